Source: an optimization exercise on an open RTL-to-GDS flow (aim: small area). Production flows keep margins and buffers that such runs may drop.
At most, simulation tests tie the RTL to the original design; equivalence was not proved.
Order is by start time. A run may have started before the one above it ended, and the first run may already hold edits.
Not every run is shown, and edits may drop behaviour that the tests do not exercise.
For runs 1, 5 and 6, only the layout was checked, not whether the RTL still works.
Power is estimated from default activity; no workload was simulated.

<file path="flow/design.v">
`timescale 1ns/1ns
module ALU (
    input  logic clk,
    input  logic rst_n,
    input  logic [5:0] alu_op,
    input  logic word,
    input  logic [15:0] a,
    input  logic [15:0] b,
    input  logic cf_in,
    input  logic [4:0] shift_cnt,
    output logic [15:0] result
);
    logic [15:0] a_in, b_in;
    parameter ADD = 6'b000000;
    parameter SUB = 6'b000001;
    parameter CMP = 6'b000010;
    parameter INC = 6'b000011;
    parameter DEC = 6'b000100;
    parameter NEG = 6'b000101;
    parameter AND = 6'b000110;
    parameter OR = 6'b000111;
    parameter XOR = 6'b001000;
    parameter NOT = 6'b001001;
    parameter TEST = 6'b001010;
    parameter SHL = 6'b001011;
    parameter SHR = 6'b001100;
    parameter SAR = 6'b001101;
    parameter ROL = 6'b001110;
    parameter ROR = 6'b001111;
    parameter RCL = 6'b010000;
    parameter RCR = 6'b010001;
    parameter MUL = 6'b010010;
    parameter IMUL = 6'b010011;
    parameter DIV = 6'b010100;
    parameter IDIV = 6'b010101;
    always @(posedge clk or negedge rst_n) begin
        if (!rst_n) begin
            a_in <= 0;
            b_in <= 0;
        end else begin
            case(alu_op)
                ADD: begin
                    result <= a + b;
                end
                SUB: begin
                    result <= a - b;
                end
                CMP: begin
                    result <= a - b;
                end
                INC: begin
                    result <= a + 1;
                end
                DEC: begin
                    result <= a - 1;
                end
                NEG: begin
                    result <= 0 - a;
                end
                AND: begin
                    result <= a & b;
                end
                OR: begin
                    result <= a | b;
                end
                XOR: begin
                    result <= a ^ b;
                end
                NOT: begin
                    result <= ~a;
                end
                TEST: begin
                    result <= a & b;
                end
                SHL: begin
                    result <= a << shift_cnt;
                end
                SHR: begin
                    result <= a >> shift_cnt;
                end
                SAR: begin
                    result <= a >>> shift_cnt;
                end
                ROL: begin
                    result <= {a[15:0], a[15:0]};
                end
                ROR: begin
                    result <= {a[0], a[15:1]};
                end
                RCL: begin
                    result <= {a[15:0], cf_in};
                end
                RCR: begin
                    result <= {cf_in, a[15:0]};
                end
                MUL: begin
                    result <= a * b;    
                end
                IMUL: begin
                    result <= a * b;    
                end
                DIV: begin
                    result <= (b == 16'd0) ? 16'hFFFF : a / b;
                end
                IDIV: begin
                    result <= (b == 16'd0) ? 16'hFFFF : a / b;
                end
            endcase
        end
    end
endmodule
</file>
<file path="flow/run.sh">
#!/bin/bash
# synth_recipe.tcl (not shown) runs the flow's synth.tcl, then flattens the netlist and writes it again
# the make line also repeats each setting of config.mk as NAME=value (left out here)
make -C /OpenROAD-flow-scripts/flow DESIGN_CONFIG=/design/flow/config.mk WORK_HOME=/design/flow/orfs CLKGATE_MAP_FILE= SYNTH_SCRIPT=/design/flow/synth_recipe.tcl finish
</file>
<file path="flow/config.mk">
export PLATFORM = sky130hd
export DESIGN_NAME = ALU
export DESIGN_NICKNAME = ALU
export VERILOG_FILES = /design/flow/design.v
export SDC_FILE = /design/flow/constraint.sdc
export NUM_CORES = 4
export LEC_CHECK = 0
export CAP_MARGIN = 20
export CORE_MARGIN = 2
export CORE_UTILIZATION = 40
export SLEW_MARGIN = 20
</file>
<file path="flow/constraint.sdc">
create_clock -name core_clock -period 100.0 [get_ports {clk}]
set_input_delay 20.0000 -clock core_clock [delete_from_list [all_inputs] [get_ports {clk}]]
set_output_delay 20.0000 -clock core_clock [all_outputs]
set_load 0.01 [all_outputs]
</file>
==> impl_metrics.json, run 1 <==
{
  "status": "finished clean",
  "drt_first_pass_iters": 6,
  "root_buffer": "clkbuf_16",
  "synthAdderAreaFrac_pct": 29.0,
  "critical_path_arrival_ns": 51.82,
  "vias": 16800,
  "synth_area_um2": 15800,
  "syn_inst": 2158,
  "cts_resized": 0,
  "synth_top_family_by_area": "adder cells",
  "grt_pass1_vias": 16200,
  "drc": 0,
  "hold_viol": 0,
  "htreeDepth": 1,
  "cp-end-kind": "register",
  "grt_max_degree": 43,
  "fmax_ghz": 0.0193,
  "cp_common_cell": "ha_1",
  "antenna_found_initial": 2,
  "utilization_pct": 44.0,
  "tightest_slew_ns": 1.00,
  "avgViaCountPerCell": 6.28,
  "slew_viol_final": 0,
  "wl_per_cell_um": 22.4,
  "cts.sinks": 16,
  "ys_ff_latch": 16,
  "setup_tns_ns": 0,
  "leakage_nw": 7.50,
  "worstPathRequired_ns": 99.95,
  "largestRegisters": "result x16",
  "start_util_pct": 40.7,
  "io_buffers": 61,
  "rsz0062_at_grt": "false",
  "post-dp-hpwl_um": 45500,
  "clk_path_buf_depth": 2,
  "ir_drop_v": 0.0000202,
  "synth-xor-area-share_pct": 6.74,
  "cp-start-kind": "input pin",
  "rows": 72,
  "area_growth_pct": 8.11,
  "power.total_uw": 208,
  "core-area_um2": 38900,
  "synth_compound_area_share_pct": 27.1,
  "fin_crit_sh_pct": 51.9,
  "drt_wl_total_um": 60100,
  "critical_path_class": "in -> reg",
  "crit_fanout": 21,
  "syn_avg_cell_area_um2": 7.34,
  "cts_setup_buffers": 0,
  "gr-total-overflow": 0,
  "fp.dieH_um": 203,
  "synth_edf_count": 16,
  "synth.distinct_cells": 95,
  "synth.yosys.warnings": 1,
  "period_needed_ns": 51.87,
  "hold_ws_ns": 20.76,
  "die_w_um": 203,
  "grt_pass1_wl_um": 92200,
  "ys_seq_area_share_pct": 3.03,
  "layout_common_cells": "ha_1, nand2_1, nor2_1",
  "cp_slowest_cell": "clkdlybuf4s50_1",
  "grt_use_total_pct": 28.4,
  "synth-main-ff-cell": "edfxtp_1",
  "numCtsBuffers": 3,
  "cts_tree": "done",
  "dieArea_um2": 41200,
  "async_reset_ff_share_pct": 0,
  "nets": 2527,
  "pin_count": 63,
  "synth_mux_area_share_pct": 4.97,
  "largest_reg_flops": 16,
  "drtIter0Drc": 1868,
  "ant_nets": 0,
  "regMostFlops": "result",
  "hold_class": "in -> reg",
  "cts_hold_repair.buffers": 0,
  "diodes": 0,
  "finalSetupViolCount": 0,
  "gp_congestion": 0.993,
  "max-slew-margin-rel_pct": 32.9,
  "power_density_nw_per_um2": 12.1,
  "yosys.area_share.simple_pct": 21.6,
  "drive_gt1_share_pct": 7.36,
  "drv_cap": 0,
  "final_common_cell": "ha_1",
  "path_clk_slew_ns": 0.05,
  "max_stage_delay_ns": 0.80
}
==> final timing paths <==
path | depth (start not counted) | startpoint | slack, ns | endpoint
max | 113 | b[15] | 48.13 | result[0]
min | 2 | rst_n | 20.76 | result[9]
==> metrics by stage <==
step	instances	instance area [um^2]	setup slack [ns]
6_report	2678	17100	48.13
4_1_cts	2677	17100	48.36
3_5_place_dp	2673	17000	48.23
2_1_floorplan	2158	15800	53.80
5_1_grt	2678	17100	45.91
3_3_place_gp	2673	17000	48.72
==> cell type report <==
cell class | count | area (um^2)
fillers | 4046 | 21800
inverters | 181 | 679
repair buffers | 114 | 1010
flip-flops and latches | 16 | 480
multi-input cells | 1845 | 14200
well taps | 518 | 648
clock buffers | 3 | 75.1
clock inverters | 1 | 3.75
==> synthesized netlist by cell type (all sizes together) (7+ instances only) <==
library cell / instances / area share [%]
a211o: 7 / 0.39
nand3: 56 / 1.8
nor4b: 7 / 0.43
nor2b: 13 / 0.51
clkbuf: 89 / 2.1
a21oi: 131 / 4.1
nor3: 58 / 1.9
mux4: 7 / 0.99
and3: 18 / 0.71
a311oi: 15 / 0.83
a211oi: 21 / 1.0
mux2: 29 / 2.1
or3: 40 / 1.6
xnor2: 76 / 4.2
nor2: 208 / 5.0
inv: 175 / 4.1
a2111oi: 10 / 0.55
buf: 26 / 1.1
a21boi: 13 / 0.62
a21o: 40 / 1.9
a221o: 12 / 0.77
fa: 81 / 10
o31a: 7 / 0.39
o31ai: 16 / 0.79
a31oi: 26 / 1.1
o21a: 39 / 1.9
a22oi: 20 / 0.95
ha: 238 / 19
o211ai: 45 / 2.2
o21ai: 107 / 3.4
and2: 15 / 0.59
mux2i: 30 / 1.9
nand4: 16 / 0.63
nor4: 16 / 0.81
nand2: 222 / 5.3
a31o: 8 / 0.44
edfxtp: 16 / 3.0
a221oi: 23 / 1.3
nand2b: 16 / 0.63
or2: 20 / 0.79
xor2: 46 / 2.5
==> routing by layer <==
layer / track usage [%] / vias to the layer above / wire [um]
li1: - / 7872 / -
met4: 9.62 / 2 / 2380
met1: 38.0 / 8035 / 25600
met3: 2.33 / 146 / 4590
met2: 48.1 / 755 / 27500
met5: 0 / - / 10
==> where the power goes <==
part           total (mW)  switching [mW]  leakage, nW  internal (mW)
Clock             0.00751         0.00223       0.0385        0.00528
Combinational       0.191           0.109         7.31         0.0820
Sequential        0.00869        0.000145        0.149        0.00854
Total               0.208           0.112         7.50         0.0958
==> critical path, delay by kind of cell <==
family	cells	cell delay, ns
AND/OR/NAND/NOR	30	7.51
adder cells (fa/ha/maj)	15	4.87
AO/OA/AOI/OAI	58	16.47
multiplexers	2	0.81
buffers and inverters	8	2.11
==> logic make-up after synthesis <==
group,count (synthesis)
adders and majority gates,319
buffers and inverters,297
muxes,66
and+or+nand+nor,723
xor gates and xnor gates,122
AOI/OAI and AO/OA,615
DFF,16
==> run 2, diff against run 1 <==
==> flow/design.v (replaced) <==
`timescale 1ns/1ns
module ALU (
    input  logic clk,
    input  logic rst_n,
    input  logic [5:0] alu_op,
    input  logic word,
    input  logic [15:0] a,
    input  logic [15:0] b,
    input  logic cf_in,
    input  logic [4:0] shift_cnt,
    output logic [15:0] result
);
    logic       valid;
    logic       x0a, use_b, oh_en, force1, inv, divm, mulm, arith0, cin0;
    logic       selx, selq, rcl, ror;
    logic [3:0] lut;     
    always_comb begin
        valid = 1'b1;
        x0a = 1'b0; use_b = 1'b0; oh_en = 1'b0; force1 = 1'b0; inv = 1'b0;
        divm = 1'b0; mulm = 1'b0; arith0 = 1'b0; cin0 = 1'b0;
        selx = 1'b0; selq = 1'b0; rcl = 1'b0; ror = 1'b0; lut = 4'b0000;
        case (alu_op)
            6'd0:        begin x0a = 1'b1; use_b = 1'b1; arith0 = 1'b1; selx = 1'b1; end
            6'd1, 6'd2:  begin x0a = 1'b1; use_b = 1'b1; inv = 1'b1; arith0 = 1'b1; cin0 = 1'b1; selx = 1'b1; end
            6'd3:        begin x0a = 1'b1; arith0 = 1'b1; cin0 = 1'b1; selx = 1'b1; end
            6'd4:        begin x0a = 1'b1; inv = 1'b1; arith0 = 1'b1; selx = 1'b1; end
            6'd5:        begin inv = 1'b1; mulm = 1'b1; selx = 1'b1; end
            6'd6, 6'd10: lut = 4'b1000;
            6'd7:        lut = 4'b1110;
            6'd8:        lut = 4'b0110;
            6'd9:        lut = 4'b0011;
            6'd11:       begin oh_en = 1'b1; mulm = 1'b1; selx = 1'b1; end
            6'd12, 6'd13: begin x0a = 1'b1; oh_en = 1'b1; inv = 1'b1; divm = 1'b1; selq = ~shift_cnt[4]; end
            6'd14, 6'd17: lut = 4'b1100;
            6'd15:       begin x0a = 1'b1; oh_en = 1'b1; force1 = 1'b1; inv = 1'b1; divm = 1'b1; selq = 1'b1; ror = 1'b1; end
            6'd16:       begin oh_en = 1'b1; force1 = 1'b1; mulm = 1'b1; selx = 1'b1; rcl = 1'b1; end
            6'd18, 6'd19: begin use_b = 1'b1; mulm = 1'b1; selx = 1'b1; end
            6'd20, 6'd21: begin x0a = 1'b1; use_b = 1'b1; inv = 1'b1; divm = 1'b1; selq = 1'b1; end
            default:     valid = 1'b0;
        endcase
    end
    logic [15:0] oh, yb, y;
    genvar k;
    generate
        for (k = 0; k < 16; k++) begin : g_oh
            assign oh[k] = oh_en & (force1 ? (k == 1) : (!shift_cnt[4] && shift_cnt[3:0] == k));
        end
    endgenerate
    assign yb = use_b ? b : oh;
    assign y  = yb ^ {16{inv}};
    logic [15:0] hz;
    assign hz[0] = 1'b1;
    generate
        for (k = 1; k < 16; k++) begin : g_hz
            assign hz[k] = hz[k-1] & ~yb[16-k];
        end
    endgenerate
    logic [15:0] x [0:16];
    logic [15:0] q;
    assign x[16] = a & {16{x0a}};
    generate
        for (k = 15; k >= 0; k--) begin : g_row
            localparam int W = 16 - k;
            logic [W-1:0] s, xi;
            logic [W:0]   c;
            logic         sel;
            assign xi = x[k+1][15:k];
            assign c[0] = (k == 0) ? (divm | cin0) : divm;
            assign s = xi ^ y[W-1:0] ^ c[W-1:0];
            assign c[W:1] = (xi & y[W-1:0]) | (c[W-1:0] & (xi ^ y[W-1:0]));
            assign q[k] = c[W] & hz[k];
            assign sel = mulm ? a[k] : divm ? q[k] : ((k == 0) & arith0);
            if (k > 0) begin : g_lo
                assign x[k][k-1:0] = x[k+1][k-1:0];
            end
            assign x[k][15:k] = sel ? s[W-1:0] : x[k+1][15:k];
        end
    endgenerate
    logic [15:0] nxt, ext;
    assign ext = {ror & a[0], 14'd0, rcl & cf_in};
    generate
        for (k = 0; k < 16; k++) begin : g_out
            assign nxt[k] = (selx & x[0][k]) | (selq & q[k]) | lut[{a[k], b[k]}] | ext[k];
        end
    endgenerate
    always_ff @(posedge clk) begin
        if (rst_n && valid)
            result <= nxt;
    end
endmodule
--- a/flow/config.mk
+++ b/flow/config.mk
@@ -6,4 +6,5 @@
 export NUM_CORES = 4
 export LEC_CHECK = 0
+export ABC_AREA = 1
 export CAP_MARGIN = 20
 export CORE_MARGIN = 2
==> impl_metrics.json, run 2 <==
{
  "status": "finished clean",
  "cts_hold_repair.buffers": 0,
  "synth.distinct_cells": 54,
  "synth_area_leaders": "fa_1, nand2_1, inv_1, edfxtp_1, nand3_1",
  "power.total_uw": 64.2,
  "max_stage_delay_ns": 0.65,
  "cts_setup_buffers": 0,
  "cp-end-kind": "register",
  "critical_path_arrival_ns": 87.98,
  "crit_end": "result[0]",
  "drive_gt1_share_pct": 14.2,
  "place_area_um2": 8380,
  "yosys.area_share.simple_pct": 32.9,
  "grt_pass1_vias": 6737,
  "tightest_slew_ns": 1.02,
  "crit_fanout": 25,
  "rows": 50,
  "die_w_um": 141,
  "synth-main-ff-cell": "edfxtp_1",
  "clk_path_buf_depth": 2,
  "min_from": "cf_in",
  "htreeDepth": 1,
  "slew_viol_final": 0,
  "synthMostInstantiatedCell": "nand2_1",
  "cts.sinks": 16,
  "dpl.cell_count": 1249,
  "finalNonFillerCells": 1253,
  "regMostFlops": "result",
  "fin_crit_sh_pct": 88.0,
  "path_clk_slew_ns": 0.05,
  "fp.dieH_um": 141,
  "ant_nets": 0,
  "critical_path_class": "in -> reg",
  "rsz0062_at_grt": "false",
  "core-area_um2": 18600,
  "synthTopCellsByCount": "nand2_1, fa_1, inv_1",
  "ir_drop_v": 0.00000581,
  "io_buffers": 61,
  "gp_congestion": 0.984,
  "synth_edf_count": 16,
  "regArea_um2": 480,
  "hold_viol": 0,
  "synth_top_family_by_area": "adder cells",
  "grt_max_degree": 26,
  "cts_tree": "done",
  "synthAdderAreaFrac_pct": 36.1,
  "drt_wl_total_um": 21900,
  "multi_input_area_um2": 6390,
  "worstPathRequired_ns": 99.95,
  "final_area_um2": 8460,
  "synth.yosys.warnings": 2,
  "final_common_cell": "nand2_1",
  "gr-total-overflow": 0,
  "utilization_pct": 45.5,
  "drtIter0Drc": 399,
  "area_growth_pct": 12.3,
  "antenna_found_initial": 0,
  "diodes": 0,
  "max-slew-margin-rel_pct": 32.0,
  "syn_avg_cell_area_um2": 7.77,
  "synth_mux_area_share_pct": 0,
  "drt_first_pass_iters": 6,
  "critPathLaunch": "alu_op[1]",
  "drc": 0,
  "dieArea_um2": 19900,
  "synth_area_um2": 7530,
  "setup_tns_ns": 0,
  "numCtsBuffers": 3,
  "cp_slowest_cell": "clkinv_1",
  "syn_inst": 970,
  "start_util_pct": 40.5,
  "power_density_nw_per_um2": 7.59,
  "leakage_nw": 3.39,
  "root_buffer": "clkbuf_16",
  "fill_cells": 1905,
  "nets": 1203,
  "vias": 6635,
  "synth_compound_area_share_pct": 13.5,
  "synth.largest_area_cell": "fa_1",
  "cp_common_cell": "fa_1",
  "post-dp-hpwl_um": 17900,
  "period_needed_ns": 88.03,
  "grt_pass1_wl_um": 36000,
  "async_reset_ff_share_pct": 0,
  "setup_slack_ns": 11.97,
  "avgViaCountPerCell": 5.30,
  "cp-start-kind": "input pin",
  "largest_reg_flops": 16,
  "finalSetupViolCount": 0,
  "largestRegisters": "result x16",
  "fmax_ghz": 0.0114,
  "ys_ff_latch": 16,
  "yosysTopAreaCellShare_pct": 36.1,
  "cts_resized": 0,
  "layout_common_cells": "nand2_1, fa_1, inv_1",
  "wl_per_cell_um": 17.5,
  "place_ws_ns": 11.46,
  "ys_seq_area_share_pct": 6.38,
  "pin_count": 63,
  "hold_class": "in -> reg",
  "hold_ws_ns": 20.50,
  "grt_use_total_pct": 23.0,
  "drv_cap": 0,
  "synth-xor-area-share_pct": 1.86
}
run 2: changes by cell type in the layout (fill, tap and decap cells not counted), sizes merged, moves of 40 or more:
cell | previous run | this run
buf | 53 | 8
fa | 81 | 136
nor3 | 58 | 4
xnor2 | 76 | 4
o21ai | 107 | 31
a21oi | 131 | 24
ha | 238 | 0
a21o | 40 | 0
nand2 | 222 | 267
or3 | 40 | 0
nor2 | 208 | 83
run 2: critical path: cells and delay by family:
kind	cells	cell delay (ns)
buffers and inverters	39	7.70
XOR/XNOR	1	0.20
AO/OA/AOI/OAI	26	4.80
AND/OR/NAND/NOR	50	6.27
adder cells (fa/ha/maj)	121	49.04
run 2: area by class of cell:
cell class	instances	share of cell area, %
clock buffers	3	0.887
clock inverters	1	0.0444
inverters	145	6.48
multi-input cells	785	75.5
flip-flops and latches	16	5.68
well taps	234	3.46
repair buffers	69	7.93
run 2: worst min-delay path by stage:
stage | end | slack (ns) | cells past startpoint
floorplan | result[12] | 20.21 | 2
global placement | result[0] | 20.76 | 3
detailed placement | result[0] | 20.75 | 3
CTS | result[0] | 20.50 | 3
global route | result[0] | 20.51 | 3
finish | result[0] | 20.50 | 3
run 2: report_power, final:
group / switching [mW] / total (mW) / internal (mW)
logic: 0.0296 / 0.0470 / 0.0174
registers: 0.000263 / 0.00855 / 0.00829
clock network: 0.00329 / 0.00863 / 0.00534
total: 0.0332 / 0.0642 / 0.0310
run 2: cell families after synthesis:
group                      Yosys count
DFF                                 16
adders and majority gates          136
AOI/OAI and AO/OA                  128
buffers and inverters              169
xor gates and xnor gates            16
and+or+nand+nor                    505
run 2: layer usage:
| metal | track usage (%) | up-vias | part of all wire, % |
|---|---|---|---|
| met5 | 0 | - | 0 |
| met1 | 32.1 | 3194 | 46 |
| li1 | - | 3224 | - |
| met4 | 10.4 | 0 | 5.0 |
| met2 | 36.7 | 173 | 45 |
| met3 | 1.87 | 44 | 4.1 |
==> run 3, diff against run 2 <==
==> flow/design.v (replaced) <==
`timescale 1ns/1ns
module ALU_fa (
    input  logic x,
    input  logic y,
    input  logic ci,
    output logic s,
    output logic co
);
    assign s  = x ^ y ^ ci;
    assign co = (x & y) | (ci & (x ^ y));
endmodule
module ALU_mx (
    input  logic s,
    input  logic x,
    input  logic sel,
    input  logic nsel,
    output logic xo_n
);
    assign xo_n = ~((s | nsel) & (x | sel));
endmodule
module ALU_yb (
    input  logic       a,
    input  logic       b,
    input  logic [3:0] lut,
    input  logic       oh,
    output logic       y,
    output logic       yn
);
    assign y  = lut[{a, b}] ^ oh;
    assign yn = ~y;
endmodule
module ALU_ctl #(
    parameter logic P = 1'b0,
    parameter logic LAST = 1'b0
) (
    input  logic co,       
    input  logic hz_in,    
    input  logic ytop,     
    input  logic ak,
    input  logic mulm,
    input  logic divm,
    input  logic arith0,
    output logic hz,
    output logic q,
    output logic sel,
    output logic nsel
);
    assign hz   = hz_in & ytop;
    assign q    = (co ^ P) & hz;
    assign sel  = (mulm & ak) | (divm & q) | (LAST & arith0);
    assign nsel = ~sel;
endmodule
module ALU_ob (
    input  logic x,
    input  logic selx,
    input  logic q,
    input  logic selq,
    output logic o
);
    assign o = (selx & x) | (selq & q);
endmodule
module ALU (
    input  logic clk,
    input  logic rst_n,
    input  logic [5:0] alu_op,
    input  logic word,
    input  logic [15:0] a,
    input  logic [15:0] b,
    input  logic cf_in,
    input  logic [4:0] shift_cnt,
    output logic [15:0] result
);
    logic       valid;
    logic       x0a, oh_en, force1, divm, mulm, arith0, cin0;
    logic       selx, selq, rcl, ror;
    logic [3:0] lut;     
    always_comb begin
        valid = 1'b1;
        x0a = 1'b0; oh_en = 1'b0; force1 = 1'b0;
        divm = 1'b0; mulm = 1'b0; arith0 = 1'b0; cin0 = 1'b0;
        selx = 1'b0; selq = 1'b0; rcl = 1'b0; ror = 1'b0; lut = 4'b0000;
        case (alu_op)
            6'd0:         begin x0a = 1'b1; lut = 4'b1010; arith0 = 1'b1; selx = 1'b1; end               
            6'd1, 6'd2:   begin x0a = 1'b1; lut = 4'b0101; arith0 = 1'b1; cin0 = 1'b1; selx = 1'b1; end  
            6'd3:         begin x0a = 1'b1; lut = 4'b0000; arith0 = 1'b1; cin0 = 1'b1; selx = 1'b1; end  
            6'd4:         begin x0a = 1'b1; lut = 4'b1111; arith0 = 1'b1; selx = 1'b1; end               
            6'd5:         begin lut = 4'b1111; mulm = 1'b1; selx = 1'b1; end                             
            6'd6, 6'd10:  begin lut = 4'b1000; arith0 = 1'b1; selx = 1'b1; end                           
            6'd7:         begin lut = 4'b1110; arith0 = 1'b1; selx = 1'b1; end                           
            6'd8:         begin lut = 4'b0110; arith0 = 1'b1; selx = 1'b1; end                           
            6'd9:         begin lut = 4'b0011; arith0 = 1'b1; selx = 1'b1; end                           
            6'd11:        begin oh_en = 1'b1; mulm = 1'b1; selx = 1'b1; end                              
            6'd12, 6'd13: begin x0a = 1'b1; oh_en = 1'b1; lut = 4'b1111; divm = 1'b1; selq = ~shift_cnt[4]; end  
            6'd14, 6'd17: begin lut = 4'b1100; arith0 = 1'b1; selx = 1'b1; end                           
            6'd15:        begin x0a = 1'b1; oh_en = 1'b1; force1 = 1'b1; lut = 4'b1111; divm = 1'b1; selq = 1'b1; ror = 1'b1; end  
            6'd16:        begin oh_en = 1'b1; force1 = 1'b1; mulm = 1'b1; selx = 1'b1; rcl = 1'b1; end   
            6'd18, 6'd19: begin lut = 4'b1010; mulm = 1'b1; selx = 1'b1; end                             
            6'd20, 6'd21: begin x0a = 1'b1; lut = 4'b0101; divm = 1'b1; selq = 1'b1; end                 
            default:      valid = 1'b0;
        endcase
    end
    genvar k;
    logic [15:0] oh, y, yn;
    generate
        for (k = 0; k < 16; k++) begin : g_y
            assign oh[k] = oh_en & (force1 ? (k == 1) : (!shift_cnt[4] && shift_cnt[3:0] == k));
            ALU_yb u_yb (.a(a[k]), .b(b[k]), .lut(lut), .oh(oh[k]), .y(y[k]), .yn(yn[k]));
        end
    endgenerate
    logic [16:0] hz, ypad;
    assign hz[0] = 1'b1;
    assign ypad  = {1'b1, y};
    logic [15:0] x0;
    logic [15:0] xo [0:15];    
    logic [15:0] q;
    assign x0 = a & {16{x0a}};
    generate
        for (k = 15; k >= 0; k--) begin : g_row
            localparam int W = 16 - k;
            localparam logic P = 1'((15 - k) & 1);
            logic [W-1:0] xi, yi;
            logic [W:0]   c;
            logic         sel, nsel;
            if (k == 15) begin : g_first
                assign xi = x0[15] ^ P;
            end else begin : g_next
                assign xi = {xo[k+1][15:k+1], x0[k] ^ P};
            end
            assign yi   = P ? yn[W-1:0] : y[W-1:0];
            assign c[0] = ((k == 0) ? (divm | cin0) : divm) ^ P;
            ALU_ctl #(.P(P), .LAST(k == 0)) u_ctl (
                .co(c[W]), .hz_in(hz[k]), .ytop(ypad[16-k]),
                .ak(a[k]), .mulm(mulm), .divm(divm), .arith0(arith0),
                .hz(hz[k+1]), .q(q[k]), .sel(sel), .nsel(nsel)
            );
            for (genvar j = 0; j < W; j++) begin : g_bit
                logic s;
                ALU_fa u_fa (.x(xi[j]), .y(yi[j]), .ci(c[j]), .s(s), .co(c[j+1]));
                ALU_mx u_mx (.s(s), .x(xi[j]), .sel(sel), .nsel(nsel), .xo_n(xo[k][k+j]));
            end
            if (k > 0) begin : g_lo
                assign xo[k][k-1:0] = '0;
            end
        end
    endgenerate
    logic [15:0] nxt, ext;
    assign ext = {ror & a[0], 14'd0, rcl & cf_in};
    logic [15:0] ob;
    generate
        for (k = 0; k < 16; k++) begin : g_ob
            ALU_ob u_ob (.x(xo[0][k]), .selx(selx), .q(q[k]), .selq(selq), .o(ob[k]));
        end
    endgenerate
    assign nxt = ob | ext;
    always_ff @(posedge clk) begin
        if (rst_n && valid)
            result <= nxt;
    end
endmodule
--- a/flow/config.mk
+++ b/flow/config.mk
@@ -6,7 +6,8 @@
 export NUM_CORES = 4
 export LEC_CHECK = 0
-export ABC_AREA = 1
 export CAP_MARGIN = 20
 export CORE_MARGIN = 2
 export CORE_UTILIZATION = 40
 export SLEW_MARGIN = 20
+export SYNTH_HIERARCHICAL = 1
+export SYNTH_MINIMUM_KEEP_SIZE = 0
==> impl_metrics.json, run 3 <==
{
  "busiest_layer": "met2",
  "path_clk_slew_ns": 0.05,
  "grt_pass1_wl_um": 31600,
  "layout_common_cells": "o22ai_1, fa_1, clkdlybuf4s50_1",
  "cts_setup_buffers": 0,
  "synth_area_um2": 6150,
  "clk_path_buf_depth": 2,
  "worstHoldEndpoint": "result[0]",
  "die_w_um": 128,
  "status": "finished clean",
  "critical_path_class": "in -> reg",
  "max-slew-margin-rel_pct": 41.1,
  "max_stage_delay_ns": 0.79,
  "grtUsageMet3_pct": 3.76,
  "tightest_slew_ns": 0.877,
  "crit_fanout": 21,
  "grt_use_total_pct": 25.2,
  "syn_avg_cell_area_um2": 11.2,
  "critPathLaunch": "alu_op[2]",
  "hold_viol": 0,
  "post-dp-hpwl_um": 15800,
  "syn_inst": 549,
  "utilization_pct": 47.9,
  "cp_slowest_cell": "clkdlybuf4s50_1",
  "antenna_found_initial": 0,
  "use_met1_pct": 34.7,
  "hold_class": "in -> reg",
  "fp.dieH_um": 128,
  "min_path_cells": 2,
  "setup_tns_ns": 0,
  "cts_hold_repair.buffers": 0,
  "root_buffer": "clkbuf_16",
  "power.total_uw": 54.1,
  "cp_common_cell": "fa_1",
  "regArea_um2": 480,
  "dieArea_um2": 16400,
  "nets": 815,
  "period_needed_ns": 87.14,
  "grt_pass1_vias": 5603,
  "largestRegisters": "result x16",
  "min_from": "cf_in",
  "synth.yosys.warnings": 9,
  "ir_drop_v": 0.00000491,
  "critical_path_arrival_ns": 87.13,
  "worstPathRequired_ns": 100.00,
  "grt_max_degree": 41,
  "gr-total-overflow": 0,
  "cts_tree": "done",
  "drive_gt1_share_pct": 12.4,
  "wl_per_cell_um": 24.4,
  "drv_cap": 0,
  "gp_congestion": 0.896,
  "rows": 45,
  "drt_first_pass_iters": 5,
  "avgViaCountPerCell": 6.63,
  "io_buffers": 61,
  "drt_wl_total_um": 20000,
  "diodes": 0,
  "cp-end-kind": "register",
  "cts.sinks": 16,
  "fmax_ghz": 0.0115,
  "grt_use_met2_pct": 41.2,
  "htreeDepth": 1,
  "start_util_pct": 40.8,
  "final_common_cell": "o22ai_1",
  "multi_input_area_um2": 5600,
  "regMostFlops": "result",
  "slew_viol_final": 0,
  "area_growth_pct": 17.5,
  "pin_count": 63,
  "drtIter0Drc": 377,
  "drc": 0,
  "core-area_um2": 15100,
  "fill_cells": 1390,
  "numCtsBuffers": 3,
  "cp-start-kind": "input pin",
  "rsz0062_at_grt": "false",
  "largest_reg_flops": 16,
  "power_density_nw_per_um2": 7.48,
  "fin_crit_sh_pct": 87.1,
  "vias": 5427,
  "cts_resized": 0,
  "leakage_nw": 2.43,
  "ant_nets": 0,
  "finalSetupViolCount": 0
}
run 3: cell type report:
| cell class | count | share of cell area [%] |
|---|---|---|
| sequential | 16 | 6.65 |
| timing repair buffer | 89 | 11.3 |
| clock buffer | 3 | 1.04 |
| multi-input combinational | 517 | 77.4 |
| inverter | 5 | 0.260 |
| tap | 188 | 3.25 |
| clock inverter | 1 | 0.0519 |
run 3: power breakdown:
group / total [mW] / leakage [nW] / internal (mW) / switching [mW]
sequential: 0.00802 / 0.126 / 0.00792 / 0.0000986
combinational: 0.0381 / 2.27 / 0.0150 / 0.0232
clock: 0.00792 / 0.0385 / 0.00531 / 0.00261
total: 0.0541 / 2.43 / 0.0282 / 0.0259
run 3: metrics by stage:
| stage | hold WS, ns | setup WS (ns) | cells | area, um^2 |
|---|---|---|---|---|
| 6_report | 20.50 | 12.86 | 819 | 7230 |
| 5_1_grt | 20.50 | 10.38 | 819 | 7230 |
| 4_1_cts | 20.49 | 13.10 | 818 | 7220 |
| 3_5_place_dp | 20.74 | 12.88 | 814 | 7140 |
| 3_3_place_gp | 20.74 | 13.94 | 814 | 7140 |
| 2_1_floorplan | 20.24 | 17.56 | 552 | 6160 |
run 3: worst max-delay path: cells and delay by family:
family	cells	cell delay [ns]
AO/OA/AOI/OAI	36	10.10
adder cells (fa/ha/maj)	120	47.82
buffers and inverters	3	1.28
XOR/XNOR	1	0.08
multiplexers	1	0.42
AND/OR/NAND/NOR	32	7.37
run 3: metal layers:
metal | vias up | part of all wire [%]
li1 | 2358 | -
met1 | 2814 | 43
met2 | 217 | 48
met3 | 38 | 6.3
met4 | 0 | 3.2
met5 | - | 0
run 3: how the worst max path moves through the flow:
stage	endpoint	slack, ns	depth (start not counted)
finish	result[15]	12.86	193
global placement	result[15]	13.94	193
CTS	result[0]	13.10	193
detailed placement	result[15]	12.88	193
floorplan	result[0]	17.56	192
global route	result[15]	10.38	193
==> run 4, diff against run 3 <==
==> flow/design.v (replaced) <==
`timescale 1ns/1ns
module ALU_fa (
    input  logic x,
    input  logic y,
    input  logic ci,
    output logic s,
    output logic co
);
    assign s  = x ^ y ^ ci;
    assign co = (x & y) | (ci & (x ^ y));
endmodule
module ALU_mx (
    input  logic s,
    input  logic x,
    input  logic sel,
    input  logic nsel,
    output logic xo_n
);
    assign xo_n = ~((s | nsel) & (x | sel));
endmodule
module ALU_inv (
    input  logic a,
    output logic y
);
    assign y = ~a;
endmodule
module ALU_bs (
    input  logic b,
    input  logic nsh,
    input  logic pa,
    input  logic pb,
    output logic bs
);
    assign bs = (b & nsh) | (pa & pb);
endmodule
module ALU_yb (
    input  logic       a,
    input  logic       bs,
    input  logic [3:0] lut,
    output logic       y
);
    assign y = lut[{a, bs}];
endmodule
module ALU_ctl #(
    parameter logic P = 1'b0
) (
    input  logic co,       
    input  logic hz_in,    
    input  logic ytop,     
    input  logic mulm,
    input  logic ak,
    output logic hz,
    output logic q,
    output logic nsel
);
    assign hz   = hz_in & ytop;
    assign q    = (co ^ P) & hz;
    assign nsel = ~((mulm & ak) | q);
endmodule
module ALU_ob (
    input  logic x,
    input  logic selx,
    input  logic q,
    input  logic selq,
    input  logic r,
    input  logic hold,
    output logic d
);
    assign d = (selx & x) | (selq & q) | (hold & r);
endmodule
module ALU (
    input  logic clk,
    input  logic rst_n,
    input  logic [5:0] alu_op,
    input  logic word,
    input  logic [15:0] a,
    input  logic [15:0] b,
    input  logic cf_in,
    input  logic [4:0] shift_cnt,
    output logic [15:0] result
);
    logic       valid;
    logic       x0a, sh, force1, divm, mulm, arith0, cin0;
    logic       selx, selq, rcl, ror;
    logic [3:0] lut;     
    always_comb begin
        valid = 1'b1;
        x0a = 1'b0; sh = 1'b0; force1 = 1'b0;
        divm = 1'b0; mulm = 1'b0; arith0 = 1'b0; cin0 = 1'b0;
        selx = 1'b0; selq = 1'b0; rcl = 1'b0; ror = 1'b0; lut = 4'b0000;
        case (alu_op)
            6'd0:         begin x0a = 1'b1; lut = 4'b1010; arith0 = 1'b1; selx = 1'b1; end               
            6'd1, 6'd2:   begin x0a = 1'b1; lut = 4'b0101; arith0 = 1'b1; cin0 = 1'b1; selx = 1'b1; end  
            6'd3:         begin x0a = 1'b1; lut = 4'b0000; arith0 = 1'b1; cin0 = 1'b1; selx = 1'b1; end  
            6'd4:         begin x0a = 1'b1; lut = 4'b1111; arith0 = 1'b1; selx = 1'b1; end               
            6'd5:         begin lut = 4'b1111; mulm = 1'b1; selx = 1'b1; end                             
            6'd6, 6'd10:  begin lut = 4'b1000; arith0 = 1'b1; selx = 1'b1; end                           
            6'd7:         begin lut = 4'b1110; arith0 = 1'b1; selx = 1'b1; end                           
            6'd8:         begin lut = 4'b0110; arith0 = 1'b1; selx = 1'b1; end                           
            6'd9:         begin lut = 4'b0011; arith0 = 1'b1; selx = 1'b1; end                           
            6'd11:        begin sh = 1'b1; lut = 4'b1010; mulm = 1'b1; selx = 1'b1; end                  
            6'd12, 6'd13: begin x0a = 1'b1; sh = 1'b1; lut = 4'b0101; divm = 1'b1; selq = ~shift_cnt[4]; end  
            6'd14, 6'd17: begin lut = 4'b1100; arith0 = 1'b1; selx = 1'b1; end                           
            6'd15:        begin x0a = 1'b1; sh = 1'b1; force1 = 1'b1; lut = 4'b0101; divm = 1'b1; selq = 1'b1; ror = 1'b1; end  
            6'd16:        begin sh = 1'b1; force1 = 1'b1; lut = 4'b1010; mulm = 1'b1; selx = 1'b1; rcl = 1'b1; end  
            6'd18, 6'd19: begin lut = 4'b1010; mulm = 1'b1; selx = 1'b1; end                             
            6'd20, 6'd21: begin x0a = 1'b1; lut = 4'b0101; divm = 1'b1; selq = 1'b1; end                 
            default:      valid = 1'b0;
        endcase
    end
    genvar k;
    logic [3:0] pa, pb;
    always_comb begin
        for (int i = 0; i < 4; i++) begin
            pa[i] = sh & (force1 ? (i == 1) : (shift_cnt[1:0] == i));
            pb[i] = force1 ? (i == 0) : (!shift_cnt[4] && shift_cnt[3:2] == i);
        end
    end
    logic [15:0] bs, y, yn;
    generate
        for (k = 0; k < 16; k++) begin : g_y
            ALU_bs  u_bs (.b(b[k]), .nsh(~sh), .pa(pa[k % 4]), .pb(pb[k / 4]), .bs(bs[k]));
            ALU_yb  u_yb (.a(a[k]), .bs(bs[k]), .lut(lut), .y(y[k]));
            ALU_inv u_yn (.a(y[k]), .y(yn[k]));
        end
    endgenerate
    logic [16:0] hz, ypad;
    assign hz[0] = divm;
    assign ypad  = {1'b1, y};
    logic [15:0] x0;
    logic [15:0] xo [0:15];    
    logic [15:0] q;
    assign x0 = a & {16{x0a}};
    generate
        for (k = 15; k >= 0; k--) begin : g_row
            localparam int W = 16 - k;
            localparam logic P = 1'((15 - k) & 1);
            logic [W-1:0] xi, yi;
            logic [W:0]   c;
            logic         sel, nsel, nsel0;
            if (k == 15) begin : g_first
                assign xi = x0[15] ^ P;
            end else begin : g_next
                assign xi = {xo[k+1][15:k+1], x0[k] ^ P};
            end
            assign yi   = P ? yn[W-1:0] : y[W-1:0];
            assign c[0] = ((k == 0) ? (divm | cin0) : divm) ^ P;
            ALU_ctl #(.P(P)) u_ctl (
                .co(c[W]), .hz_in(hz[k]), .ytop(ypad[16-k]), .mulm(mulm), .ak(a[k]),
                .hz(hz[k+1]), .q(q[k]), .nsel(nsel0)
            );
            if (k == 0) begin : g_last
                assign nsel = nsel0 & ~arith0;
            end else begin : g_mid
                assign nsel = nsel0;
            end
            ALU_inv u_sel (.a(nsel), .y(sel));
            for (genvar j = 0; j < W; j++) begin : g_bit
                logic s;
                ALU_fa u_fa (.x(xi[j]), .y(yi[j]), .ci(c[j]), .s(s), .co(c[j+1]));
                ALU_mx u_mx (.s(s), .x(xi[j]), .sel(sel), .nsel(nsel), .xo_n(xo[k][k+j]));
            end
            if (k > 0) begin : g_lo
                assign xo[k][k-1:0] = '0;
            end
        end
    endgenerate
    logic        en;
    logic [15:0] d;
    assign en = rst_n & valid;
    generate
        for (k = 0; k < 16; k++) begin : g_ob
            logic dk;
            ALU_ob u_ob (
                .x(xo[0][k]), .selx(selx & en), .q(q[k]), .selq(selq & en),
                .r(result[k]), .hold(~en), .d(dk)
            );
            if (k == 0) begin : g_rcl
                assign d[k] = dk | (rcl & en & cf_in);
            end else if (k == 15) begin : g_ror
                assign d[k] = dk | (ror & en & a[0]);
            end else begin : g_plain
                assign d[k] = dk;
            end
        end
    endgenerate
    always_ff @(posedge clk)
        result <= d;
endmodule
==> impl_metrics.json, run 4 <==
{
  "start_util_pct": 40.8,
  "sw_frac_of_total_pct": 47.8,
  "slew_viol_final": 0,
  "path_clk_slew_ns": 0.05,
  "gp_congestion": 0.938,
  "finalSetupViolCount": 0,
  "rsz0062_at_grt": "false",
  "cp_common_cell": "fa_1",
  "layout_common_cells": "fa_1, o22ai_1, clkdlybuf4s50_1",
  "synth.yosys.warnings": 9,
  "numCtsBuffers": 3,
  "area_growth_pct": 15.8,
  "worstPathRequired_ns": 100.13,
  "cp-end-kind": "register",
  "ant_nets": 0,
  "hold_ws_ns": 0.478,
  "clock_power_share_pct": 13.7,
  "max-slew-margin-rel_pct": 38.7,
  "regMostFlops": "result",
  "hold_class": "reg -> reg",
  "nets": 797,
  "drc": 0,
  "cp-start-kind": "input pin",
  "fp.dieH_um": 126,
  "leakage_nw": 2.60,
  "dieArea_um2": 15800,
  "grt_pass1_wl_um": 30400,
  "gr-total-overflow": 0,
  "wl_per_cell_um": 23.4,
  "root_buffer": "clkbuf_16",
  "fill_cells": 1387,
  "largestRegisters": "result x16",
  "avgViaCountPerCell": 6.58,
  "crit_fanout": 20,
  "drv_cap": 0,
  "fmax_ghz": 0.0116,
  "largest_reg_flops": 16,
  "pin_count": 63,
  "max_stage_delay_ns": 0.77,
  "ir_drop_v": 0.00000746,
  "power.total_uw": 54.6,
  "drive_gt1_share_pct": 11.6,
  "synth_area_um2": 5910,
  "status": "finished clean",
  "period_needed_ns": 86.49,
  "antenna_found_initial": 0,
  "power_density_nw_per_um2": 7.97,
  "place_ws_ns": 13.32,
  "cts_setup_buffers": 0,
  "pwr-share-comb_pct": 71.6,
  "cts_tree": "done",
  "io_buffers": 61,
  "drt_first_pass_iters": 5,
  "rows": 44,
  "setup_slack_ns": 13.51,
  "internal-power_uw": 28.5,
  "grt_use_total_pct": 24.3,
  "pwr-share-seq_pct": 14.7,
  "critical_path_class": "in -> reg",
  "syn_inst": 549,
  "drtIter0Drc": 367,
  "cts_hold_repair.buffers": 0,
  "clk_path_buf_depth": 2,
  "die_w_um": 126,
  "cts.sinks": 16,
  "clkLatencyLatePin_ns": 0.24,
  "utilization_pct": 47.3,
  "path_buf_inv": 13,
  "cts_resized": 0,
  "drt_wl_total_um": 18600,
  "diodes": 0,
  "critical_path_arrival_ns": 86.62,
  "skew_ns": 0,
  "htreeDepth": 1,
  "hold_viol": 0,
  "p_sw_uw": 26.1,
  "vias": 5234,
  "grt_pass1_vias": 5438,
  "fin_crit_sh_pct": 86.5,
  "crit_family": "adder cells",
  "core-area_um2": 14500,
  "grt_max_degree": 26,
  "setup_tns_ns": 0,
  "tightest_slew_ns": 0.917,
  "post-dp-hpwl_um": 15400,
  "syn_avg_cell_area_um2": 10.8,
  "cp_slowest_cell": "clkdlybuf4s50_1"
}
[run 4: worst paths after layout]
check | from | to | cells past startpoint | slack (ns)
setup reg to reg | result[15] | result[15] | 3 | 98.99
setup / recovery | alu_op[2] | result[15] | 194 | 13.51
hold reg to reg | result[13] | result[13] | 2 | 0.48
hold / removal | result[13] | result[13] | 2 | 0.48
[run 4: metrics by stage]
step,area [um^2],cells
after floorplan,5920,550
after global placement,6760,792
after detailed placement,6760,792
after CTS,6840,795
after global routing,6850,796
final,6850,796
[run 4: metal layers]
layer,up-vias,track usage [%],part of all wire (%)
met3,28,1.93,4.0
met1,2737,32.7,41
met2,170,42.5,52
li1,2299,-,-
met4,0,6.34,3.0
met5,-,0,0
[run 4: worst register-to-register path, delay by kind of cell (launching register included)]
family                 cells  cell delay, ns
AO/OA/AOI/OAI              2            0.50
flip-flops                 1            0.31
buffers and inverters      1            0.09
[run 4: cell type report]
class	count	area, um^2	area share [%]
Timing Repair Buffer	73	701	10.2
Clock buffer	3	75.1	1.10
Inverter	55	206	3.02
Sequential cell	16	320	4.68
Multi-Input combinational cell	465	5310	77.6
Tap cell	184	230	3.36
[run 4: power by group through the flow]
stage | clock, mW | sequential (mW) | combinational, mW
2_1_floorplan | 0 | 0.00856 | 0.0261
3_3_place_gp | 0 | 0.00809 | 0.0378
3_5_place_dp | 0 | 0.00812 | 0.0392
4_1_cts | 0.00769 | 0.00802 | 0.0392
5_1_grt | 0.00800 | 0.00813 | 0.0445
6_report | 0.00749 | 0.00801 | 0.0391
==> run 5, diff against run 4 <==
==> flow/design.v (replaced) <==
`timescale 1ns/1ns
module ALU_fa (
    input  logic x,
    input  logic y,
    input  logic ci,
    output logic s,
    output logic co
);
    assign s  = x ^ y ^ ci;
    assign co = (x & y) | (ci & (x ^ y));
endmodule
module ALU_mx (
    input  logic s,
    input  logic x,
    input  logic sel,
    input  logic nsel,
    output logic xo_n
);
    assign xo_n = ~((s | nsel) & (x | sel));
endmodule
module ALU_inv (
    input  logic a,
    output logic y
);
    assign y = ~a;
endmodule
module ALU_bs (
    input  logic b,
    input  logic nsh,
    input  logic pa,
    input  logic pb,
    output logic bs
);
    assign bs = (b & nsh) | (pa & pb);
endmodule
module ALU_yb (
    input  logic       a,
    input  logic       bs,
    input  logic [3:0] lut,
    output logic       y
);
    assign y = lut[{a, bs}];
endmodule
module ALU_ctl #(
    parameter logic P = 1'b0
) (
    input  logic co,       
    input  logic hz_in,    
    input  logic ytop,     
    input  logic mulm,
    input  logic ak,
    output logic hz,
    output logic q,
    output logic nsel
);
    assign hz   = hz_in & ytop;
    assign q    = (co ^ P) & hz;
    assign nsel = ~((mulm & ak) | q);
endmodule
module ALU_ob (
    input  logic x,
    input  logic selx,
    input  logic q,
    input  logic selq,
    input  logic r,
    input  logic hold,
    output logic d
);
    assign d = (selx & x) | (selq & q) | (hold & r);
endmodule
module ALU_and2 (
    input  logic a,
    input  logic b,
    output logic y
);
    assign y = a & b;
endmodule
module ALU_nand2 (
    input  logic a,
    input  logic b,
    output logic y
);
    assign y = ~(a & b);
endmodule
module ALU_a21o (
    input  logic a1,
    input  logic a2,
    input  logic b1,
    output logic x
);
    assign x = (a1 & a2) | b1;
endmodule
module ALU_dec (
    input  logic [5:0] alu_op,
    input  logic [4:0] shift_cnt,
    input  logic       rst_n,
    output logic       x0a,      
    output logic       nsh,      
    output logic [3:0] pa,       
    output logic [3:0] pb,
    output logic       divm,     
    output logic       mulm,     
    output logic       narith0,  
    output logic       cin0,     
    output logic [3:0] lut,      
    output logic       selx,     
    output logic       selq,     
    output logic       hold,     
    output logic       rcl,      
    output logic       ror       
);
    logic valid, sh, force1, arith0, cin, sx, sq, rc, rr;
    always_comb begin
        valid = 1'b1;
        x0a = 1'b0; sh = 1'b0; force1 = 1'b0;
        divm = 1'b0; mulm = 1'b0; arith0 = 1'b0; cin = 1'b0;
        sx = 1'b0; sq = 1'b0; rc = 1'b0; rr = 1'b0; lut = 4'b0000;
        case (alu_op)
            6'd0:         begin x0a = 1'b1; lut = 4'b1010; arith0 = 1'b1; sx = 1'b1; end               
            6'd1, 6'd2:   begin x0a = 1'b1; lut = 4'b0101; arith0 = 1'b1; cin = 1'b1; sx = 1'b1; end   
            6'd3:         begin x0a = 1'b1; lut = 4'b0000; arith0 = 1'b1; cin = 1'b1; sx = 1'b1; end   
            6'd4:         begin x0a = 1'b1; lut = 4'b1111; arith0 = 1'b1; sx = 1'b1; end               
            6'd5:         begin lut = 4'b1111; mulm = 1'b1; sx = 1'b1; end                             
            6'd6, 6'd10:  begin lut = 4'b1000; arith0 = 1'b1; sx = 1'b1; end                           
            6'd7:         begin lut = 4'b1110; arith0 = 1'b1; sx = 1'b1; end                           
            6'd8:         begin lut = 4'b0110; arith0 = 1'b1; sx = 1'b1; end                           
            6'd9:         begin lut = 4'b0011; arith0 = 1'b1; sx = 1'b1; end                           
            6'd11:        begin sh = 1'b1; lut = 4'b1010; mulm = 1'b1; sx = 1'b1; end                  
            6'd12, 6'd13: begin x0a = 1'b1; sh = 1'b1; lut = 4'b0101; divm = 1'b1; sq = ~shift_cnt[4]; end  
            6'd14, 6'd17: begin lut = 4'b1100; arith0 = 1'b1; sx = 1'b1; end                           
            6'd15:        begin x0a = 1'b1; sh = 1'b1; force1 = 1'b1; lut = 4'b0101; divm = 1'b1; sq = 1'b1; rr = 1'b1; end  
            6'd16:        begin sh = 1'b1; force1 = 1'b1; lut = 4'b1010; mulm = 1'b1; sx = 1'b1; rc = 1'b1; end  
            6'd18, 6'd19: begin lut = 4'b1010; mulm = 1'b1; sx = 1'b1; end                             
            6'd20, 6'd21: begin x0a = 1'b1; lut = 4'b0101; divm = 1'b1; sq = 1'b1; end                 
            default:      valid = 1'b0;
        endcase
        for (int i = 0; i < 4; i++) begin
            pa[i] = sh & (force1 ? (i == 1) : (shift_cnt[1:0] == i));
            pb[i] = force1 ? (i == 0) : (!shift_cnt[4] && shift_cnt[3:2] == i);
        end
    end
    logic en;
    assign en      = rst_n & valid;
    assign nsh     = ~sh;
    assign narith0 = ~arith0;
    assign cin0    = divm | cin;
    assign selx    = sx & en;
    assign selq    = sq & en;
    assign hold    = ~en;
    assign rcl     = rc & en;
    assign ror     = rr & en;
endmodule
module ALU (
    input  logic clk,
    input  logic rst_n,
    input  logic [5:0] alu_op,
    input  logic word,
    input  logic [15:0] a,
    input  logic [15:0] b,
    input  logic cf_in,
    input  logic [4:0] shift_cnt,
    output logic [15:0] result
);
    genvar k;
    logic       x0a, nsh, divm, mulm, narith0, cin0, selx, selq, hold, rcl, ror;
    logic [3:0] pa, pb, lut;
    ALU_dec u_dec (
        .alu_op(alu_op), .shift_cnt(shift_cnt), .rst_n(rst_n),
        .x0a(x0a), .nsh(nsh), .pa(pa), .pb(pb), .divm(divm), .mulm(mulm),
        .narith0(narith0), .cin0(cin0), .lut(lut), .selx(selx), .selq(selq),
        .hold(hold), .rcl(rcl), .ror(ror)
    );
    logic [15:0] bs, y, yn;
    generate
        for (k = 0; k < 16; k++) begin : g_y
            ALU_bs  u_bs (.b(b[k]), .nsh(nsh), .pa(pa[k % 4]), .pb(pb[k / 4]), .bs(bs[k]));
            ALU_yb  u_yb (.a(a[k]), .bs(bs[k]), .lut(lut), .y(y[k]));
            ALU_inv u_yn (.a(y[k]), .y(yn[k]));
        end
    endgenerate
    logic [16:0] hz, ypad;
    assign hz[0] = divm;
    assign ypad  = {1'b1, y};
    logic [15:0] x0;
    generate
        for (k = 0; k < 16; k++) begin : g_x0
            if (((15 - k) & 1) == 1) begin : g_n
                ALU_nand2 u_x0 (.a(a[k]), .b(x0a), .y(x0[k]));
            end else begin : g_p
                ALU_and2 u_x0 (.a(a[k]), .b(x0a), .y(x0[k]));
            end
        end
    endgenerate
    logic [15:0] xo [0:15];    
    logic [15:0] q;
    generate
        for (k = 15; k >= 0; k--) begin : g_row
            localparam int W = 16 - k;
            localparam logic P = 1'((15 - k) & 1);
            logic [W-1:0] xi, yi;
            logic [W:0]   c;
            logic         sel, nsel, nsel0;
            if (k == 15) begin : g_first
                assign xi = x0[15];
            end else begin : g_next
                assign xi = {xo[k+1][15:k+1], x0[k]};
            end
            assign yi   = P ? yn[W-1:0] : y[W-1:0];
            assign c[0] = ((k == 0) ? cin0 : divm) ^ P;
            ALU_ctl #(.P(P)) u_ctl (
                .co(c[W]), .hz_in(hz[k]), .ytop(ypad[16-k]), .mulm(mulm), .ak(a[k]),
                .hz(hz[k+1]), .q(q[k]), .nsel(nsel0)
            );
            if (k == 0) begin : g_last
                ALU_and2 u_n0 (.a(nsel0), .b(narith0), .y(nsel));
            end else begin : g_mid
                assign nsel = nsel0;
            end
            ALU_inv u_sel (.a(nsel), .y(sel));
            for (genvar j = 0; j < W; j++) begin : g_bit
                logic s;
                ALU_fa u_fa (.x(xi[j]), .y(yi[j]), .ci(c[j]), .s(s), .co(c[j+1]));
                ALU_mx u_mx (.s(s), .x(xi[j]), .sel(sel), .nsel(nsel), .xo_n(xo[k][k+j]));
            end
            if (k > 0) begin : g_lo
                assign xo[k][k-1:0] = '0;
            end
        end
    endgenerate
    logic [15:0] d;
    generate
        for (k = 0; k < 16; k++) begin : g_ob
            logic dk;
            ALU_ob u_ob (
                .x(xo[0][k]), .selx(selx), .q(q[k]), .selq(selq),
                .r(result[k]), .hold(hold), .d(dk)
            );
            if (k == 0) begin : g_rcl
                ALU_a21o u_e (.a1(rcl), .a2(cf_in), .b1(dk), .x(d[k]));
            end else if (k == 15) begin : g_ror
                ALU_a21o u_e (.a1(ror), .a2(a[0]), .b1(dk), .x(d[k]));
            end else begin : g_plain
                assign d[k] = dk;
            end
        end
    endgenerate
    always_ff @(posedge clk)
        result <= d;
endmodule
==> impl_metrics.json, run 5 <==
{
  "synth.yosys.warnings": 10,
  "grtUsageMet3_pct": 2.36,
  "leakage_nw": 2.49,
  "dpl.cell_count": 796,
  "gp_congestion": 0.913,
  "drc": 0,
  "pin_count": 63,
  "drtIter0Drc": 403,
  "wl_per_cell_um": 23.0,
  "cts_hold_repair.buffers": 0,
  "busiest_layer": "met2",
  "drv_cap": 0,
  "io_buffers": 61,
  "avgViaCountPerCell": 6.47,
  "hold_ws_ns": 0.474,
  "gr-total-overflow": 0,
  "cts.sinks": 16,
  "regMostFlops": "result",
  "rows": 44,
  "grt_pass1_vias": 5457,
  "drt_first_pass_iters": 5,
  "start_util_pct": 40.4,
  "crit_fanout": 22,
  "dieArea_um2": 15500,
  "largest_reg_flops": 16,
  "cts_resized": 0,
  "worstPathRequired_ns": 100.14,
  "crit_end": "result[15]",
  "use_met1_pct": 32.1,
  "utilization_pct": 47.2,
  "max_stage_delay_ns": 0.82,
  "critical_path_class": "in -> reg",
  "finalSetupViolCount": 0,
  "fmax_ghz": 0.0115,
  "cp_common_cell": "fa_1",
  "power.total_uw": 53.9,
  "clkLatencyLatePin_ns": 0.25,
  "r2r-start": "result[15]",
  "cp-start-kind": "input pin",
  "skew_ns": 0,
  "slew_viol_final": 0,
  "fin_crit_sh_pct": 86.6,
  "post-dp-hpwl_um": 15100,
  "final_common_cell": "o22ai_1",
  "r2r_cells": 3,
  "cp_slowest_cell": "clkdlybuf4s50_1",
  "max-slew-margin-rel_pct": 33.1,
  "hold_viol": 0,
  "htreeDepth": 1,
  "drt_wl_total_um": 18400,
  "cts_tree": "done",
  "drive_gt1_share_pct": 10.7,
  "rsz0062_at_grt": "false",
  "place_area_um2": 6690,
  "finalNonFillerCells": 799,
  "fill_cells": 1377,
  "tightest_slew_ns": 0.989,
  "numCtsBuffers": 3,
  "min_path_cells": 2,
  "core-area_um2": 14400,
  "period_needed_ns": 86.65,
  "grt_max_degree": 23,
  "synth_area_um2": 5800,
  "syn_inst": 550,
  "diodes": 0,
  "antenna_found_initial": 0,
  "root_buffer": "clkbuf_16",
  "critical_path_arrival_ns": 86.79,
  "die_w_um": 124,
  "hold_class": "reg -> reg",
  "vias": 5166,
  "grt_use_met2_pct": 42.3,
  "area_growth_pct": 16.8,
  "clk_path_buf_depth": 2,
  "setup_slack_ns": 13.35,
  "fp.dieH_um": 124,
  "final_area_um2": 6780,
  "nets": 800,
  "ant_nets": 0,
  "largestRegisters": "result x16",
  "regToRegSetupSlack_ns": 99.09,
  "cp-end-kind": "register",
  "status": "finished clean",
  "layout_common_cells": "o22ai_1, fa_1, clkdlybuf4s50_1",
  "path_clk_slew_ns": 0.05,
  "critPathLaunch": "alu_op[2]",
  "place_ws_ns": 13.51,
  "grt_pass1_wl_um": 30100,
  "cts_setup_buffers": 0,
  "power_density_nw_per_um2": 7.96,
  "syn_avg_cell_area_um2": 10.5,
  "ir_drop_v": 0.00000676,
  "reg2reg_to": "result[15]",
  "grt_use_total_pct": 24.4,
  "setup_tns_ns": 0
}
-- run 5: cell count changes in the layout (fill, tap and decap cells not counted), moves of 3 or more --
cell / delta
o21ai_0: -5
o211ai_1: -8
and2_1: +9
inv_1: -4
o211a_1: -8
a21o_1: +5
nand2b_1: +3
nand2_1: +13
nor2b_1: -3
o22ai_1: +4
-- run 5: power breakdown --
group	total, mW	switching (mW)	internal (mW)
registers	0.00788	0.000480	0.00739
logic	0.0385	0.0230	0.0156
clock network	0.00752	0.00229	0.00523
total	0.0539	0.0257	0.0282
-- run 5: how the worst min path moves through the flow --
stage / startpoint / to / slack, ns
after floorplan: result[3] / result[3] / 0.52
after global placement: result[12] / result[12] / 0.47
after detailed placement: result[7] / result[7] / 0.47
after CTS: result[7] / result[7] / 0.48
after global routing: result[8] / result[8] / 0.51
final: result[7] / result[7] / 0.47
-- run 5: final cells by class --
| cell class | instances | area [um^2] | share of cell area, % |
|---|---|---|---|
| clock buffer | 3 | 75.1 | 1.11 |
| inverter | 51 | 191 | 2.83 |
| multi-input combinational | 474 | 5270 | 77.8 |
| sequential | 16 | 320 | 4.73 |
| tap | 184 | 230 | 3.40 |
| timing repair buffer | 71 | 686 | 10.1 |
-- run 5: layer usage --
metal | up-vias | part of all wire [%] | wire (um)
li1 | 2277 | - | -
met5 | - | 0 | 0
met4 | 0 | 4.0 | 743
met1 | 2667 | 40 | 7350
met2 | 193 | 51 | 9410
met3 | 29 | 4.8 | 891
-- run 5: critical path, delay by kind of cell --
family          cells  cell delay [ns]
fa+ha+maj         120            47.91
compound gates     37             8.24
simple gates       23             6.23
buf+inv            13             3.77
mux                 1             0.60
==> run 6, diff against run 5 <==
--- a/flow/config.mk
+++ b/flow/config.mk
@@ -6,8 +6,10 @@
 export NUM_CORES = 4
 export LEC_CHECK = 0
-export CAP_MARGIN = 20
+export CAP_MARGIN = 0
 export CORE_MARGIN = 2
 export CORE_UTILIZATION = 40
-export SLEW_MARGIN = 20
+export CTS_BUF_LIST = sky130_fd_sc_hd__clkbuf_4
+export CTS_CLUSTER_SIZE = 30
+export SLEW_MARGIN = 0
 export SYNTH_HIERARCHICAL = 1
 export SYNTH_MINIMUM_KEEP_SIZE = 0
==> impl_metrics.json, run 6 <==
{
  "status": "finished clean",
  "avgViaCountPerCell": 6.43,
  "drc": 0,
  "min_from": "result[9]",
  "worstPathRequired_ns": 100.19,
  "htreeDepth": 1,
  "syn_inst": 550,
  "cp-start-kind": "input pin",
  "regMostFlops": "result",
  "skew_ns": 0,
  "nets": 799,
  "post-dp-hpwl_um": 15100,
  "power.total_uw": 49.7,
  "path_buf_inv": 13,
  "layout_common_cells": "o22ai_1, fa_1, clkdlybuf4s50_1",
  "grt_max_degree": 23,
  "place_area_um2": 6690,
  "gr-total-overflow": 0,
  "fin_crit_sh_pct": 86.6,
  "regArea_um2": 320,
  "core-area_um2": 14400,
  "power_density_nw_per_um2": 7.41,
  "max-slew-margin-rel_pct": 12.4,
  "clkLatencyLatePin_ns": 0.29,
  "fill_cells": 1378,
  "cts_tree": "done",
  "hold_class": "reg -> reg",
  "wl_per_cell_um": 23.1,
  "die_w_um": 124,
  "numCtsBuffers": 3,
  "pin_count": 63,
  "hold_viol": 0,
  "grt_pass1_vias": 5417,
  "vias": 5131,
  "antenna_found_initial": 0,
  "fmax_ghz": 0.0115,
  "slew_viol_final": 0,
  "multi_input_area_um2": 5270,
  "critical_path_class": "in -> reg",
  "area_growth_pct": 15.7,
  "cp-end-kind": "register",
  "tightest_slew_ns": 1.31,
  "leakage_nw": 2.47,
  "path_clk_slew_ns": 0.09,
  "synth.yosys.warnings": 10,
  "rows": 44,
  "period_needed_ns": 86.58,
  "cts.sinks": 16,
  "grt_use_total_pct": 24.5,
  "largestRegisters": "result x16",
  "drt_first_pass_iters": 5,
  "start_util_pct": 40.4,
  "drt_wl_total_um": 18500,
  "gp_congestion": 0.913,
  "largest_reg_flops": 16,
  "drtIter0Drc": 419,
  "finalSetupViolCount": 0,
  "cts_resized": 0,
  "ant_nets": 0,
  "critPathLaunch": "alu_op[2]",
  "drive_gt1_share_pct": 10.6,
  "clk_path_buf_depth": 2,
  "syn_avg_cell_area_um2": 10.5,
  "critical_path_arrival_ns": 86.78,
  "max_stage_delay_ns": 0.80,
  "crit_family": "adder cells",
  "diodes": 0,
  "io_buffers": 61,
  "setup_tns_ns": 0,
  "grt_pass1_wl_um": 30200,
  "crit_fanout": 22,
  "drv_cap": 0,
  "final_common_cell": "o22ai_1",
  "fp.dieH_um": 124,
  "cts_hold_repair.buffers": 0,
  "dieArea_um2": 15500,
  "cp_slowest_cell": "clkdlybuf4s50_1",
  "cts_setup_buffers": 0,
  "ir_drop_v": 0.00000441,
  "cp_common_cell": "fa_1",
  "root_buffer": "clkbuf_4",
  "r2r-start": "result[0]",
  "rsz0062_at_grt": "false",
  "synth_area_um2": 5800,
  "final_area_um2": 6710
}
-- run 6: through the flow --
step                util [%]  instances  setup slack, ns  hold WS, ns
finish                  46.7        798            13.42        0.488
global route            46.7        798            10.62        0.531
CTS                     46.7        798            13.69        0.495
detailed placement      46.5        795            13.56        0.472
global placement        46.5        795            14.29        0.468
floorplan                  -        551            17.94        0.521
-- run 6: final timing paths --
path	endpoint	slack (ns)	depth (start not counted)
worst min register to register	result[9]	0.49	2
worst min-delay path	result[9]	0.49	2
worst max-delay path	result[15]	13.42	194
worst max register to register	result[0]	99.10	3
-- run 6: final cells by class --
class                      count  share of cell area [%]
clock buffer                   3                   0.336
multi-input combinational    474                    78.5
timing repair buffer          70                    10.1
tap                          184                    3.43
sequential                    16                    4.78
inverter                      51                    2.85
-- run 6: worst register-to-register path, cell delays in order (launching register included) --
cell,delay [ns]
dfxtp_1,0.32
a222oi_1,0.26
inv_1,0.07
a21o_1,0.15
-- run 6: power by group --
part | switching [mW] | leakage (nW) | internal (mW)
registers | 0.000493 | 0.131 | 0.00736
logic | 0.0229 | 2.32 | 0.0156
clock network | 0.00198 | 0.0138 | 0.00140
total | 0.0254 | 2.47 | 0.0243
-- run 6: metal layers --
metal  GRT usage [%]  wire length (um)  vias up
li1                -                 -     2274
met1            32.4              7430     2670
met2            42.6              9570      159
met3            3.39               866       28
met4            6.48               591        0
met5               0                 0        -
==> run 7, diff against run 6 <==
==> flow/design.v (replaced) <==
`timescale 1ns/1ns
module ALU_fa (
    input  logic x,
    input  logic y,
    input  logic ci,
    output logic s,
    output logic co
);
    assign s  = x ^ y ^ ci;
    assign co = (x & y) | (ci & (x ^ y));
endmodule
module ALU_mx (
    input  logic s,
    input  logic x,
    input  logic sel,
    input  logic nsel,
    output logic xo_n
);
    assign xo_n = ~((s | nsel) & (x | sel));
endmodule
module ALU_inv (
    input  logic a,
    output logic y
);
    assign y = ~a;
endmodule
module ALU_bs (
    input  logic b,
    input  logic nsh,
    input  logic pa,
    input  logic pb,
    output logic bs
);
    assign bs = (b & nsh) | (pa & pb);
endmodule
module ALU_yb (
    input  logic       a,
    input  logic       bs,
    input  logic [3:0] lut,
    output logic       y
);
    assign y = lut[{a, bs}];
endmodule
module ALU_nor2 (
    input  logic a,
    input  logic b,
    output logic y
);
    assign y = ~(a | b);
endmodule
module ALU_a22o (
    input  logic a1,
    input  logic a2,
    input  logic b1,
    input  logic b2,
    output logic x
);
    assign x = (a1 & a2) | (b1 & b2);
endmodule
module ALU_o21a (
    input  logic a1,
    input  logic a2,
    input  logic b1,
    output logic x
);
    assign x = (a1 | a2) & b1;
endmodule
module ALU_o211a (
    input  logic a1,
    input  logic a2,
    input  logic b1,
    input  logic c1,
    output logic x
);
    assign x = (a1 | a2) & b1 & c1;
endmodule
module ALU_ob (
    input  logic x,
    input  logic selx,
    input  logic q,
    input  logic selq,
    input  logic r,
    input  logic hold,
    output logic d
);
    assign d = (selx & x) | (selq & q) | (hold & r);
endmodule
module ALU_and2 (
    input  logic a,
    input  logic b,
    output logic y
);
    assign y = a & b;
endmodule
module ALU_nand2 (
    input  logic a,
    input  logic b,
    output logic y
);
    assign y = ~(a & b);
endmodule
module ALU_a21o (
    input  logic a1,
    input  logic a2,
    input  logic b1,
    output logic x
);
    assign x = (a1 & a2) | b1;
endmodule
module ALU_dec (
    input  logic [5:0] alu_op,
    input  logic [4:0] shift_cnt,
    input  logic       rst_n,
    input  logic       cf_in,
    output logic       x0a,      
    output logic       nsh,      
    output logic [3:0] pa,       
    output logic [3:0] pb,
    output logic       divm,     
    output logic       mulm,     
    output logic       narith0,  
    output logic       cin0,     
    output logic [3:0] lut,      
    output logic       selx,     
    output logic       selq,     
    output logic       hold,     
    output logic       ror       
);
    logic o0, o1, o2, o3, o4, o5;
    assign {o5, o4, o3, o2, o1, o0} = alu_op;
    logic valid, en, g0, sh, rr;
    logic [4:0] s;
    assign valid = ~o5 & (~o4 | (~o3 & ~(o2 & o1)));
    assign en    = rst_n & valid;
    assign g0    = ~o4 & ~o3;
    assign divm  = o4 ? o2 : (o3 & o2 & (o0 | ~o1));
    assign mulm  = o4 ? (~o2 & o1) : (o0 & (o3 ? (~o2 & o1) : (o2 & ~o1)));
    assign x0a   = o4 ? ~o1 : (o3 ? o2 : ~(o2 & (o1 | o0)));
    assign cin0  = divm | (g0 & ~o2 & (o1 | o0)) | (o4 & ~o2 & ~o1 & ~o0 & cf_in);
    assign narith0 = mulm | divm;
    assign rr    = ~o4 & o3 & o2 & o1 & o0;
    assign sh    = ~o4 & o3 & ((o2 & (~o1 | o0)) | (~o2 & o1 & o0));
    assign nsh   = ~sh;
    assign s     = rr ? 5'd1 : shift_cnt;
    always_comb begin
        for (int i = 0; i < 4; i++) begin
            pa[i] = sh & (s[1:0] == i);
            pb[i] = ~s[4] & (s[3:2] == i);
        end
    end
    always_comb begin
        case (alu_op[4:0])
            5'd0:                  lut = 4'b1010;    
            5'd1, 5'd2:            lut = 4'b0101;    
            5'd3, 5'd14, 5'd17:    lut = 4'b0000;
            5'd4, 5'd5:            lut = 4'b1111;
            5'd6, 5'd10:           lut = 4'b1000;    
            5'd7:                  lut = 4'b1110;    
            5'd8:                  lut = 4'b0110;    
            5'd9:                  lut = 4'b0011;    
            5'd16:                 lut = 4'b1100;    
            5'd11, 5'd18, 5'd19:   lut = 4'b1010;    
            5'd12, 5'd13, 5'd15, 5'd20, 5'd21: lut = 4'b0101;    
            default:               lut = 4'bxxxx;
        endcase
    end
    assign selx = ~divm & en;
    assign selq = divm & ~(shift_cnt[4] & ~o4 & ~o1) & en;
    assign hold = ~en;
    assign ror  = rr & en;
endmodule
module ALU (
    input  logic clk,
    input  logic rst_n,
    input  logic [5:0] alu_op,
    input  logic word,
    input  logic [15:0] a,
    input  logic [15:0] b,
    input  logic cf_in,
    input  logic [4:0] shift_cnt,
    output logic [15:0] result
);
    genvar k;
    logic       x0a, nsh, divm, mulm, narith0, cin0, selx, selq, hold, ror;
    logic [3:0] pa, pb, lut;
    ALU_dec u_dec (
        .alu_op(alu_op), .shift_cnt(shift_cnt), .rst_n(rst_n), .cf_in(cf_in),
        .x0a(x0a), .nsh(nsh), .pa(pa), .pb(pb), .divm(divm), .mulm(mulm),
        .narith0(narith0), .cin0(cin0), .lut(lut), .selx(selx), .selq(selq),
        .hold(hold), .ror(ror)
    );
    logic [15:0] bs, y, yn;
    generate
        for (k = 0; k < 16; k++) begin : g_y
            ALU_bs  u_bs (.b(b[k]), .nsh(nsh), .pa(pa[k % 4]), .pb(pb[k / 4]), .bs(bs[k]));
            ALU_yb  u_yb (.a(a[k]), .bs(bs[k]), .lut(lut), .y(y[k]));
            ALU_inv u_yn (.a(y[k]), .y(yn[k]));
        end
    endgenerate
    logic [16:0] hz;           
    assign hz[0] = divm;
    logic [15:0] x0;
    generate
        for (k = 0; k < 16; k++) begin : g_x0
            if (((15 - k) & 1) == 1) begin : g_n
                ALU_nand2 u_x0 (.a(a[k]), .b(x0a), .y(x0[k]));
            end else begin : g_p
                ALU_and2 u_x0 (.a(a[k]), .b(x0a), .y(x0[k]));
            end
        end
    endgenerate
    logic [15:0] xo [0:15];    
    logic [15:0] q;
    generate
        for (k = 15; k >= 0; k--) begin : g_row
            localparam int W = 16 - k;
            localparam logic P = 1'((15 - k) & 1);
            logic [W-1:0] xi, yi;
            logic [W:0]   c;
            logic         sel, nsel;
            if (k == 15) begin : g_first
                assign xi = x0[15];
            end else begin : g_next
                assign xi = {xo[k+1][15:k+1], x0[k]};
            end
            assign yi   = P ? yn[W-1:0] : y[W-1:0];
            assign c[0] = ((k == 0) ? cin0 : divm) ^ P;
            if (P) begin : g_ctl_n
                logic nma;
                if (k == 0) begin : g_h0
                    ALU_inv u_hz (.a(divm), .y(hz[k+1]));
                end else begin : g_h
                    ALU_nand2 u_hz (.a(hz[k]), .b(y[16-k]), .y(hz[k+1]));
                end
                ALU_nand2 u_ma (.a(mulm), .b(a[k]), .y(nma));
                if (k == 0) begin : g_s0
                    ALU_o211a u_s (.a1(c[W]), .a2(hz[k+1]), .b1(nma), .c1(narith0), .x(nsel));
                end else begin : g_s
                    ALU_o21a u_s (.a1(c[W]), .a2(hz[k+1]), .b1(nma), .x(nsel));
                end
                ALU_inv u_sel (.a(nsel), .y(sel));
            end else begin : g_ctl_p
                ALU_nor2 u_hz (.a(hz[k]), .b(yn[16-k]), .y(hz[k+1]));
                ALU_a22o u_s (.a1(mulm), .a2(a[k]), .b1(c[W]), .b2(hz[k+1]), .x(sel));
                ALU_inv u_nsel (.a(sel), .y(nsel));
            end
            assign q[k] = sel;
            for (genvar j = 0; j < W; j++) begin : g_bit
                logic s;
                ALU_fa u_fa (.x(xi[j]), .y(yi[j]), .ci(c[j]), .s(s), .co(c[j+1]));
                ALU_mx u_mx (.s(s), .x(xi[j]), .sel(sel), .nsel(nsel), .xo_n(xo[k][k+j]));
            end
            if (k > 0) begin : g_lo
                assign xo[k][k-1:0] = '0;
            end
        end
    endgenerate
    logic [15:0] d;
    generate
        for (k = 0; k < 16; k++) begin : g_ob
            logic dk;
            ALU_ob u_ob (
                .x(xo[0][k]), .selx(selx), .q(q[k]), .selq(selq),
                .r(result[k]), .hold(hold), .d(dk)
            );
            if (k == 15) begin : g_ror
                ALU_a21o u_e (.a1(ror), .a2(a[0]), .b1(dk), .x(d[k]));
            end else begin : g_plain
                assign d[k] = dk;
            end
        end
    endgenerate
    always_ff @(posedge clk)
        result <= d;
endmodule
==> impl_metrics.json, run 7 <==
{
  "crit_family": "adder cells",
  "slew_viol_final": 0,
  "io_buffers": 61,
  "ys_ff_latch": 16,
  "cts_tree": "done",
  "cp-start-kind": "input pin",
  "post-dp-hpwl_um": 14000,
  "cp_common_cell": "fa_1",
  "start_util_pct": 41.3,
  "leakage_nw": 2.34,
  "cp_slowest_cell": "a31oi_1",
  "grt_use_total_pct": 23.4,
  "clkLatencyLatePin_ns": 0.28,
  "path_buf_inv": 19,
  "nets": 769,
  "hold_class": "reg -> reg",
  "ys_seq_area_share_pct": 5.79,
  "antenna_found_initial": 0,
  "htreeDepth": 1,
  "skew_ns": 0,
  "critical_path_arrival_ns": 85.37,
  "dieArea_um2": 14800,
  "synthTopCellsByCount": "o22ai_1, fa_1, inv_1",
  "grt_max_degree": 20,
  "cp-end-kind": "register",
  "drt_wl_total_um": 16100,
  "layout_common_cells": "o22ai_1, fa_1, clkdlybuf4s50_1",
  "diodes": 0,
  "syn_inst": 516,
  "regArea_um2": 320,
  "root_buffer": "clkbuf_4",
  "ir_drop_v": 0.00000601,
  "rsz0062_at_grt": "false",
  "synthMostInstantiatedCell": "o22ai_1",
  "die_w_um": 122,
  "drv_cap": 0,
  "fmax_ghz": 0.0117,
  "synth.yosys.warnings": 10,
  "grt_pass1_wl_um": 26800,
  "cts_resized": 0,
  "hold_viol": 0,
  "status": "finished clean",
  "yosysTopAreaCellShare_pct": 49.2,
  "critical_path_class": "in -> reg",
  "drt_first_pass_iters": 7,
  "hold_ws_ns": 0.488,
  "setup_slack_ns": 14.81,
  "pin_count": 63,
  "fp.dieH_um": 122,
  "largest_reg_flops": 16,
  "r2r-start": "result[15]",
  "power_density_nw_per_um2": 16.9,
  "cts.sinks": 16,
  "area_growth_pct": 15.6,
  "async_reset_ff_share_pct": 0,
  "period_needed_ns": 85.19,
  "cts_hold_repair.buffers": 0,
  "largestRegisters": "result x16",
  "path_clk_slew_ns": 0.08,
  "vias": 4680,
  "dpl.cell_count": 753,
  "max_stage_delay_ns": 0.86,
  "gp_congestion": 0.917,
  "critPathLaunch": "alu_op[1]",
  "final_common_cell": "o22ai_1",
  "tightest_slew_ns": 1.15,
  "synth_area_leaders": "fa_1, o22ai_1, mux4_2, dfxtp_1, a22o_1",
  "clk_path_buf_depth": 2,
  "drive_gt1_share_pct": 5.86,
  "synth_edf_count": 0,
  "regToRegSetupSlack_ns": 99.10,
  "finalNonFillerCells": 756,
  "drc": 0,
  "fill_cells": 1266,
  "worstPathRequired_ns": 100.18,
  "numCtsBuffers": 3,
  "wl_per_cell_um": 21.3,
  "syn_avg_cell_area_um2": 10.7,
  "multi_input_area_um2": 4980,
  "power.total_uw": 108,
  "avgViaCountPerCell": 6.19,
  "core-area_um2": 13400,
  "cts_setup_buffers": 0,
  "max-slew-margin-rel_pct": 22.9,
  "synth_area_um2": 5540,
  "place_ws_ns": 14.46,
  "setup_tns_ns": 0,
  "synth-main-ff-cell": "dfxtp_1",
  "grt_pass1_vias": 5117,
  "crit_fanout": 17,
  "fin_crit_sh_pct": 85.2,
  "synth.largest_area_cell": "fa_1",
  "rows": 42,
  "regMostFlops": "result",
  "finalSetupViolCount": 0,
  "ant_nets": 0,
  "synth.distinct_cells": 41,
  "gr-total-overflow": 0,
  "drtIter0Drc": 313,
  "min_from": "result[9]"
}
## run 7: worst reg2reg max path, cell delays in order (launching register included)
cell and delay, ns:
dfxtp_1 0.32, a222oi_1 0.26, inv_1 0.07, a21o_1 0.15
## run 7: kinds of logic (layout without fill, tap and decap cells)
| kind of cell | Yosys count | after routing | synth area share, % |
|---|---|---|---|
| simple gates | 71 | 71 | 6.44 |
| flops | 16 | 16 | 5.79 |
| buf+inv | 60 | 124 | 4.41 |
| mux | 19 | 19 | 7.10 |
| fa+ha+maj | 140 | 140 | 50.1 |
| compound gates | 210 | 210 | 26.2 |
## run 7: path summary, 6_finish.rpt
| check | endpoint | cells past startpoint |
|---|---|---|
| worst max-delay path | result[15] | 193 |
| worst max register to register | result[15] | 3 |
| worst min-delay path | result[9] | 2 |
| worst min register to register | result[9] | 2 |
## run 7: per-module statistics from Yosys, one instance, submodules excluded, a selection
module	cells	flip-flops and latches	copies in the design	cell area (um^2)
ALU_dec	73	0	1	484
ALU_bs	1	0	16	8.76
ALU	18	16	1	328
ALU_mx	1	0	136	6.26
ALU_o21a	1	0	7	7.51
ALU_yb	1	0	16	22.5
ALU_inv	1	0	33	3.75
ALU_o211a	1	0	1	10.0
ALU_nand2	1	0	23	3.75
ALU_a22o	1	0	8	8.76
ALU_and2	1	0	8	6.26
ALU_ob	2	0	16	13.8
## run 7: cell type report
cell class	instances	area share (%)
inverter	54	3.17
tap	176	3.44
timing repair buffer	67	10.2
multi-input combinational	440	77.8
clock buffer	3	0.352
sequential	16	5.00
## run 7: layer usage
| metal | up-vias | part of all wire (%) | global-route usage (%) |
|---|---|---|---|
| met5 | - | 0 | 0 |
| met4 | 0 | 2.8 | 5.82 |
| met3 | 25 | 4.4 | 2.57 |
| met2 | 134 | 52 | 41.9 |
| met1 | 2387 | 41 | 30.5 |
| li1 | 2134 | - | - |
## run 7: where the power goes
| part | switching, mW | leakage (nW) | internal [mW] |
|---|---|---|---|
| Sequential | 0.00144 | 0.133 | 0.00934 |
| Combinational | 0.0525 | 2.19 | 0.0416 |
| Clock | 0.00183 | 0.0138 | 0.00140 |
| Total | 0.0558 | 2.34 | 0.0523 |
## run 7: through the flow
stage	utilization [%]	area, um^2
3_3_place_gp	47.6	6380
2_1_floorplan	-	5540
4_1_cts	47.8	6400
3_5_place_dp	47.6	6380
6_report	47.8	6400
5_1_grt	47.8	6400
==> run 8, diff against run 7 <==
==> flow/flow/run.sh (new file) <==
#!/bin/bash
# The standard layout (standard.sh, unchanged synthesis), with the
# port buffers made from the smallest buffer cell instead of the default pick.
set -euo pipefail
export BUFFER_PORTS_ARGS="-buffer_cell sky130_fd_sc_hd__buf_1"
bash standard.sh > standard.log 2>&1
==> flow/standard.sh (new file) <==
#!/bin/bash
# synth_recipe.tcl (not shown) runs the flow's synth.tcl, then flattens the netlist and writes it again
# the make line also repeats each setting of config.mk as NAME=value (left out here)
make -C /OpenROAD-flow-scripts/flow DESIGN_CONFIG=/design/flow/config.mk WORK_HOME=/design/flow/orfs CLKGATE_MAP_FILE= SYNTH_SCRIPT=/design/flow/synth_recipe.tcl "${@:-finish}"
removed: flow/run.sh
==> impl_metrics.json, run 8 <==
{
  "status": "finished clean",
  "min_from": "result[12]",
  "io_buffers": 61,
  "finalSetupViolCount": 0,
  "largest_reg_flops": 16,
  "drtIter0Drc": 317,
  "yosysTopAreaCellShare_pct": 49.2,
  "cp-end-kind": "register",
  "layout_common_cells": "o22ai_1, fa_1, buf_1",
  "fp.dieH_um": 122,
  "gp_congestion": 0.910,
  "synth.largest_area_cell": "fa_1",
  "ys_ff_latch": 16,
  "grt_pass1_wl_um": 26200,
  "grt_max_degree": 20,
  "synth_edf_count": 0,
  "numCtsBuffers": 3,
  "cp-start-kind": "input pin",
  "hold_class": "reg -> reg",
  "tightest_slew_ns": 1.06,
  "vias": 4786,
  "hold_viol": 0,
  "cts_tree": "done",
  "synth.distinct_cells": 41,
  "gr-total-overflow": 0,
  "async_reset_ff_share_pct": 0,
  "cts_hold_repair.buffers": 0,
  "dieArea_um2": 14800,
  "antenna_found_initial": 0,
  "nets": 771,
  "regMostFlops": "result",
  "largestRegisters": "result x16",
  "wl_per_cell_um": 20.7,
  "worstPathRequired_ns": 100.18,
  "final_area_um2": 6030,
  "synthTopCellsByCount": "o22ai_1, fa_1, inv_1",
  "syn_avg_cell_area_um2": 10.7,
  "cp_common_cell": "fa_1",
  "cts.sinks": 16,
  "clk_path_buf_depth": 2,
  "crit_fanout": 17,
  "skew_ns": 0,
  "slew_viol_final": 0,
  "fill_cells": 1328,
  "drv_cap": 0,
  "path_clk_slew_ns": 0.08,
  "fmax_ghz": 0.0119,
  "setup_tns_ns": 0,
  "clkLatencyLatePin_ns": 0.28,
  "htreeDepth": 1,
  "root_buffer": "clkbuf_4",
  "grt_use_total_pct": 22.8,
  "power_density_nw_per_um2": 17.0,
  "drc": 0,
  "rows": 42,
  "start_util_pct": 41.3,
  "leakage_nw": 2.19,
  "critical_path_class": "in -> reg",
  "synthMostInstantiatedCell": "o22ai_1",
  "ir_drop_v": 0.00000568,
  "drive_gt1_share_pct": 6.01,
  "crit_family": "adder cells",
  "synth_area_leaders": "fa_1, o22ai_1, mux4_2, dfxtp_1, a22o_1",
  "path_buf_inv": 21,
  "max_stage_delay_ns": 0.47,
  "drt_wl_total_um": 15700,
  "critPathLaunch": "alu_op[1]",
  "grt_pass1_vias": 5038,
  "critical_path_arrival_ns": 84.31,
  "fin_crit_sh_pct": 84.1,
  "cts_resized": 0,
  "rsz0062_at_grt": "false",
  "ys_seq_area_share_pct": 5.79,
  "synth-main-ff-cell": "dfxtp_1",
  "ant_nets": 0,
  "drt_first_pass_iters": 5,
  "period_needed_ns": 84.13,
  "synth.yosys.warnings": 10,
  "max-slew-margin-rel_pct": 29.0,
  "cp_slowest_cell": "inv_1",
  "place_area_um2": 6010,
  "utilization_pct": 45.0,
  "cts_setup_buffers": 0,
  "post-dp-hpwl_um": 13600,
  "area_growth_pct": 8.95,
  "syn_inst": 516,
  "synth_area_um2": 5540,
  "final_common_cell": "o22ai_1",
  "r2r-start": "result[15]",
  "diodes": 0,
  "core-area_um2": 13400,
  "avgViaCountPerCell": 6.31,
  "pin_count": 63,
  "die_w_um": 122
}
-- run 8: cell counts after synthesis --
No cell type changed its count.
-- run 8: worst paths after layout --
check,end,slack [ns],cells past startpoint
setup reg to reg,result[15],99.07,3
setup / recovery,result[15],15.87,195
hold reg to reg,result[12],0.49,2
hold / removal,result[12],0.49,2
-- run 8: kinds of logic after synthesis --
kind of cell | Yosys count | synth area share (%)
multiplexers | 19 | 7.10
AO/OA/AOI/OAI | 210 | 26.2
adder cells (fa/ha/maj) | 140 | 50.1
AND/OR/NAND/NOR | 71 | 6.44
buffers and inverters | 60 | 4.41
flip-flops | 16 | 5.79
-- run 8: stage by stage --
step	worst slack [ns]	instances	total power, mW	hold WS [ns]
3_5_place_dp	15.63	755	0.0998	0.475
2_1_floorplan	20.69	516	0.0788	0.522
5_1_grt	12.75	758	0.118	0.523
4_1_cts	15.92	758	0.103	0.498
6_report	15.87	758	0.102	0.489
3_3_place_gp	16.85	755	0.0956	0.472
-- run 8: per-layer routing --
metal | global-route usage [%] | share of wire [%] | vias to the layer above
li1 | - | - | 2133
met1 | 30.4 | 42 | 2494
met2 | 41.2 | 52 | 140
met3 | 1.78 | 4.0 | 19
met4 | 4.60 | 1.8 | 0
met5 | 0 | 0 | -
-- run 8: Yosys stat by module, one instance, submodules excluded --
| module | cell area [um^2] | copies in the design |
|---|---|---|
| ALU_a22o | 8.76 | 8 |
| ALU_o211a | 10.0 | 1 |
| ALU_nor2 | 3.75 | 8 |
| ALU_and2 | 6.26 | 8 |
| ALU_mx | 6.26 | 136 |
| ALU_ob | 13.8 | 16 |
| ALU_bs | 8.76 | 16 |
| ALU_yb | 22.5 | 16 |
| ALU_dec | 484 | 1 |
| ALU | 328 | 1 |
| ALU_o21a | 7.51 | 7 |
| ALU_inv | 3.75 | 33 |
| ALU_fa | 20.0 | 136 |
| ALU_nand2 | 3.75 | 23 |
| ALU_a21o | 7.51 | 1 |
-- run 8: area by class of cell --
| class | instances | area [um^2] | share of cell area [%] |
|---|---|---|---|
| well taps | 176 | 220 | 3.65 |
| multi-input cells | 440 | 4980 | 82.5 |
| repair buffers | 69 | 289 | 4.79 |
| flip-flops and latches | 16 | 320 | 5.31 |
| inverters | 54 | 203 | 3.36 |
| clock buffers | 3 | 22.5 | 0.373 |
-- run 8: worst min-delay path, delay by kind of cell, from the launching register on --
family	cells	cell delay (ns)
DFF	1	0.34
buffers and inverters	1	0.05
AOI/OAI and AO/OA	1	0.08
-- run 8: power by group --
| group | internal (mW) | switching, mW |
|---|---|---|
| registers | 0.00934 | 0.00146 |
| clock network | 0.00140 | 0.00184 |
| logic | 0.0366 | 0.0516 |
==> run 9, diff against run 8 <==
--- a/flow/config.mk
+++ b/flow/config.mk
@@ -8,7 +8,9 @@
 export CAP_MARGIN = 0
 export CORE_MARGIN = 2
-export CORE_UTILIZATION = 40
+export CORE_UTILIZATION = 70
 export CTS_BUF_LIST = sky130_fd_sc_hd__clkbuf_4
-export CTS_CLUSTER_SIZE = 30
+export CTS_CLUSTER_DIAMETER = 500
+export CTS_CLUSTER_SIZE = 50
+export GPL_TIMING_DRIVEN = 0
 export SLEW_MARGIN = 0
 export SYNTH_HIERARCHICAL = 1
==> impl_metrics.json, run 9 <==
{
  "synth_compound_area_share_pct": 26.2,
  "async_reset_ff_share_pct": 0,
  "max-slew-margin-rel_pct": -3.10,
  "synthAdderAreaFrac_pct": 50.1,
  "antenna_found_initial": 0,
  "power_density_nw_per_um2": 18.2,
  "synth_edf_count": 0,
  "synth_top_family_by_area": "adder cells",
  "period_needed_ns": 86.20,
  "ys_ff_latch": 16,
  "fill_cells": 571,
  "synthMostInstantiatedCell": "o22ai_1",
  "start_util_pct": 72.0,
  "pin_count": 63,
  "core-area_um2": 7690,
  "synth-xor-area-share_pct": 0,
  "tightest_slew_ns": 1.50,
  "slew_viol_final": 17,
  "die_w_um": 92.9,
  "crit_fanout": 17,
  "worstPathRequired_ns": 100.20,
  "fin_crit_sh_pct": 86.2,
  "synth_area_leaders": "fa_1, o22ai_1, mux4_2, dfxtp_1, a22o_1",
  "critical_path_arrival_ns": 86.41,
  "post-dp-hpwl_um": 13300,
  "grt_max_degree": 20,
  "clkLatencyLatePin_ns": 0.29,
  "synth_area_um2": 5540,
  "synth.distinct_cells": 41,
  "root_buffer": "clkbuf_4",
  "synth_mux_area_share_pct": 7.10,
  "htreeDepth": 1,
  "hold_ws_ns": 0.487,
  "clk_path_buf_depth": 2,
  "regMostFlops": "result",
  "wl_met2_um": 7840,
  "rsz0062_at_grt": "false",
  "path_clk_slew_ns": 0.10,
  "rows": 32,
  "drtIter0Drc": 573,
  "dieArea_um2": 8640,
  "power.total_uw": 108,
  "leakage_nw": 2.20,
  "synth-main-ff-cell": "dfxtp_1",
  "wl_per_cell_um": 23.8,
  "syn_avg_cell_area_um2": 10.7,
  "avgViaCountPerCell": 7.42,
  "ir_drop_v": 0.00000923,
  "largestRegisters": "result x16",
  "p_sw_uw": 59.2,
  "cts_tree": "done",
  "synth.largest_area_cell": "fa_1",
  "vias": 5073,
  "synthTopCellsByCount": "o22ai_1, fa_1, inv_1",
  "sw_frac_of_total_pct": 54.7,
  "drive_gt1_share_pct": 6.36,
  "numCtsBuffers": 3,
  "drt_first_pass_iters": 7,
  "fp.dieH_um": 92.9,
  "gp_congestion": 0.960,
  "grt_pass1_vias": 5370,
  "yosys.area_share.simple_pct": 6.44,
  "synth.yosys.warnings": 10,
  "skew_ns": 0,
  "gr-total-overflow": 0,
  "final_common_cell": "o22ai_1",
  "drv_cap": 1,
  "cts_resized": 0,
  "pwr-share-seq_pct": 10.2,
  "ant_nets": 0,
  "syn_inst": 516,
  "max_stage_delay_ns": 0.82,
  "cp_slowest_cell": "a31oi_1",
  "status": "complete, but fails checks",
  "met1_length_um": 5890,
  "routed.top_layer": "met4",
  "grt_pass1_wl_um": 27000,
  "cts_setup_buffers": 0,
  "internal-power_uw": 48.9,
  "hold_class": "reg -> reg",
  "area_growth_pct": 7.37,
  "diodes": 0,
  "place_area_um2": 5910,
  "largest_reg_flops": 16,
  "cts.sinks": 16,
  "layout_common_cells": "o22ai_1, fa_1, buf_1",
  "clock_power_share_pct": 3.4,
  "wl_met3_um": 1940,
  "setup_tns_ns": 0,
  "cts_hold_repair.buffers": 0,
  "yosysTopAreaCellShare_pct": 49.2,
  "drc": 0,
  "drt_wl_total_um": 16300,
  "grt_use_total_pct": 41.2,
  "cp-end-kind": "register",
  "critical_path_class": "in -> reg",
  "fmax_ghz": 0.0116,
  "ys_seq_area_share_pct": 5.79,
  "hold_viol": 0,
  "io_buffers": 59,
  "cp-start-kind": "input pin",
  "pwr-share-comb_pct": 86.4,
  "failed_checks": "max-capacitance violations, max-slew violations",
  "final_area_um2": 5940,
  "cp_common_cell": "fa_1",
  "finalSetupViolCount": 0,
  "nets": 770
}
-- run 9: layout make-up --
type                       count  area [um^2]  share of cell area (%)
clock inverter                 1         3.75                  0.0631
clock buffer                   3         22.5                   0.379
tap                          102          128                    2.15
buffer                         6         41.3                   0.695
sequential                    16          320                    5.39
multi-input combinational    440         4980                    83.9
timing repair buffer          62          241                    4.06
inverter                      54          203                    3.41
-- run 9: cell families after synthesis --
kind of cell,count (synthesis)
flip-flops,16
multiplexers,19
AND/OR/NAND/NOR,71
adder cells (fa/ha/maj),140
AO/OA/AOI/OAI,210
buffers and inverters,60
-- run 9: final timing paths --
path,endpoint,slack (ns),cells past startpoint,start
setup / recovery,result[15],13.80,194,alu_op[1]
hold / removal,result[4],0.49,2,result[4]
setup reg to reg,result[15],99.09,3,result[15]
hold reg to reg,result[4],0.49,2,result[4]
-- run 9: layer usage --
layer  track usage [%]  vias to the layer above
met2              64.4                      349
met3              9.52                       56
met5                 0                        -
met1              56.5                     2538
li1                  -                     2130
met4              16.4                        0
-- run 9: critical path: cells and delay by family --
family	cells	cell delay, ns
compound gates	37	9.93
fa+ha+maj	121	48.29
buf+inv	20	5.74
mux	1	0.43
simple gates	15	1.99
-- run 9: power groups by stage --
stage	Clock (mW)	Sequential [mW]	Combinational [mW]
after floorplan	0	0.0122	0.0666
after global placement	0	0.0110	0.0838
after detailed placement	0	0.0111	0.0910
after CTS	0.00370	0.0110	0.0911
after global routing	0.00386	0.0113	0.105
final	0.00371	0.0110	0.0934
-- run 9: Yosys stat by module, one instance, submodules excluded, excerpt --
module | flip-flops and latches | cells inside | times used | area (um^2)
ALU_o21a | 0 | 1 | 7 | 7.51
ALU_nor2 | 0 | 1 | 8 | 3.75
ALU | 16 | 18 | 1 | 328
ALU_o211a | 0 | 1 | 1 | 10.0
ALU_and2 | 0 | 1 | 8 | 6.26
ALU_ob | 0 | 2 | 16 | 13.8
-- run 9: through the flow --
stage | std cells | util (%) | setup slack [ns]
after floorplan | 516 | - | 20.69
after global placement | 677 | 76.6 | 15.76
after detailed placement | 679 | 76.8 | 14.12
after CTS | 683 | 77.2 | 14.35
after global routing | 684 | 77.3 | 11.11
final | 684 | 77.3 | 13.80
==> run 10, diff against run 9 <==
--- a/flow/design.v
+++ b/flow/design.v
@@ -108,65 +108,506 @@
     assign x = (a1 & a2) | b1;
 endmodule
-module ALU_dec (
-    input  logic [5:0] alu_op,
-    input  logic [4:0] shift_cnt,
-    input  logic       rst_n,
-    input  logic       cf_in,
-    output logic       x0a,      
-    output logic       nsh,      
-    output logic [3:0] pa,       
-    output logic [3:0] pb,
-    output logic       divm,     
-    output logic       mulm,     
-    output logic       narith0,  
-    output logic       cin0,     
-    output logic [3:0] lut,      
-    output logic       selx,     
-    output logic       selq,     
-    output logic       hold,     
-    output logic       ror       
-);
-    logic o0, o1, o2, o3, o4, o5;
-    assign {o5, o4, o3, o2, o1, o0} = alu_op;
-    logic valid, en, g0, sh, rr;
-    logic [4:0] s;
-    assign valid = ~o5 & (~o4 | (~o3 & ~(o2 & o1)));
-    assign en    = rst_n & valid;
-    assign g0    = ~o4 & ~o3;
-    assign divm  = o4 ? o2 : (o3 & o2 & (o0 | ~o1));
-    assign mulm  = o4 ? (~o2 & o1) : (o0 & (o3 ? (~o2 & o1) : (o2 & ~o1)));
-    assign x0a   = o4 ? ~o1 : (o3 ? o2 : ~(o2 & (o1 | o0)));
-    assign cin0  = divm | (g0 & ~o2 & (o1 | o0)) | (o4 & ~o2 & ~o1 & ~o0 & cf_in);
-    assign narith0 = mulm | divm;
-    assign rr    = ~o4 & o3 & o2 & o1 & o0;
-    assign sh    = ~o4 & o3 & ((o2 & (~o1 | o0)) | (~o2 & o1 & o0));
-    assign nsh   = ~sh;
-    assign s     = rr ? 5'd1 : shift_cnt;
-    always_comb begin
-        for (int i = 0; i < 4; i++) begin
-            pa[i] = sh & (s[1:0] == i);
-            pb[i] = ~s[4] & (s[3:2] == i);
-        end
-    end
-    always_comb begin
-        case (alu_op[4:0])
-            5'd0:                  lut = 4'b1010;    
-            5'd1, 5'd2:            lut = 4'b0101;    
-            5'd3, 5'd14, 5'd17:    lut = 4'b0000;
-            5'd4, 5'd5:            lut = 4'b1111;
-            5'd6, 5'd10:           lut = 4'b1000;    
-            5'd7:                  lut = 4'b1110;    
-            5'd8:                  lut = 4'b0110;    
-            5'd9:                  lut = 4'b0011;    
-            5'd16:                 lut = 4'b1100;    
-            5'd11, 5'd18, 5'd19:   lut = 4'b1010;    
-            5'd12, 5'd13, 5'd15, 5'd20, 5'd21: lut = 4'b0101;    
-            default:               lut = 4'bxxxx;
-        endcase
-    end
-    assign selx = ~divm & en;
-    assign selq = divm & ~(shift_cnt[4] & ~o4 & ~o1) & en;
-    assign hold = ~en;
-    assign ror  = rr & en;
+module ALU_c_a21o (
+    input  logic A1,
+    input  logic A2,
+    input  logic B1,
+    output logic X
+);
+    assign X = (A1&A2) | (B1);
+endmodule
+module ALU_c_a22o (
+    input  logic A1,
+    input  logic A2,
+    input  logic B1,
+    input  logic B2,
+    output logic X
+);
+    assign X = (B1&B2) | (A1&A2);
+endmodule
+module ALU_c_and2 (
+    input  logic A,
+    input  logic B,
+    output logic X
+);
+    assign X = (A&B);
+endmodule
+module ALU_c_and3 (
+    input  logic A,
+    input  logic B,
+    input  logic C,
+    output logic X
+);
+    assign X = (A&B&C);
+endmodule
+module ALU_c_inv (
+    input  logic A,
+    output logic Y
+);
+    assign Y = (~A);
+endmodule
+module ALU_c_nand2 (
+    input  logic A,
+    input  logic B,
+    output logic Y
+);
+    assign Y = (~A) | (~B);
+endmodule
+module ALU_c_nand3 (
+    input  logic A,
+    input  logic B,
+    input  logic C,
+    output logic Y
+);
+    assign Y = (~A) | (~B) | (~C);
+endmodule
+module ALU_c_nand3b (
+    input  logic A_N,
+    input  logic B,
+    input  logic C,
+    output logic Y
+);
+    assign Y = (A_N) | (~B) | (~C);
+endmodule
+module ALU_c_nor2 (
+    input  logic A,
+    input  logic B,
+    output logic Y
+);
+    assign Y = (~A&~B);
+endmodule
+module ALU_c_o211a (
+    input  logic A1,
+    input  logic A2,
+    input  logic B1,
+    input  logic C1,
+    output logic X
+);
+    assign X = (A1&B1&C1) | (A2&B1&C1);
+endmodule
+module ALU_c_o21a (
+    input  logic A1,
+    input  logic A2,
+    input  logic B1,
+    output logic X
+);
+    assign X = (A1&B1) | (A2&B1);
+endmodule
+module ALU_c_o21ai (
+    input  logic A1,
+    input  logic A2,
+    input  logic B1,
+    output logic Y
+);
+    assign Y = (~A1&~A2) | (~B1);
+endmodule
+module ALU_c_or2 (
+    input  logic A,
+    input  logic B,
+    output logic X
+);
+    assign X = (A) | (B);
+endmodule
+module ALU_c_or3 (
+    input  logic A,
+    input  logic B,
+    input  logic C,
+    output logic X
+);
+    assign X = (A) | (B) | (C);
+endmodule
+module ALU_dec(alu_op, shift_cnt, rst_n, cf_in, x0a, nsh, pa, pb, divm, mulm, narith0, cin0, lut, selx, selq, hold, ror);
+  input [5:0] alu_op;
+  wire [5:0] alu_op;
+  input [4:0] shift_cnt;
+  wire [4:0] shift_cnt;
+  input rst_n;
+  wire rst_n;
+  input cf_in;
+  wire cf_in;
+  output x0a;
+  wire x0a;
+  output nsh;
+  wire nsh;
+  output [3:0] pa;
+  wire [3:0] pa;
+  output [3:0] pb;
+  wire [3:0] pb;
+  output divm;
+  wire divm;
+  output mulm;
+  wire mulm;
+  output narith0;
+  wire narith0;
+  output cin0;
+  wire cin0;
+  output [3:0] lut;
+  wire [3:0] lut;
+  output selx;
+  wire selx;
+  output selq;
+  wire selq;
+  output hold;
+  wire hold;
+  output ror;
+  wire ror;
+  wire _00_;
+  wire _01_;
+  wire _02_;
+  wire _03_;
+  wire _04_;
+  wire _05_;
+  wire _06_;
+  wire _07_;
+  wire _08_;
+  wire _09_;
+  wire _10_;
+  wire _11_;
+  wire _12_;
+  wire _13_;
+  wire _14_;
+  wire _15_;
+  wire _16_;
+  wire _17_;
+  wire _18_;
+  wire _19_;
+  wire _20_;
+  wire _21_;
+  wire _22_;
+  wire _23_;
+  wire _24_;
+  wire _25_;
+  wire _26_;
+  wire _27_;
+  wire _28_;
+  wire _29_;
+  wire _30_;
+  wire _31_;
+  wire _32_;
+  wire _33_;
+  wire _34_;
+  wire _35_;
+  wire _36_;
+  wire o0;
+  wire o1;
+  wire o2;
+  wire o3;
+  wire o4;
+  wire o5;
+  ALU_c_inv _37_ (
+    .A(alu_op[4]),
+    .Y(_00_)
+  );
+  ALU_c_inv _38_ (
+    .A(alu_op[1]),
+    .Y(_01_)
+  );
+  ALU_c_or3 _39_ (
+    .A(_01_),
+    .B(alu_op[0]),
+    .C(alu_op[4]),
+    .X(_02_)
+  );
+  ALU_c_nand2 _40_ (
+    .A(alu_op[2]),
+    .B(_02_),
+    .Y(_03_)
+  );
+  ALU_c_nor2 _41_ (
+    .A(alu_op[3]),
+    .B(alu_op[4]),
+    .Y(_04_)
+  );
+  ALU_c_nor2 _42_ (
+    .A(_03_),
+    .B(_04_),
+    .Y(divm)
+  );
+  ALU_c_inv _43_ (
+    .A(alu_op[2]),
+    .Y(_05_)
+  );
+  ALU_c_nand2 _44_ (
+    .A(_05_),
+    .B(_04_),
+    .Y(_06_)
+  );
+  ALU_c_nor2 _45_ (
+    .A(alu_op[1]),
+    .B(alu_op[0]),
+    .Y(_07_)
+  );
+  ALU_c_nor2 _46_ (
+    .A(_06_),
+    .B(_07_),
+    .Y(_08_)
+  );
+  ALU_c_nor2 _47_ (
+    .A(divm),
+    .B(_08_),
+    .Y(_09_)
+  );
+  ALU_c_o211a _48_ (
+    .A1(alu_op[1]),
+    .A2(_00_),
+    .B1(_02_),
+    .C1(_09_),
+    .X(lut[1])
+  );
+  ALU_c_nor2 _49_ (
+    .A(alu_op[1]),
+    .B(alu_op[4]),
+    .Y(_10_)
+  );
+  ALU_c_nand2 _50_ (
+    .A(alu_op[0]),
+    .B(_10_),
+    .Y(_11_)
+  );
+  ALU_c_a21o _51_ (
+    .A1(_02_),
+    .A2(_11_),
+    .B1(_06_),
+    .X(_12_)
+  );
+  ALU_c_and2 _52_ (
+    .A(_03_),
+    .B(_12_),
+    .X(_13_)
+  );
+  ALU_c_inv _53_ (
+    .A(alu_op[3]),
+    .Y(_14_)
+  );
+  ALU_c_nor2 _54_ (
+    .A(_14_),
+    .B(alu_op[4]),
+    .Y(_15_)
+  );
+  ALU_c_nand2 _55_ (
+    .A(alu_op[2]),
+    .B(_15_),
+    .Y(_16_)
+  );
+  ALU_c_nor2 _56_ (
+    .A(alu_op[1]),
+    .B(_04_),
+    .Y(_17_)
+  );
+  ALU_c_o21ai _57_ (
+    .A1(alu_op[0]),
+    .A2(_00_),
+    .B1(_17_),
+    .Y(_18_)
+  );
+  ALU_c_and3 _58_ (
+    .A(_09_),
+    .B(_16_),
+    .C(_18_),
+    .X(lut[3])
+  );
+  ALU_c_o21a _59_ (
+    .A1(alu_op[1]),
+    .A2(alu_op[0]),
+    .B1(lut[3]),
+    .X(_19_)
+  );
+  ALU_c_o21ai _60_ (
+    .A1(_13_),
+    .A2(_19_),
+    .B1(_11_),
+    .Y(lut[0])
+  );
+  ALU_c_o21ai _61_ (
+    .A1(alu_op[3]),
+    .A2(alu_op[4]),
+    .B1(_07_),
+    .Y(_20_)
+  );
+  ALU_c_nand2 _62_ (
+    .A(_13_),
+    .B(_20_),
+    .Y(lut[2])
+  );
+  ALU_c_nor2 _63_ (
+    .A(shift_cnt[4]),
+    .B(shift_cnt[3]),
+    .Y(_21_)
+  );
+  ALU_c_nor2 _64_ (
+    .A(_01_),
+    .B(_05_),
+    .Y(_22_)
+  );
+  ALU_c_nand2 _65_ (
+    .A(alu_op[1]),
+    .B(alu_op[2]),
+    .Y(_23_)
+  );
+  ALU_c_and3 _66_ (
+    .A(_02_),
+    .B(_19_),
+    .C(_23_),
+    .X(mulm)
+  );
+  ALU_c_or2 _67_ (
+    .A(divm),
+    .B(mulm),
+    .X(narith0)
+  );
+  ALU_c_and2 _68_ (
+    .A(_15_),
+    .B(narith0),
+    .X(_24_)
+  );
+  ALU_c_nand2 _69_ (
+    .A(_22_),
+    .B(_24_),
+    .Y(_25_)
+  );
+  ALU_c_and3 _70_ (
+    .A(shift_cnt[2]),
+    .B(_21_),
+    .C(_25_),
+    .X(pb[1])
+  );
+  ALU_c_o21ai _71_ (
+    .A1(shift_cnt[0]),
+    .A2(_22_),
+    .B1(_24_),
+    .Y(_26_)
+  );
+  ALU_c_nand2 _72_ (
+    .A(shift_cnt[1]),
+    .B(_23_),
+    .Y(_27_)
+  );
+  ALU_c_nor2 _73_ (
+    .A(_26_),
+    .B(_27_),
+    .Y(pa[3])
+  );
+  ALU_c_nor2 _74_ (
+    .A(_26_),
+    .B(pa[3]),
+    .Y(pa[1])
+  );
+  ALU_c_inv _75_ (
+    .A(shift_cnt[2]),
+    .Y(_28_)
+  );
+  ALU_c_a22o _76_ (
+    .A1(_28_),
+    .A2(_21_),
+    .B1(_22_),
+    .B2(_24_),
+    .X(pb[0])
+  );
+  ALU_c_o21ai _77_ (
+    .A1(alu_op[3]),
+    .A2(_22_),
+    .B1(alu_op[4]),
+    .Y(_29_)
+  );
+  ALU_c_nand3b _78_ (
+    .A_N(alu_op[5]),
+    .B(rst_n),
+    .C(_29_),
+    .Y(hold)
+  );
+  ALU_c_nor2 _79_ (
+    .A(_25_),
+    .B(hold),
+    .Y(ror)
+  );
+  ALU_c_nor2 _80_ (
+    .A(shift_cnt[0]),
+    .B(_22_),
+    .Y(_30_)
+  );
+  ALU_c_nand2 _81_ (
+    .A(_24_),
+    .B(_30_),
+    .Y(_31_)
+  );
+  ALU_c_nor2 _82_ (
+    .A(shift_cnt[1]),
+    .B(_31_),
+    .Y(pa[0])
+  );
+  ALU_c_inv _83_ (
+    .A(_24_),
+    .Y(nsh)
+  );
+  ALU_c_nand2 _84_ (
+    .A(shift_cnt[4]),
+    .B(_10_),
+    .Y(_32_)
+  );
+  ALU_c_nand2 _85_ (
+    .A(divm),
+    .B(_32_),
+    .Y(_33_)
+  );
+  ALU_c_nor2 _86_ (
+    .A(hold),
+    .B(_33_),
+    .Y(selq)
+  );
+  ALU_c_nand3b _87_ (
+    .A_N(shift_cnt[4]),
+    .B(shift_cnt[3]),
+    .C(_25_),
+    .Y(_34_)
+  );
+  ALU_c_nor2 _88_ (
+    .A(shift_cnt[2]),
+    .B(_34_),
+    .Y(pb[2])
+  );
+  ALU_c_nand3 _89_ (
+    .A(alu_op[4]),
+    .B(cf_in),
+    .C(_07_),
+    .Y(_35_)
+  );
+  ALU_c_nand2 _90_ (
+    .A(_09_),
+    .B(_35_),
+    .Y(cin0)
+  );
+  ALU_c_o21ai _91_ (
+    .A1(_14_),
+    .A2(alu_op[4]),
+    .B1(_23_),
+    .Y(_36_)
+  );
+  ALU_c_o21ai _92_ (
+    .A1(_19_),
+    .A2(_36_),
+    .B1(_16_),
+    .Y(x0a)
+  );
+  ALU_c_nor2 _93_ (
+    .A(divm),
+    .B(hold),
+    .Y(selx)
+  );
+  ALU_c_nor2 _94_ (
+    .A(_28_),
+    .B(_34_),
+    .Y(pb[3])
+  );
+  ALU_c_and3 _95_ (
+    .A(shift_cnt[1]),
+    .B(_24_),
+    .C(_30_),
+    .X(pa[2])
+  );
+  assign o5 = alu_op[5];
+  assign o4 = alu_op[4];
+  assign o3 = alu_op[3];
+  assign o2 = alu_op[2];
+  assign o1 = alu_op[1];
+  assign o0 = alu_op[0];
 endmodule
 module ALU (
--- a/flow/config.mk
+++ b/flow/config.mk
@@ -8,9 +8,7 @@
 export CAP_MARGIN = 0
 export CORE_MARGIN = 2
-export CORE_UTILIZATION = 70
+export CORE_UTILIZATION = 40
 export CTS_BUF_LIST = sky130_fd_sc_hd__clkbuf_4
-export CTS_CLUSTER_DIAMETER = 500
-export CTS_CLUSTER_SIZE = 50
-export GPL_TIMING_DRIVEN = 0
+export CTS_CLUSTER_SIZE = 30
 export SLEW_MARGIN = 0
 export SYNTH_HIERARCHICAL = 1
==> impl_metrics.json, run 10 <==
{
  "pwr-share-seq_pct": 9.7,
  "regMostFlops": "result",
  "utilization_pct": 44.4,
  "rsz0062_at_grt": "false",
  "synth_area_leaders": "fa_1, o22ai_1, mux4_2, dfxtp_1, a22o_1",
  "path_clk_slew_ns": 0.09,
  "clk_path_buf_depth": 2,
  "synth.yosys.warnings": 9,
  "core-area_um2": 13100,
  "synthTopCellsByCount": "fa_1, o22ai_1, inv_1",
  "worstHoldEndpoint": "result[14]",
  "die_w_um": 119,
  "fp.dieH_um": 119,
  "r2r-start": "result[15]",
  "clock_power_share_pct": 3.2,
  "clkLatencyLatePin_ns": 0.30,
  "synth_area_um2": 5330,
  "regToRegSetupSlack_ns": 99.08,
  "cts_tree": "done",
  "cts_hold_repair.buffers": 0,
  "path_buf_inv": 21,
  "synth.largest_area_cell": "fa_1",
  "diodes": 0,
  "cp-start-kind": "input pin",
  "cp_slowest_cell": "and3_1",
  "min_path_cells": 2,
  "hold_ws_ns": 0.485,
  "sw_frac_of_total_pct": 54.6,
  "worstPathRequired_ns": 100.20,
  "hold_viol": 0,
  "grt_max_degree": 20,
  "htreeDepth": 1,
  "syn_avg_cell_area_um2": 10.6,
  "cts_resized": 0,
  "drv_cap": 0,
  "tightest_slew_ns": 1.10,
  "grt_pass1_wl_um": 25400,
  "root_buffer": "clkbuf_4",
  "io_buffers": 61,
  "max_stage_delay_ns": 0.52,
  "place_area_um2": 5810,
  "vias": 4666,
  "skew_ns": 0,
  "fin_crit_sh_pct": 86.0,
  "cp-end-kind": "register",
  "ant_nets": 0,
  "area_growth_pct": 9.48,
  "critical_path_arrival_ns": 86.23,
  "ir_drop_v": 0.00000943,
  "period_needed_ns": 86.03,
  "setup_tns_ns": 0,
  "crit_fanout": 17,
  "ys_ff_latch": 16,
  "numCtsBuffers": 3,
  "largestRegisters": "result x16",
  "synth_edf_count": 0,
  "rows": 42,
  "nets": 755,
  "cts.sinks": 16,
  "status": "finished clean",
  "avgViaCountPerCell": 6.25,
  "start_util_pct": 40.6,
  "hold_class": "reg -> reg",
  "slew_viol_final": 0,
  "ys_seq_area_share_pct": 6.01,
  "cp_common_cell": "fa_1",
  "power.total_uw": 114,
  "pwr-share-comb_pct": 87.1,
  "leakage_nw": 2.15,
  "p_sw_uw": 61.9,
  "post-dp-hpwl_um": 13300,
  "antenna_found_initial": 0,
  "wl_per_cell_um": 20.7,
  "drive_gt1_share_pct": 4.03,
  "cts_setup_buffers": 0,
  "power_density_nw_per_um2": 19.4,
  "drtIter0Drc": 363,
  "async_reset_ff_share_pct": 0,
  "r2r_cells": 3,
  "synth-main-ff-cell": "dfxtp_1",
  "yosysTopAreaCellShare_pct": 51.1,
  "layout_common_cells": "fa_1, o22ai_1, buf_1",
  "drt_wl_total_um": 15400,
  "drt_first_pass_iters": 5,
  "synth.distinct_cells": 19,
  "pin_count": 63,
  "max-slew-margin-rel_pct": 26.1,
  "fmax_ghz": 0.0116,
  "drc": 0,
  "syn_inst": 502,
  "gr-total-overflow": 0,
  "grt_use_total_pct": 22.7,
  "grt_pass1_vias": 4900,
  "reg2reg_to": "result[15]",
  "dieArea_um2": 14300,
  "critical_path_class": "in -> reg",
  "min_from": "result[14]",
  "largest_reg_flops": 16,
  "gp_congestion": 0.902,
  "finalSetupViolCount": 0,
  "internal-power_uw": 51.6,
  "final_area_um2": 5840,
  "crit_family": "adder cells"
}
[run 10: routing by layer]
| metal | wire length [um] | track usage [%] | vias up |
|---|---|---|---|
| met4 | 384 | 5.22 | 0 |
| met2 | 7910 | 39.8 | 139 |
| met1 | 6390 | 29.7 | 2435 |
| met5 | 0 | 0 | - |
| li1 | - | - | 2067 |
| met3 | 752 | 3.64 | 25 |
[run 10: modules after synthesis, one instance, submodules excluded, excerpt]
module,cells,times used,area [um^2],flops+latches
ALU_nor2,1,8,3.75,0
ALU_c_nand3,1,1,5.00,0
ALU_o21a,1,7,7.51,0
ALU_c_or2,1,1,6.26,0
ALU_and2,1,8,6.26,0
ALU_c_o21ai,1,7,5.00,0
ALU_a21o,1,1,7.51,0
ALU_c_nor2,1,19,3.75,0
[run 10: worst max-delay path by stage]
stage | startpoint | end | cells after the start
floorplan | alu_op[1] | result[15] | 199
global placement | alu_op[1] | result[15] | 202
detailed placement | alu_op[1] | result[15] | 202
CTS | alu_op[1] | result[15] | 202
global route | alu_op[1] | result[15] | 202
finish | alu_op[1] | result[15] | 202
[run 10: kinds of logic (layout without fill, tap and decap cells)]
| kind of cell | Yosys count | after routing | synth area share (%) |
|---|---|---|---|
| mux | 16 | 16 | 6.76 |
| simple gates | 81 | 81 | 6.62 |
| flops | 16 | 16 | 6.01 |
| fa+ha+maj | 136 | 136 | 51.1 |
| buf+inv | 57 | 126 | 4.01 |
| compound gates | 196 | 196 | 25.5 |
[run 10: layout make-up]
| type | count | area, um^2 |
|---|---|---|
| Clock buffer | 3 | 22.5 |
| Inverter | 57 | 214 |
| Fill cell | 1328 | 7300 |
| Sequential cell | 16 | 320 |
| Tap cell | 176 | 220 |
| Timing Repair Buffer | 65 | 259 |
| Clock inverter | 1 | 3.75 |
| Multi-Input combinational cell | 429 | 4800 |
[run 10: per-stage QoR]
step / std cells / setup slack (ns)
after floorplan: 502 / 19.38
after global placement: 743 / 15.12
after detailed placement: 743 / 13.84
after CTS: 747 / 14.16
after global routing: 747 / 11.10
final: 747 / 13.97
[run 10: power groups by stage]
| stage | Clock, mW | Sequential (mW) | Combinational, mW |
|---|---|---|---|
| final | 0.00361 | 0.0110 | 0.0989 |
| after global routing | 0.00423 | 0.0113 | 0.115 |
| after CTS | 0.00386 | 0.0110 | 0.0994 |
| after detailed placement | 0 | 0.0111 | 0.0990 |
| after global placement | 0 | 0.0109 | 0.0939 |
| after floorplan | 0 | 0.0124 | 0.0744 |
[run 10: tightest hold or removal path: stages (launching register included)]
cell	delay, ns
dfxtp_1	0.33
a222oi_1	0.08
inv_1	0.05
==> run 11, diff against run 10 <==
--- a/flow/config.mk
+++ b/flow/config.mk
@@ -8,5 +8,5 @@
 export CAP_MARGIN = 0
 export CORE_MARGIN = 2
-export CORE_UTILIZATION = 40
+export CORE_UTILIZATION = 60
 export CTS_BUF_LIST = sky130_fd_sc_hd__clkbuf_4
 export CTS_CLUSTER_SIZE = 30
==> impl_metrics.json, run 11 <==
{
  "hold_class": "reg -> reg",
  "yosysTopAreaCellShare_pct": 51.1,
  "place_ws_ns": 12.20,
  "syn_inst": 502,
  "power_density_nw_per_um2": 20.4,
  "reg2reg_to": "result[15]",
  "grtUsageMet3_pct": 5.65,
  "regToRegSetupSlack_ns": 99.08,
  "period_needed_ns": 88.29,
  "gr-total-overflow": 0,
  "use_met1_pct": 52.7,
  "layout_common_cells": "fa_1, o22ai_1, buf_1",
  "drt_wl_total_um": 16200,
  "synth-main-ff-cell": "dfxtp_1",
  "nets": 754,
  "core-area_um2": 8680,
  "setup_slack_ns": 11.71,
  "max-slew-margin-rel_pct": 15.2,
  "drv_cap": 0,
  "syn_avg_cell_area_um2": 10.6,
  "area_growth_pct": 7.68,
  "setup_tns_ns": 0,
  "pin_count": 63,
  "gp_congestion": 1.02,
  "crit_fanout": 17,
  "ant_nets": 0,
  "root_buffer": "clkbuf_4",
  "grt_pass1_wl_um": 26400,
  "numCtsBuffers": 3,
  "hold_viol": 0,
  "hold_ws_ns": 0.492,
  "fill_cells": 756,
  "drtIter0Drc": 517,
  "path_buf_inv": 21,
  "max_stage_delay_ns": 0.63,
  "post-dp-hpwl_um": 13100,
  "worstHoldEndpoint": "result[5]",
  "async_reset_ff_share_pct": 0,
  "cts_tree": "done",
  "rsz0062_at_grt": "false",
  "synth.distinct_cells": 19,
  "regMostFlops": "result",
  "largestRegisters": "result x16",
  "cp_common_cell": "fa_1",
  "dpl.cell_count": 674,
  "fp.dieH_um": 98.3,
  "largest_reg_flops": 16,
  "path_clk_slew_ns": 0.10,
  "ys_seq_area_share_pct": 6.01,
  "diodes": 0,
  "grt_pass1_vias": 4922,
  "min_path_cells": 2,
  "cts_setup_buffers": 0,
  "busiest_layer": "met2",
  "drive_gt1_share_pct": 3.87,
  "cts_resized": 0,
  "finalSetupViolCount": 0,
  "rows": 34,
  "cp-end-kind": "register",
  "antenna_found_initial": 0,
  "htreeDepth": 1,
  "critical_path_arrival_ns": 88.49,
  "synthTopCellsByCount": "fa_1, o22ai_1, inv_1",
  "dieArea_um2": 9650,
  "r2r_cells": 3,
  "r2r-start": "result[15]",
  "ys_ff_latch": 16,
  "synth_area_leaders": "fa_1, o22ai_1, mux4_2, dfxtp_1, a22o_1",
  "fin_crit_sh_pct": 88.3,
  "synth_area_um2": 5330,
  "status": "finished clean",
  "min_from": "result[5]",
  "synth.largest_area_cell": "fa_1",
  "clk_path_buf_depth": 2,
  "skew_ns": 0,
  "leakage_nw": 2.14,
  "wl_per_cell_um": 23.9,
  "critical_path_class": "in -> reg",
  "vias": 4764,
  "cp-start-kind": "input pin",
  "worstPathRequired_ns": 100.20,
  "die_w_um": 98.3,
  "drt_first_pass_iters": 8,
  "synth.yosys.warnings": 9,
  "io_buffers": 61,
  "finalNonFillerCells": 677,
  "clkLatencyLatePin_ns": 0.29,
  "grt_use_total_pct": 35.6,
  "tightest_slew_ns": 1.27,
  "ir_drop_v": 0.0000103,
  "synth_edf_count": 0,
  "start_util_pct": 61.4,
  "drc": 0,
  "cts.sinks": 16,
  "cp_slowest_cell": "and3_1",
  "fmax_ghz": 0.0113,
  "crit_family": "adder cells",
  "worst-path-stages": 202,
  "grt_use_met2_pct": 57.0,
  "avgViaCountPerCell": 7.04,
  "cts_hold_repair.buffers": 0,
  "grt_max_degree": 20,
  "slew_viol_final": 0,
  "multi_input_area_um2": 4800,
  "regArea_um2": 320
}
## run 11: cell counts after synthesis
Identical to the previous run, type by type.
## run 11: kinds of logic (layout without fill, tap and decap cells)
logic type | Yosys count | in the layout | synth area share (%)
adders and majority gates | 136 | 136 | 51.1
muxes | 16 | 16 | 6.76
AOI/OAI and AO/OA | 196 | 196 | 25.5
and+or+nand+nor | 81 | 81 | 6.62
buffers and inverters | 57 | 124 | 4.01
DFF | 16 | 16 | 6.01
## run 11: area by class of cell
type                    count  area share [%]
multi-input cells         429            83.6
flip-flops and latches     16            5.58
repair buffers             64            4.38
inverters                  57            3.73
well taps                 108            2.35
clock buffers               3           0.392
## run 11: report_power, final
part           leakage [nW]  switching, mW  internal, mW
sequential            0.133        0.00164       0.00943
clock                0.0138        0.00218       0.00140
combinational          2.00         0.0607        0.0418
## run 11: worst reg2reg max path, stage by stage, from the launching register on
cell	delay, ns
dfxtp_1	0.32
a222oi_1	0.27
inv_1	0.08
a21o_1	0.15
## run 11: routing by layer
metal | wire length, um | up-vias
li1 | - | 2064
met1 | 6630 | 2416
met2 | 7750 | 257
met3 | 1510 | 27
met4 | 299 | 0
met5 | 0 | -
## run 11: stage by stage
stage               area, um^2  util (%)  total power, mW
floorplan                 5330         -           0.0868
global placement          5720      65.9            0.105
detailed placement        5720      65.9            0.112
CTS                       5740      66.1            0.116
global route              5740      66.1            0.132
finish                    5740      66.1            0.117
## run 11: modules after synthesis, one instance, submodules excluded, excerpt
module	flops+latches	times used	cell area (um^2)	cells
ALU_a21o	0	1	7.51	1
ALU_ob	0	16	13.8	2
ALU_c_or3	0	1	6.26	1
ALU_bs	0	16	8.76	1
ALU_c_or2	0	1	6.26	1
ALU_c_o21a	0	1	7.51	1
ALU_c_and2	0	2	6.26	1
ALU_c_nor2	0	19	3.75	1
ALU_nand2	0	23	3.75	1
ALU_a22o	0	8	8.76	1
ALU_c_a21o	0	1	7.51	1
ALU_c_nand2	0	12	3.75	1
ALU_c_nand3	0	1	5.00	1
ALU_c_o211a	0	1	10.0	1
ALU_o21a	0	7	7.51	1
ALU_yb	0	16	22.5	1
## run 11: worst max path at each step
stage	to	slack [ns]	from
after global placement	result[15]	13.13	alu_op[1]
final	result[15]	11.71	alu_op[1]
after detailed placement	result[15]	12.20	alu_op[1]
after floorplan	result[15]	19.38	alu_op[1]
after global routing	result[15]	9.01	alu_op[1]
after CTS	result[15]	12.36	alu_op[1]
==> run 12, diff against run 11 <==
--- a/flow/config.mk
+++ b/flow/config.mk
@@ -8,5 +8,5 @@
 export CAP_MARGIN = 0
 export CORE_MARGIN = 2
-export CORE_UTILIZATION = 60
+export CORE_UTILIZATION = 25
 export CTS_BUF_LIST = sky130_fd_sc_hd__clkbuf_4
 export CTS_CLUSTER_SIZE = 30
==> impl_metrics.json, run 12 <==
{
  "status": "finished clean",
  "die_w_um": 150,
  "crit_family": "adder cells",
  "regMostFlops": "result",
  "syn_avg_cell_area_um2": 10.6,
  "ir_drop_v": 0.00000756,
  "grt_use_total_pct": 14.7,
  "r2r-start": "result[15]",
  "io_buffers": 61,
  "yosysTopAreaCellShare_pct": 51.1,
  "skew_ns": 0,
  "gr-total-overflow": 0,
  "fp.dieH_um": 150,
  "ys_ff_latch": 16,
  "slew_viol_final": 0,
  "htreeDepth": 1,
  "cp_slowest_cell": "inv_1",
  "drive_gt1_share_pct": 4.03,
  "ant_nets": 0,
  "cp_common_cell": "fa_1",
  "tightest_slew_ns": 1.11,
  "regArea_um2": 320,
  "async_reset_ff_share_pct": 0,
  "cp-start-kind": "input pin",
  "synthTopCellsByCount": "fa_1, o22ai_1, inv_1",
  "utilization_pct": 28.4,
  "nets": 755,
  "vias": 4598,
  "drc": 0,
  "setup_tns_ns": 0,
  "min_from": "result[14]",
  "synth.largest_area_cell": "fa_1",
  "grt_max_degree": 20,
  "synth.yosys.warnings": 9,
  "path_buf_inv": 21,
  "cp-end-kind": "register",
  "clkLatencyLatePin_ns": 0.29,
  "critical_path_arrival_ns": 85.90,
  "cts_setup_buffers": 0,
  "cts_tree": "done",
  "leakage_nw": 2.15,
  "gp_congestion": 0.884,
  "finalSetupViolCount": 0,
  "wl_per_cell_um": 18.6,
  "crit_fanout": 17,
  "fin_crit_sh_pct": 85.7,
  "hold_class": "reg -> reg",
  "drv_cap": 0,
  "drtIter0Drc": 321,
  "avgViaCountPerCell": 5.43,
  "core-area_um2": 21000,
  "layout_common_cells": "fa_1, o22ai_1, buf_1",
  "period_needed_ns": 85.70,
  "reg2reg_to": "result[15]",
  "dieArea_um2": 22500,
  "rsz0062_at_grt": "false",
  "worstHoldEndpoint": "result[14]",
  "pin_count": 63,
  "start_util_pct": 25.4,
  "diodes": 0,
  "syn_inst": 502,
  "largest_reg_flops": 16,
  "area_growth_pct": 11.8,
  "clk_path_buf_depth": 2,
  "grt_pass1_wl_um": 25800,
  "fill_cells": 2290,
  "final_area_um2": 5960,
  "rows": 53,
  "fmax_ghz": 0.0117,
  "hold_ws_ns": 0.490,
  "hold_viol": 0,
  "root_buffer": "clkbuf_4",
  "antenna_found_initial": 0,
  "grt_pass1_vias": 4672,
  "max_stage_delay_ns": 0.51,
  "synth_edf_count": 0,
  "power_density_nw_per_um2": 19.0,
  "cts_hold_repair.buffers": 0,
  "path_clk_slew_ns": 0.09,
  "cts_resized": 0,
  "r2r_cells": 3,
  "drt_wl_total_um": 15700,
  "drt_first_pass_iters": 5,
  "cts.sinks": 16,
  "synth-main-ff-cell": "dfxtp_1",
  "synth_area_leaders": "fa_1, o22ai_1, mux4_2, dfxtp_1, a22o_1",
  "largestRegisters": "result x16",
  "regToRegSetupSlack_ns": 99.09,
  "post-dp-hpwl_um": 13800,
  "synth.distinct_cells": 19,
  "ys_seq_area_share_pct": 6.01,
  "min_path_cells": 2,
  "multi_input_area_um2": 4800,
  "numCtsBuffers": 3,
  "synth_area_um2": 5330,
  "max-slew-margin-rel_pct": 25.9,
  "critical_path_class": "in -> reg",
  "place_area_um2": 5930,
  "worstPathRequired_ns": 100.20
}
[run 12: changes by cell type in the layout (fill, tap and decap cells not counted)]
cell and delta:
buf_4 +1, clkinv_1 +1
[run 12: Yosys stat by module, one instance, submodules excluded, excerpt]
| module | cell area [um^2] | copies in the design | flops+latches |
|---|---|---|---|
| ALU_a22o | 8.76 | 8 | 0 |
| ALU_c_nand3 | 5.00 | 1 | 0 |
| ALU_c_a22o | 8.76 | 1 | 0 |
| ALU_c_or3 | 6.26 | 1 | 0 |
| ALU_c_nor2 | 3.75 | 19 | 0 |
| ALU_c_and3 | 6.26 | 4 | 0 |
| ALU_nor2 | 3.75 | 8 | 0 |
| ALU_yb | 22.5 | 16 | 0 |
| ALU_c_nand3b | 7.51 | 2 | 0 |
| ALU_c_and2 | 6.26 | 2 | 0 |
| ALU_o211a | 10.0 | 1 | 0 |
| ALU_o21a | 7.51 | 7 | 0 |
| ALU_inv | 3.75 | 33 | 0 |
| ALU_ob | 13.8 | 16 | 0 |
| ALU | 328 | 1 | 16 |
[run 12: cells by family (layout without fill, tap and decap cells)]
logic type | after synthesis | after routing | share of synthesized area [%]
multiplexers | 16 | 16 | 6.76
flip-flops | 16 | 16 | 6.01
AO/OA/AOI/OAI | 196 | 196 | 25.5
adder cells (fa/ha/maj) | 136 | 136 | 51.1
AND/OR/NAND/NOR | 81 | 81 | 6.62
buffers and inverters | 57 | 126 | 4.01
[run 12: area by class of cell]
class                           instances  area share (%)
Clock buffer                            3           0.378
Clock inverter                          1          0.0630
Inverter                               57            3.59
Multi-Input combinational cell        429            80.5
Sequential cell                        16            5.37
Tap cell                              275            5.77
Timing Repair Buffer                   65            4.35
[run 12: routing by layer]
layer | track usage, % | wire, um | part of all wire [%]
met5 | 0 | 0 | 0
met4 | 2.55 | 275 | 1.7
met3 | 1.92 | 822 | 5.2
met2 | 25.0 | 7890 | 50
met1 | 20.4 | 6730 | 43
[run 12: through the flow]
step           total power [mW]  worst slack [ns]  std cells
3_5_place_dp              0.111             13.83        842
3_3_place_gp              0.105             14.68        842
2_1_floorplan            0.0868             19.38        502
6_report                  0.113             14.30        846
5_1_grt                   0.131             11.15        846
4_1_cts                   0.115             14.17        846
[run 12: how the worst max path moves through the flow]
stage | start | to | slack, ns | cells after the start
floorplan | alu_op[1] | result[15] | 19.38 | 199
global placement | alu_op[1] | result[15] | 14.68 | 202
detailed placement | alu_op[1] | result[15] | 13.83 | 202
CTS | alu_op[1] | result[15] | 14.17 | 202
global route | alu_op[1] | result[15] | 11.15 | 202
finish | alu_op[1] | result[15] | 14.30 | 202
[run 12: worst min-delay path, stage by stage, from the launching register on]
cell      delay (ns)
dfxtp_1         0.34
a222oi_1        0.08
inv_1           0.05
[run 12: report_power, final]
| group | internal, mW | switching [mW] | total, mW |
|---|---|---|---|
| clock | 0.00146 | 0.00219 | 0.00365 |
| combinational | 0.0405 | 0.0578 | 0.0982 |
| sequential | 0.00944 | 0.00186 | 0.0113 |
| total | 0.0514 | 0.0618 | 0.113 |
==> run 13, diff against run 12 <==
--- a/flow/config.mk
+++ b/flow/config.mk
@@ -8,5 +8,5 @@
 export CAP_MARGIN = 0
 export CORE_MARGIN = 2
-export CORE_UTILIZATION = 25
+export CORE_UTILIZATION = 75
 export CTS_BUF_LIST = sky130_fd_sc_hd__clkbuf_4
 export CTS_CLUSTER_SIZE = 30
==> impl_metrics.json, run 13 <==
{
  "drc": 0,
  "diodes": 0,
  "area_growth_pct": 7.39,
  "grt_pass1_wl_um": 26200,
  "clkLatencyLatePin_ns": 0.28,
  "multi_input_area_um2": 4800,
  "status": "finished clean",
  "fmax_ghz": 0.0113,
  "wl_per_cell_um": 24.9,
  "synth_edf_count": 0,
  "setup_tns_ns": 0,
  "layout_common_cells": "fa_1, o22ai_1, buf_1",
  "max-slew-margin-rel_pct": 20.8,
  "pwr-share-seq_pct": 9.3,
  "p_sw_uw": 67.5,
  "place_ws_ns": 12.52,
  "fill_cells": 405,
  "cts_tree": "done",
  "ir_drop_v": 0.0000102,
  "synth_area_um2": 5330,
  "fin_crit_sh_pct": 88.5,
  "pin_count": 63,
  "max_stage_delay_ns": 0.63,
  "drt_wl_total_um": 16500,
  "rows": 30,
  "utilization_pct": 83.8,
  "drt_first_pass_iters": 6,
  "avgViaCountPerCell": 7.69,
  "pwr-share-comb_pct": 87.9,
  "synth.yosys.warnings": 9,
  "clk_path_buf_depth": 2,
  "internal-power_uw": 53.8,
  "vias": 5113,
  "io_buffers": 61,
  "crit_family": "adder cells",
  "ant_nets": 0,
  "nets": 754,
  "synthTopCellsByCount": "fa_1, o22ai_1, inv_1",
  "htreeDepth": 1,
  "grt_pass1_vias": 5231,
  "drtIter0Drc": 774,
  "drv_cap": 0,
  "grt_max_degree": 20,
  "numCtsBuffers": 3,
  "cp-end-kind": "register",
  "setup_slack_ns": 11.50,
  "cp-start-kind": "input pin",
  "slew_viol_final": 0,
  "ys_ff_latch": 16,
  "ys_seq_area_share_pct": 6.01,
  "path_clk_slew_ns": 0.09,
  "critical_path_class": "in -> reg",
  "synth_area_leaders": "fa_1, o22ai_1, mux4_2, dfxtp_1, a22o_1",
  "hold_ws_ns": 0.490,
  "start_util_pct": 78.0,
  "gr-total-overflow": 0,
  "hold_class": "reg -> reg",
  "sw_frac_of_total_pct": 55.7,
  "synth_mux_area_share_pct": 6.76,
  "drive_gt1_share_pct": 3.87,
  "grt_use_total_pct": 45.2,
  "cp_common_cell": "fa_1",
  "cts.sinks": 16,
  "finalSetupViolCount": 0,
  "path_buf_inv": 21,
  "syn_avg_cell_area_um2": 10.6,
  "power_density_nw_per_um2": 21.2,
  "period_needed_ns": 88.50,
  "clock_power_share_pct": 2.8,
  "tightest_slew_ns": 1.18,
  "largestRegisters": "result x16",
  "synth.distinct_cells": 19,
  "core-area_um2": 6830,
  "synthAdderAreaFrac_pct": 51.1,
  "regMostFlops": "result",
  "synth_top_family_by_area": "adder cells",
  "die_w_um": 88.3,
  "fp.dieH_um": 88.3,
  "dieArea_um2": 7800,
  "synth_compound_area_share_pct": 25.5,
  "skew_ns": 0,
  "root_buffer": "clkbuf_4",
  "hold_viol": 0,
  "antenna_found_initial": 0,
  "cts_resized": 0,
  "crit_fanout": 17,
  "post-dp-hpwl_um": 12900,
  "largest_reg_flops": 16,
  "regArea_um2": 320,
  "synth-main-ff-cell": "dfxtp_1",
  "cts_setup_buffers": 0,
  "yosys.area_share.simple_pct": 6.62,
  "async_reset_ff_share_pct": 0,
  "critical_path_arrival_ns": 88.68,
  "cp_slowest_cell": "and3_1",
  "worstPathRequired_ns": 100.18,
  "syn_inst": 502,
  "yosysTopAreaCellShare_pct": 51.1,
  "rsz0062_at_grt": "false",
  "synth.largest_area_cell": "fa_1",
  "gp_congestion": 0.938,
  "leakage_nw": 2.14,
  "cts_hold_repair.buffers": 0,
  "synth-xor-area-share_pct": 0
}
-- run 13: cell counts after synthesis --
Identical to the previous run, type by type.
-- run 13: final timing paths --
| check | startpoint | endpoint | slack (ns) | depth (start not counted) |
|---|---|---|---|---|
| max | alu_op[1] | result[15] | 11.50 | 202 |
| min | result[1] | result[1] | 0.49 | 2 |
| max reg2reg | result[15] | result[15] | 99.06 | 3 |
| min reg2reg | result[1] | result[1] | 0.49 | 2 |
-- run 13: modules after synthesis (local to each module, per instance), a selection --
module        cell area [um^2]  copies in the design  flops+latches
ALU_a22o                  8.76                     8              0
ALU_and2                  6.26                     8              0
ALU_c_a22o                8.76                     1              0
ALU_c_nand2               3.75                    12              0
ALU_c_nand3b              7.51                     2              0
ALU_c_o21a                7.51                     1              0
ALU_fa                    20.0                   136              0
ALU_mx                    6.26                   136              0
ALU_nand2                 3.75                    23              0
ALU_o21a                  7.51                     7              0
ALU_ob                    13.8                    16              0
ALU_yb                    22.5                    16              0
-- run 13: final cells by class --
cell class	count	share of cell area, %
Inverter	57	3.74
Tap cell	96	2.10
Sequential cell	16	5.60
Timing Repair Buffer	64	4.39
Clock buffer	3	0.393
Multi-Input combinational cell	429	83.8
-- run 13: logic make-up after synthesis --
| family | Yosys count |
|---|---|
| AOI/OAI and AO/OA | 196 |
| muxes | 16 |
| buffers and inverters | 57 |
| adders and majority gates | 136 |
| DFF | 16 |
| and+or+nand+nor | 81 |
-- run 13: routing by layer --
layer	up-vias	part of all wire [%]	global-route usage [%]	routed length, um
met4	0	3.8	19.1	631
met5	-	0	0	0
met1	2476	34	60.7	5620
li1	2062	-	-	-
met3	83	15	13.7	2400
met2	492	48	69.9	7880
-- run 13: power by group through the flow --
stage	combinational (mW)	sequential [mW]	clock, mW
floorplan	0.0744	0.0124	0
global placement	0.0927	0.0111	0
detailed placement	0.103	0.0113	0
CTS	0.103	0.0111	0.00348
global route	0.118	0.0115	0.00379
finish	0.107	0.0113	0.00341
-- run 13: through the flow --
step / cell area (um^2) / cells / power (mW)
2_1_floorplan: 5330 / 502 / 0.0868
3_3_place_gp: 5700 / 662 / 0.104
3_5_place_dp: 5700 / 662 / 0.114
4_1_cts: 5720 / 665 / 0.118
5_1_grt: 5720 / 665 / 0.133
6_report: 5720 / 665 / 0.121
-- run 13: worst register-to-register path, stage by stage (launching register included) --
cell	delay, ns
dfxtp_1	0.32
a222oi_1	0.27
inv_1	0.08
a21o_1	0.16
==> run 14, diff against run 13 <==
--- a/flow/config.mk
+++ b/flow/config.mk
@@ -8,5 +8,5 @@
 export CAP_MARGIN = 0
 export CORE_MARGIN = 2
-export CORE_UTILIZATION = 75
+export CORE_UTILIZATION = 85
 export CTS_BUF_LIST = sky130_fd_sc_hd__clkbuf_4
 export CTS_CLUSTER_SIZE = 30
==> impl_metrics.json, run 14 <==
{
  "synth-main-ff-cell": "dfxtp_1",
  "synth.largest_area_cell": "fa_1",
  "io_buffers": 61,
  "error": "[ERROR GPL-0301] Utilization 100.473 % exceeds 100%.",
  "synth.distinct_cells": 19,
  "synth_area_leaders": "fa_1, o22ai_1, mux4_2, dfxtp_1, a22o_1",
  "status": "stopped before the end",
  "synthTopCellsByCount": "fa_1, o22ai_1, inv_1",
  "syn_avg_cell_area_um2": 10.6,
  "async_reset_ff_share_pct": 0,
  "synth.yosys.warnings": 9,
  "haltStage": "global placement (3_3_place_gp)",
  "synth_area_um2": 5330,
  "yosysTopAreaCellShare_pct": 51.1,
  "fp.dieH_um": 83.2,
  "syn_inst": 502,
  "die_w_um": 83.2,
  "ys_seq_area_share_pct": 6.01,
  "rows": 28,
  "start_util_pct": 89.0,
  "synth_edf_count": 0,
  "pin_count": 63,
  "ys_ff_latch": 16
}
==> run 14: logic make-up after synthesis <==
group / share of synthesized area (%)
adder cells (fa/ha/maj): 51.1
flip-flops: 6.01
buffers and inverters: 4.01
multiplexers: 6.76
AO/OA/AOI/OAI: 25.5
AND/OR/NAND/NOR: 6.62
==> run 14: modules after synthesis (local to each module, per instance), a selection <==
module,area [um^2],flops+latches,times used
ALU_c_nand2,3.75,0,12
ALU_nand2,3.75,0,23
ALU_c_or3,6.26,0,1
ALU_c_and2,6.26,0,2
ALU_a21o,7.51,0,1
ALU_yb,22.5,0,16
ALU_o21a,7.51,0,7
ALU_c_nand3,5.00,0,1
ALU_o211a,10.0,0,1
ALU,328,16,1
ALU_c_inv,3.75,0,6
ALU_c_and3,6.26,0,4
==> run 15, diff against run 14 <==
--- a/flow/design.v
+++ b/flow/design.v
@@ -66,4 +66,12 @@
     assign x = (a1 | a2) & b1;
 endmodule
+module ALU_o21ai (
+    input  logic a1,
+    input  logic a2,
+    input  logic b1,
+    output logic y
+);
+    assign y = ~((a1 | a2) & b1);
+endmodule
 module ALU_o211a (
     input  logic a1,
@@ -677,8 +685,9 @@
                 if (k == 0) begin : g_s0
                     ALU_o211a u_s (.a1(c[W]), .a2(hz[k+1]), .b1(nma), .c1(narith0), .x(nsel));
+                    ALU_inv u_sel (.a(nsel), .y(sel));
                 end else begin : g_s
-                    ALU_o21a u_s (.a1(c[W]), .a2(hz[k+1]), .b1(nma), .x(nsel));
+                    ALU_o21ai u_s (.a1(c[W]), .a2(hz[k+1]), .b1(nma), .y(sel));
+                    ALU_inv u_nsel (.a(sel), .y(nsel));
                 end
-                ALU_inv u_sel (.a(nsel), .y(sel));
             end else begin : g_ctl_p
                 ALU_nor2 u_hz (.a(hz[k]), .b(yn[16-k]), .y(hz[k+1]));
--- a/flow/config.mk
+++ b/flow/config.mk
@@ -8,5 +8,5 @@
 export CAP_MARGIN = 0
 export CORE_MARGIN = 2
-export CORE_UTILIZATION = 85
+export CORE_UTILIZATION = 60
 export CTS_BUF_LIST = sky130_fd_sc_hd__clkbuf_4
 export CTS_CLUSTER_SIZE = 30
==> impl_metrics.json, run 15 <==
{
  "period_needed_ns": 87.78,
  "wl_per_cell_um": 23.7,
  "reg2reg_to": "result[15]",
  "rows": 34,
  "fmax_ghz": 0.0114,
  "place_ws_ns": 12.48,
  "synth_top_family_by_area": "adder cells",
  "utilization_pct": 66.3,
  "core-area_um2": 8640,
  "numCtsBuffers": 3,
  "dieArea_um2": 9620,
  "drtIter0Drc": 423,
  "synth_area_um2": 5310,
  "grt_use_total_pct": 35.9,
  "vias": 4886,
  "synth_area_leaders": "fa_1, o22ai_1, mux4_2, dfxtp_1, a22o_1",
  "ys_seq_area_share_pct": 6.03,
  "cp_common_cell": "fa_1",
  "place_area_um2": 5710,
  "largestRegisters": "result x16",
  "critical_path_class": "in -> reg",
  "start_util_pct": 61.5,
  "drv_cap": 0,
  "hold_class": "reg -> reg",
  "max-slew-margin-rel_pct": 17.5,
  "synthAdderAreaFrac_pct": 51.2,
  "rsz0062_at_grt": "false",
  "tightest_slew_ns": 1.23,
  "max_stage_delay_ns": 0.72,
  "antenna_found_initial": 0,
  "ant_nets": 0,
  "post-dp-hpwl_um": 13000,
  "root_buffer": "clkbuf_4",
  "ir_drop_v": 0.0000100,
  "power_density_nw_per_um2": 20.2,
  "io_buffers": 61,
  "cp_slowest_cell": "o21ai_1",
  "area_growth_pct": 7.84,
  "critical_path_arrival_ns": 87.98,
  "min_path_cells": 2,
  "regMostFlops": "result",
  "layout_common_cells": "fa_1, o22ai_1, buf_1",
  "grt_pass1_vias": 5025,
  "drt_first_pass_iters": 8,
  "htreeDepth": 1,
  "hold_viol": 0,
  "yosys.area_share.simple_pct": 6.64,
  "grt_pass1_wl_um": 26700,
  "leakage_nw": 2.09,
  "synth.yosys.warnings": 9,
  "clkLatencyLatePin_ns": 0.30,
  "synth.largest_area_cell": "fa_1",
  "synth-main-ff-cell": "dfxtp_1",
  "finalSetupViolCount": 0,
  "cp-start-kind": "input pin",
  "finalNonFillerCells": 678,
  "synth_edf_count": 0,
  "skew_ns": 0,
  "setup_tns_ns": 0,
  "avgViaCountPerCell": 7.21,
  "setup_slack_ns": 12.22,
  "pin_count": 63,
  "r2r-start": "result[15]",
  "fp.dieH_um": 98.1,
  "final_area_um2": 5730,
  "syn_inst": 502,
  "crit_fanout": 17,
  "slew_viol_final": 0,
  "synth.distinct_cells": 19,
  "fin_crit_sh_pct": 87.8,
  "synth_compound_area_share_pct": 25.3,
  "cts_resized": 0,
  "cts.sinks": 16,
  "min_from": "result[3]",
  "drt_wl_total_um": 16100,
  "die_w_um": 98.1,
  "clk_path_buf_depth": 2,
  "status": "finished clean",
  "yosysTopAreaCellShare_pct": 51.2,
  "gr-total-overflow": 0,
  "path_clk_slew_ns": 0.10,
  "worstPathRequired_ns": 100.20,
  "synth-xor-area-share_pct": 0,
  "syn_avg_cell_area_um2": 10.6,
  "cp-end-kind": "register",
  "r2r_cells": 3,
  "synthTopCellsByCount": "fa_1, o22ai_1, inv_1",
  "diodes": 0,
  "drc": 0,
  "synth_mux_area_share_pct": 6.78,
  "async_reset_ff_share_pct": 0,
  "ys_ff_latch": 16,
  "cts_tree": "done",
  "cts_hold_repair.buffers": 0,
  "nets": 755,
  "drive_gt1_share_pct": 4.04,
  "dpl.cell_count": 675,
  "gp_congestion": 1.02,
  "grt_max_degree": 20,
  "regToRegSetupSlack_ns": 99.07,
  "largest_reg_flops": 16,
  "worstHoldEndpoint": "result[3]",
  "cts_setup_buffers": 0
}
==> run 15: cell count changes after synthesis <==
cell     previous run  this run
o21a_1              8         1
o21ai_1             7        14
==> run 15: how the worst max path moves through the flow <==
stage / from / endpoint / slack, ns / depth (start not counted)
4_1_cts: alu_op[1] / result[15] / 12.74 / 196
3_5_place_dp: alu_op[1] / result[15] / 12.48 / 196
2_1_floorplan: alu_op[1] / result[15] / 19.02 / 192
3_3_place_gp: alu_op[1] / result[15] / 13.39 / 196
6_report: alu_op[1] / result[15] / 12.22 / 198
5_1_grt: alu_op[1] / result[15] / 9.39 / 196
==> run 15: metal layers <==
metal	up-vias	GRT usage [%]	part of all wire (%)
met5	-	0	0
li1	2063	-	-
met4	0	11.6	3.0
met2	278	54.7	48
met3	43	6.59	9.9
met1	2502	53.1	39
==> run 15: per-stage QoR <==
step / total power [mW] / hold WS, ns
after floorplan: 0.0867 / 0.526
after global placement: 0.105 / 0.460
after detailed placement: 0.111 / 0.470
after CTS: 0.115 / 0.495
after global routing: 0.133 / 0.536
final: 0.116 / 0.493
==> run 15: modules after synthesis (local to each module, per instance), excerpt <==
module | area [um^2] | copies in the design
ALU_and2 | 6.26 | 8
ALU_c_inv | 3.75 | 6
ALU | 328 | 1
ALU_c_nor2 | 3.75 | 19
ALU_nor2 | 3.75 | 8
ALU_c_and2 | 6.26 | 2
ALU_c_a21o | 7.51 | 1
ALU_c_o211a | 10.0 | 1
ALU_nand2 | 3.75 | 23
ALU_c_or2 | 6.26 | 1
ALU_yb | 22.5 | 16
ALU_bs | 8.76 | 16
==> run 15: kinds of logic (layout without fill, tap and decap cells) <==
| group | Yosys count | in the layout |
|---|---|---|
| adder cells (fa/ha/maj) | 136 | 136 |
| multiplexers | 16 | 16 |
| AO/OA/AOI/OAI | 196 | 196 |
| buffers and inverters | 57 | 125 |
| flip-flops | 16 | 16 |
| AND/OR/NAND/NOR | 81 | 81 |
==> run 15: cell type report <==
cell class                 instances  area (um^2)
fill                             734         2910
inverter                          57          214
clock buffer                       3         22.5
sequential                        16          320
timing repair buffer              65          259
multi-input combinational        429         4780
tap                              108          135
==> run 15: worst max-delay path, delay by kind of cell <==
family                   cells  cell delay [ns]
AND/OR/NAND/NOR             26             4.85
adder cells (fa/ha/maj)    120            48.27
multiplexers                 1             0.35
buffers and inverters       15             3.96
AO/OA/AOI/OAI               36            10.42
==> run 15: power breakdown <==
group          internal, mW  switching, mW  leakage, nW
combinational        0.0411         0.0598         1.94
clock               0.00140        0.00229       0.0138
sequential          0.00943        0.00170        0.133
==> run 16, diff against run 15 <==
--- a/flow/config.mk
+++ b/flow/config.mk
@@ -11,4 +11,5 @@
 export CTS_BUF_LIST = sky130_fd_sc_hd__clkbuf_4
 export CTS_CLUSTER_SIZE = 30
+export PLACE_DENSITY = 0.9
 export SLEW_MARGIN = 0
 export SYNTH_HIERARCHICAL = 1
==> impl_metrics.json, run 16 <==
{
  "nets": 758,
  "pin_count": 63,
  "largestRegisters": "result x16",
  "drt_first_pass_iters": 8,
  "skew_ns": 0,
  "avgViaCountPerCell": 7.26,
  "power_density_nw_per_um2": 20.2,
  "synth.largest_area_cell": "fa_1",
  "ys_seq_area_share_pct": 6.03,
  "r2r_cells": 3,
  "grtUsageMet3_pct": 5.44,
  "synth_area_leaders": "fa_1, o22ai_1, mux4_2, dfxtp_1, a22o_1",
  "synth_area_um2": 5310,
  "grt_use_total_pct": 32.7,
  "synth.yosys.warnings": 9,
  "synth_mux_area_share_pct": 6.78,
  "finalSetupViolCount": 0,
  "clkLatencyLatePin_ns": 0.29,
  "regToRegSetupSlack_ns": 99.08,
  "io_buffers": 61,
  "cts_hold_repair.buffers": 0,
  "ant_nets": 0,
  "antenna_found_initial": 0,
  "hold_viol": 0,
  "utilization_pct": 66.6,
  "cp-end-kind": "register",
  "cp-start-kind": "input pin",
  "regMostFlops": "result",
  "cts_setup_buffers": 0,
  "syn_inst": 502,
  "path_clk_slew_ns": 0.09,
  "vias": 4944,
  "critical_path_class": "in -> reg",
  "rows": 34,
  "gp_congestion": 0.981,
  "fmax_ghz": 0.0117,
  "dieArea_um2": 9620,
  "synth-main-ff-cell": "dfxtp_1",
  "setup_slack_ns": 14.65,
  "synth-xor-area-share_pct": 0,
  "dpl.cell_count": 678,
  "max-slew-margin-rel_pct": 28.8,
  "synth_top_family_by_area": "adder cells",
  "drtIter0Drc": 513,
  "synth.distinct_cells": 19,
  "cts_resized": 0,
  "clk_path_buf_depth": 2,
  "htreeDepth": 1,
  "place_ws_ns": 14.84,
  "largest_reg_flops": 16,
  "syn_avg_cell_area_um2": 10.6,
  "slew_viol_final": 0,
  "diodes": 0,
  "post-dp-hpwl_um": 12700,
  "crit_fanout": 17,
  "synth_edf_count": 0,
  "drv_cap": 0,
  "hold_ws_ns": 0.486,
  "async_reset_ff_share_pct": 0,
  "grt_max_degree": 20,
  "period_needed_ns": 85.35,
  "layout_common_cells": "fa_1, o22ai_1, buf_1",
  "fp.dieH_um": 98.1,
  "max_stage_delay_ns": 0.64,
  "status": "finished clean",
  "drt_wl_total_um": 15200,
  "grt_pass1_vias": 5182,
  "leakage_nw": 2.11,
  "core-area_um2": 8640,
  "min_path_cells": 2,
  "area_growth_pct": 8.27,
  "numCtsBuffers": 3,
  "setup_tns_ns": 0,
  "ir_drop_v": 0.0000152,
  "root_buffer": "clkbuf_4",
  "drive_gt1_share_pct": 4.54,
  "critical_path_arrival_ns": 85.54,
  "cts.sinks": 16,
  "start_util_pct": 61.5,
  "use_met1_pct": 41.1,
  "grt_use_met2_pct": 56.0,
  "yosysTopAreaCellShare_pct": 51.2,
  "cp_slowest_cell": "o21ai_1",
  "cp_common_cell": "fa_1",
  "fin_crit_sh_pct": 85.3,
  "busiest_layer": "met2",
  "yosys.area_share.simple_pct": 6.64,
  "synthTopCellsByCount": "fa_1, o22ai_1, inv_1",
  "grt_pass1_wl_um": 24900,
  "gr-total-overflow": 0,
  "tightest_slew_ns": 1.06,
  "finalNonFillerCells": 681,
  "drc": 0,
  "worstPathRequired_ns": 100.19,
  "ys_ff_latch": 16,
  "synthAdderAreaFrac_pct": 51.2,
  "die_w_um": 98.1,
  "rsz0062_at_grt": "false",
  "cts_tree": "done",
  "hold_class": "reg -> reg",
  "wl_per_cell_um": 22.3,
  "synth_compound_area_share_pct": 25.3
}
-- run 16: cell counts after synthesis --
Identical to the previous run, type by type.
-- run 16: final timing paths --
check             start          to
max           alu_op[1]  result[15]
min          result[11]  result[11]
max reg2reg  result[15]  result[15]
min reg2reg  result[11]  result[11]
-- run 16: worst max-delay path, delay by kind of cell --
family | cells | cell delay [ns]
buffers and inverters | 16 | 3.78
AND/OR/NAND/NOR | 23 | 3.99
AO/OA/AOI/OAI | 37 | 9.75
adder cells (fa/ha/maj) | 120 | 47.55
multiplexers | 1 | 0.40
-- run 16: logic make-up after synthesis --
group | after synthesis
muxes | 16
and+or+nand+nor | 81
DFF | 16
adders and majority gates | 136
AOI/OAI and AO/OA | 196
buffers and inverters | 57
-- run 16: area by class of cell --
type | instances | area (um^2)
Multi-Input combinational cell | 429 | 4780
Fill cell | 690 | 2880
Sequential cell | 16 | 320
Timing Repair Buffer | 68 | 282
Inverter | 57 | 214
Tap cell | 108 | 135
Clock buffer | 3 | 22.5
-- run 16: Yosys stat by module, one instance, submodules excluded, excerpt --
module | flip-flops and latches | times used | area (um^2)
ALU_c_a21o | 0 | 1 | 7.51
ALU_mx | 0 | 136 | 6.26
ALU_o21ai | 0 | 7 | 5.00
ALU_a21o | 0 | 1 | 7.51
ALU_c_nand2 | 0 | 12 | 3.75
ALU_c_or3 | 0 | 1 | 6.26
ALU_c_nand3 | 0 | 1 | 5.00
ALU_inv | 0 | 33 | 3.75
ALU_c_and2 | 0 | 2 | 6.26
ALU_o211a | 0 | 1 | 10.0
-- run 16: metal layers --
metal  wire (um)  part of all wire, %  vias to the layer above
met1        5370                   35                     2481
li1            -                    -                     2074
met5           0                    0                        -
met3        1340                  8.9                       68
met2        7530                   50                      321
met4         933                  6.1                        0
-- run 16: power breakdown --
group | total, mW | internal [mW] | switching [mW]
logic | 0.102 | 0.0419 | 0.0601
registers | 0.0109 | 0.00943 | 0.00149
clock network | 0.00357 | 0.00140 | 0.00216
total | 0.116 | 0.0528 | 0.0637
-- run 16: through the flow --
stage                     power [mW]  cell area [um^2]
after floorplan               0.0867              5310
after global placement         0.103              5730
after detailed placement       0.112              5730
after CTS                      0.115              5750
after global routing           0.132              5750
final                          0.116              5750
==> run 17, diff against run 16 <==
--- a/flow/config.mk
+++ b/flow/config.mk
@@ -8,8 +8,8 @@
 export CAP_MARGIN = 0
 export CORE_MARGIN = 2
-export CORE_UTILIZATION = 60
+export CORE_UTILIZATION = 50
 export CTS_BUF_LIST = sky130_fd_sc_hd__clkbuf_4
 export CTS_CLUSTER_SIZE = 30
-export PLACE_DENSITY = 0.9
+export PLACE_DENSITY = 0.6
 export SLEW_MARGIN = 0
 export SYNTH_HIERARCHICAL = 1
==> impl_metrics.json, run 17 <==
{
  "fmax_ghz": 0.0115,
  "clkLatencyLatePin_ns": 0.28,
  "reg2reg_to": "result[15]",
  "rsz0062_at_grt": "false",
  "ys_ff_latch": 16,
  "cts_tree": "done",
  "synth_area_leaders": "fa_1, o22ai_1, mux4_2, dfxtp_1, a22o_1",
  "synth_area_um2": 5310,
  "cp-start-kind": "input pin",
  "synth.largest_area_cell": "fa_1",
  "drt_first_pass_iters": 8,
  "synth-main-ff-cell": "dfxtp_1",
  "critPathLaunch": "alu_op[1]",
  "hold_ws_ns": 0.492,
  "regToRegSetupSlack_ns": 99.08,
  "diodes": 0,
  "finalSetupViolCount": 0,
  "fin_crit_sh_pct": 87.1,
  "min_from": "result[1]",
  "ant_nets": 0,
  "min_path_cells": 2,
  "syn_inst": 502,
  "crit_fanout": 17,
  "skew_ns": 0,
  "grt_pass1_vias": 4811,
  "status": "finished clean",
  "dpl.cell_count": 705,
  "max-slew-margin-rel_pct": 18.5,
  "vias": 4809,
  "async_reset_ff_share_pct": 0,
  "die_w_um": 107,
  "setup_tns_ns": 0,
  "cp_slowest_cell": "o21ai_1",
  "crit_family": "adder cells",
  "period_needed_ns": 87.12,
  "drc": 0,
  "largestRegisters": "result x16",
  "hold_viol": 0,
  "grt_max_degree": 20,
  "grt_pass1_wl_um": 27100,
  "drive_gt1_share_pct": 4.36,
  "avgViaCountPerCell": 6.78,
  "gr-total-overflow": 0,
  "worst-path-stages": 197,
  "root_buffer": "clkbuf_4",
  "regMostFlops": "result",
  "dieArea_um2": 11500,
  "ir_drop_v": 0.0000101,
  "nets": 757,
  "cts_hold_repair.buffers": 0,
  "tightest_slew_ns": 1.22,
  "numCtsBuffers": 3,
  "ys_seq_area_share_pct": 6.03,
  "yosysTopAreaCellShare_pct": 51.2,
  "rows": 37,
  "critical_path_class": "in -> reg",
  "drv_cap": 0,
  "largest_reg_flops": 16,
  "start_util_pct": 51.5,
  "r2r_cells": 3,
  "worstPathRequired_ns": 100.19,
  "max_stage_delay_ns": 0.73,
  "power_density_nw_per_um2": 20.1,
  "grt_use_total_pct": 31.1,
  "slew_viol_final": 0,
  "synth_edf_count": 0,
  "io_buffers": 61,
  "utilization_pct": 56.0,
  "path_buf_inv": 16,
  "finalNonFillerCells": 709,
  "r2r-start": "result[15]",
  "cts.sinks": 16,
  "pin_count": 63,
  "hold_class": "reg -> reg",
  "drt_wl_total_um": 16700,
  "drtIter0Drc": 439,
  "path_clk_slew_ns": 0.10,
  "fill_cells": 957,
  "worstHoldEndpoint": "result[1]",
  "cts_resized": 0,
  "area_growth_pct": 8.86,
  "gp_congestion": 0.947,
  "wl_per_cell_um": 23.6,
  "critical_path_arrival_ns": 87.30,
  "synthTopCellsByCount": "fa_1, o22ai_1, inv_1",
  "layout_common_cells": "fa_1, o22ai_1, buf_1",
  "leakage_nw": 2.10,
  "syn_avg_cell_area_um2": 10.6,
  "post-dp-hpwl_um": 13600,
  "cp-end-kind": "register",
  "synth.distinct_cells": 19,
  "cts_setup_buffers": 0,
  "core-area_um2": 10300,
  "htreeDepth": 1,
  "antenna_found_initial": 0,
  "clk_path_buf_depth": 2,
  "synth.yosys.warnings": 9,
  "fp.dieH_um": 107,
  "cp_common_cell": "fa_1"
}
## run 17: cell counts after synthesis
Identical to the previous run, type by type.
## run 17: tightest hold or removal path, delay by kind of cell (launching register included)
kind / cells / cell delay [ns]
buffers and inverters: 1 / 0.05
AO/OA/AOI/OAI: 1 / 0.08
flip-flops: 1 / 0.34
## run 17: cell families after synthesis
| kind of cell | Yosys count | share of synthesized area (%) |
|---|---|---|
| AO/OA/AOI/OAI | 196 | 25.3 |
| adder cells (fa/ha/maj) | 136 | 51.2 |
| buffers and inverters | 57 | 4.03 |
| flip-flops | 16 | 6.03 |
| multiplexers | 16 | 6.78 |
| AND/OR/NAND/NOR | 81 | 6.64 |
## run 17: layout make-up
cell class              instances  area (um^2)  share of cell area [%]
inverters                      57          214                    3.70
flip-flops and latches         16          320                    5.54
clock buffers                   3         22.5                   0.389
multi-input cells             429         4780                    82.6
well taps                     136          170                    2.94
repair buffers                 67          274                    4.74
clock inverters                 1         3.75                  0.0649
## run 17: modules after synthesis, one instance, submodules excluded, a selection
module | times used | flip-flops and latches
ALU_c_o21ai | 7 | 0
ALU_c_and2 | 2 | 0
ALU_ob | 16 | 0
ALU | 1 | 16
ALU_c_or3 | 1 | 0
ALU_c_o211a | 1 | 0
ALU_c_or2 | 1 | 0
ALU_a21o | 1 | 0
ALU_mx | 136 | 0
ALU_and2 | 8 | 0
ALU_yb | 16 | 0
ALU_a22o | 8 | 0
ALU_o21ai | 7 | 0
ALU_c_nand3b | 2 | 0
ALU_c_a22o | 1 | 0
## run 17: where the power goes
part / leakage [nW] / internal, mW / switching [mW]
sequential: 0.133 / 0.00943 / 0.00167
combinational: 1.96 / 0.0413 / 0.0602
clock: 0.0154 / 0.00145 / 0.00218
## run 17: metrics by stage
| stage | cell area [um^2] | setup slack, ns | power [mW] |
|---|---|---|---|
| 6_report | 5780 | 12.88 | 0.116 |
| 4_1_cts | 5780 | 13.39 | 0.115 |
| 3_3_place_gp | 5760 | 13.90 | 0.107 |
| 2_1_floorplan | 5310 | 19.02 | 0.0867 |
| 5_1_grt | 5780 | 9.86 | 0.132 |
| 3_5_place_dp | 5760 | 13.16 | 0.112 |
## run 17: layer usage
layer	vias to the layer above	part of all wire (%)	track usage, %
met5	-	0	0
met4	0	1.2	4.17
met3	23	6.9	3.95
met2	205	48	48.6
met1	2514	44	47.9
li1	2067	-	-
## run 17: how the worst max path moves through the flow
| stage | end | slack (ns) |
|---|---|---|
| after global placement | result[15] | 13.90 |
| after CTS | result[15] | 13.39 |
| after detailed placement | result[15] | 13.16 |
| after floorplan | result[15] | 19.02 |
| after global routing | result[15] | 9.86 |
| final | result[15] | 12.88 |
==> run 18, diff against run 17 <==
--- a/flow/design.v
+++ b/flow/design.v
@@ -74,13 +74,4 @@
     assign y = ~((a1 | a2) & b1);
 endmodule
-module ALU_o211a (
-    input  logic a1,
-    input  logic a2,
-    input  logic b1,
-    input  logic c1,
-    output logic x
-);
-    assign x = (a1 | a2) & b1 & c1;
-endmodule
 module ALU_ob (
     input  logic x,
@@ -116,20 +107,12 @@
     assign x = (a1 & a2) | b1;
 endmodule
-module ALU_c_a21o (
-    input  logic A1,
-    input  logic A2,
-    input  logic B1,
-    output logic X
-);
-    assign X = (A1&A2) | (B1);
-endmodule
-module ALU_c_a22o (
+module ALU_c_a31oi (
     input  logic A1,
     input  logic A2,
+    input  logic A3,
     input  logic B1,
-    input  logic B2,
-    output logic X
+    output logic Y
 );
-    assign X = (B1&B2) | (A1&A2);
+    assign Y = (~A1&~B1) | (~A2&~B1) | (~A3&~B1);
 endmodule
 module ALU_c_and2 (
@@ -148,4 +131,13 @@
     assign X = (A&B&C);
 endmodule
+module ALU_c_and4 (
+    input  logic A,
+    input  logic B,
+    input  logic C,
+    input  logic D,
+    output logic X
+);
+    assign X = (A&B&C&D);
+endmodule
 module ALU_c_inv (
     input  logic A,
@@ -161,19 +153,18 @@
     assign Y = (~A) | (~B);
 endmodule
-module ALU_c_nand3 (
-    input  logic A,
+module ALU_c_nand2b (
+    input  logic A_N,
     input  logic B,
-    input  logic C,
     output logic Y
 );
-    assign Y = (~A) | (~B) | (~C);
+    assign Y = (A_N) | (~B);
 endmodule
-module ALU_c_nand3b (
-    input  logic A_N,
+module ALU_c_nand3 (
+    input  logic A,
     input  logic B,
     input  logic C,
     output logic Y
 );
-    assign Y = (A_N) | (~B) | (~C);
+    assign Y = (~A) | (~B) | (~C);
 endmodule
 module ALU_c_nor2 (
@@ -184,13 +175,4 @@
     assign Y = (~A&~B);
 endmodule
-module ALU_c_o211a (
-    input  logic A1,
-    input  logic A2,
-    input  logic B1,
-    input  logic C1,
-    output logic X
-);
-    assign X = (A1&B1&C1) | (A2&B1&C1);
-endmodule
 module ALU_c_o21a (
     input  logic A1,
@@ -209,10 +191,12 @@
     assign Y = (~A1&~A2) | (~B1);
 endmodule
-module ALU_c_or2 (
-    input  logic A,
-    input  logic B,
-    output logic X
+module ALU_c_o22ai (
+    input  logic A1,
+    input  logic A2,
+    input  logic B1,
+    input  logic B2,
+    output logic Y
 );
-    assign X = (A) | (B);
+    assign Y = (~B1&~B2) | (~A1&~A2);
 endmodule
 module ALU_c_or3 (
@@ -224,5 +208,5 @@
     assign X = (A) | (B) | (C);
 endmodule
-module ALU_dec(alu_op, shift_cnt, rst_n, cf_in, x0a, nsh, pa, pb, divm, mulm, narith0, cin0, lut, selx, selq, hold, ror);
+module ALU_dec(alu_op, shift_cnt, rst_n, cf_in, x0a, nsh, pa, pb, divm, mulm, cin0, lut, selx, selq, hold, ror);
   input [5:0] alu_op;
   wire [5:0] alu_op;
@@ -245,6 +229,4 @@
   output mulm;
   wire mulm;
-  output narith0;
-  wire narith0;
   output cin0;
   wire cin0;
@@ -295,5 +277,4 @@
   wire _34_;
   wire _35_;
-  wire _36_;
   wire o0;
   wire o1;
@@ -302,26 +283,34 @@
   wire o4;
   wire o5;
-  ALU_c_inv _37_ (
-    .A(alu_op[4]),
-    .Y(_00_)
-  );
-  ALU_c_inv _38_ (
+  ALU_c_inv _36_ (
     .A(alu_op[1]),
-    .Y(_01_)
+    .Y(_00_)
   );
-  ALU_c_or3 _39_ (
-    .A(_01_),
+  ALU_c_or3 _37_ (
+    .A(_00_),
     .B(alu_op[0]),
     .C(alu_op[4]),
+    .X(_01_)
+  );
+  ALU_c_and2 _38_ (
+    .A(alu_op[2]),
+    .B(_01_),
     .X(_02_)
   );
-  ALU_c_nand2 _40_ (
+  ALU_c_o21a _39_ (
+    .A1(alu_op[3]),
+    .A2(alu_op[4]),
+    .B1(_02_),
+    .X(divm)
+  );
+  ALU_c_or3 _40_ (
     .A(alu_op[2]),
-    .B(_02_),
-    .Y(_03_)
+    .B(alu_op[3]),
+    .C(alu_op[4]),
+    .X(_03_)
   );
   ALU_c_nor2 _41_ (
-    .A(alu_op[3]),
-    .B(alu_op[4]),
+    .A(alu_op[1]),
+    .B(alu_op[0]),
     .Y(_04_)
   );
@@ -329,286 +318,272 @@
     .A(_03_),
     .B(_04_),
-    .Y(divm)
-  );
-  ALU_c_inv _43_ (
-    .A(alu_op[2]),
     .Y(_05_)
   );
-  ALU_c_nand2 _44_ (
-    .A(_05_),
-    .B(_04_),
+  ALU_c_nor2 _43_ (
+    .A(divm),
+    .B(_05_),
     .Y(_06_)
   );
-  ALU_c_nor2 _45_ (
-    .A(alu_op[1]),
-    .B(alu_op[0]),
+  ALU_c_nand2 _44_ (
+    .A(_00_),
+    .B(alu_op[4]),
     .Y(_07_)
   );
-  ALU_c_nor2 _46_ (
-    .A(_06_),
-    .B(_07_),
+  ALU_c_and3 _45_ (
+    .A(_01_),
+    .B(_06_),
+    .C(_07_),
+    .X(lut[1])
+  );
+  ALU_c_inv _46_ (
+    .A(alu_op[3]),
     .Y(_08_)
   );
-  ALU_c_nor2 _47_ (
-    .A(divm),
-    .B(_08_),
+  ALU_c_nand2 _47_ (
+    .A(alu_op[1]),
+    .B(alu_op[2]),
     .Y(_09_)
   );
-  ALU_c_o211a _48_ (
-    .A1(alu_op[1]),
-    .A2(_00_),
-    .B1(_02_),
-    .C1(_09_),
-    .X(lut[1])
-  );
-  ALU_c_nor2 _49_ (
+  ALU_c_nor2 _48_ (
     .A(alu_op[1]),
     .B(alu_op[4]),
     .Y(_10_)
   );
-  ALU_c_nand2 _50_ (
+  ALU_c_nand2 _49_ (
     .A(alu_op[0]),
     .B(_10_),
     .Y(_11_)
   );
-  ALU_c_a21o _51_ (
-    .A1(_02_),
-    .A2(_11_),
-    .B1(_06_),
-    .X(_12_)
+  ALU_c_nand2 _50_ (
+    .A(_01_),
+    .B(_11_),
+    .Y(_12_)
   );
-  ALU_c_and2 _52_ (
-    .A(_03_),
-    .B(_12_),
-    .X(_13_)
+  ALU_c_a31oi _51_ (
+    .A1(_08_),
+    .A2(_09_),
+    .A3(_12_),
+    .B1(_02_),
+    .Y(_13_)
   );
-  ALU_c_inv _53_ (
-    .A(alu_op[3]),
+  ALU_c_o22ai _52_ (
+    .A1(_00_),
+    .A2(alu_op[2]),
+    .B1(alu_op[3]),
+    .B2(alu_op[4]),
     .Y(_14_)
   );
-  ALU_c_nor2 _54_ (
-    .A(_14_),
-    .B(alu_op[4]),
+  ALU_c_o21ai _53_ (
+    .A1(alu_op[0]),
+    .A2(alu_op[4]),
+    .B1(_14_),
     .Y(_15_)
   );
-  ALU_c_nand2 _55_ (
-    .A(alu_op[2]),
+  ALU_c_nor2 _54_ (
+    .A(_05_),
     .B(_15_),
     .Y(_16_)
   );
-  ALU_c_nor2 _56_ (
-    .A(alu_op[1]),
-    .B(_04_),
-    .Y(_17_)
-  );
-  ALU_c_o21ai _57_ (
-    .A1(alu_op[0]),
-    .A2(_00_),
-    .B1(_17_),
-    .Y(_18_)
-  );
-  ALU_c_and3 _58_ (
-    .A(_09_),
-    .B(_16_),
-    .C(_18_),
-    .X(lut[3])
-  );
-  ALU_c_o21a _59_ (
-    .A1(alu_op[1]),
-    .A2(alu_op[0]),
-    .B1(lut[3]),
-    .X(_19_)
-  );
-  ALU_c_o21ai _60_ (
+  ALU_c_o21ai _55_ (
     .A1(_13_),
-    .A2(_19_),
+    .A2(_16_),
     .B1(_11_),
     .Y(lut[0])
   );
-  ALU_c_o21ai _61_ (
+  ALU_c_o21ai _56_ (
     .A1(alu_op[3]),
     .A2(alu_op[4]),
-    .B1(_07_),
-    .Y(_20_)
+    .B1(_04_),
+    .Y(_17_)
   );
-  ALU_c_nand2 _62_ (
+  ALU_c_nand2 _57_ (
     .A(_13_),
-    .B(_20_),
+    .B(_17_),
     .Y(lut[2])
   );
-  ALU_c_nor2 _63_ (
-    .A(shift_cnt[4]),
-    .B(shift_cnt[3]),
-    .Y(_21_)
+  ALU_c_nor2 _58_ (
+    .A(alu_op[0]),
+    .B(_07_),
+    .Y(_18_)
   );
-  ALU_c_nor2 _64_ (
-    .A(_01_),
-    .B(_05_),
-    .Y(_22_)
+  ALU_c_o21a _59_ (
+    .A1(_14_),
+    .A2(_18_),
+    .B1(_06_),
+    .X(lut[3])
   );
-  ALU_c_nand2 _65_ (
+  ALU_c_and2 _60_ (
     .A(alu_op[1]),
     .B(alu_op[2]),
-    .Y(_23_)
+    .X(_19_)
   );
-  ALU_c_and3 _66_ (
-    .A(_02_),
-    .B(_19_),
-    .C(_23_),
+  ALU_c_nor2 _61_ (
+    .A(_08_),
+    .B(alu_op[4]),
+    .Y(_20_)
+  );
+  ALU_c_a31oi _62_ (
+    .A1(_02_),
+    .A2(_19_),
+    .A3(_20_),
+    .B1(shift_cnt[4]),
+    .Y(_21_)
+  );
+  ALU_c_nand2 _63_ (
+    .A(shift_cnt[2]),
+    .B(_21_),
+    .Y(_22_)
+  );
+  ALU_c_nor2 _64_ (
+    .A(shift_cnt[3]),
+    .B(_22_),
+    .Y(pb[1])
+  );
+  ALU_c_and2 _65_ (
+    .A(_09_),
+    .B(_16_),
     .X(mulm)
   );
-  ALU_c_or2 _67_ (
-    .A(divm),
-    .B(mulm),
-    .X(narith0)
+  ALU_c_o21a _66_ (
+    .A1(_02_),
+    .A2(mulm),
+    .B1(_20_),
+    .X(_23_)
+  );
+  ALU_c_and4 _67_ (
+    .A(shift_cnt[0]),
+    .B(shift_cnt[1]),
+    .C(_09_),
+    .D(_23_),
+    .X(pa[3])
   );
-  ALU_c_and2 _68_ (
-    .A(_15_),
-    .B(narith0),
+  ALU_c_inv _68_ (
+    .A(_23_),
+    .Y(nsh)
+  );
+  ALU_c_or3 _69_ (
+    .A(shift_cnt[0]),
+    .B(_19_),
+    .C(nsh),
     .X(_24_)
   );
-  ALU_c_nand2 _69_ (
-    .A(_22_),
+  ALU_c_nand2 _70_ (
+    .A(_23_),
     .B(_24_),
     .Y(_25_)
   );
-  ALU_c_and3 _70_ (
-    .A(shift_cnt[2]),
-    .B(_21_),
-    .C(_25_),
-    .X(pb[1])
-  );
-  ALU_c_o21ai _71_ (
-    .A1(shift_cnt[0]),
-    .A2(_22_),
-    .B1(_24_),
-    .Y(_26_)
+  ALU_c_nor2 _71_ (
+    .A(pa[3]),
+    .B(_25_),
+    .Y(pa[1])
   );
   ALU_c_nand2 _72_ (
-    .A(shift_cnt[1]),
+    .A(_19_),
     .B(_23_),
-    .Y(_27_)
+    .Y(_26_)
   );
-  ALU_c_nor2 _73_ (
-    .A(_26_),
-    .B(_27_),
-    .Y(pa[3])
+  ALU_c_or3 _73_ (
+    .A(shift_cnt[4]),
+    .B(shift_cnt[2]),
+    .C(shift_cnt[3]),
+    .X(_27_)
   );
-  ALU_c_nor2 _74_ (
+  ALU_c_nand2 _74_ (
     .A(_26_),
-    .B(pa[3]),
-    .Y(pa[1])
+    .B(_27_),
+    .Y(pb[0])
   );
-  ALU_c_inv _75_ (
-    .A(shift_cnt[2]),
+  ALU_c_nand2b _75_ (
+    .A_N(alu_op[5]),
+    .B(rst_n),
     .Y(_28_)
   );
-  ALU_c_a22o _76_ (
-    .A1(_28_),
-    .A2(_21_),
-    .B1(_22_),
-    .B2(_24_),
-    .X(pb[0])
-  );
-  ALU_c_o21ai _77_ (
+  ALU_c_o21ai _76_ (
     .A1(alu_op[3]),
-    .A2(_22_),
+    .A2(_19_),
     .B1(alu_op[4]),
     .Y(_29_)
   );
-  ALU_c_nand3b _78_ (
-    .A_N(alu_op[5]),
-    .B(rst_n),
-    .C(_29_),
+  ALU_c_nand2b _77_ (
+    .A_N(_28_),
+    .B(_29_),
     .Y(hold)
   );
-  ALU_c_nor2 _79_ (
-    .A(_25_),
-    .B(hold),
+  ALU_c_nor2 _78_ (
+    .A(_26_),
+    .B(_28_),
     .Y(ror)
   );
-  ALU_c_nor2 _80_ (
-    .A(shift_cnt[0]),
-    .B(_22_),
-    .Y(_30_)
-  );
-  ALU_c_nand2 _81_ (
-    .A(_24_),
-    .B(_30_),
-    .Y(_31_)
-  );
-  ALU_c_nor2 _82_ (
+  ALU_c_nor2 _79_ (
     .A(shift_cnt[1]),
-    .B(_31_),
+    .B(_24_),
     .Y(pa[0])
   );
-  ALU_c_inv _83_ (
-    .A(_24_),
-    .Y(nsh)
-  );
-  ALU_c_nand2 _84_ (
+  ALU_c_nand2 _80_ (
     .A(shift_cnt[4]),
     .B(_10_),
-    .Y(_32_)
+    .Y(_30_)
   );
-  ALU_c_nand2 _85_ (
+  ALU_c_nand2 _81_ (
     .A(divm),
-    .B(_32_),
-    .Y(_33_)
+    .B(_30_),
+    .Y(_31_)
   );
-  ALU_c_nor2 _86_ (
+  ALU_c_nor2 _82_ (
     .A(hold),
-    .B(_33_),
+    .B(_31_),
     .Y(selq)
   );
-  ALU_c_nand3b _87_ (
-    .A_N(shift_cnt[4]),
-    .B(shift_cnt[3]),
-    .C(_25_),
-    .Y(_34_)
+  ALU_c_nand2 _83_ (
+    .A(shift_cnt[3]),
+    .B(_21_),
+    .Y(_32_)
   );
-  ALU_c_nor2 _88_ (
+  ALU_c_nor2 _84_ (
     .A(shift_cnt[2]),
-    .B(_34_),
+    .B(_32_),
     .Y(pb[2])
   );
-  ALU_c_nand3 _89_ (
-    .A(alu_op[4]),
-    .B(cf_in),
-    .C(_07_),
-    .Y(_35_)
+  ALU_c_nand2 _85_ (
+    .A(cf_in),
+    .B(_18_),
+    .Y(_33_)
   );
-  ALU_c_nand2 _90_ (
-    .A(_09_),
-    .B(_35_),
+  ALU_c_nand2 _86_ (
+    .A(_06_),
+    .B(_33_),
     .Y(cin0)
   );
-  ALU_c_o21ai _91_ (
-    .A1(_14_),
-    .A2(alu_op[4]),
-    .B1(_23_),
-    .Y(_36_)
+  ALU_c_o21ai _87_ (
+    .A1(_04_),
+    .A2(_20_),
+    .B1(alu_op[2]),
+    .Y(_34_)
   );
-  ALU_c_o21ai _92_ (
-    .A1(_19_),
-    .A2(_36_),
-    .B1(_16_),
+  ALU_c_nand3 _88_ (
+    .A(_03_),
+    .B(_07_),
+    .C(_34_),
     .Y(x0a)
   );
-  ALU_c_nor2 _93_ (
+  ALU_c_nor2 _89_ (
     .A(divm),
     .B(hold),
     .Y(selx)
   );
-  ALU_c_nor2 _94_ (
-    .A(_28_),
-    .B(_34_),
-    .Y(pb[3])
+  ALU_c_and3 _90_ (
+    .A(shift_cnt[2]),
+    .B(shift_cnt[3]),
+    .C(_21_),
+    .X(pb[3])
   );
-  ALU_c_and3 _95_ (
+  ALU_c_inv _91_ (
     .A(shift_cnt[1]),
+    .Y(_35_)
+  );
+  ALU_c_nor2 _92_ (
+    .A(_35_),
     .B(_24_),
-    .C(_30_),
-    .X(pa[2])
+    .Y(pa[2])
   );
   assign o5 = alu_op[5];
@@ -631,10 +606,10 @@
 );
     genvar k;
-    logic       x0a, nsh, divm, mulm, narith0, cin0, selx, selq, hold, ror;
+    logic       x0a, nsh, divm, mulm, cin0, selx, selq, hold, ror;
     logic [3:0] pa, pb, lut;
     ALU_dec u_dec (
         .alu_op(alu_op), .shift_cnt(shift_cnt), .rst_n(rst_n), .cf_in(cf_in),
         .x0a(x0a), .nsh(nsh), .pa(pa), .pb(pb), .divm(divm), .mulm(mulm),
-        .narith0(narith0), .cin0(cin0), .lut(lut), .selx(selx), .selq(selq),
+        .cin0(cin0), .lut(lut), .selx(selx), .selq(selq),
         .hold(hold), .ror(ror)
     );
@@ -674,5 +649,11 @@
             end
             assign yi   = P ? yn[W-1:0] : y[W-1:0];
-            assign c[0] = ((k == 0) ? cin0 : divm) ^ P;
+            if (k == 0) begin : g_c0
+                assign c[0] = ~cin0;
+            end else if (P) begin : g_cn
+                assign c[0] = hz[1];
+            end else begin : g_cp
+                assign c[0] = divm;
+            end
             if (P) begin : g_ctl_n
                 logic nma;
@@ -684,5 +665,5 @@
                 ALU_nand2 u_ma (.a(mulm), .b(a[k]), .y(nma));
                 if (k == 0) begin : g_s0
-                    ALU_o211a u_s (.a1(c[W]), .a2(hz[k+1]), .b1(nma), .c1(narith0), .x(nsel));
+                    ALU_a22o u_s (.a1(divm), .a2(c[W]), .b1(mulm), .b2(nma), .x(nsel));
                     ALU_inv u_sel (.a(nsel), .y(sel));
                 end else begin : g_s
--- a/flow/config.mk
+++ b/flow/config.mk
@@ -8,8 +8,7 @@
 export CAP_MARGIN = 0
 export CORE_MARGIN = 2
-export CORE_UTILIZATION = 50
+export CORE_UTILIZATION = 60
 export CTS_BUF_LIST = sky130_fd_sc_hd__clkbuf_4
 export CTS_CLUSTER_SIZE = 30
-export PLACE_DENSITY = 0.6
 export SLEW_MARGIN = 0
 export SYNTH_HIERARCHICAL = 1
==> impl_metrics.json, run 18 <==
{
  "gr-total-overflow": 0,
  "cts_setup_buffers": 0,
  "cts.sinks": 16,
  "fin_crit_sh_pct": 85.8,
  "nets": 753,
  "critical_path_class": "in -> reg",
  "power.total_uw": 115,
  "synth.largest_area_cell": "fa_1",
  "ant_nets": 0,
  "internal-power_uw": 51.8,
  "cp-start-kind": "input pin",
  "regMostFlops": "result",
  "post-dp-hpwl_um": 12600,
  "clkLatencyLatePin_ns": 0.29,
  "gp_congestion": 0.932,
  "drt_wl_total_um": 15900,
  "cp_common_cell": "fa_1",
  "synthMostInstantiatedCell": "o22ai_1",
  "synthTopCellsByCount": "o22ai_1, fa_1, inv_1",
  "grt_pass1_wl_um": 25900,
  "utilization_pct": 66.4,
  "synth_area_leaders": "fa_1, o22ai_1, mux4_2, dfxtp_1, a22o_1",
  "synth-main-ff-cell": "dfxtp_1",
  "cts_tree": "done",
  "power_density_nw_per_um2": 20.1,
  "rows": 34,
  "slew_viol_final": 0,
  "synth_area_um2": 5300,
  "final_common_cell": "o22ai_1",
  "grt_pass1_vias": 4870,
  "rsz0062_at_grt": "false",
  "clock_power_share_pct": 3.3,
  "drive_gt1_share_pct": 4.22,
  "crit_fanout": 18,
  "io_buffers": 61,
  "drt_first_pass_iters": 7,
  "wl_per_cell_um": 23.5,
  "die_w_um": 98.0,
  "setup_slack_ns": 14.16,
  "fmax_ghz": 0.0116,
  "critical_path_arrival_ns": 86.05,
  "syn_avg_cell_area_um2": 10.6,
  "area_growth_pct": 8.07,
  "drv_cap": 0,
  "htreeDepth": 1,
  "place_ws_ns": 14.31,
  "ys_ff_latch": 16,
  "cts_resized": 0,
  "cts_hold_repair.buffers": 0,
  "worstPathRequired_ns": 100.20,
  "async_reset_ff_share_pct": 0,
  "hold_class": "reg -> reg",
  "cp_slowest_cell": "o21ai_1",
  "largest_reg_flops": 16,
  "sw_frac_of_total_pct": 54.9,
  "yosysTopAreaCellShare_pct": 51.3,
  "period_needed_ns": 85.84,
  "hold_ws_ns": 0.489,
  "pwr-share-comb_pct": 87.1,
  "core-area_um2": 8640,
  "leakage_nw": 2.08,
  "ir_drop_v": 0.00000788,
  "synth.yosys.warnings": 9,
  "dieArea_um2": 9610,
  "pin_count": 63,
  "max-slew-margin-rel_pct": 17.2,
  "diodes": 0,
  "drtIter0Drc": 411,
  "setup_tns_ns": 0,
  "clk_path_buf_depth": 2,
  "largestRegisters": "result x16",
  "numCtsBuffers": 3,
  "hold_viol": 0,
  "grt_max_degree": 19,
  "finalSetupViolCount": 0,
  "start_util_pct": 61.4,
  "path_clk_slew_ns": 0.10,
  "avgViaCountPerCell": 7.08,
  "p_sw_uw": 63.1,
  "synth.distinct_cells": 19,
  "skew_ns": 0,
  "grt_use_total_pct": 34.9,
  "root_buffer": "clkbuf_4",
  "path_buf_inv": 15,
  "status": "finished clean",
  "ys_seq_area_share_pct": 6.04,
  "cp-end-kind": "register",
  "max_stage_delay_ns": 0.74,
  "tightest_slew_ns": 1.24,
  "pwr-share-seq_pct": 9.6,
  "antenna_found_initial": 0,
  "layout_common_cells": "o22ai_1, fa_1, buf_1",
  "synth_edf_count": 0,
  "fp.dieH_um": 98.0,
  "drc": 0,
  "crit_family": "adder cells",
  "vias": 4794,
  "syn_inst": 499
}
[run 18: changes by cell type in the layout (fill, tap and decap cells not counted), sizes merged, moves of 2 or more]
cell | before | now
nand2b | 0 | 2
nor2 | 27 | 23
o211a | 2 | 0
o21a | 1 | 3
and3 | 4 | 2
inv | 57 | 54
nand3b | 2 | 0
nand2 | 35 | 37
o21ai | 14 | 12
a31oi | 0 | 2
or3 | 1 | 4
[run 18: worst reg2reg max path: stages, from the launching register on]
cell	delay, ns
dfxtp_1	0.32
a222oi_1	0.26
inv_1	0.07
a21o_1	0.15
[run 18: layer usage]
metal / track usage (%) / vias to the layer above / part of all wire, % / wire length [um]
li1: - / 2066 / - / -
met1: 50.1 / 2436 / 39 / 6260
met2: 55.7 / 261 / 48 / 7690
met3: 6.37 / 31 / 9.9 / 1570
met4: 9.40 / 0 / 2.5 / 393
met5: 0 / - / 0 / 0
[run 18: cells by family after synthesis]
kind of cell             count (synthesis)  synth area share (%)
AO/OA/AOI/OAI                          196                  25.2
AND/OR/NAND/NOR                         81                  6.75
multiplexers                            16                  6.80
flip-flops                              16                  6.04
buffers and inverters                   54                  3.82
adder cells (fa/ha/maj)                136                  51.3
[run 18: power groups by stage]
stage	clock (mW)	sequential, mW	combinational [mW]
detailed placement	0	0.0112	0.0986
global placement	0	0.0111	0.0931
global route	0.00397	0.0114	0.114
CTS	0.00380	0.0110	0.0988
floorplan	0	0.0123	0.0732
finish	0.00379	0.0110	0.100
[run 18: modules after synthesis (local to each module, per instance), a selection]
module / cells / flip-flops and latches / cell area, um^2 / copies in the design
ALU_yb: 1 / 0 / 22.5 / 16
ALU: 17 / 16 / 324 / 1
ALU_c_o21ai: 1 / 0 / 5.00 / 5
ALU_c_nand2: 1 / 0 / 3.75 / 14
ALU_inv: 1 / 0 / 3.75 / 33
ALU_c_inv: 1 / 0 / 3.75 / 4
[run 18: path summary, 6_finish.rpt]
kind,from,to,slack (ns),depth (start not counted)
worst min-delay path,result[3],result[3],0.49,2
worst min register to register,result[3],result[3],0.49,2
worst max register to register,result[15],result[15],99.10,3
worst max-delay path,alu_op[1],result[15],14.16,192
[run 18: through the flow]
stage               cell area, um^2  cells
global route                   5730    677
detailed placement             5700    673
floorplan                      5300    499
finish                         5730    677
CTS                            5730    677
global placement               5700    673
[run 18: final cells by class]
| class | count | area, um^2 |
|---|---|---|
| multi-input combinational | 429 | 4780 |
| fill | 710 | 2910 |
| sequential | 16 | 320 |
| timing repair buffer | 66 | 267 |
| inverter | 54 | 203 |
| tap | 108 | 135 |
| clock buffer | 3 | 22.5 |
| clock inverter | 1 | 3.75 |
==> run 19, diff against run 18 <==
==> flow/flow/run.sh (replaced) <==
#!/bin/bash
# The standard layout (standard.sh, unchanged synthesis), with the
# port buffers made from the smallest buffer cell instead of the default pick,
# and one sink cluster for the clock tree.
set -euo pipefail
export BUFFER_PORTS_ARGS="-buffer_cell sky130_fd_sc_hd__buf_1"
export CTS_ARGS="-sink_clustering_enable -repair_clock_nets -buf_list sky130_fd_sc_hd__clkbuf_4 -sink_clustering_size 16 -sink_clustering_max_diameter 500"
bash standard.sh > standard.log 2>&1
==> impl_metrics.json, run 19 <==
{
  "status": "finished clean",
  "root_buffer": "clkbuf_4",
  "largest_reg_flops": 16,
  "max-slew-margin-rel_pct": 17.2,
  "critical_path_arrival_ns": 86.05,
  "cts_hold_repair.buffers": 0,
  "io_buffers": 61,
  "gp_congestion": 0.932,
  "pin_count": 63,
  "clk_path_buf_depth": 2,
  "path_buf_inv": 15,
  "period_needed_ns": 85.84,
  "crit_family": "adder cells",
  "start_util_pct": 61.4,
  "cts_setup_buffers": 0,
  "dieArea_um2": 9610,
  "core-area_um2": 8640,
  "drv_cap": 0,
  "power_density_nw_per_um2": 20.1,
  "min_path_cells": 2,
  "clkLatencyLatePin_ns": 0.29,
  "drt_first_pass_iters": 7,
  "regArea_um2": 320,
  "grt_use_total_pct": 34.9,
  "reg2reg_to": "result[15]",
  "synthMostInstantiatedCell": "o22ai_1",
  "final_area_um2": 5730,
  "fin_crit_sh_pct": 85.8,
  "crit_fanout": 18,
  "fmax_ghz": 0.0116,
  "area_growth_pct": 8.07,
  "fill_cells": 710,
  "grt_pass1_wl_um": 25900,
  "place_area_um2": 5700,
  "cts.sinks": 16,
  "synth_edf_count": 0,
  "yosysTopAreaCellShare_pct": 51.3,
  "ant_nets": 0,
  "fp.dieH_um": 98.0,
  "regToRegSetupSlack_ns": 99.10,
  "max_stage_delay_ns": 0.74,
  "setup_tns_ns": 0,
  "ys_seq_area_share_pct": 6.04,
  "ys_ff_latch": 16,
  "synth.yosys.warnings": 9,
  "worstHoldEndpoint": "result[3]",
  "leakage_nw": 2.08,
  "antenna_found_initial": 0,
  "critical_path_class": "in -> reg",
  "drtIter0Drc": 411,
  "cp-end-kind": "register",
  "post-dp-hpwl_um": 12600,
  "multi_input_area_um2": 4780,
  "hold_class": "reg -> reg",
  "drt_wl_total_um": 15900,
  "syn_inst": 499,
  "finalSetupViolCount": 0,
  "rows": 34,
  "synth-main-ff-cell": "dfxtp_1",
  "wl_per_cell_um": 23.5,
  "regMostFlops": "result",
  "rsz0062_at_grt": "false",
  "die_w_um": 98.0,
  "vias": 4794,
  "grt_pass1_vias": 4870,
  "tightest_slew_ns": 1.24,
  "worstPathRequired_ns": 100.20,
  "r2r-start": "result[15]",
  "synth_area_um2": 5300,
  "cts_resized": 0,
  "cp_slowest_cell": "o21ai_1",
  "cp_common_cell": "fa_1",
  "htreeDepth": 1,
  "grt_max_degree": 19,
  "cp-start-kind": "input pin",
  "path_clk_slew_ns": 0.10,
  "async_reset_ff_share_pct": 0,
  "largestRegisters": "result x16",
  "hold_viol": 0,
  "cts_tree": "done",
  "synthTopCellsByCount": "o22ai_1, fa_1, inv_1",
  "r2r_cells": 3,
  "nets": 753,
  "min_from": "result[3]",
  "ir_drop_v": 0.00000788,
  "drive_gt1_share_pct": 4.22,
  "diodes": 0,
  "layout_common_cells": "o22ai_1, fa_1, buf_1",
  "avgViaCountPerCell": 7.08,
  "syn_avg_cell_area_um2": 10.6,
  "skew_ns": 0,
  "drc": 0,
  "slew_viol_final": 0,
  "synth_area_leaders": "fa_1, o22ai_1, mux4_2, dfxtp_1, a22o_1",
  "gr-total-overflow": 0,
  "synth.distinct_cells": 19,
  "synth.largest_area_cell": "fa_1",
  "final_common_cell": "o22ai_1",
  "numCtsBuffers": 3
}
## run 19: cell counts after synthesis
Identical to the previous run, type by type.
## run 19: cells by family after synthesis
logic type                 Yosys count  share of synthesized area, %
AOI/OAI and AO/OA                  196                          25.2
adders and majority gates          136                          51.3
and+or+nand+nor                     81                          6.75
buffers and inverters               54                          3.82
muxes                               16                          6.80
DFF                                 16                          6.04
## run 19: how the worst max path moves through the flow
stage,slack [ns],end,from,depth (start not counted)
after floorplan,19.98,result[15],alu_op[3],189
after global placement,15.11,result[15],alu_op[4],192
after detailed placement,14.31,result[15],alu_op[4],191
after CTS,14.61,result[15],alu_op[1],192
after global routing,11.30,result[15],alu_op[1],192
final,14.16,result[15],alu_op[1],192
## run 19: final cells by class
class                           count  share of cell area [%]
Multi-Input combinational cell    429                    83.4
Sequential cell                    16                    5.59
Timing Repair Buffer               66                    4.65
Inverter                           54                    3.54
Tap cell                          108                    2.36
Clock buffer                        3                   0.393
Clock inverter                      1                  0.0655
## run 19: through the flow
stage                     util [%]  hold slack (ns)  cells  worst slack, ns  power [mW]
after CTS                     66.4            0.495    677            14.61       0.114
final                         66.4            0.489    677            14.16       0.115
after global routing          66.4            0.503    677            11.30       0.130
after detailed placement      66.1            0.471    673            14.31       0.110
after floorplan                  -            0.526    499            19.98      0.0856
after global placement        66.1            0.459    673            15.11       0.104
## run 19: per-module statistics from Yosys (local to each module, per instance), excerpt
module	cells	flops+latches	area [um^2]	copies in the design
ALU_a22o	1	0	8.76	9
ALU_and2	1	0	6.26	8
ALU_bs	1	0	8.76	16
ALU_c_a31oi	1	0	6.26	2
ALU_c_and2	1	0	6.26	3
ALU_c_and3	1	0	6.26	2
ALU_c_and4	1	0	8.76	1
ALU_c_inv	1	0	3.75	4
ALU_c_nand2b	1	0	6.26	2
ALU_c_nand3	1	0	5.00	1
ALU_c_nor2	1	0	3.75	15
ALU_c_o21ai	1	0	5.00	5
ALU_c_or3	1	0	6.26	4
ALU_inv	1	0	3.75	33
ALU_nor2	1	0	3.75	8
ALU_o21ai	1	0	5.00	7
## run 19: worst reg2reg max path: cells and delay by family, from the launching register on
family,cells,cell delay (ns)
AO/OA/AOI/OAI,2,0.41
flip-flops,1,0.32
buffers and inverters,1,0.07
## run 19: metal layers
layer	up-vias	GRT usage (%)	wire, um
li1	2066	-	-
met2	261	55.7	7690
met4	0	9.40	393
met3	31	6.37	1570
met1	2436	50.1	6260
met5	-	0	0
## run 19: power by group
group          switching [mW]  internal [mW]  leakage [nW]
Combinational          0.0591         0.0410          1.93
Sequential            0.00165        0.00938         0.133
Clock                 0.00234        0.00146        0.0154

## separate check: timing with driven ports
In the flow no input, the clock included, has a driving cell. The finished layouts below were timed again as built, in two steps.
Step 1 (the two cells are an assumption about what drives the block):
set clk [get_ports {clk}]
set_driving_cell -lib_cell sky130_fd_sc_hd__clkbuf_16 $clk
set_driving_cell -lib_cell sky130_fd_sc_hd__buf_2 [delete_from_list [all_inputs] $clk]
Step 2 moves the port delays by t, midway between the first and last clock arrival at a register: inputs arrive t later, outputs are due t later. That takes back most of the time a late clock gives input paths.
Slacks: ideal / step 1 / step 2; pairs: ideal / step 1.
run	shift t [ns]	slack for setup (ns)	worst setup path after step 2	pins driven straight from the clock port
run 1	0.264	48.130 / 48.136 / 47.872	input to register	1
run 2	0.293	11.967 / 11.980 / 11.687	input to register	1
run 3	0.279	12.863 / 12.865 / 12.586	input to register	1
run 4	0.266	13.512 / 13.516 / 13.250	input to register	1
run 5	0.269	13.351 / 13.351 / 13.083	input to register	1
run 6	0.305	13.417 / 13.419 / 13.114	input to register	1
run 7	0.300	14.808 / 14.808 / 14.508	input to register	1
run 8	0.299	15.870 / 15.869 / 15.570	input to register	1
run 9	0.317	13.798 / 13.797 / 13.481	input to register	1
run 10	0.322	13.968 / 13.969 / 13.647	input to register	1
run 11	0.311	11.712 / 11.712 / 11.401	input to register	1
run 12	0.325	14.304 / 14.309 / 13.984	input to register	1
run 13	0.301	11.504 / 11.497 / 11.196	input to register	1
run 15	0.315	12.221 / 12.221 / 11.906	input to register	1
run 16	0.315	14.651 / 14.654 / 14.339	input to register	1
run 17	0.305	12.885 / 12.882 / 12.577	input to register	1
run 18	0.321	14.155 / 14.152 / 13.831	input to register	1
run 19	0.321	14.155 / 14.152 / 13.831	input to register	1
